Source: an optimization exercise on an open RTL-to-GDS flow (aim: small area, a short achievable clock period and few clock cycles). Production flows keep margins and buffers that such runs may drop.
RTL that was checked went through simulation tests only; none was proved equivalent to the original.
The runs stand in the order in which they began. Some may have run side by side, so a run need not build on the results above it, and the first need not be the original design.
Not every run is shown, and edits may drop behaviour that the tests do not exercise.
No functional check of the RTL was part of run 2.

==> design.v <==
module arm (
	clk,
	reset,
	MemWrite,
	Adr,
	WriteData,
	ReadData
);
	input wire clk;
	input wire reset;
	output wire MemWrite;
	output wire [31:0] Adr;
	output wire [31:0] WriteData;
	input wire [31:0] ReadData;
	wire [31:0] Instr;
	wire [3:0] ALUFlags;
	wire PCWrite;
	wire RegWrite;
	wire IRWrite;
	wire AdrSrc;
	wire [1:0] RegSrc;
	wire [1:0] ALUSrcA;
	wire [1:0] ALUSrcB;
	wire [1:0] ImmSrc;
  	wire [2:0] ALUControl;
	wire [1:0] ResultSrc;
  	wire lmulFlag;
  	wire RegSrcMul;
	controller c(
		.clk(clk),
		.reset(reset),
		.Instr(Instr),
		.ALUFlags(ALUFlags),
		.PCWrite(PCWrite),
		.MemWrite(MemWrite),
		.RegWrite(RegWrite),
		.IRWrite(IRWrite),
		.AdrSrc(AdrSrc),
		.RegSrc(RegSrc),
		.ALUSrcA(ALUSrcA),
		.ALUSrcB(ALUSrcB),
		.ResultSrc(ResultSrc),
		.ImmSrc(ImmSrc),
      	.ALUControl(ALUControl),
      	.lmulFlag(lmulFlag),
      	.RegSrcMul(RegSrcMul)
	);
	datapath dp(
		.clk(clk),
		.reset(reset),
		.Adr(Adr),
		.WriteData(WriteData),
		.ReadData(ReadData),
		.Instr(Instr),
		.ALUFlags(ALUFlags),
		.PCWrite(PCWrite),
      	.RegWrite(RegWrite),
		.IRWrite(IRWrite),
		.AdrSrc(AdrSrc),
		.RegSrc(RegSrc),
		.ALUSrcA(ALUSrcA),
		.ALUSrcB(ALUSrcB),
		.ResultSrc(ResultSrc),
		.ImmSrc(ImmSrc),
      	.ALUControl(ALUControl),
      	.lmulFlag(lmulFlag),
      	.RegSrcMul(RegSrcMul)
	);
endmodule
module controller (
	clk,
	reset,
	Instr,
	ALUFlags,
	PCWrite,
	MemWrite,
	RegWrite,
	IRWrite,
	AdrSrc,
	RegSrc,
	ALUSrcA,
	ALUSrcB,
	ResultSrc,
	ImmSrc,
	ALUControl,
  	lmulFlag,
  	RegSrcMul
);
	input wire clk;
	input wire reset;
  	input wire [31:0] Instr;
	input wire [3:0] ALUFlags;
	output wire PCWrite;
	output wire MemWrite;
	output wire RegWrite;
	output wire IRWrite;
	output wire AdrSrc;
	output wire [1:0] RegSrc;
	output wire [1:0] ALUSrcA;
	output wire [1:0] ALUSrcB;
	output wire [1:0] ResultSrc;
	output wire [1:0] ImmSrc;
  	output wire [2:0] ALUControl;
  	output wire lmulFlag;
  	output wire RegSrcMul;
	wire [1:0] FlagW;
	wire PCS;
	wire NextPC;
	wire RegW;
	wire MemW;
	decode dec(
		.clk(clk),
		.reset(reset),
		.Op(Instr[27:26]),
      	.Mop(Instr[7:4]),
		.Funct(Instr[25:20]),
		.Rd(Instr[15:12]),
		.FlagW(FlagW),
		.PCS(PCS),
		.NextPC(NextPC),
		.RegW(RegW),
		.MemW(MemW),
		.IRWrite(IRWrite),
		.AdrSrc(AdrSrc),
		.ResultSrc(ResultSrc),
		.ALUSrcA(ALUSrcA),
		.ALUSrcB(ALUSrcB),
		.ImmSrc(ImmSrc),
		.RegSrc(RegSrc),
      	.ALUControl(ALUControl),
      	.lmulFlag(lmulFlag),
      	.RegSrcMul(RegSrcMul)
	);
	condlogic cl(
		.clk(clk),
		.reset(reset),
		.Cond(Instr[31:28]),
		.ALUFlags(ALUFlags),
		.FlagW(FlagW),
		.PCS(PCS),
		.NextPC(NextPC),
		.RegW(RegW),
		.MemW(MemW),
		.PCWrite(PCWrite),
		.RegWrite(RegWrite),
		.MemWrite(MemWrite)
	);
endmodule
module decode (
	clk,
	reset,
	Op,
  	Mop,
	Funct,
	Rd,
	FlagW,
	PCS,
	NextPC,
	RegW,
	MemW,
	IRWrite,
	AdrSrc,
	ResultSrc,
	ALUSrcA,
	ALUSrcB,
	ImmSrc,
	RegSrc,
	ALUControl,
  	lmulFlag,
  	RegSrcMul
);
	input wire clk;
	input wire reset;
	input wire [1:0] Op;
	input wire [5:0] Funct;
  	input wire [3:0] Mop;
	input wire [3:0] Rd;
	output reg [1:0] FlagW;
	output wire PCS;
	output wire NextPC;
	output wire RegW;
	output wire MemW;
	output wire IRWrite;
	output wire AdrSrc;
	output wire [1:0] ResultSrc;
	output wire [1:0] ALUSrcA;
	output wire [1:0] ALUSrcB;
	output wire [1:0] ImmSrc;
	output wire [1:0] RegSrc;
  	output wire lmulFlag;
  	output reg [2:0] ALUControl;
	wire Branch;
	wire ALUOp;
  	output wire RegSrcMul; 
	mainfsm fsm(
		.clk(clk),
		.reset(reset),
		.Op(Op),
		.Funct(Funct),
		.IRWrite(IRWrite),
		.AdrSrc(AdrSrc),
		.ALUSrcA(ALUSrcA),
		.ALUSrcB(ALUSrcB),
		.ResultSrc(ResultSrc),
		.NextPC(NextPC),
		.RegW(RegW),
		.MemW(MemW),
		.Branch(Branch),
      	.ALUOp(ALUOp),
      	.lmulFlag(lmulFlag)
	);
	always @(*) begin
    	if (ALUOp) begin
        	if (RegSrcMul) begin
            	ALUControl = 3'b101;                     
        	end
        	else begin
            	case (Funct[4:1])
                	4'b0100: ALUControl = 3'b000;        
                	4'b0010: ALUControl = 3'b001;        
                	4'b0000: ALUControl = 3'b010;        
                	4'b1100: ALUControl = 3'b011;        
                	4'b0001: ALUControl = 3'b100;        
                	default: ALUControl = 3'bxxx;
            	endcase
        	end
        	FlagW[1] = Funct[0];
        	FlagW[0] = Funct[0] & ((ALUControl == 3'b000) | (ALUControl == 3'b001));
    	end
    	else begin
        	ALUControl = 3'b000;
        	FlagW = 2'b00;
    	end
	end
	assign PCS = ((Rd == 4'b1111) & RegW) | Branch;
	assign ImmSrc = Op;
  	assign RegSrc[1] = Op == 2'b01;  
	assign RegSrc[0] = Op == 2'b10;  
    assign RegSrcMul = (Op == 2'b00) & ~Funct[5] & (Mop[3:0] == 4'b1001);
endmodule
module mainfsm (
	clk,
	reset,
	Op,
	Funct,
	IRWrite,
	AdrSrc,
	ALUSrcA,
	ALUSrcB,
	ResultSrc,
	NextPC,
	RegW,
	MemW,
	Branch,
	ALUOp,
  	lmulFlag
);
	input wire clk;
	input wire reset;
	input wire [1:0] Op;
	input wire [5:0] Funct;
	output wire IRWrite;
	output wire AdrSrc;
	output wire [1:0] ALUSrcA;
	output wire [1:0] ALUSrcB;
	output wire [1:0] ResultSrc;
	output wire NextPC;
	output wire RegW;
	output wire MemW;
	output wire Branch;
	output wire ALUOp;
  	output wire lmulFlag;
	reg [3:0] state;
	reg [3:0] nextstate;
  	reg [13:0] controls;
	localparam [3:0] FETCH = 0;
	localparam [3:0] DECODE = 1;
	localparam [3:0] MEMADR = 2;
	localparam [3:0] MEMRD = 3;
	localparam [3:0] MEMWB = 4;
	localparam [3:0] MEMWR = 5;
	localparam [3:0] EXECUTER = 6;
	localparam [3:0] EXECUTEI = 7;
	localparam [3:0] ALUWB = 8;
	localparam [3:0] BRANCH = 9;
	localparam [3:0] UNKNOWN = 10;
	always @(posedge clk or posedge reset)
		if (reset)
			state <= FETCH;
		else
			state <= nextstate;
	always @(*)
		casex (state)
			FETCH: nextstate = DECODE;
			DECODE:
				case (Op)
					2'b00:
						if (Funct[5])
							nextstate = EXECUTEI;
						else
							nextstate = EXECUTER;
					2'b01: nextstate = MEMADR;
					2'b10: nextstate = BRANCH;
					default: nextstate = UNKNOWN;
				endcase
			MEMADR:
				if (Funct[0]) 
					nextstate = MEMRD;
				else
					nextstate = MEMWR;
			MEMRD: nextstate = MEMWB;
			MEMWB: nextstate = FETCH;
			MEMWR: nextstate = FETCH;
			EXECUTER: nextstate = ALUWB;
			EXECUTEI: nextstate = ALUWB;
			ALUWB: nextstate = FETCH;
			BRANCH: nextstate = FETCH;
			default: nextstate = FETCH;
		endcase
	always @(*) begin
		case (state)
			FETCH: controls =    14'b10001010011000;
			DECODE: controls =   14'b00000010011000;
			MEMADR: controls =   14'b00000000000100;
			MEMRD: controls =    14'b00000100000000;
			MEMWB: controls =    14'b00010001000000;
			MEMWR: controls =    14'b00100100000000;
			EXECUTER: controls = 14'b00000000000010;
			EXECUTEI: controls = 14'b00000000000110;
			ALUWB: controls =    14'b00010000000000;
			BRANCH: controls =   14'b01000010100100;
			default: controls =  14'bxxxxxxxxxxxxxx;
		endcase
	end
  assign {NextPC, Branch, MemW, RegW, IRWrite, AdrSrc,
        ResultSrc, ALUSrcA, ALUSrcB, ALUOp, lmulFlag} = controls;
endmodule
module condlogic (
	clk,
	reset,
	Cond,
	ALUFlags,
	FlagW,
	PCS,
	NextPC,
	RegW,
	MemW,
	PCWrite,
	RegWrite,
	MemWrite
);
	input wire clk;
	input wire reset;
	input wire [3:0] Cond;
	input wire [3:0] ALUFlags;
	input wire [1:0] FlagW;
	input wire PCS;
	input wire NextPC;
	input wire RegW;
	input wire MemW;
	output wire PCWrite;
	output wire RegWrite;
	output wire MemWrite;
	wire [1:0] FlagWrite;
	wire [3:0] Flags;
	wire CondEx;
  	wire actualCondEx;
  	wire PCSrc;
	flopenr #(2) flagreg1 (      
        .clk(clk),
		.reset(reset),
		.en(FlagWrite[1]),
		.d(ALUFlags[3:2]),
		.q(Flags[3:2])           
    );
  	flopenr #(2) flagreg0 (     
        .clk(clk),
		.reset(reset),
		.en(FlagWrite[0]),
		.d(ALUFlags[1:0]),
		.q(Flags[1:0])
    );
  	flopr #(1) condexreg (
        .clk(clk),
		.reset(reset),
		.d(CondEx),
		.q(actualCondEx)
    );
  	condcheck cc (
        .Cond(Cond),
        .Flags(Flags),
        .CondEx(CondEx)
    );
  	assign FlagWrite = FlagW & {2 {CondEx}};
  	assign RegWrite = RegW & actualCondEx;
    assign MemWrite = MemW & actualCondEx;
    assign PCSrc   = PCS & actualCondEx;
    assign PCWrite = PCSrc | NextPC;
endmodule
module condcheck (
	Cond,
	Flags,
	CondEx
);
	input wire [3:0] Cond;
	input wire [3:0] Flags;
	output reg CondEx;
  	wire neg;
	wire zero;
	wire carry;
	wire overflow;
	wire ge;
	assign {neg, zero, carry, overflow} = Flags;
	assign ge = neg == overflow;
	always @(*)
		case (Cond)
			4'b0000: CondEx = zero;
			4'b0001: CondEx = ~zero;
			4'b0010: CondEx = carry;
			4'b0011: CondEx = ~carry;
			4'b0100: CondEx = neg;
			4'b0101: CondEx = ~neg;
			4'b0110: CondEx = overflow;
			4'b0111: CondEx = ~overflow;
			4'b1000: CondEx = carry & ~zero;
			4'b1001: CondEx = ~(carry & ~zero);
			4'b1010: CondEx = ge;
			4'b1011: CondEx = ~ge;
			4'b1100: CondEx = ~zero & ge;
			4'b1101: CondEx = ~(~zero & ge);
			4'b1110: CondEx = 1'b1;
			default: CondEx = 1'bx;
		endcase
endmodule
module datapath (
	clk,
	reset,
	Adr,
	WriteData,
	ReadData,
	Instr,
	ALUFlags,
	PCWrite,
	RegWrite,
	IRWrite,
	AdrSrc,
	RegSrc,
	ALUSrcA,
	ALUSrcB,
	ResultSrc,
	ImmSrc,
	ALUControl,
  	lmulFlag,
  	RegSrcMul
);
	input wire clk;
	input wire reset;
	output wire [31:0] Adr;
	output wire [31:0] WriteData;
	input wire [31:0] ReadData;
	output wire [31:0] Instr;
	output wire [3:0] ALUFlags;
	input wire PCWrite;
	input wire RegWrite;
	input wire IRWrite;
	input wire AdrSrc;
	input wire [1:0] RegSrc;
	input wire [1:0] ALUSrcA;
	input wire [1:0] ALUSrcB;
	input wire [1:0] ResultSrc;
	input wire [1:0] ImmSrc;
  	input wire [2:0] ALUControl;
  	input wire lmulFlag;
  	input wire RegSrcMul;
	wire [31:0] PCNext;
	wire [31:0] PC;
	wire [31:0] ExtImm;
	wire [31:0] SrcA;
	wire [31:0] SrcB;
	wire [31:0] Result;
	wire [31:0] Data;
	wire [31:0] RD1;
	wire [31:0] RD2;
	wire [31:0] A;
	wire [31:0] ALUResult;
	wire [31:0] ALUOut;
	wire [3:0] RA1;
	wire [3:0] RA2;
  	wire [3:0] _RA1, _RA2, A3;
  	flopenr #(32) pcreg(
		.clk(clk),
		.reset(reset),
		.en(PCWrite),
		.d(Result),
		.q(PC)
	);
	mux2 #(32) adrmux(
		.d0(PC),
		.d1(Result),
		.s(AdrSrc),
		.y(Adr)
	);
	flopenr #(32) instrreg(
		.clk(clk),
		.reset(reset),
		.en(IRWrite),
		.d(ReadData),
		.q(Instr)
	);
	flopr #(32) readdatareg(
		.clk(clk),
		.reset(reset),
		.d(ReadData),
		.q(Data)
	);
  	mux2 #(4) ra1mulmux(
      .d0(Instr[19:16]), 
      .d1(Instr[3:0]), 
      .s(RegSrcMul), 
      .y(_RA1)
    );
  	mux2 #(4) ra2mulmux(
    	.d0(Instr[3:0]),     
    	.d1(Instr[11:8]),    
    	.s(RegSrcMul),
    	.y(_RA2)
	);
  	mux2 #(4) a3mux(
    	.d0(Instr[15:12]),   
    	.d1(Instr[19:16]),   
    	.s(RegSrcMul),
    	.y(A3)
	);
  	mux2 #(4) ra1mux(
    	.d0(_RA1),
    	.d1(4'd15),
    	.s(RegSrc[0]),
    	.y(RA1)
	);
  	mux2 #(4) ra2mux(
    	.d0(_RA2),
    	.d1(Instr[15:12]),
    	.s(RegSrc[1]),
    	.y(RA2)
	);
	regfile rf(
		.clk(clk),
		.we3(RegWrite),
		.ra1(RA1),
		.ra2(RA2),
      	.wa3(A3),
		.wd3(Result),
		.r15(Result),
		.rd1(RD1),
		.rd2(RD2)
	);
	extend ext(
		.Instr(Instr[23:0]),
		.ImmSrc(ImmSrc),
		.ExtImm(ExtImm)
	);
	flopr2 #(32) regdatareg(
		.clk(clk),
		.reset(reset),
		.d0(RD1),
		.d1(RD2),
		.q0(A),
		.q1(WriteData)
	);
	mux3 #(32) srcamux(
		.d0(A),
		.d1(PC),
		.d2(ALUOut),
		.s(ALUSrcA),
		.y(SrcA)
	);
	mux3 #(32) srcbmux(
		.d0(WriteData),
		.d1(ExtImm),
		.d2(4),
		.s(ALUSrcB),
		.y(SrcB)
	);
	alu alu(
		SrcA,
		SrcB,
		ALUControl,
		ALUResult,
		ALUFlags
	);
	flopr #(32) aluresultreg(
		.clk(clk),
		.reset(reset),
		.d(ALUResult),
		.q(ALUOut)
	);
	mux3 #(32) resmux(
		.d0(ALUOut),
		.d1(Data),
		.d2(ALUResult),
		.s(ResultSrc),
		.y(Result)
	);
endmodule
module mux3 (
	d0,
	d1,
	d2,
	s,
	y
);
	parameter WIDTH = 8;
	input wire [WIDTH - 1:0] d0;
	input wire [WIDTH - 1:0] d1;
	input wire [WIDTH - 1:0] d2;
	input wire [1:0] s;
	output wire [WIDTH - 1:0] y;
	assign y = (s[1] ? d2 : (s[0] ? d1 : d0));
endmodule
module flopr (
	clk,
	reset,
	d,
	q
);
	parameter WIDTH = 8;
	input wire clk;
	input wire reset;
	input wire [WIDTH - 1:0] d;
	output reg [WIDTH - 1:0] q;
	always @(posedge clk or posedge reset)
		if (reset)
			q <= 0;
		else
			q <= d;
endmodule
module alu(input  [31:0] a, b,
           input  [2:0]  ALUControl,
           output reg [31:0] Result,
           output wire [3:0]  ALUFlags);
	wire        neg, zero, carry, overflow;
    wire [31:0] condinvb;
    wire [32:0] sum;
    assign condinvb = ALUControl[0] ? ~b : b;
    assign sum = a + condinvb + ALUControl[0];
    always @(*)
    begin
      	casex (ALUControl[2:0])
        3'b00?: Result = sum;
        3'b010: Result = a & b;
        3'b011: Result = a | b;
        3'b100: Result = a ^ b;
        3'b101: Result = a * b;
        default: Result = 32'bx;
        endcase
    end
    assign neg      = Result[31];
    assign zero     = (Result == 32'b0);
    assign carry    = (ALUControl[1] == 1'b0) & sum[32];
    assign overflow = (ALUControl[1] == 1'b0) & ~(a[31] ^ b[31] ^ ALUControl[0]) & (a[31] ^ sum[31]);
    assign ALUFlags = {neg, zero, carry, overflow};
endmodule
module flopr2 (
	clk,
	reset,
	d0,
    d1,
	q0,
    q1
);
	parameter WIDTH = 8;
	input wire clk;
	input wire reset;
	input wire [WIDTH - 1:0] d0;
    input wire [WIDTH - 1:0] d1;
	output reg [WIDTH - 1:0] q0;
    output reg [WIDTH - 1:0] q1;
	always @(posedge clk or posedge reset) begin
		if (reset) begin
			q0 <= 0;
            q1 <= 0;
        end
		else begin
			q0 <= d0;
            q1 <= d1;
        end
    end
endmodule
module extend (
	Instr,
	ImmSrc,
	ExtImm
);
	input wire [23:0] Instr;
	input wire [1:0] ImmSrc;
	output reg [31:0] ExtImm;
	always @(*)
		case (ImmSrc)
			2'b00: ExtImm = {24'b000000000000000000000000, Instr[7:0]};
			2'b01: ExtImm = {20'b00000000000000000000, Instr[11:0]};
			2'b10: ExtImm = {{6 {Instr[23]}}, Instr[23:0], 2'b00};
			default: ExtImm = 32'bxxxxxxxxxxxxxxxxxxxxxxxxxxxxxxxx;
		endcase
endmodule
module regfile (
	clk,
	we3,
	ra1,
	ra2,
	wa3,
	wd3,
	r15,
	rd1,
	rd2
);
	input wire clk;
	input wire we3;
	input wire [3:0] ra1;
	input wire [3:0] ra2;
	input wire [3:0] wa3;
	input wire [31:0] wd3;
	input wire [31:0] r15;
	output wire [31:0] rd1;
	output wire [31:0] rd2;
	reg [31:0] rf [14:0];
	always @(posedge clk)
		if (we3) begin
			rf[wa3] <= wd3;
		end
	assign rd1 = (ra1 == 4'b1111 ? r15 : rf[ra1]);
	assign rd2 = (ra2 == 4'b1111 ? r15 : rf[ra2]);
endmodule
module mux2 (
	d0,
	d1,
	s,
	y
);
	parameter WIDTH = 8;
	input wire [WIDTH - 1:0] d0;
	input wire [WIDTH - 1:0] d1;
	input wire s;
	output wire [WIDTH - 1:0] y;
	assign y = (s ? d1 : d0);
endmodule
module flopenr (
	clk,
	reset,
	en,
	d,
	q
);
	parameter WIDTH = 8;
	input wire clk;
	input wire reset;
	input wire en;
	input wire [WIDTH - 1:0] d;
	output reg [WIDTH - 1:0] q;
	always @(posedge clk or posedge reset)
		if (reset)
			q <= 0;
		else if (en)
			q <= d;
endmodule
==> run.sh <==
#!/bin/bash
# synth_recipe.tcl (not shown) runs the flow's synth.tcl, then flattens the netlist and writes it again
# the make line also repeats each setting of config.mk as NAME=value (left out here)
make -C /OpenROAD-flow-scripts/flow DESIGN_CONFIG=/design/flow/config.mk WORK_HOME=/design/flow/orfs CLKGATE_MAP_FILE= SYNTH_SCRIPT=/design/flow/synth_recipe.tcl finish
==> config.mk <==
export PLATFORM = sky130hd
export DESIGN_NAME = arm
export DESIGN_NICKNAME = arm
export VERILOG_FILES = /design/flow/design.v
export SDC_FILE = /design/flow/constraint.sdc
export NUM_CORES = 4
export LEC_CHECK = 0
export CAP_MARGIN = 20
export CORE_MARGIN = 2
export CORE_UTILIZATION = 40
export SETUP_SLACK_MARGIN = 0.4
export SLEW_MARGIN = 20
==> constraint.sdc <==
create_clock -name core_clock -period 13.0 [get_ports {clk}]
set_input_delay 2.6000 -clock core_clock [delete_from_list [all_inputs] [get_ports {clk}]]
set_output_delay 2.6000 -clock core_clock [all_outputs]
set_load 0.01 [all_outputs]
==> metrics.md, run 1 <==
| Metric | Value |
|---|---|
| Status | `no timing/DRC/antenna violations` |
| Fin nets | `5886` |
| Final period utilization | `95.6%` |
| WL per Instance | `27.3 microns` |
| Hold Violations, Final | `0` |
| Vias in the first global route | `40100` |
| Die height | `362 microns` |
| Largest net degree at the start of global routing | `175` |
| Root buf cell | `clkbuf_16` |
| Mapped Cells | `5102` |
| CP Depth | `31` |
| All-layer global routing usage | `28.5%` |
| Synth cell types | `90` |
| Antenna diode count | `0` |
| CP Max Fanout | `12` |
| Layout cells sized above 1 | `13.5%` |
| Main synth FF type | `edfxtp_1` |
| Post-DP HPWL | `133000 microns` |
| Initial DRC count | `4566` |
| Slowest CP cell | `clkdlybuf4s50_1` |
| Netlist Area Pre-Place | `0.0513 sq mm` |
| Most frequent cell after synthesis | `nand2_1` |
| Syn Nets | `5770` |
| Cell Rows | `131` |
| R2r setup slk | `3.06 ns` |
| Rel. slew slack | `25.8%` |
| Post-DRT Antenna Nets | `0` |
| Min Tclk post-route | `12.43 ns` |
| Achievable frequency | `80.5 MHz` |
| Seq/Total Area, Yosys | `37.9%` |
| Slew @ Worst Pin | `1.10 ns` |
| Clock-pin slew on the worst setup and hold paths | `0.07 ns` |
| Top area cells in the synthesized netlist | `edfxtp_1 28%, fa_1 16%, dfrtp_1 9.8%, nand2_1 6.8%, ha_1 5.5%` |
| Port bufs | `98` |
| CTS H-tree depth | `3` |
| # Max-Cap Violations | `0` |
| Setup crit end kind | `output port` |
| CTS tree | `built` |
| RSZ-0062 raised after global routing | `yes` |
| Ys async rst share | `29.5%` |
| Synth warn | `11` |
| Initial core utilization | `40.3%` |
| Chip width | `362 microns` |
| Final Max Slew Viols | `0` |
| First-pass GRT wire length | `274000 microns` |
| Syn-to-layout area delta | `14.5%` |
| Crit path required time | `10.40 ns` |
| Cell family with most CP delay | `adder cells` |
| CP Data Arrival Time | `9.83 ns` |
| DR vias | `40600` |
| CP startpoint kind | `flop` |
| RR Startpoint | `dp.instrreg.q[26]$_DFFE_PP0P_` |
| R2R Path End | `c.cl.flagreg1.q[1]$_DFFE_PP0P_` |
| TritonCTS Buffers | `68` |
| Clock Skew | `0.0393 ns` |
| Routed wire length | `189000 microns` |
| Full die area | `0.131 sq mm` |
| Buf/Inv on CP | `8` |
| DR pass1 iterations | `6` |
| Residual DRC | `0` |
| Top Layer Used | `met5` |
| Yosys top cell area share | `28.1%` |
| Gp weighted congestion | `1.04` |
| Post-synth EDFFs | `480` |
| Max stage delay on crit path | `0.54 ns` |
| Final setup vio count | `0` |
| Via density | `5.86` |
| Max Root-Sink Buffers | `3` |
| Final setup TNS | `0 ns` |
| Most used cell, CP | `fa_1` |
| Worst setup path startpoint | `c.dec.fsm.state[2]$_DFF_PP0_` |
| HP Class | `flop to flop` |
| Io pins | `99` |
| Flop and latch count out of synthesis | `681` |
| Worst Reg-to-Reg Cells | `32` |
| CTS sink cnt | `681` |
| WS Path Type | `flop to output port` |
| Met3 wire length | `15400 microns` |
| Met2 wire len | `88100 microns` |
| Mean Syn Cell Area | `10.0 sq um` |
| Gr ovfl total | `0` |
| Synth top cells by count | `934 x nand2_1, 529 x nor2_1, 480 x edfxtp_1, 452 x inv_1, 409 x fa_1` |
| Clk Latency, worst-skew pair | `0.65 ns` |
| Area of the core | `0.127 sq mm` |
| WL met1 | `73800 microns` |
| Synth area leader | `edfxtp_1` |
| Initial antenna violation count | `3` |
| Crit path capture | `Adr[21]` |
| CTS Hold Bufs | `0` |
[sequential cells by signal, indices dropped and copies added (netlist names)]
| register | flops |
|---|---|
| dp.readdatareg.q | 32 |
| c.cl.condexreg.q | 1 |
| dp.aluresultreg.q | 32 |
| dp.regdatareg.q1 | 32 |
| c.cl.flagreg0.q | 2 |
| dp.rf.rf | 480 |
| dp.pcreg.q | 32 |
| dp.regdatareg.q0 | 32 |
| c.cl.flagreg1.q | 2 |
| dp.instrreg.q | 32 |
| c.dec.fsm.state | 4 |
[layout make-up]
cell class	count	area, sq um
clock buffers	84	1850
clock inverters	38	534
fillers	11800	68700
inverters	472	1880
multi-input cells	3635	29600
flip-flops and latches	681	19400
well taps	1662	2080
repair buffers	360	3270
[worst register-to-register path, delay by kind of cell (launching register included)]
family	cells	cell delay [ns]
flip-flops	1	0.44
multiplexers	1	0.38
AND/OR/NAND/NOR	2	0.44
buffers and inverters	6	0.86
AO/OA/AOI/OAI	4	1.53
adder cells (fa/ha/maj)	9	3.84
XOR/XNOR	10	2.36
[metal layers]
layer / up-vias / global-route usage (%)
li1: 17700 / -
met3: 422 / 4.24
met4: 2 / 15.5
met5: - / 0
met1: 20500 / 36.8
met2: 1959 / 46.3
[placed cells by master, fill, tap and decap left out, types with 16 or more instances in the layout]
| cell type | synthesis | routed |
|---|---|---|
| fa_1 | 409 | 405 |
| a211oi_1 | 32 | 30 |
| a311oi_1 | 98 | 97 |
| mux2_2 | 58 | 57 |
| nor2_1 | 529 | 503 |
| xor2_1 | 22 | 22 |
| a31oi_1 | 77 | 69 |
| and3_1 | 46 | 46 |
| edfxtp_1 | 480 | 480 |
| nor3_1 | 22 | 19 |
| ha_1 | 225 | 210 |
| nand2_1 | 934 | 931 |
| nand3_1 | 168 | 168 |
| inv_2 | 17 | 16 |
| clkdlybuf4s50_1 | 0 | 94 |
| clkbuf_16 | 0 | 71 |
| inv_1 | 452 | 434 |
| nor2_4 | 0 | 19 |
| dfrtp_1 | 201 | 196 |
| o211ai_1 | 31 | 31 |
| a21o_1 | 43 | 43 |
| o21ai_1 | 19 | 28 |
| buf_4 | 5 | 223 |
| mux2i_1 | 95 | 85 |
| o21a_1 | 19 | 17 |
| mux4_2 | 96 | 96 |
| xnor2_1 | 103 | 103 |
| a21oi_1 | 150 | 141 |
| o21ai_0 | 220 | 201 |
| buf_6 | 3 | 20 |
[kinds of logic after synthesis]
kind of cell               share of synthesized area, %
adders and majority gates                          21.5
xor gates and xnor gates                           2.27
DFF                                                37.9
muxes                                              7.35
buffers and inverters                              5.89
AOI/OAI and AO/OA                                  10.4
and+or+nand+nor                                    14.7
[repair_timing]
action                     in CTS  in global routing
resized for setup             112                 87
gates cloned                    2                  0
pin swaps                      15                 24
buffers inserted               25                 19
setup endpoints to repair      17                 16
[through the flow]
stage               instance area [sq um]  utilization (%)  hold WS (ns)  std cells  worst slack (ns)
global placement                    55100             43.3         0.487       6764             0.294
finish                              58700             46.1         0.509       6932             0.571
global route                        58700             46.1         0.536       6932             0.353
detailed placement                  55100             43.3         0.492       6764             0.208
CTS                                 58200             45.7         0.508       6913             0.337
floorplan                           51300                -         0.471       5102              1.70
[worst min path at each step]
stage	startpoint	endpoint	slack [ns]	cells after the start
2_1_floorplan	dp.pcreg.q[0]$_DFFE_PP0P_	dp.pcreg.q[0]$_DFFE_PP0P_	0.47	2
3_3_place_gp	dp.pcreg.q[27]$_DFFE_PP0P_	dp.pcreg.q[27]$_DFFE_PP0P_	0.49	2
3_5_place_dp	dp.pcreg.q[29]$_DFFE_PP0P_	dp.pcreg.q[29]$_DFFE_PP0P_	0.49	2
4_1_cts	dp.pcreg.q[29]$_DFFE_PP0P_	dp.pcreg.q[29]$_DFFE_PP0P_	0.51	2
5_1_grt	dp.pcreg.q[26]$_DFFE_PP0P_	dp.pcreg.q[26]$_DFFE_PP0P_	0.54	2
6_report	dp.pcreg.q[29]$_DFFE_PP0P_	dp.pcreg.q[29]$_DFFE_PP0P_	0.51	2
Testbench counts, summed over its fixed seeds: cycles 127,253.
Power of run 1 is not shown: default switching activity piles up to over one toggle a cycle in this logic, so the estimate is an artifact.
==> run 2, diff against run 1 <==
==> design.v (replaced) <==
module arm (
	input  wire        clk,
	input  wire        reset,
	output wire        MemWrite,
	output wire [31:0] Adr,
	output wire [31:0] WriteData,
	input  wire [31:0] ReadData
);
	localparam [1:0] S_EX = 2'd0, S_MEM = 2'd1, S_M2 = 2'd2, S_M3 = 2'd3;
	reg  [1:0]  st;
	reg  [10:0] pc;         
	reg         iv;         
	reg  [3:0]  flags;      
	reg  [3:0]  d_cond;
	reg         d_dp, d_mul, d_ldr, d_str, d_b, d_immop, d_s;
	reg  [1:0]  d_lop;      
	reg         d_sub, d_arith;
	reg  [11:0] d_imm;
	reg  [3:0]  d_ra1, d_ra2, d_wa;
	reg  [31:0] X, Y;
	reg  [3:0]  ld_wa;
	reg         m_str;
	reg  [31:0] rf [0:14];
	wire [31:0] fw = ReadData;
	wire f_mul = (fw[27:26] == 2'b00) & ~fw[25] & (fw[7:4] == 4'b1001);
	wire f_mem = (fw[27:26] == 2'b01);
	wire [3:0] f_cmd = fw[24:21];
	reg cpass;
	wire fN = flags[3], fZ = flags[2], fC = flags[1], fV = flags[0];
	always @(*)
		case (d_cond)
			4'b0000: cpass = fZ;
			4'b0001: cpass = ~fZ;
			4'b0010: cpass = fC;
			4'b0011: cpass = ~fC;
			4'b0100: cpass = fN;
			4'b0101: cpass = ~fN;
			4'b0110: cpass = fV;
			4'b0111: cpass = ~fV;
			4'b1000: cpass = fC & ~fZ;
			4'b1001: cpass = ~(fC & ~fZ);
			4'b1010: cpass = fN == fV;
			4'b1011: cpass = fN != fV;
			4'b1100: cpass = ~fZ & (fN == fV);
			4'b1101: cpass = ~(~fZ & (fN == fV));
			default: cpass = 1'b1;
		endcase
	wire ex = (st == S_EX) & iv;
	wire go = ex & cpass;
	wire [31:0] r15 = {19'b0, pc + 11'd1, 2'b00};
	wire [31:0] rd1 = (d_ra1 == 4'd15) ? r15 : rf[d_ra1];
	wire [31:0] rd2 = (d_ra2 == 4'd15) ? r15 : rf[d_ra2];
	wire m3 = (st == S_M3);
	wire [31:0] opa = m3 ? X : rd1;
	wire [31:0] opb = m3 ? Y : (d_immop ? {20'b0, d_imm} : rd2);
	wire sub = d_sub & ~m3;
	wire [32:0] sum = {1'b0, opa} + {1'b0, sub ? ~opb : opb} + {32'b0, sub};
	reg  [31:0] res;
	always @(*)
		case (m3 ? 2'd0 : d_lop)
			2'd0: res = sum[31:0];
			2'd1: res = opa & opb;
			2'd2: res = opa | opb;
			default: res = opa ^ opb;
		endcase
	wire resN = res[31];
	wire resZ = (res == 32'b0);
	wire resC = sum[32];
	wire resV = ~(opa[31] ^ opb[31] ^ sub) & (opa[31] ^ sum[31]);
	wire        mem_ld = (st == S_MEM) & ~m_str;
	wire        we = (go & d_dp) | (m3) | mem_ld;
	wire [3:0]  wa = (st == S_MEM) ? ld_wa : d_wa;
	wire [31:0] wd = (st == S_MEM) ? ReadData : res;
	integer i;
	always @(posedge clk)
		for (i = 0; i < 15; i = i + 1)
			if (we && wa == i) rf[i] <= wd;
	always @(posedge clk or posedge reset)
		if (reset) flags <= 4'b0;
		else if ((go & d_dp & d_s) | (m3 & d_s)) begin
			flags[3] <= resN;
			flags[2] <= resZ;
			if (d_arith & ~m3) begin
				flags[1] <= resC;
				flags[0] <= resV;
			end
		end
	wire [31:0] prod = X * Y;
	always @(posedge clk) begin
		if (ex) begin
			X <= d_mul ? rd1 : sum[31:0];
			Y <= rd2;
			ld_wa <= d_wa;
			m_str <= d_str;
		end else if (st == S_M2) begin
			X <= prod;
			Y <= 32'b0;
		end
	end
	wire taken = go & d_b;
	wire fetch = ((st == S_EX) & ~(iv & d_mul & cpass)) | m3;
	always @(posedge clk or posedge reset)
		if (reset) begin
			st <= S_EX;
			pc <= 11'd0;
			iv <= 1'b0;
		end else begin
			case (st)
				S_EX: if (go & (d_ldr | d_str)) st <= S_MEM;
				      else if (go & d_mul) st <= S_M2;
				S_MEM: st <= S_EX;
				S_M2: st <= S_M3;
				default: st <= S_EX;
			endcase
			if (taken) begin
				pc <= pc + 11'd1 + d_imm[10:0];
				iv <= 1'b0;
			end else if (fetch) begin
				pc <= pc + 11'd1;
				iv <= 1'b1;
			end
		end
	always @(posedge clk)
		if (fetch) begin
			d_cond  <= fw[31:28];
			d_mul   <= f_mul;
			d_dp    <= (fw[27:26] == 2'b00) & ~f_mul;
			d_ldr   <= f_mem & fw[20];
			d_str   <= f_mem & ~fw[20];
			d_b     <= (fw[27:26] == 2'b10);
			d_immop <= fw[25] | f_mem;
			d_s     <= fw[20];
			d_imm   <= fw[11:0];
			d_sub   <= (f_cmd == 4'b0010) & ~f_mem;
			d_arith <= (f_cmd == 4'b0010) | (f_cmd == 4'b0100);
			d_lop   <= f_mem ? 2'd0 :
			           (f_cmd == 4'b0000) ? 2'd1 :
			           (f_cmd == 4'b1100) ? 2'd2 :
			           (f_cmd == 4'b0001) ? 2'd3 : 2'd0;
			d_ra1   <= f_mul ? fw[11:8] : fw[19:16];
			d_ra2   <= f_mem ? fw[15:12] : fw[3:0];
			d_wa    <= f_mul ? fw[19:16] : fw[15:12];
		end
	assign Adr       = (st == S_MEM) ? X : {19'b0, pc, 2'b00};
	assign WriteData = Y;
	assign MemWrite  = (st == S_MEM) & m_str;
endmodule
==> run 2 against run 1 <==
Against the previous run: via count decreased by 6.9%; critical path depth is 4 lower; still clean; worst setup slack gained 4.3 ns; hold slack got worse by 0.025 ns; synthesized cell count shrank 11%; global-route usage shrank 0.064 points; wire length down 7.3%; critical endpoint is now X[31]$_DFFE_PP_; design area decreased by 11%; register-to-register slack better by 1.8 ns; non-clock buffer count decreased by 142; count of clock-buffer cells in the layout is 4 lower.
==> metrics.md, run 2 <==
| Metric | Value |
|---|---|
| CTS Hold Bufs | `0` |
| WL met1 | `64800 microns` |
| # Max-Cap Violations | `0` |
| Residual DRC | `0` |
| Achievable frequency | `123 MHz` |
| Buf/Inv on CP | `5` |
| Layout cells sized above 1 | `6.69%` |
| Status | `no timing/DRC/antenna violations` |
| All-layer global routing usage | `28.5%` |
| Commonest non-fill, non-tap cells in the layout | `588 x edfxtp_1, 474 x inv_1, 467 x nand2_1` |
| CTS H-tree depth | `3` |
| HP Class | `flop to flop` |
| Clock-pin slew on the worst setup and hold paths | `0.06 ns` |
| Max FFs per register | `480` |
| WL per Instance | `28.7 microns` |
| Full die area | `0.121 sq mm` |
| CTS tree | `built` |
| Final setup vio count | `0` |
| Syn-to-layout area delta | `11.0%` |
| Fin nets | `5197` |
| Crit path required time | `13.38 ns` |
| Most frequent cell after synthesis | `edfxtp_1` |
| TritonCTS Buffers | `68` |
| Synth area leader | `edfxtp_1` |
| Gr ovfl total | `0` |
| Cell family with most CP delay | `adder cells` |
| Routed wire length | `175000 microns` |
| Largest net degree at the start of global routing | `86` |
| Max Root-Sink Buffers | `3` |
| Die height | `348 microns` |
| Seq/Total Area, Yosys | `38.3%` |
| CP Max Fanout | `25` |
| Post-DRT Antenna Nets | `0` |
| Io pins | `99` |
| Synth cell types | `82` |
| Mapped Cells | `4526` |
| Leading cell type in the layout, fill and taps excluded | `edfxtp_1` |
| Max stage delay on crit path | `1.07 ns` |
| Top area cells in the synthesized netlist | `edfxtp_1 37%, fa_1 17%, ha_1 6.1%, a22oi_1 5.0%, and2_1 4.5%` |
| Root buf cell | `clkbuf_16` |
| Synth top cells by count | `588 x edfxtp_1, 474 x inv_1, 469 x nand2_1, 410 x fa_1, 337 x and2_1` |
| CP Data Arrival Time | `8.53 ns` |
| Min Tclk post-route | `8.15 ns` |
| Port bufs | `98` |
| Syn Nets | `5199` |
| Most used cell, CP | `fa_1` |
| Mean Syn Cell Area | `10.4 sq um` |
| Vias in the first global route | `37900` |
| Flop and latch count out of synthesis | `606` |
| Post-CTS sizing | `0` |
| Post-DP HPWL | `113000 microns` |
| First-pass GRT wire length | `254000 microns` |
| DR vias | `37800` |
| WS Path Type | `flop to flop` |
| Gp weighted congestion | `0.967` |
| Ys async rst share | `2.97%` |
| Netlist Area Pre-Place | `0.0473 sq mm` |
| Final Max Slew Viols | `0` |
| Slew @ Worst Pin | `1.25 ns` |
| Post-synth EDFFs | `588` |
| Biggest regs | `rf: 480 flops, X: 32 flops, Y: 32 flops` |
| CP startpoint kind | `flop` |
| Clock Skew | `0.0325 ns` |
| Initial core utilization | `40.2%` |
| Final period utilization | `62.7%` |
| Area of the core | `0.118 sq mm` |
| Setup crit end kind | `flop` |
| Yosys top cell area share | `37.3%` |
| RSZ-0062 raised after global routing | `no` |
| Fill cell count | `11000` |
| CTS sink cnt | `606` |
| Clk Latency, worst-skew pair | `0.63 ns` |
| DR pass1 iterations | `10` |
| Met2 wire len | `79200 microns` |
| Rel. slew slack | `16.3%` |
| Final setup TNS | `0 ns` |
| Chip width | `348 microns` |
| Synth warn | `2` |
| Largest Register | `rf` |
| Via density | `6.18` |
| Main synth FF type | `edfxtp_1` |
| Top Layer Used | `met5` |
| Slowest CP cell | `edfxtp_1` |
| Hold Violations, Final | `0` |
| Initial antenna violation count | `8` |
| Cell Rows | `126` |
| Setup Fix Bufs, Post-CTS | `0` |
| Initial DRC count | `5652` |
| Met3 wire length | `20700 microns` |
## run 2: final timing paths
path | from | end | slack, ns | cells past startpoint
max in group asynchronous | reset | st[1]$_DFFE_PP0P_ | 9.93 | 2
worst max register to register | X[9]$_DFFE_PP_ | X[31]$_DFFE_PP_ | 4.85 | 27
worst min register to register | d_str$_DFFE_PP_ | m_str$_DFFE_PP_ | 0.48 | 0
min in group asynchronous | reset | pc[10]$_DFFE_PP0P_ | 2.49 | 2
worst min-delay path | d_str$_DFFE_PP_ | m_str$_DFFE_PP_ | 0.48 | 0
worst max-delay path | X[9]$_DFFE_PP_ | X[31]$_DFFE_PP_ | 4.85 | 27
## run 2: final cells by class
type / count / area (sq um) / area share, %
multi-input combinational: 3152 / 26600 / 50.7
sequential: 606 / 18100 / 34.5
tap: 1536 / 1920 / 3.66
timing repair buffer: 218 / 1880 / 3.59
inverter: 478 / 1790 / 3.42
clock buffer: 80 / 1750 / 3.33
clock inverter: 42 / 407 / 0.775
antenna: 2 / 5.00 / 0.00954
## run 2: metrics by stage
step | instances | setup WS (ns) | hold WS (ns) | util, % | area [sq um]
global placement | 5990 | 4.86 | 0.494 | 42.8 | 50300
finish | 6114 | 4.85 | 0.484 | 44.6 | 52500
CTS | 6112 | 4.77 | 0.486 | 44.6 | 52400
floorplan | 4526 | 5.66 | 0.445 | - | 47300
global route | 6112 | 4.49 | 0.511 | 44.6 | 52500
detailed placement | 5990 | 4.81 | 0.473 | 42.8 | 50300
## run 2: kinds of logic (layout without fill, tap and decap cells)
kind of cell    count (synthesis)  after routing  synth area share (%)
xor+xnor                      177            177                  3.28
other cells                     0              2                     0
flops                         606            606                  38.3
buf+inv                       768            818                  6.13
simple gates                 1315           1315                  13.7
compound gates                986            986                  14.4
fa+ha+maj                     639            639                  23.4
mux                            35             35                 0.765
## run 2: routing by layer
layer	GRT usage, %	vias to the layer above
li1	-	15900
met1	36.0	18700
met2	45.3	2597
met3	6.95	649
met4	14.6	2
met5	0	-
Power of run 2 is left out for the same reason.
==> run 3, diff against run 2 <==
--- a/design.v
+++ b/design.v
@@ -16,7 +16,8 @@
 	reg  [1:0]  d_lop;      
 	reg         d_sub, d_arith;
 	reg  [11:0] d_imm;
-	reg  [3:0]  d_ra1, d_ra2, d_wa;
+	reg  [15:0] d_ra1, d_ra2;    
+	reg  [3:0]  d_wa;
 	reg  [31:0] X, Y;
 	reg  [3:0]  ld_wa;
 	reg         m_str;
@@ -48,8 +49,16 @@
 	wire ex = (st == S_EX) & iv;
 	wire go = ex & cpass;
 	wire [31:0] r15 = {19'b0, pc + 11'd1, 2'b00};
-	wire [31:0] rd1 = (d_ra1 == 4'd15) ? r15 : rf[d_ra1];
-	wire [31:0] rd2 = (d_ra2 == 4'd15) ? r15 : rf[d_ra2];
+	reg  [31:0] rd1, rd2;
+	integer k;
+	always @(*) begin
+		rd1 = {32{d_ra1[15]}} & r15;
+		rd2 = {32{d_ra2[15]}} & r15;
+		for (k = 0; k < 15; k = k + 1) begin
+			rd1 = rd1 | ({32{d_ra1[k]}} & rf[k]);
+			rd2 = rd2 | ({32{d_ra2[k]}} & rf[k]);
+		end
+	end
 	wire m3 = (st == S_M3);
 	wire [31:0] opa = m3 ? X : rd1;
 	wire [31:0] opb = m3 ? Y : (d_immop ? {20'b0, d_imm} : rd2);
@@ -85,7 +94,8 @@
 				flags[0] <= resV;
 			end
 		end
-	wire [31:0] prod = X * Y;
+	wire [31:0] ps, pc2;
+	mul_csa mul (.a(X), .b(Y), .s(ps), .c(pc2));
 	always @(posedge clk) begin
 		if (ex) begin
 			X <= d_mul ? rd1 : sum[31:0];
@@ -93,8 +103,8 @@
 			ld_wa <= d_wa;
 			m_str <= d_str;
 		end else if (st == S_M2) begin
-			X <= prod;
-			Y <= 32'b0;
+			X <= ps;
+			Y <= pc2;
 		end
 	end
 	wire taken = go & d_b;
@@ -137,11 +147,815 @@
 			           (f_cmd == 4'b0000) ? 2'd1 :
 			           (f_cmd == 4'b1100) ? 2'd2 :
 			           (f_cmd == 4'b0001) ? 2'd3 : 2'd0;
-			d_ra1   <= f_mul ? fw[11:8] : fw[19:16];
-			d_ra2   <= f_mem ? fw[15:12] : fw[3:0];
+			d_ra1   <= 16'd1 << (f_mul ? fw[11:8] : fw[19:16]);
+			d_ra2   <= 16'd1 << (f_mem ? fw[15:12] : fw[3:0]);
 			d_wa    <= f_mul ? fw[19:16] : fw[15:12];
 		end
 	assign Adr       = (st == S_MEM) ? X : {19'b0, pc, 2'b00};
 	assign WriteData = Y;
 	assign MemWrite  = (st == S_MEM) & m_str;
 endmodule
+module mul_csa (input wire [31:0] a, input wire [31:0] b, output wire [31:0] s, output wire [31:0] c);
+	wire neg0 = b[1];
+	wire one0 = b[0] ^ 1'b0;
+	wire two0 = (b[1] & ~b[0] & ~1'b0) | (~b[1] & b[0] & 1'b0);
+	wire pp0_0 = (one0 & a[0]) ^ neg0;
+	wire pp0_1 = ((one0 & a[1]) | (two0 & a[0])) ^ neg0;
+	wire pp0_2 = ((one0 & a[2]) | (two0 & a[1])) ^ neg0;
+	wire pp0_3 = ((one0 & a[3]) | (two0 & a[2])) ^ neg0;
+	wire pp0_4 = ((one0 & a[4]) | (two0 & a[3])) ^ neg0;
+	wire pp0_5 = ((one0 & a[5]) | (two0 & a[4])) ^ neg0;
+	wire pp0_6 = ((one0 & a[6]) | (two0 & a[5])) ^ neg0;
+	wire pp0_7 = ((one0 & a[7]) | (two0 & a[6])) ^ neg0;
+	wire pp0_8 = ((one0 & a[8]) | (two0 & a[7])) ^ neg0;
+	wire pp0_9 = ((one0 & a[9]) | (two0 & a[8])) ^ neg0;
+	wire pp0_10 = ((one0 & a[10]) | (two0 & a[9])) ^ neg0;
+	wire pp0_11 = ((one0 & a[11]) | (two0 & a[10])) ^ neg0;
+	wire pp0_12 = ((one0 & a[12]) | (two0 & a[11])) ^ neg0;
+	wire pp0_13 = ((one0 & a[13]) | (two0 & a[12])) ^ neg0;
+	wire pp0_14 = ((one0 & a[14]) | (two0 & a[13])) ^ neg0;
+	wire pp0_15 = ((one0 & a[15]) | (two0 & a[14])) ^ neg0;
+	wire pp0_16 = ((one0 & a[16]) | (two0 & a[15])) ^ neg0;
+	wire pp0_17 = ((one0 & a[17]) | (two0 & a[16])) ^ neg0;
+	wire pp0_18 = ((one0 & a[18]) | (two0 & a[17])) ^ neg0;
+	wire pp0_19 = ((one0 & a[19]) | (two0 & a[18])) ^ neg0;
+	wire pp0_20 = ((one0 & a[20]) | (two0 & a[19])) ^ neg0;
+	wire pp0_21 = ((one0 & a[21]) | (two0 & a[20])) ^ neg0;
+	wire pp0_22 = ((one0 & a[22]) | (two0 & a[21])) ^ neg0;
+	wire pp0_23 = ((one0 & a[23]) | (two0 & a[22])) ^ neg0;
+	wire pp0_24 = ((one0 & a[24]) | (two0 & a[23])) ^ neg0;
+	wire pp0_25 = ((one0 & a[25]) | (two0 & a[24])) ^ neg0;
+	wire pp0_26 = ((one0 & a[26]) | (two0 & a[25])) ^ neg0;
+	wire pp0_27 = ((one0 & a[27]) | (two0 & a[26])) ^ neg0;
+	wire pp0_28 = ((one0 & a[28]) | (two0 & a[27])) ^ neg0;
+	wire pp0_29 = ((one0 & a[29]) | (two0 & a[28])) ^ neg0;
+	wire pp0_30 = ((one0 & a[30]) | (two0 & a[29])) ^ neg0;
+	wire pp0_31 = ((one0 & a[31]) | (two0 & a[30])) ^ neg0;
+	wire neg1 = b[3];
+	wire one1 = b[2] ^ b[1];
+	wire two1 = (b[3] & ~b[2] & ~b[1]) | (~b[3] & b[2] & b[1]);
+	wire pp1_0 = (one1 & a[0]) ^ neg1;
+	wire pp1_1 = ((one1 & a[1]) | (two1 & a[0])) ^ neg1;
+	wire pp1_2 = ((one1 & a[2]) | (two1 & a[1])) ^ neg1;
+	wire pp1_3 = ((one1 & a[3]) | (two1 & a[2])) ^ neg1;
+	wire pp1_4 = ((one1 & a[4]) | (two1 & a[3])) ^ neg1;
+	wire pp1_5 = ((one1 & a[5]) | (two1 & a[4])) ^ neg1;
+	wire pp1_6 = ((one1 & a[6]) | (two1 & a[5])) ^ neg1;
+	wire pp1_7 = ((one1 & a[7]) | (two1 & a[6])) ^ neg1;
+	wire pp1_8 = ((one1 & a[8]) | (two1 & a[7])) ^ neg1;
+	wire pp1_9 = ((one1 & a[9]) | (two1 & a[8])) ^ neg1;
+	wire pp1_10 = ((one1 & a[10]) | (two1 & a[9])) ^ neg1;
+	wire pp1_11 = ((one1 & a[11]) | (two1 & a[10])) ^ neg1;
+	wire pp1_12 = ((one1 & a[12]) | (two1 & a[11])) ^ neg1;
+	wire pp1_13 = ((one1 & a[13]) | (two1 & a[12])) ^ neg1;
+	wire pp1_14 = ((one1 & a[14]) | (two1 & a[13])) ^ neg1;
+	wire pp1_15 = ((one1 & a[15]) | (two1 & a[14])) ^ neg1;
+	wire pp1_16 = ((one1 & a[16]) | (two1 & a[15])) ^ neg1;
+	wire pp1_17 = ((one1 & a[17]) | (two1 & a[16])) ^ neg1;
+	wire pp1_18 = ((one1 & a[18]) | (two1 & a[17])) ^ neg1;
+	wire pp1_19 = ((one1 & a[19]) | (two1 & a[18])) ^ neg1;
+	wire pp1_20 = ((one1 & a[20]) | (two1 & a[19])) ^ neg1;
+	wire pp1_21 = ((one1 & a[21]) | (two1 & a[20])) ^ neg1;
+	wire pp1_22 = ((one1 & a[22]) | (two1 & a[21])) ^ neg1;
+	wire pp1_23 = ((one1 & a[23]) | (two1 & a[22])) ^ neg1;
+	wire pp1_24 = ((one1 & a[24]) | (two1 & a[23])) ^ neg1;
+	wire pp1_25 = ((one1 & a[25]) | (two1 & a[24])) ^ neg1;
+	wire pp1_26 = ((one1 & a[26]) | (two1 & a[25])) ^ neg1;
+	wire pp1_27 = ((one1 & a[27]) | (two1 & a[26])) ^ neg1;
+	wire pp1_28 = ((one1 & a[28]) | (two1 & a[27])) ^ neg1;
+	wire pp1_29 = ((one1 & a[29]) | (two1 & a[28])) ^ neg1;
+	wire neg2 = b[5];
+	wire one2 = b[4] ^ b[3];
+	wire two2 = (b[5] & ~b[4] & ~b[3]) | (~b[5] & b[4] & b[3]);
+	wire pp2_0 = (one2 & a[0]) ^ neg2;
+	wire pp2_1 = ((one2 & a[1]) | (two2 & a[0])) ^ neg2;
+	wire pp2_2 = ((one2 & a[2]) | (two2 & a[1])) ^ neg2;
+	wire pp2_3 = ((one2 & a[3]) | (two2 & a[2])) ^ neg2;
+	wire pp2_4 = ((one2 & a[4]) | (two2 & a[3])) ^ neg2;
+	wire pp2_5 = ((one2 & a[5]) | (two2 & a[4])) ^ neg2;
+	wire pp2_6 = ((one2 & a[6]) | (two2 & a[5])) ^ neg2;
+	wire pp2_7 = ((one2 & a[7]) | (two2 & a[6])) ^ neg2;
+	wire pp2_8 = ((one2 & a[8]) | (two2 & a[7])) ^ neg2;
+	wire pp2_9 = ((one2 & a[9]) | (two2 & a[8])) ^ neg2;
+	wire pp2_10 = ((one2 & a[10]) | (two2 & a[9])) ^ neg2;
+	wire pp2_11 = ((one2 & a[11]) | (two2 & a[10])) ^ neg2;
+	wire pp2_12 = ((one2 & a[12]) | (two2 & a[11])) ^ neg2;
+	wire pp2_13 = ((one2 & a[13]) | (two2 & a[12])) ^ neg2;
+	wire pp2_14 = ((one2 & a[14]) | (two2 & a[13])) ^ neg2;
+	wire pp2_15 = ((one2 & a[15]) | (two2 & a[14])) ^ neg2;
+	wire pp2_16 = ((one2 & a[16]) | (two2 & a[15])) ^ neg2;
+	wire pp2_17 = ((one2 & a[17]) | (two2 & a[16])) ^ neg2;
+	wire pp2_18 = ((one2 & a[18]) | (two2 & a[17])) ^ neg2;
+	wire pp2_19 = ((one2 & a[19]) | (two2 & a[18])) ^ neg2;
+	wire pp2_20 = ((one2 & a[20]) | (two2 & a[19])) ^ neg2;
+	wire pp2_21 = ((one2 & a[21]) | (two2 & a[20])) ^ neg2;
+	wire pp2_22 = ((one2 & a[22]) | (two2 & a[21])) ^ neg2;
+	wire pp2_23 = ((one2 & a[23]) | (two2 & a[22])) ^ neg2;
+	wire pp2_24 = ((one2 & a[24]) | (two2 & a[23])) ^ neg2;
+	wire pp2_25 = ((one2 & a[25]) | (two2 & a[24])) ^ neg2;
+	wire pp2_26 = ((one2 & a[26]) | (two2 & a[25])) ^ neg2;
+	wire pp2_27 = ((one2 & a[27]) | (two2 & a[26])) ^ neg2;
+	wire neg3 = b[7];
+	wire one3 = b[6] ^ b[5];
+	wire two3 = (b[7] & ~b[6] & ~b[5]) | (~b[7] & b[6] & b[5]);
+	wire pp3_0 = (one3 & a[0]) ^ neg3;
+	wire pp3_1 = ((one3 & a[1]) | (two3 & a[0])) ^ neg3;
+	wire pp3_2 = ((one3 & a[2]) | (two3 & a[1])) ^ neg3;
+	wire pp3_3 = ((one3 & a[3]) | (two3 & a[2])) ^ neg3;
+	wire pp3_4 = ((one3 & a[4]) | (two3 & a[3])) ^ neg3;
+	wire pp3_5 = ((one3 & a[5]) | (two3 & a[4])) ^ neg3;
+	wire pp3_6 = ((one3 & a[6]) | (two3 & a[5])) ^ neg3;
+	wire pp3_7 = ((one3 & a[7]) | (two3 & a[6])) ^ neg3;
+	wire pp3_8 = ((one3 & a[8]) | (two3 & a[7])) ^ neg3;
+	wire pp3_9 = ((one3 & a[9]) | (two3 & a[8])) ^ neg3;
+	wire pp3_10 = ((one3 & a[10]) | (two3 & a[9])) ^ neg3;
+	wire pp3_11 = ((one3 & a[11]) | (two3 & a[10])) ^ neg3;
+	wire pp3_12 = ((one3 & a[12]) | (two3 & a[11])) ^ neg3;
+	wire pp3_13 = ((one3 & a[13]) | (two3 & a[12])) ^ neg3;
+	wire pp3_14 = ((one3 & a[14]) | (two3 & a[13])) ^ neg3;
+	wire pp3_15 = ((one3 & a[15]) | (two3 & a[14])) ^ neg3;
+	wire pp3_16 = ((one3 & a[16]) | (two3 & a[15])) ^ neg3;
+	wire pp3_17 = ((one3 & a[17]) | (two3 & a[16])) ^ neg3;
+	wire pp3_18 = ((one3 & a[18]) | (two3 & a[17])) ^ neg3;
+	wire pp3_19 = ((one3 & a[19]) | (two3 & a[18])) ^ neg3;
+	wire pp3_20 = ((one3 & a[20]) | (two3 & a[19])) ^ neg3;
+	wire pp3_21 = ((one3 & a[21]) | (two3 & a[20])) ^ neg3;
+	wire pp3_22 = ((one3 & a[22]) | (two3 & a[21])) ^ neg3;
+	wire pp3_23 = ((one3 & a[23]) | (two3 & a[22])) ^ neg3;
+	wire pp3_24 = ((one3 & a[24]) | (two3 & a[23])) ^ neg3;
+	wire pp3_25 = ((one3 & a[25]) | (two3 & a[24])) ^ neg3;
+	wire neg4 = b[9];
+	wire one4 = b[8] ^ b[7];
+	wire two4 = (b[9] & ~b[8] & ~b[7]) | (~b[9] & b[8] & b[7]);
+	wire pp4_0 = (one4 & a[0]) ^ neg4;
+	wire pp4_1 = ((one4 & a[1]) | (two4 & a[0])) ^ neg4;
+	wire pp4_2 = ((one4 & a[2]) | (two4 & a[1])) ^ neg4;
+	wire pp4_3 = ((one4 & a[3]) | (two4 & a[2])) ^ neg4;
+	wire pp4_4 = ((one4 & a[4]) | (two4 & a[3])) ^ neg4;
+	wire pp4_5 = ((one4 & a[5]) | (two4 & a[4])) ^ neg4;
+	wire pp4_6 = ((one4 & a[6]) | (two4 & a[5])) ^ neg4;
+	wire pp4_7 = ((one4 & a[7]) | (two4 & a[6])) ^ neg4;
+	wire pp4_8 = ((one4 & a[8]) | (two4 & a[7])) ^ neg4;
+	wire pp4_9 = ((one4 & a[9]) | (two4 & a[8])) ^ neg4;
+	wire pp4_10 = ((one4 & a[10]) | (two4 & a[9])) ^ neg4;
+	wire pp4_11 = ((one4 & a[11]) | (two4 & a[10])) ^ neg4;
+	wire pp4_12 = ((one4 & a[12]) | (two4 & a[11])) ^ neg4;
+	wire pp4_13 = ((one4 & a[13]) | (two4 & a[12])) ^ neg4;
+	wire pp4_14 = ((one4 & a[14]) | (two4 & a[13])) ^ neg4;
+	wire pp4_15 = ((one4 & a[15]) | (two4 & a[14])) ^ neg4;
+	wire pp4_16 = ((one4 & a[16]) | (two4 & a[15])) ^ neg4;
+	wire pp4_17 = ((one4 & a[17]) | (two4 & a[16])) ^ neg4;
+	wire pp4_18 = ((one4 & a[18]) | (two4 & a[17])) ^ neg4;
+	wire pp4_19 = ((one4 & a[19]) | (two4 & a[18])) ^ neg4;
+	wire pp4_20 = ((one4 & a[20]) | (two4 & a[19])) ^ neg4;
+	wire pp4_21 = ((one4 & a[21]) | (two4 & a[20])) ^ neg4;
+	wire pp4_22 = ((one4 & a[22]) | (two4 & a[21])) ^ neg4;
+	wire pp4_23 = ((one4 & a[23]) | (two4 & a[22])) ^ neg4;
+	wire neg5 = b[11];
+	wire one5 = b[10] ^ b[9];
+	wire two5 = (b[11] & ~b[10] & ~b[9]) | (~b[11] & b[10] & b[9]);
+	wire pp5_0 = (one5 & a[0]) ^ neg5;
+	wire pp5_1 = ((one5 & a[1]) | (two5 & a[0])) ^ neg5;
+	wire pp5_2 = ((one5 & a[2]) | (two5 & a[1])) ^ neg5;
+	wire pp5_3 = ((one5 & a[3]) | (two5 & a[2])) ^ neg5;
+	wire pp5_4 = ((one5 & a[4]) | (two5 & a[3])) ^ neg5;
+	wire pp5_5 = ((one5 & a[5]) | (two5 & a[4])) ^ neg5;
+	wire pp5_6 = ((one5 & a[6]) | (two5 & a[5])) ^ neg5;
+	wire pp5_7 = ((one5 & a[7]) | (two5 & a[6])) ^ neg5;
+	wire pp5_8 = ((one5 & a[8]) | (two5 & a[7])) ^ neg5;
+	wire pp5_9 = ((one5 & a[9]) | (two5 & a[8])) ^ neg5;
+	wire pp5_10 = ((one5 & a[10]) | (two5 & a[9])) ^ neg5;
+	wire pp5_11 = ((one5 & a[11]) | (two5 & a[10])) ^ neg5;
+	wire pp5_12 = ((one5 & a[12]) | (two5 & a[11])) ^ neg5;
+	wire pp5_13 = ((one5 & a[13]) | (two5 & a[12])) ^ neg5;
+	wire pp5_14 = ((one5 & a[14]) | (two5 & a[13])) ^ neg5;
+	wire pp5_15 = ((one5 & a[15]) | (two5 & a[14])) ^ neg5;
+	wire pp5_16 = ((one5 & a[16]) | (two5 & a[15])) ^ neg5;
+	wire pp5_17 = ((one5 & a[17]) | (two5 & a[16])) ^ neg5;
+	wire pp5_18 = ((one5 & a[18]) | (two5 & a[17])) ^ neg5;
+	wire pp5_19 = ((one5 & a[19]) | (two5 & a[18])) ^ neg5;
+	wire pp5_20 = ((one5 & a[20]) | (two5 & a[19])) ^ neg5;
+	wire pp5_21 = ((one5 & a[21]) | (two5 & a[20])) ^ neg5;
+	wire neg6 = b[13];
+	wire one6 = b[12] ^ b[11];
+	wire two6 = (b[13] & ~b[12] & ~b[11]) | (~b[13] & b[12] & b[11]);
+	wire pp6_0 = (one6 & a[0]) ^ neg6;
+	wire pp6_1 = ((one6 & a[1]) | (two6 & a[0])) ^ neg6;
+	wire pp6_2 = ((one6 & a[2]) | (two6 & a[1])) ^ neg6;
+	wire pp6_3 = ((one6 & a[3]) | (two6 & a[2])) ^ neg6;
+	wire pp6_4 = ((one6 & a[4]) | (two6 & a[3])) ^ neg6;
+	wire pp6_5 = ((one6 & a[5]) | (two6 & a[4])) ^ neg6;
+	wire pp6_6 = ((one6 & a[6]) | (two6 & a[5])) ^ neg6;
+	wire pp6_7 = ((one6 & a[7]) | (two6 & a[6])) ^ neg6;
+	wire pp6_8 = ((one6 & a[8]) | (two6 & a[7])) ^ neg6;
+	wire pp6_9 = ((one6 & a[9]) | (two6 & a[8])) ^ neg6;
+	wire pp6_10 = ((one6 & a[10]) | (two6 & a[9])) ^ neg6;
+	wire pp6_11 = ((one6 & a[11]) | (two6 & a[10])) ^ neg6;
+	wire pp6_12 = ((one6 & a[12]) | (two6 & a[11])) ^ neg6;
+	wire pp6_13 = ((one6 & a[13]) | (two6 & a[12])) ^ neg6;
+	wire pp6_14 = ((one6 & a[14]) | (two6 & a[13])) ^ neg6;
+	wire pp6_15 = ((one6 & a[15]) | (two6 & a[14])) ^ neg6;
+	wire pp6_16 = ((one6 & a[16]) | (two6 & a[15])) ^ neg6;
+	wire pp6_17 = ((one6 & a[17]) | (two6 & a[16])) ^ neg6;
+	wire pp6_18 = ((one6 & a[18]) | (two6 & a[17])) ^ neg6;
+	wire pp6_19 = ((one6 & a[19]) | (two6 & a[18])) ^ neg6;
+	wire neg7 = b[15];
+	wire one7 = b[14] ^ b[13];
+	wire two7 = (b[15] & ~b[14] & ~b[13]) | (~b[15] & b[14] & b[13]);
+	wire pp7_0 = (one7 & a[0]) ^ neg7;
+	wire pp7_1 = ((one7 & a[1]) | (two7 & a[0])) ^ neg7;
+	wire pp7_2 = ((one7 & a[2]) | (two7 & a[1])) ^ neg7;
+	wire pp7_3 = ((one7 & a[3]) | (two7 & a[2])) ^ neg7;
+	wire pp7_4 = ((one7 & a[4]) | (two7 & a[3])) ^ neg7;
+	wire pp7_5 = ((one7 & a[5]) | (two7 & a[4])) ^ neg7;
+	wire pp7_6 = ((one7 & a[6]) | (two7 & a[5])) ^ neg7;
+	wire pp7_7 = ((one7 & a[7]) | (two7 & a[6])) ^ neg7;
+	wire pp7_8 = ((one7 & a[8]) | (two7 & a[7])) ^ neg7;
+	wire pp7_9 = ((one7 & a[9]) | (two7 & a[8])) ^ neg7;
+	wire pp7_10 = ((one7 & a[10]) | (two7 & a[9])) ^ neg7;
+	wire pp7_11 = ((one7 & a[11]) | (two7 & a[10])) ^ neg7;
+	wire pp7_12 = ((one7 & a[12]) | (two7 & a[11])) ^ neg7;
+	wire pp7_13 = ((one7 & a[13]) | (two7 & a[12])) ^ neg7;
+	wire pp7_14 = ((one7 & a[14]) | (two7 & a[13])) ^ neg7;
+	wire pp7_15 = ((one7 & a[15]) | (two7 & a[14])) ^ neg7;
+	wire pp7_16 = ((one7 & a[16]) | (two7 & a[15])) ^ neg7;
+	wire pp7_17 = ((one7 & a[17]) | (two7 & a[16])) ^ neg7;
+	wire neg8 = b[17];
+	wire one8 = b[16] ^ b[15];
+	wire two8 = (b[17] & ~b[16] & ~b[15]) | (~b[17] & b[16] & b[15]);
+	wire pp8_0 = (one8 & a[0]) ^ neg8;
+	wire pp8_1 = ((one8 & a[1]) | (two8 & a[0])) ^ neg8;
+	wire pp8_2 = ((one8 & a[2]) | (two8 & a[1])) ^ neg8;
+	wire pp8_3 = ((one8 & a[3]) | (two8 & a[2])) ^ neg8;
+	wire pp8_4 = ((one8 & a[4]) | (two8 & a[3])) ^ neg8;
+	wire pp8_5 = ((one8 & a[5]) | (two8 & a[4])) ^ neg8;
+	wire pp8_6 = ((one8 & a[6]) | (two8 & a[5])) ^ neg8;
+	wire pp8_7 = ((one8 & a[7]) | (two8 & a[6])) ^ neg8;
+	wire pp8_8 = ((one8 & a[8]) | (two8 & a[7])) ^ neg8;
+	wire pp8_9 = ((one8 & a[9]) | (two8 & a[8])) ^ neg8;
+	wire pp8_10 = ((one8 & a[10]) | (two8 & a[9])) ^ neg8;
+	wire pp8_11 = ((one8 & a[11]) | (two8 & a[10])) ^ neg8;
+	wire pp8_12 = ((one8 & a[12]) | (two8 & a[11])) ^ neg8;
+	wire pp8_13 = ((one8 & a[13]) | (two8 & a[12])) ^ neg8;
+	wire pp8_14 = ((one8 & a[14]) | (two8 & a[13])) ^ neg8;
+	wire pp8_15 = ((one8 & a[15]) | (two8 & a[14])) ^ neg8;
+	wire neg9 = b[19];
+	wire one9 = b[18] ^ b[17];
+	wire two9 = (b[19] & ~b[18] & ~b[17]) | (~b[19] & b[18] & b[17]);
+	wire pp9_0 = (one9 & a[0]) ^ neg9;
+	wire pp9_1 = ((one9 & a[1]) | (two9 & a[0])) ^ neg9;
+	wire pp9_2 = ((one9 & a[2]) | (two9 & a[1])) ^ neg9;
+	wire pp9_3 = ((one9 & a[3]) | (two9 & a[2])) ^ neg9;
+	wire pp9_4 = ((one9 & a[4]) | (two9 & a[3])) ^ neg9;
+	wire pp9_5 = ((one9 & a[5]) | (two9 & a[4])) ^ neg9;
+	wire pp9_6 = ((one9 & a[6]) | (two9 & a[5])) ^ neg9;
+	wire pp9_7 = ((one9 & a[7]) | (two9 & a[6])) ^ neg9;
+	wire pp9_8 = ((one9 & a[8]) | (two9 & a[7])) ^ neg9;
+	wire pp9_9 = ((one9 & a[9]) | (two9 & a[8])) ^ neg9;
+	wire pp9_10 = ((one9 & a[10]) | (two9 & a[9])) ^ neg9;
+	wire pp9_11 = ((one9 & a[11]) | (two9 & a[10])) ^ neg9;
+	wire pp9_12 = ((one9 & a[12]) | (two9 & a[11])) ^ neg9;
+	wire pp9_13 = ((one9 & a[13]) | (two9 & a[12])) ^ neg9;
+	wire neg10 = b[21];
+	wire one10 = b[20] ^ b[19];
+	wire two10 = (b[21] & ~b[20] & ~b[19]) | (~b[21] & b[20] & b[19]);
+	wire pp10_0 = (one10 & a[0]) ^ neg10;
+	wire pp10_1 = ((one10 & a[1]) | (two10 & a[0])) ^ neg10;
+	wire pp10_2 = ((one10 & a[2]) | (two10 & a[1])) ^ neg10;
+	wire pp10_3 = ((one10 & a[3]) | (two10 & a[2])) ^ neg10;
+	wire pp10_4 = ((one10 & a[4]) | (two10 & a[3])) ^ neg10;
+	wire pp10_5 = ((one10 & a[5]) | (two10 & a[4])) ^ neg10;
+	wire pp10_6 = ((one10 & a[6]) | (two10 & a[5])) ^ neg10;
+	wire pp10_7 = ((one10 & a[7]) | (two10 & a[6])) ^ neg10;
+	wire pp10_8 = ((one10 & a[8]) | (two10 & a[7])) ^ neg10;
+	wire pp10_9 = ((one10 & a[9]) | (two10 & a[8])) ^ neg10;
+	wire pp10_10 = ((one10 & a[10]) | (two10 & a[9])) ^ neg10;
+	wire pp10_11 = ((one10 & a[11]) | (two10 & a[10])) ^ neg10;
+	wire neg11 = b[23];
+	wire one11 = b[22] ^ b[21];
+	wire two11 = (b[23] & ~b[22] & ~b[21]) | (~b[23] & b[22] & b[21]);
+	wire pp11_0 = (one11 & a[0]) ^ neg11;
+	wire pp11_1 = ((one11 & a[1]) | (two11 & a[0])) ^ neg11;
+	wire pp11_2 = ((one11 & a[2]) | (two11 & a[1])) ^ neg11;
+	wire pp11_3 = ((one11 & a[3]) | (two11 & a[2])) ^ neg11;
+	wire pp11_4 = ((one11 & a[4]) | (two11 & a[3])) ^ neg11;
+	wire pp11_5 = ((one11 & a[5]) | (two11 & a[4])) ^ neg11;
+	wire pp11_6 = ((one11 & a[6]) | (two11 & a[5])) ^ neg11;
+	wire pp11_7 = ((one11 & a[7]) | (two11 & a[6])) ^ neg11;
+	wire pp11_8 = ((one11 & a[8]) | (two11 & a[7])) ^ neg11;
+	wire pp11_9 = ((one11 & a[9]) | (two11 & a[8])) ^ neg11;
+	wire neg12 = b[25];
+	wire one12 = b[24] ^ b[23];
+	wire two12 = (b[25] & ~b[24] & ~b[23]) | (~b[25] & b[24] & b[23]);
+	wire pp12_0 = (one12 & a[0]) ^ neg12;
+	wire pp12_1 = ((one12 & a[1]) | (two12 & a[0])) ^ neg12;
+	wire pp12_2 = ((one12 & a[2]) | (two12 & a[1])) ^ neg12;
+	wire pp12_3 = ((one12 & a[3]) | (two12 & a[2])) ^ neg12;
+	wire pp12_4 = ((one12 & a[4]) | (two12 & a[3])) ^ neg12;
+	wire pp12_5 = ((one12 & a[5]) | (two12 & a[4])) ^ neg12;
+	wire pp12_6 = ((one12 & a[6]) | (two12 & a[5])) ^ neg12;
+	wire pp12_7 = ((one12 & a[7]) | (two12 & a[6])) ^ neg12;
+	wire neg13 = b[27];
+	wire one13 = b[26] ^ b[25];
+	wire two13 = (b[27] & ~b[26] & ~b[25]) | (~b[27] & b[26] & b[25]);
+	wire pp13_0 = (one13 & a[0]) ^ neg13;
+	wire pp13_1 = ((one13 & a[1]) | (two13 & a[0])) ^ neg13;
+	wire pp13_2 = ((one13 & a[2]) | (two13 & a[1])) ^ neg13;
+	wire pp13_3 = ((one13 & a[3]) | (two13 & a[2])) ^ neg13;
+	wire pp13_4 = ((one13 & a[4]) | (two13 & a[3])) ^ neg13;
+	wire pp13_5 = ((one13 & a[5]) | (two13 & a[4])) ^ neg13;
+	wire neg14 = b[29];
+	wire one14 = b[28] ^ b[27];
+	wire two14 = (b[29] & ~b[28] & ~b[27]) | (~b[29] & b[28] & b[27]);
+	wire pp14_0 = (one14 & a[0]) ^ neg14;
+	wire pp14_1 = ((one14 & a[1]) | (two14 & a[0])) ^ neg14;
+	wire pp14_2 = ((one14 & a[2]) | (two14 & a[1])) ^ neg14;
+	wire pp14_3 = ((one14 & a[3]) | (two14 & a[2])) ^ neg14;
+	wire neg15 = b[31];
+	wire one15 = b[30] ^ b[29];
+	wire two15 = (b[31] & ~b[30] & ~b[29]) | (~b[31] & b[30] & b[29]);
+	wire pp15_0 = (one15 & a[0]) ^ neg15;
+	wire pp15_1 = ((one15 & a[1]) | (two15 & a[0])) ^ neg15;
+	wire s1 = pp0_24 ^ pp1_22;
+	wire c2 = pp0_24 & pp1_22;
+	wire s3 = pp0_25 ^ pp1_23;
+	wire c4 = pp0_25 & pp1_23;
+	wire s5 = pp0_26 ^ pp1_24 ^ pp2_22;
+	wire c6 = (pp0_26 & pp1_24) | (pp0_26 & pp2_22) | (pp1_24 & pp2_22);
+	wire s7 = pp3_20 ^ pp4_18;
+	wire c8 = pp3_20 & pp4_18;
+	wire s9 = pp0_27 ^ pp1_25 ^ pp2_23;
+	wire c10 = (pp0_27 & pp1_25) | (pp0_27 & pp2_23) | (pp1_25 & pp2_23);
+	wire s11 = pp3_21 ^ pp4_19;
+	wire c12 = pp3_21 & pp4_19;
+	wire s13 = pp0_28 ^ pp1_26 ^ pp2_24;
+	wire c14 = (pp0_28 & pp1_26) | (pp0_28 & pp2_24) | (pp1_26 & pp2_24);
+	wire s15 = pp3_22 ^ pp4_20 ^ pp5_18;
+	wire c16 = (pp3_22 & pp4_20) | (pp3_22 & pp5_18) | (pp4_20 & pp5_18);
+	wire s17 = pp6_16 ^ pp7_14;
+	wire c18 = pp6_16 & pp7_14;
+	wire s19 = pp0_29 ^ pp1_27 ^ pp2_25;
+	wire c20 = (pp0_29 & pp1_27) | (pp0_29 & pp2_25) | (pp1_27 & pp2_25);
+	wire s21 = pp3_23 ^ pp4_21 ^ pp5_19;
+	wire c22 = (pp3_23 & pp4_21) | (pp3_23 & pp5_19) | (pp4_21 & pp5_19);
+	wire s23 = pp6_17 ^ pp7_15;
+	wire c24 = pp6_17 & pp7_15;
+	wire s25 = pp0_30 ^ pp1_28 ^ pp2_26;
+	wire c26 = (pp0_30 & pp1_28) | (pp0_30 & pp2_26) | (pp1_28 & pp2_26);
+	wire s27 = pp3_24 ^ pp4_22 ^ pp5_20;
+	wire c28 = (pp3_24 & pp4_22) | (pp3_24 & pp5_20) | (pp4_22 & pp5_20);
+	wire s29 = pp6_18 ^ pp7_16 ^ pp8_14;
+	wire c30 = (pp6_18 & pp7_16) | (pp6_18 & pp8_14) | (pp7_16 & pp8_14);
+	wire s31 = pp9_12 ^ pp10_10;
+	wire c32 = pp9_12 & pp10_10;
+	wire s33 = pp0_31 ^ pp1_29 ^ pp2_27;
+	wire c34 = (pp0_31 & pp1_29) | (pp0_31 & pp2_27) | (pp1_29 & pp2_27);
+	wire s35 = pp3_25 ^ pp4_23 ^ pp5_21;
+	wire c36 = (pp3_25 & pp4_23) | (pp3_25 & pp5_21) | (pp4_23 & pp5_21);
+	wire s37 = pp6_19 ^ pp7_17 ^ pp8_15;
+	wire c38 = (pp6_19 & pp7_17) | (pp6_19 & pp8_15) | (pp7_17 & pp8_15);
+	wire s39 = pp9_13 ^ pp10_11;
+	wire c40 = pp9_13 & pp10_11;
+	wire s41 = pp0_16 ^ pp1_14;
+	wire c42 = pp0_16 & pp1_14;
+	wire s43 = pp0_17 ^ pp1_15;
+	wire c44 = pp0_17 & pp1_15;
+	wire s45 = pp0_18 ^ pp1_16 ^ pp2_14;
+	wire c46 = (pp0_18 & pp1_16) | (pp0_18 & pp2_14) | (pp1_16 & pp2_14);
+	wire s47 = pp3_12 ^ pp4_10;
+	wire c48 = pp3_12 & pp4_10;
+	wire s49 = pp0_19 ^ pp1_17 ^ pp2_15;
+	wire c50 = (pp0_19 & pp1_17) | (pp0_19 & pp2_15) | (pp1_17 & pp2_15);
+	wire s51 = pp3_13 ^ pp4_11;
+	wire c52 = pp3_13 & pp4_11;
+	wire s53 = pp0_20 ^ pp1_18 ^ pp2_16;
+	wire c54 = (pp0_20 & pp1_18) | (pp0_20 & pp2_16) | (pp1_18 & pp2_16);
+	wire s55 = pp3_14 ^ pp4_12 ^ pp5_10;
+	wire c56 = (pp3_14 & pp4_12) | (pp3_14 & pp5_10) | (pp4_12 & pp5_10);
+	wire s57 = pp6_8 ^ pp7_6;
+	wire c58 = pp6_8 & pp7_6;
+	wire s59 = pp0_21 ^ pp1_19 ^ pp2_17;
+	wire c60 = (pp0_21 & pp1_19) | (pp0_21 & pp2_17) | (pp1_19 & pp2_17);
+	wire s61 = pp3_15 ^ pp4_13 ^ pp5_11;
+	wire c62 = (pp3_15 & pp4_13) | (pp3_15 & pp5_11) | (pp4_13 & pp5_11);
+	wire s63 = pp6_9 ^ pp7_7;
+	wire c64 = pp6_9 & pp7_7;
+	wire s65 = pp0_22 ^ pp1_20 ^ pp2_18;
+	wire c66 = (pp0_22 & pp1_20) | (pp0_22 & pp2_18) | (pp1_20 & pp2_18);
+	wire s67 = pp3_16 ^ pp4_14 ^ pp5_12;
+	wire c68 = (pp3_16 & pp4_14) | (pp3_16 & pp5_12) | (pp4_14 & pp5_12);
+	wire s69 = pp6_10 ^ pp7_8 ^ pp8_6;
+	wire c70 = (pp6_10 & pp7_8) | (pp6_10 & pp8_6) | (pp7_8 & pp8_6);
+	wire s71 = pp9_4 ^ pp10_2;
+	wire c72 = pp9_4 & pp10_2;
+	wire s73 = pp0_23 ^ pp1_21 ^ pp2_19;
+	wire c74 = (pp0_23 & pp1_21) | (pp0_23 & pp2_19) | (pp1_21 & pp2_19);
+	wire s75 = pp3_17 ^ pp4_15 ^ pp5_13;
+	wire c76 = (pp3_17 & pp4_15) | (pp3_17 & pp5_13) | (pp4_15 & pp5_13);
+	wire s77 = pp6_11 ^ pp7_9 ^ pp8_7;
+	wire c78 = (pp6_11 & pp7_9) | (pp6_11 & pp8_7) | (pp7_9 & pp8_7);
+	wire s79 = pp9_5 ^ pp10_3;
+	wire c80 = pp9_5 & pp10_3;
+	wire s81 = s1 ^ pp2_20 ^ pp3_18;
+	wire c82 = (s1 & pp2_20) | (s1 & pp3_18) | (pp2_20 & pp3_18);
+	wire s83 = pp4_16 ^ pp5_14 ^ pp6_12;
+	wire c84 = (pp4_16 & pp5_14) | (pp4_16 & pp6_12) | (pp5_14 & pp6_12);
+	wire s85 = pp7_10 ^ pp8_8 ^ pp9_6;
+	wire c86 = (pp7_10 & pp8_8) | (pp7_10 & pp9_6) | (pp8_8 & pp9_6);
+	wire s87 = pp10_4 ^ pp11_2 ^ pp12_0;
+	wire c88 = (pp10_4 & pp11_2) | (pp10_4 & pp12_0) | (pp11_2 & pp12_0);
+	wire s89 = s3 ^ pp2_21 ^ pp3_19;
+	wire c90 = (s3 & pp2_21) | (s3 & pp3_19) | (pp2_21 & pp3_19);
+	wire s91 = pp4_17 ^ pp5_15 ^ pp6_13;
+	wire c92 = (pp4_17 & pp5_15) | (pp4_17 & pp6_13) | (pp5_15 & pp6_13);
+	wire s93 = pp7_11 ^ pp8_9 ^ pp9_7;
+	wire c94 = (pp7_11 & pp8_9) | (pp7_11 & pp9_7) | (pp8_9 & pp9_7);
+	wire s95 = pp10_5 ^ pp11_3 ^ pp12_1;
+	wire c96 = (pp10_5 & pp11_3) | (pp10_5 & pp12_1) | (pp11_3 & pp12_1);
+	wire s97 = s5 ^ s7 ^ pp5_16;
+	wire c98 = (s5 & s7) | (s5 & pp5_16) | (s7 & pp5_16);
+	wire s99 = pp6_14 ^ pp7_12 ^ pp8_10;
+	wire c100 = (pp6_14 & pp7_12) | (pp6_14 & pp8_10) | (pp7_12 & pp8_10);
+	wire s101 = pp9_8 ^ pp10_6 ^ pp11_4;
+	wire c102 = (pp9_8 & pp10_6) | (pp9_8 & pp11_4) | (pp10_6 & pp11_4);
+	wire s103 = pp12_2 ^ pp13_0 ^ neg13;
+	wire c104 = (pp12_2 & pp13_0) | (pp12_2 & neg13) | (pp13_0 & neg13);
+	wire s105 = s9 ^ s11 ^ pp5_17;
+	wire c106 = (s9 & s11) | (s9 & pp5_17) | (s11 & pp5_17);
+	wire s107 = pp6_15 ^ pp7_13 ^ pp8_11;
+	wire c108 = (pp6_15 & pp7_13) | (pp6_15 & pp8_11) | (pp7_13 & pp8_11);
+	wire s109 = pp9_9 ^ pp10_7 ^ pp11_5;
+	wire c110 = (pp9_9 & pp10_7) | (pp9_9 & pp11_5) | (pp10_7 & pp11_5);
+	wire s111 = pp12_3 ^ pp13_1 ^ c6;
+	wire c112 = (pp12_3 & pp13_1) | (pp12_3 & c6) | (pp13_1 & c6);
+	wire s113 = s13 ^ s15 ^ s17;
+	wire c114 = (s13 & s15) | (s13 & s17) | (s15 & s17);
+	wire s115 = pp8_12 ^ pp9_10 ^ pp10_8;
+	wire c116 = (pp8_12 & pp9_10) | (pp8_12 & pp10_8) | (pp9_10 & pp10_8);
+	wire s117 = pp11_6 ^ pp12_4 ^ pp13_2;
+	wire c118 = (pp11_6 & pp12_4) | (pp11_6 & pp13_2) | (pp12_4 & pp13_2);
+	wire s119 = pp14_0 ^ neg14 ^ c10;
+	wire c120 = (pp14_0 & neg14) | (pp14_0 & c10) | (neg14 & c10);
+	wire s121 = s19 ^ s21 ^ s23;
+	wire c122 = (s19 & s21) | (s19 & s23) | (s21 & s23);
+	wire s123 = pp8_13 ^ pp9_11 ^ pp10_9;
+	wire c124 = (pp8_13 & pp9_11) | (pp8_13 & pp10_9) | (pp9_11 & pp10_9);
+	wire s125 = pp11_7 ^ pp12_5 ^ pp13_3;
+	wire c126 = (pp11_7 & pp12_5) | (pp11_7 & pp13_3) | (pp12_5 & pp13_3);
+	wire s127 = pp14_1 ^ c14 ^ c16;
+	wire c128 = (pp14_1 & c14) | (pp14_1 & c16) | (c14 & c16);
+	wire s129 = s25 ^ s27 ^ s29;
+	wire c130 = (s25 & s27) | (s25 & s29) | (s27 & s29);
+	wire s131 = s31 ^ pp11_8 ^ pp12_6;
+	wire c132 = (s31 & pp11_8) | (s31 & pp12_6) | (pp11_8 & pp12_6);
+	wire s133 = pp13_4 ^ pp14_2 ^ pp15_0;
+	wire c134 = (pp13_4 & pp14_2) | (pp13_4 & pp15_0) | (pp14_2 & pp15_0);
+	wire s135 = neg15 ^ c20 ^ c22;
+	wire c136 = (neg15 & c20) | (neg15 & c22) | (c20 & c22);
+	wire s137 = s33 ^ s35 ^ s37;
+	wire c138 = (s33 & s35) | (s33 & s37) | (s35 & s37);
+	wire s139 = s39 ^ pp11_9 ^ pp12_7;
+	wire c140 = (s39 & pp11_9) | (s39 & pp12_7) | (pp11_9 & pp12_7);
+	wire s141 = pp13_5 ^ pp14_3 ^ pp15_1;
+	wire c142 = (pp13_5 & pp14_3) | (pp13_5 & pp15_1) | (pp14_3 & pp15_1);
+	wire s143 = c26 ^ c28 ^ c30;
+	wire c144 = (c26 & c28) | (c26 & c30) | (c28 & c30);
+	wire s145 = pp0_10 ^ pp1_8;
+	wire c146 = pp0_10 & pp1_8;
+	wire s147 = pp0_11 ^ pp1_9;
+	wire c148 = pp0_11 & pp1_9;
+	wire s149 = pp0_12 ^ pp1_10 ^ pp2_8;
+	wire c150 = (pp0_12 & pp1_10) | (pp0_12 & pp2_8) | (pp1_10 & pp2_8);
+	wire s151 = pp3_6 ^ pp4_4;
+	wire c152 = pp3_6 & pp4_4;
+	wire s153 = pp0_13 ^ pp1_11 ^ pp2_9;
+	wire c154 = (pp0_13 & pp1_11) | (pp0_13 & pp2_9) | (pp1_11 & pp2_9);
+	wire s155 = pp3_7 ^ pp4_5;
+	wire c156 = pp3_7 & pp4_5;
+	wire s157 = pp0_14 ^ pp1_12 ^ pp2_10;
+	wire c158 = (pp0_14 & pp1_12) | (pp0_14 & pp2_10) | (pp1_12 & pp2_10);
+	wire s159 = pp3_8 ^ pp4_6 ^ pp5_4;
+	wire c160 = (pp3_8 & pp4_6) | (pp3_8 & pp5_4) | (pp4_6 & pp5_4);
+	wire s161 = pp6_2 ^ pp7_0;
+	wire c162 = pp6_2 & pp7_0;
+	wire s163 = pp0_15 ^ pp1_13 ^ pp2_11;
+	wire c164 = (pp0_15 & pp1_13) | (pp0_15 & pp2_11) | (pp1_13 & pp2_11);
+	wire s165 = pp3_9 ^ pp4_7 ^ pp5_5;
+	wire c166 = (pp3_9 & pp4_7) | (pp3_9 & pp5_5) | (pp4_7 & pp5_5);
+	wire s167 = pp6_3 ^ pp7_1;
+	wire c168 = pp6_3 & pp7_1;
+	wire s169 = s41 ^ pp2_12 ^ pp3_10;
+	wire c170 = (s41 & pp2_12) | (s41 & pp3_10) | (pp2_12 & pp3_10);
+	wire s171 = pp4_8 ^ pp5_6 ^ pp6_4;
+	wire c172 = (pp4_8 & pp5_6) | (pp4_8 & pp6_4) | (pp5_6 & pp6_4);
+	wire s173 = pp7_2 ^ pp8_0 ^ neg8;
+	wire c174 = (pp7_2 & pp8_0) | (pp7_2 & neg8) | (pp8_0 & neg8);
+	wire s175 = s43 ^ pp2_13 ^ pp3_11;
+	wire c176 = (s43 & pp2_13) | (s43 & pp3_11) | (pp2_13 & pp3_11);
+	wire s177 = pp4_9 ^ pp5_7 ^ pp6_5;
+	wire c178 = (pp4_9 & pp5_7) | (pp4_9 & pp6_5) | (pp5_7 & pp6_5);
+	wire s179 = pp7_3 ^ pp8_1 ^ c42;
+	wire c180 = (pp7_3 & pp8_1) | (pp7_3 & c42) | (pp8_1 & c42);
+	wire s181 = s45 ^ s47 ^ pp5_8;
+	wire c182 = (s45 & s47) | (s45 & pp5_8) | (s47 & pp5_8);
+	wire s183 = pp6_6 ^ pp7_4 ^ pp8_2;
+	wire c184 = (pp6_6 & pp7_4) | (pp6_6 & pp8_2) | (pp7_4 & pp8_2);
+	wire s185 = pp9_0 ^ neg9 ^ c44;
+	wire c186 = (pp9_0 & neg9) | (pp9_0 & c44) | (neg9 & c44);
+	wire s187 = s49 ^ s51 ^ pp5_9;
+	wire c188 = (s49 & s51) | (s49 & pp5_9) | (s51 & pp5_9);
+	wire s189 = pp6_7 ^ pp7_5 ^ pp8_3;
+	wire c190 = (pp6_7 & pp7_5) | (pp6_7 & pp8_3) | (pp7_5 & pp8_3);
+	wire s191 = pp9_1 ^ c46 ^ c48;
+	wire c192 = (pp9_1 & c46) | (pp9_1 & c48) | (c46 & c48);
+	wire s193 = s53 ^ s55 ^ s57;
+	wire c194 = (s53 & s55) | (s53 & s57) | (s55 & s57);
+	wire s195 = pp8_4 ^ pp9_2 ^ pp10_0;
+	wire c196 = (pp8_4 & pp9_2) | (pp8_4 & pp10_0) | (pp9_2 & pp10_0);
+	wire s197 = neg10 ^ c50 ^ c52;
+	wire c198 = (neg10 & c50) | (neg10 & c52) | (c50 & c52);
+	wire s199 = s59 ^ s61 ^ s63;
+	wire c200 = (s59 & s61) | (s59 & s63) | (s61 & s63);
+	wire s201 = pp8_5 ^ pp9_3 ^ pp10_1;
+	wire c202 = (pp8_5 & pp9_3) | (pp8_5 & pp10_1) | (pp9_3 & pp10_1);
+	wire s203 = c54 ^ c56 ^ c58;
+	wire c204 = (c54 & c56) | (c54 & c58) | (c56 & c58);
+	wire s205 = s65 ^ s67 ^ s69;
+	wire c206 = (s65 & s67) | (s65 & s69) | (s67 & s69);
+	wire s207 = s71 ^ pp11_0 ^ neg11;
+	wire c208 = (s71 & pp11_0) | (s71 & neg11) | (pp11_0 & neg11);
+	wire s209 = c60 ^ c62 ^ c64;
+	wire c210 = (c60 & c62) | (c60 & c64) | (c62 & c64);
+	wire s211 = s73 ^ s75 ^ s77;
+	wire c212 = (s73 & s75) | (s73 & s77) | (s75 & s77);
+	wire s213 = s79 ^ pp11_1 ^ c66;
+	wire c214 = (s79 & pp11_1) | (s79 & c66) | (pp11_1 & c66);
+	wire s215 = c68 ^ c70 ^ c72;
+	wire c216 = (c68 & c70) | (c68 & c72) | (c70 & c72);
+	wire s217 = s81 ^ s83 ^ s85;
+	wire c218 = (s81 & s83) | (s81 & s85) | (s83 & s85);
+	wire s219 = s87 ^ neg12 ^ c74;
+	wire c220 = (s87 & neg12) | (s87 & c74) | (neg12 & c74);
+	wire s221 = c76 ^ c78 ^ c80;
+	wire c222 = (c76 & c78) | (c76 & c80) | (c78 & c80);
+	wire s223 = s89 ^ s91 ^ s93;
+	wire c224 = (s89 & s91) | (s89 & s93) | (s91 & s93);
+	wire s225 = s95 ^ c2 ^ c82;
+	wire c226 = (s95 & c2) | (s95 & c82) | (c2 & c82);
+	wire s227 = c84 ^ c86 ^ c88;
+	wire c228 = (c84 & c86) | (c84 & c88) | (c86 & c88);
+	wire s229 = s97 ^ s99 ^ s101;
+	wire c230 = (s97 & s99) | (s97 & s101) | (s99 & s101);
+	wire s231 = s103 ^ c4 ^ c90;
+	wire c232 = (s103 & c4) | (s103 & c90) | (c4 & c90);
+	wire s233 = c92 ^ c94 ^ c96;
+	wire c234 = (c92 & c94) | (c92 & c96) | (c94 & c96);
+	wire s235 = s105 ^ s107 ^ s109;
+	wire c236 = (s105 & s107) | (s105 & s109) | (s107 & s109);
+	wire s237 = s111 ^ c8 ^ c98;
+	wire c238 = (s111 & c8) | (s111 & c98) | (c8 & c98);
+	wire s239 = c100 ^ c102 ^ c104;
+	wire c240 = (c100 & c102) | (c100 & c104) | (c102 & c104);
+	wire s241 = s113 ^ s115 ^ s117;
+	wire c242 = (s113 & s115) | (s113 & s117) | (s115 & s117);
+	wire s243 = s119 ^ c12 ^ c106;
+	wire c244 = (s119 & c12) | (s119 & c106) | (c12 & c106);
+	wire s245 = c108 ^ c110 ^ c112;
+	wire c246 = (c108 & c110) | (c108 & c112) | (c110 & c112);
+	wire s247 = s121 ^ s123 ^ s125;
+	wire c248 = (s121 & s123) | (s121 & s125) | (s123 & s125);
+	wire s249 = s127 ^ c18 ^ c114;
+	wire c250 = (s127 & c18) | (s127 & c114) | (c18 & c114);
+	wire s251 = c116 ^ c118 ^ c120;
+	wire c252 = (c116 & c118) | (c116 & c120) | (c118 & c120);
+	wire s253 = s129 ^ s131 ^ s133;
+	wire c254 = (s129 & s131) | (s129 & s133) | (s131 & s133);
+	wire s255 = s135 ^ c24 ^ c122;
+	wire c256 = (s135 & c24) | (s135 & c122) | (c24 & c122);
+	wire s257 = c124 ^ c126 ^ c128;
+	wire c258 = (c124 & c126) | (c124 & c128) | (c126 & c128);
+	wire s259 = s137 ^ s139 ^ s141;
+	wire c260 = (s137 & s139) | (s137 & s141) | (s139 & s141);
+	wire s261 = s143 ^ c32 ^ c130;
+	wire c262 = (s143 & c32) | (s143 & c130) | (c32 & c130);
+	wire s263 = c132 ^ c134 ^ c136;
+	wire c264 = (c132 & c134) | (c132 & c136) | (c134 & c136);
+	wire s265 = pp0_6 ^ pp1_4;
+	wire c266 = pp0_6 & pp1_4;
+	wire s267 = pp0_7 ^ pp1_5;
+	wire c268 = pp0_7 & pp1_5;
+	wire s269 = pp0_8 ^ pp1_6 ^ pp2_4;
+	wire c270 = (pp0_8 & pp1_6) | (pp0_8 & pp2_4) | (pp1_6 & pp2_4);
+	wire s271 = pp3_2 ^ pp4_0;
+	wire c272 = pp3_2 & pp4_0;
+	wire s273 = pp0_9 ^ pp1_7 ^ pp2_5;
+	wire c274 = (pp0_9 & pp1_7) | (pp0_9 & pp2_5) | (pp1_7 & pp2_5);
+	wire s275 = pp3_3 ^ pp4_1;
+	wire c276 = pp3_3 & pp4_1;
+	wire s277 = s145 ^ pp2_6 ^ pp3_4;
+	wire c278 = (s145 & pp2_6) | (s145 & pp3_4) | (pp2_6 & pp3_4);
+	wire s279 = pp4_2 ^ pp5_0 ^ neg5;
+	wire c280 = (pp4_2 & pp5_0) | (pp4_2 & neg5) | (pp5_0 & neg5);
+	wire s281 = s147 ^ pp2_7 ^ pp3_5;
+	wire c282 = (s147 & pp2_7) | (s147 & pp3_5) | (pp2_7 & pp3_5);
+	wire s283 = pp4_3 ^ pp5_1 ^ c146;
+	wire c284 = (pp4_3 & pp5_1) | (pp4_3 & c146) | (pp5_1 & c146);
+	wire s285 = s149 ^ s151 ^ pp5_2;
+	wire c286 = (s149 & s151) | (s149 & pp5_2) | (s151 & pp5_2);
+	wire s287 = pp6_0 ^ neg6 ^ c148;
+	wire c288 = (pp6_0 & neg6) | (pp6_0 & c148) | (neg6 & c148);
+	wire s289 = s153 ^ s155 ^ pp5_3;
+	wire c290 = (s153 & s155) | (s153 & pp5_3) | (s155 & pp5_3);
+	wire s291 = pp6_1 ^ c150 ^ c152;
+	wire c292 = (pp6_1 & c150) | (pp6_1 & c152) | (c150 & c152);
+	wire s293 = s157 ^ s159 ^ s161;
+	wire c294 = (s157 & s159) | (s157 & s161) | (s159 & s161);
+	wire s295 = neg7 ^ c154 ^ c156;
+	wire c296 = (neg7 & c154) | (neg7 & c156) | (c154 & c156);
+	wire s297 = s163 ^ s165 ^ s167;
+	wire c298 = (s163 & s165) | (s163 & s167) | (s165 & s167);
+	wire s299 = c158 ^ c160 ^ c162;
+	wire c300 = (c158 & c160) | (c158 & c162) | (c160 & c162);
+	wire s301 = s169 ^ s171 ^ s173;
+	wire c302 = (s169 & s171) | (s169 & s173) | (s171 & s173);
+	wire s303 = c164 ^ c166 ^ c168;
+	wire c304 = (c164 & c166) | (c164 & c168) | (c166 & c168);
+	wire s305 = s175 ^ s177 ^ s179;
+	wire c306 = (s175 & s177) | (s175 & s179) | (s177 & s179);
+	wire s307 = c170 ^ c172 ^ c174;
+	wire c308 = (c170 & c172) | (c170 & c174) | (c172 & c174);
+	wire s309 = s181 ^ s183 ^ s185;
+	wire c310 = (s181 & s183) | (s181 & s185) | (s183 & s185);
+	wire s311 = c176 ^ c178 ^ c180;
+	wire c312 = (c176 & c178) | (c176 & c180) | (c178 & c180);
+	wire s313 = s187 ^ s189 ^ s191;
+	wire c314 = (s187 & s189) | (s187 & s191) | (s189 & s191);
+	wire s315 = c182 ^ c184 ^ c186;
+	wire c316 = (c182 & c184) | (c182 & c186) | (c184 & c186);
+	wire s317 = s193 ^ s195 ^ s197;
+	wire c318 = (s193 & s195) | (s193 & s197) | (s195 & s197);
+	wire s319 = c188 ^ c190 ^ c192;
+	wire c320 = (c188 & c190) | (c188 & c192) | (c190 & c192);
+	wire s321 = s199 ^ s201 ^ s203;
+	wire c322 = (s199 & s201) | (s199 & s203) | (s201 & s203);
+	wire s323 = c194 ^ c196 ^ c198;
+	wire c324 = (c194 & c196) | (c194 & c198) | (c196 & c198);
+	wire s325 = s205 ^ s207 ^ s209;
+	wire c326 = (s205 & s207) | (s205 & s209) | (s207 & s209);
+	wire s327 = c200 ^ c202 ^ c204;
+	wire c328 = (c200 & c202) | (c200 & c204) | (c202 & c204);
+	wire s329 = s211 ^ s213 ^ s215;
+	wire c330 = (s211 & s213) | (s211 & s215) | (s213 & s215);
+	wire s331 = c206 ^ c208 ^ c210;
+	wire c332 = (c206 & c208) | (c206 & c210) | (c208 & c210);
+	wire s333 = s217 ^ s219 ^ s221;
+	wire c334 = (s217 & s219) | (s217 & s221) | (s219 & s221);
+	wire s335 = c212 ^ c214 ^ c216;
+	wire c336 = (c212 & c214) | (c212 & c216) | (c214 & c216);
+	wire s337 = s223 ^ s225 ^ s227;
+	wire c338 = (s223 & s225) | (s223 & s227) | (s225 & s227);
+	wire s339 = c218 ^ c220 ^ c222;
+	wire c340 = (c218 & c220) | (c218 & c222) | (c220 & c222);
+	wire s341 = s229 ^ s231 ^ s233;
+	wire c342 = (s229 & s231) | (s229 & s233) | (s231 & s233);
+	wire s343 = c224 ^ c226 ^ c228;
+	wire c344 = (c224 & c226) | (c224 & c228) | (c226 & c228);
+	wire s345 = s235 ^ s237 ^ s239;
+	wire c346 = (s235 & s237) | (s235 & s239) | (s237 & s239);
+	wire s347 = c230 ^ c232 ^ c234;
+	wire c348 = (c230 & c232) | (c230 & c234) | (c232 & c234);
+	wire s349 = s241 ^ s243 ^ s245;
+	wire c350 = (s241 & s243) | (s241 & s245) | (s243 & s245);
+	wire s351 = c236 ^ c238 ^ c240;
+	wire c352 = (c236 & c238) | (c236 & c240) | (c238 & c240);
+	wire s353 = s247 ^ s249 ^ s251;
+	wire c354 = (s247 & s249) | (s247 & s251) | (s249 & s251);
+	wire s355 = c242 ^ c244 ^ c246;
+	wire c356 = (c242 & c244) | (c242 & c246) | (c244 & c246);
+	wire s357 = s253 ^ s255 ^ s257;
+	wire c358 = (s253 & s255) | (s253 & s257) | (s255 & s257);
+	wire s359 = c248 ^ c250 ^ c252;
+	wire c360 = (c248 & c250) | (c248 & c252) | (c250 & c252);
+	wire s361 = s259 ^ s261 ^ s263;
+	wire c362 = (s259 & s261) | (s259 & s263) | (s261 & s263);
+	wire s363 = c254 ^ c256 ^ c258;
+	wire c364 = (c254 & c256) | (c254 & c258) | (c256 & c258);
+	wire s365 = pp0_4 ^ pp1_2;
+	wire c366 = pp0_4 & pp1_2;
+	wire s367 = pp0_5 ^ pp1_3;
+	wire c368 = pp0_5 & pp1_3;
+	wire s369 = s265 ^ pp2_2 ^ pp3_0;
+	wire c370 = (s265 & pp2_2) | (s265 & pp3_0) | (pp2_2 & pp3_0);
+	wire s371 = s267 ^ pp2_3 ^ pp3_1;
+	wire c372 = (s267 & pp2_3) | (s267 & pp3_1) | (pp2_3 & pp3_1);
+	wire s373 = s269 ^ s271 ^ neg4;
+	wire c374 = (s269 & s271) | (s269 & neg4) | (s271 & neg4);
+	wire s375 = s273 ^ s275 ^ c270;
+	wire c376 = (s273 & s275) | (s273 & c270) | (s275 & c270);
+	wire s377 = s277 ^ s279 ^ c274;
+	wire c378 = (s277 & s279) | (s277 & c274) | (s279 & c274);
+	wire s379 = s281 ^ s283 ^ c278;
+	wire c380 = (s281 & s283) | (s281 & c278) | (s283 & c278);
+	wire s381 = s285 ^ s287 ^ c282;
+	wire c382 = (s285 & s287) | (s285 & c282) | (s287 & c282);
+	wire s383 = s289 ^ s291 ^ c286;
+	wire c384 = (s289 & s291) | (s289 & c286) | (s291 & c286);
+	wire s385 = s293 ^ s295 ^ c290;
+	wire c386 = (s293 & s295) | (s293 & c290) | (s295 & c290);
+	wire s387 = s297 ^ s299 ^ c294;
+	wire c388 = (s297 & s299) | (s297 & c294) | (s299 & c294);
+	wire s389 = s301 ^ s303 ^ c298;
+	wire c390 = (s301 & s303) | (s301 & c298) | (s303 & c298);
+	wire s391 = s305 ^ s307 ^ c302;
+	wire c392 = (s305 & s307) | (s305 & c302) | (s307 & c302);
+	wire s393 = s309 ^ s311 ^ c306;
+	wire c394 = (s309 & s311) | (s309 & c306) | (s311 & c306);
+	wire s395 = s313 ^ s315 ^ c310;
+	wire c396 = (s313 & s315) | (s313 & c310) | (s315 & c310);
+	wire s397 = s317 ^ s319 ^ c314;
+	wire c398 = (s317 & s319) | (s317 & c314) | (s319 & c314);
+	wire s399 = s321 ^ s323 ^ c318;
+	wire c400 = (s321 & s323) | (s321 & c318) | (s323 & c318);
+	wire s401 = s325 ^ s327 ^ c322;
+	wire c402 = (s325 & s327) | (s325 & c322) | (s327 & c322);
+	wire s403 = s329 ^ s331 ^ c326;
+	wire c404 = (s329 & s331) | (s329 & c326) | (s331 & c326);
+	wire s405 = s333 ^ s335 ^ c330;
+	wire c406 = (s333 & s335) | (s333 & c330) | (s335 & c330);
+	wire s407 = s337 ^ s339 ^ c334;
+	wire c408 = (s337 & s339) | (s337 & c334) | (s339 & c334);
+	wire s409 = s341 ^ s343 ^ c338;
+	wire c410 = (s341 & s343) | (s341 & c338) | (s343 & c338);
+	wire s411 = s345 ^ s347 ^ c342;
+	wire c412 = (s345 & s347) | (s345 & c342) | (s347 & c342);
+	wire s413 = s349 ^ s351 ^ c346;
+	wire c414 = (s349 & s351) | (s349 & c346) | (s351 & c346);
+	wire s415 = s353 ^ s355 ^ c350;
+	wire c416 = (s353 & s355) | (s353 & c350) | (s355 & c350);
+	wire s417 = s357 ^ s359 ^ c354;
+	wire c418 = (s357 & s359) | (s357 & c354) | (s359 & c354);
+	wire s419 = s361 ^ s363 ^ c358;
+	wire c420 = (s361 & s363) | (s361 & c358) | (s363 & c358);
+	wire s421 = pp0_2 ^ pp1_0;
+	wire c422 = pp0_2 & pp1_0;
+	wire s423 = pp0_3 ^ pp1_1;
+	wire c424 = pp0_3 & pp1_1;
+	wire s425 = s365 ^ pp2_0 ^ neg2;
+	wire c426 = (s365 & pp2_0) | (s365 & neg2) | (pp2_0 & neg2);
+	wire s427 = s367 ^ pp2_1 ^ c366;
+	wire c428 = (s367 & pp2_1) | (s367 & c366) | (pp2_1 & c366);
+	wire s429 = s369 ^ neg3 ^ c368;
+	wire c430 = (s369 & neg3) | (s369 & c368) | (neg3 & c368);
+	wire s431 = s371 ^ c266 ^ c370;
+	wire c432 = (s371 & c266) | (s371 & c370) | (c266 & c370);
+	wire s433 = s373 ^ c268 ^ c372;
+	wire c434 = (s373 & c268) | (s373 & c372) | (c268 & c372);
+	wire s435 = s375 ^ c272 ^ c374;
+	wire c436 = (s375 & c272) | (s375 & c374) | (c272 & c374);
+	wire s437 = s377 ^ c276 ^ c376;
+	wire c438 = (s377 & c276) | (s377 & c376) | (c276 & c376);
+	wire s439 = s379 ^ c280 ^ c378;
+	wire c440 = (s379 & c280) | (s379 & c378) | (c280 & c378);
+	wire s441 = s381 ^ c284 ^ c380;
+	wire c442 = (s381 & c284) | (s381 & c380) | (c284 & c380);
+	wire s443 = s383 ^ c288 ^ c382;
+	wire c444 = (s383 & c288) | (s383 & c382) | (c288 & c382);
+	wire s445 = s385 ^ c292 ^ c384;
+	wire c446 = (s385 & c292) | (s385 & c384) | (c292 & c384);
+	wire s447 = s387 ^ c296 ^ c386;
+	wire c448 = (s387 & c296) | (s387 & c386) | (c296 & c386);
+	wire s449 = s389 ^ c300 ^ c388;
+	wire c450 = (s389 & c300) | (s389 & c388) | (c300 & c388);
+	wire s451 = s391 ^ c304 ^ c390;
+	wire c452 = (s391 & c304) | (s391 & c390) | (c304 & c390);
+	wire s453 = s393 ^ c308 ^ c392;
+	wire c454 = (s393 & c308) | (s393 & c392) | (c308 & c392);
+	wire s455 = s395 ^ c312 ^ c394;
+	wire c456 = (s395 & c312) | (s395 & c394) | (c312 & c394);
+	wire s457 = s397 ^ c316 ^ c396;
+	wire c458 = (s397 & c316) | (s397 & c396) | (c316 & c396);
+	wire s459 = s399 ^ c320 ^ c398;
+	wire c460 = (s399 & c320) | (s399 & c398) | (c320 & c398);
+	wire s461 = s401 ^ c324 ^ c400;
+	wire c462 = (s401 & c324) | (s401 & c400) | (c324 & c400);
+	wire s463 = s403 ^ c328 ^ c402;
+	wire c464 = (s403 & c328) | (s403 & c402) | (c328 & c402);
+	wire s465 = s405 ^ c332 ^ c404;
+	wire c466 = (s405 & c332) | (s405 & c404) | (c332 & c404);
+	wire s467 = s407 ^ c336 ^ c406;
+	wire c468 = (s407 & c336) | (s407 & c406) | (c336 & c406);
+	wire s469 = s409 ^ c340 ^ c408;
+	wire c470 = (s409 & c340) | (s409 & c408) | (c340 & c408);
+	wire s471 = s411 ^ c344 ^ c410;
+	wire c472 = (s411 & c344) | (s411 & c410) | (c344 & c410);
+	wire s473 = s413 ^ c348 ^ c412;
+	wire c474 = (s413 & c348) | (s413 & c412) | (c348 & c412);
+	wire s475 = s415 ^ c352 ^ c414;
+	wire c476 = (s415 & c352) | (s415 & c414) | (c352 & c414);
+	wire s477 = s417 ^ c356 ^ c416;
+	wire c478 = (s417 & c356) | (s417 & c416) | (c356 & c416);
+	wire s479 = s419 ^ c360 ^ c418;
+	wire c480 = (s419 & c360) | (s419 & c418) | (c360 & c418);
+	assign s = {s479, s477, s475, s473, s471, s469, s467, s465, s463, s461, s459, s457, s455, s453, s451, s449, s447, s445, s443, s441, s439, s437, s435, s433, s431, s429, s427, s425, s423, s421, pp0_1, pp0_0};
+	assign c = {c478, c476, c474, c472, c470, c468, c466, c464, c462, c460, c458, c456, c454, c452, c450, c448, c446, c444, c442, c440, c438, c436, c434, c432, c430, c428, c426, c424, c422, neg1, 1'b0, neg0};
+endmodule
==> flow/run.sh (new file) <==
#!/bin/bash
# Standard ORFS layout (standard.sh), with timing repair aimed at a
# tighter setup slack than the default so that the layout's achieved period
# shrinks. Constraints (clock period, I/O delays) are the standard flow's, unchanged.
set -euo pipefail
MARGIN=$(cat flow/margin.txt 2>/dev/null || echo 8)
bash standard.sh SETUP_SLACK_MARGIN=$MARGIN finish > flow_standard.log 2>&1
==> flow/margin.txt (new file) <==
8
==> standard.sh (new file) <==
#!/bin/bash
# synth_recipe.tcl (not shown) runs the flow's synth.tcl, then flattens the netlist and writes it again
# the make line also repeats each setting of config.mk as NAME=value (left out here)
make -C /OpenROAD-flow-scripts/flow DESIGN_CONFIG=/design/flow/config.mk WORK_HOME=/design/flow/orfs CLKGATE_MAP_FILE= SYNTH_SCRIPT=/design/flow/synth_recipe.tcl "${@:-finish}"
removed: run.sh
==> run 3 against run 2 <==
Against the previous run: register-to-register slack gained 2.8 ns; count of clock-buffer cells in the layout fell by 1; first-iteration DRC count rose by 33%; global-route usage is 4.5 points higher.
==> metrics.md, run 3 <==
| Metric | Value |
|---|---|
| Achievable frequency | `188 MHz` |
| Gr ovfl total | `0` |
| Mean Syn Cell Area | `9.44 sq um` |
| Clk Latency, worst-skew pair | `0.67 ns` |
| Synth top cells by count | `612 x edfxtp_1, 510 x a22oi_1, 466 x nand2_1, 453 x nor2_1, 396 x clkbuf_1` |
| R2r setup slk | `7.69 ns` |
| Layout cells sized above 1 | `15.1%` |
| Worst Hold Endpoint | `m_str$_DFFE_PP_` |
| Rel. slew slack | `22.4%` |
| Synth warn | `2` |
| CP startpoint kind | `flop` |
| Leading cell type in the layout, fill and taps excluded | `edfxtp_1` |
| Post-DRT Antenna Nets | `0` |
| Syn-to-layout area delta | `18.6%` |
| Max FFs per register | `480` |
| Initial core utilization | `40.3%` |
| Worst Reg-to-Reg Cells | `24` |
| Hold Violations, Final | `0` |
| Vias in the first global route | `40500` |
| DR vias | `43900` |
| Final setup vio count | `0` |
| Port bufs | `98` |
| WS Path Type | `flop to flop` |
| CTS Hold Bufs | `0` |
| Ys async rst share | `2.86%` |
| Area of the core | `0.116 sq mm` |
| Gp weighted congestion | `0.987` |
| Full die area | `0.120 sq mm` |
| CP Max Fanout | `3` |
| Initial DRC count | `7498` |
| Clock Skew | `0.0426 ns` |
| Seq/Total Area, Yosys | `40.3%` |
| RSZ-0062 raised after global routing | `yes` |
| Post-synth EDFFs | `612` |
| DR pass1 iterations | `11` |
| CTS sink cnt | `630` |
| Root buf cell | `clkbuf_16` |
| CTS H-tree depth | `3` |
| RR Startpoint | `pc[1]$_DFFE_PP0P_` |
| HP Class | `flop to flop` |
| Slowest CP cell | `dfrtp_2` |
| Biggest regs | `rf: 480 flops, X: 32 flops, Y: 31 flops` |
| Setup crit end kind | `flop` |
| Largest net degree at the start of global routing | `94` |
| Slew @ Worst Pin | `1.16 ns` |
| Fin nets | `5339` |
| Initial antenna violation count | `8` |
| Top area cells in the synthesized netlist | `edfxtp_1 39%, a22oi_1 8.2%, fa_1 8.1%, nand2_1 3.7%, nor2_1 3.6%` |
| CTS tree | `built` |
| Io pins | `99` |
| Via density | `6.69` |
| All-layer global routing usage | `32.9%` |
| Yosys top cell area share | `39.3%` |
| Max Root-Sink Buffers | `3` |
| Clock-pin slew on the worst setup and hold paths | `0.07 ns` |
| Mapped Cells | `4947` |
| Fill cell count | `10700` |
| # Max-Cap Violations | `0` |
| Largest Register | `rf` |
| Residual DRC | `0` |
| Final period utilization | `40.8%` |
| Chip width | `346 microns` |
| Netlist Area Pre-Place | `0.0467 sq mm` |
| Synth cell types | `87` |
| Place WS | `6.53 ns` |
| Status | `no timing/DRC/antenna violations` |
| Commonest non-fill, non-tap cells in the layout | `612 x edfxtp_1, 502 x a22oi_1, 451 x nand2_1` |
| Hold depth | `0` |
| WL per Instance | `31.4 microns` |
| Cell Rows | `125` |
| First-pass GRT wire length | `290000 microns` |
| Hold slack | `0.489 ns` |
| Flop and latch count out of synthesis | `630` |
| Hold_sp | `d_str$_DFFE_PP_` |
| Syn Nets | `5306` |
| Crit-path cells | `ha_4, nand3_4, nor2_4, and3_4, nand3_4, xnor2_4, buf_12, a211oi_4, or2_4, xor2_1, o21ai_1, ha_2, and4_1, and3_4, nand2_2, or3_4, o2111a_2, o31a_1, xor2_2, buf_4, o211ai_1, nor4_4, nand2_1, o41ai_2` |
| R2R Path End | `flags[2]$_DFFE_PP0P_` |
| Routed wire length | `206000 microns` |
| Final setup TNS | `0 ns` |
| CP Data Arrival Time | `5.85 ns` |
| Post-DP HPWL | `125000 microns` |
| Synth area leader | `edfxtp_1` |
| Setup ws final | `7.69 ns` |
| Min Tclk post-route | `5.31 ns` |
| Die height | `346 microns` |
| Final Max Slew Viols | `0` |
| Max stage delay on crit path | `0.42 ns` |
| Most frequent cell after synthesis | `edfxtp_1` |
| Main synth FF type | `edfxtp_1` |
| Crit path required time | `13.54 ns` |
| TritonCTS Buffers | `71` |
run 3: cell families after synthesis:
| family | Yosys count | share of synthesized area (%) |
|---|---|---|
| adders and majority gates | 346 | 12.2 |
| AOI/OAI and AO/OA | 1666 | 23.9 |
| buffers and inverters | 759 | 6.25 |
| muxes | 90 | 2.01 |
| and+or+nand+nor | 1286 | 12.1 |
| xor gates and xnor gates | 170 | 3.19 |
| DFF | 630 | 40.3 |
run 3: worst max-delay path: cells and delay by family (launching register included):
kind	cells	cell delay [ns]
simple gates	11	2.04
compound gates	6	1.39
fa+ha+maj	2	0.53
buf+inv	2	0.29
xor+xnor	3	0.52
flops	1	0.42
run 3: routing by layer:
layer	GRT usage, %	vias up	wire [microns]	share of wire (%)
met5	0	-	71	0.034
met4	19.5	10	15200	7.4
li1	-	18400	-	-
met3	8.78	825	27700	13
met2	50.6	3535	90000	44
met1	41.6	21100	72800	35
run 3: how the worst max path moves through the flow:
stage | start | to | slack (ns) | cells after the start
CTS | pc[0]$_DFFE_PP0P_ | flags[2]$_DFFE_PP0P_ | 7.80 | 21
finish | pc[1]$_DFFE_PP0P_ | flags[2]$_DFFE_PP0P_ | 7.69 | 24
detailed placement | pc[1]$_DFFE_PP0P_ | flags[2]$_DFFE_PP0P_ | 6.53 | 22
global placement | pc[1]$_DFFE_PP0P_ | flags[2]$_DFFE_PP0P_ | 6.55 | 22
global route | Y[4]$_DFFE_PP_ | X[31]$_DFFE_PP_ | 7.57 | 23
floorplan | Y[1]$_SDFFCE_PN0P_ | X[31]$_DFFE_PP_ | 7.86 | 24
run 3: layout make-up:
| cell class | count | area [sq um] | area share [%] |
|---|---|---|---|
| tap | 1524 | 1910 | 3.44 |
| antenna | 3 | 7.51 | 0.0136 |
| inverter | 260 | 991 | 1.79 |
| timing repair buffer | 455 | 4830 | 8.73 |
| clock buffer | 79 | 1810 | 3.26 |
| clock inverter | 51 | 539 | 0.974 |
| multi-input combinational | 3562 | 26500 | 47.8 |
| sequential | 630 | 18800 | 34.0 |
run 3: timing repair:
action	in CTS	in global routing
cloned	23	5
buffers inserted	135	42
pin swaps	59	60
endpoints found under the setup margin	414	394
endpoints found under the hold margin	0	0
resized for setup	309	156
run 3: through the flow:
step           cells  cell area, sq um  util, %
2_1_floorplan   4947             46900        -
3_3_place_gp    6226             49000     42.2
3_5_place_dp    6226             49000     42.3
4_1_cts         6514             54400     46.8
5_1_grt         6562             55400     47.7
6_report        6564             55400     47.7
Testbench counts for the RTL of run 3, summed over its fixed seeds: cycles 47,477.
Power of run 3 is left out for the same reason.
==> run 4, diff against run 3 <==
--- a/design.v
+++ b/design.v
@@ -6,156 +6,235 @@
 	output wire [31:0] WriteData,
 	input  wire [31:0] ReadData
 );
-	localparam [1:0] S_EX = 2'd0, S_MEM = 2'd1, S_M2 = 2'd2, S_M3 = 2'd3;
-	reg  [1:0]  st;
 	reg  [10:0] pc;         
-	reg         iv;         
 	reg  [3:0]  flags;      
-	reg  [3:0]  d_cond;
-	reg         d_dp, d_mul, d_ldr, d_str, d_b, d_immop, d_s;
-	reg  [1:0]  d_lop;      
-	reg         d_sub, d_arith;
-	reg  [11:0] d_imm;
-	reg  [15:0] d_ra1, d_ra2;    
-	reg  [3:0]  d_wa;
-	reg  [31:0] X, Y;
-	reg  [3:0]  ld_wa;
-	reg         m_str;
+	reg         Dv;
+	reg  [3:0]  D_cond;
+	reg  [1:0]  D_op;
+	reg         D_I, D_S, D_mop, D_bneg, D_fpred;
+	reg  [3:0]  D_cmd, D_rn, D_rd;
+	reg  [11:0] D_imm;
+	reg  [10:0] D_pc8;      
+	reg         Ev;
+	reg         E_m2;       
+	reg         E_m3;       
+	reg  [3:0]  E_cond;
+	reg         E_dp, E_mul, E_ldr, E_str, E_immop, E_s, E_sub, E_arith;
+	reg  [1:0]  E_lop;
+	reg  [3:0]  E_ra1, E_ra2, E_wa;
+	reg  [31:0] A, B, Y;
+	reg         E_bchk;     
+	reg         E_pred;     
+	reg         Mv;
+	reg         M_ldr;
+	reg         M_wr;       
+	reg  [3:0]  M_wa;
+	reg  [31:0] AR;         
+	reg  [31:0] WD;
 	reg  [31:0] rf [0:14];
-	wire [31:0] fw = ReadData;
-	wire f_mul = (fw[27:26] == 2'b00) & ~fw[25] & (fw[7:4] == 4'b1001);
-	wire f_mem = (fw[27:26] == 2'b01);
-	wire [3:0] f_cmd = fw[24:21];
-	reg cpass;
-	wire fN = flags[3], fZ = flags[2], fC = flags[1], fV = flags[0];
-	always @(*)
-		case (d_cond)
-			4'b0000: cpass = fZ;
-			4'b0001: cpass = ~fZ;
-			4'b0010: cpass = fC;
-			4'b0011: cpass = ~fC;
-			4'b0100: cpass = fN;
-			4'b0101: cpass = ~fN;
-			4'b0110: cpass = fV;
-			4'b0111: cpass = ~fV;
-			4'b1000: cpass = fC & ~fZ;
-			4'b1001: cpass = ~(fC & ~fZ);
-			4'b1010: cpass = fN == fV;
-			4'b1011: cpass = fN != fV;
-			4'b1100: cpass = ~fZ & (fN == fV);
-			4'b1101: cpass = ~(~fZ & (fN == fV));
-			default: cpass = 1'b1;
-		endcase
-	wire ex = (st == S_EX) & iv;
-	wire go = ex & cpass;
-	wire [31:0] r15 = {19'b0, pc + 11'd1, 2'b00};
-	reg  [31:0] rd1, rd2;
-	integer k;
-	always @(*) begin
-		rd1 = {32{d_ra1[15]}} & r15;
-		rd2 = {32{d_ra2[15]}} & r15;
-		for (k = 0; k < 15; k = k + 1) begin
-			rd1 = rd1 | ({32{d_ra1[k]}} & rf[k]);
-			rd2 = rd2 | ({32{d_ra2[k]}} & rf[k]);
+	function automatic condok(input [3:0] c, input [3:0] f);
+		reg n, z, cc, v;
+		begin
+			{n, z, cc, v} = f;
+			case (c)
+				4'b0000: condok = z;
+				4'b0001: condok = ~z;
+				4'b0010: condok = cc;
+				4'b0011: condok = ~cc;
+				4'b0100: condok = n;
+				4'b0101: condok = ~n;
+				4'b0110: condok = v;
+				4'b0111: condok = ~v;
+				4'b1000: condok = cc & ~z;
+				4'b1001: condok = ~(cc & ~z);
+				4'b1010: condok = n == v;
+				4'b1011: condok = n != v;
+				4'b1100: condok = ~z & (n == v);
+				4'b1101: condok = ~(~z & (n == v));
+				default: condok = 1'b1;
+			endcase
 		end
-	end
-	wire m3 = (st == S_M3);
-	wire [31:0] opa = m3 ? X : rd1;
-	wire [31:0] opb = m3 ? Y : (d_immop ? {20'b0, d_imm} : rd2);
-	wire sub = d_sub & ~m3;
-	wire [32:0] sum = {1'b0, opa} + {1'b0, sub ? ~opb : opb} + {32'b0, sub};
-	reg  [31:0] res;
+	endfunction
+	wire e_run  = Ev & ~Mv;
+	wire pass   = condok(E_cond, flags);
+	wire e1     = e_run & ~E_m2 & ~E_m3;
+	wire go     = e1 & pass;
+	wire e_to_m2  = go & E_mul;
+	wire e_m2   = e_run & E_m2;
+	wire e_to_mem = go & (E_ldr | E_str);
+	wire e_last = ~Ev | (e_run & ~e_to_m2 & ~E_m2);
+	wire [32:0] sum = {1'b0, A} + {1'b0, B} + {32'b0, E_sub};
+	reg  [31:0] alures;
 	always @(*)
-		case (m3 ? 2'd0 : d_lop)
-			2'd0: res = sum[31:0];
-			2'd1: res = opa & opb;
-			2'd2: res = opa | opb;
-			default: res = opa ^ opb;
+		case (E_lop)
+			2'd0: alures = sum[31:0];
+			2'd1: alures = A & B;
+			2'd2: alures = A | B;
+			default: alures = A ^ B;
 		endcase
-	wire resN = res[31];
-	wire resZ = (res == 32'b0);
-	wire resC = sum[32];
-	wire resV = ~(opa[31] ^ opb[31] ^ sub) & (opa[31] ^ sum[31]);
-	wire        mem_ld = (st == S_MEM) & ~m_str;
-	wire        we = (go & d_dp) | (m3) | mem_ld;
-	wire [3:0]  wa = (st == S_MEM) ? ld_wa : d_wa;
-	wire [31:0] wd = (st == S_MEM) ? ReadData : res;
+	wire [31:0] r0, r1, r2, r3;
+	mul_csa4 mul (.a(A), .b(B), .s(r0), .c(r1), .t(r2), .u(r3));
+	wire [31:0] m2s, m2c;
+	csa42 m2 (.a(A), .b(B), .c(WD), .d(Y), .s(m2s), .co(m2c));
+	wire        we_e = (go & E_dp) | (e_run & E_m3);
+	wire        we   = we_e | (Mv & M_ldr);
+	wire [3:0]  wa   = Mv ? M_wa : E_wa;
+	wire [31:0] ewd  = alures;
+	wire [31:0] wd   = Mv ? ReadData : ewd;
 	integer i;
 	always @(posedge clk)
 		for (i = 0; i < 15; i = i + 1)
 			if (we && wa == i) rf[i] <= wd;
+	wire resN = ewd[31];
+	wire resZ = (ewd == 32'b0);
+	wire resC = sum[32];
+	wire resV = ~(A[31] ^ B[31]) & (A[31] ^ sum[31]);
 	always @(posedge clk or posedge reset)
 		if (reset) flags <= 4'b0;
-		else if ((go & d_dp & d_s) | (m3 & d_s)) begin
+		else if (E_s & we_e) begin
 			flags[3] <= resN;
 			flags[2] <= resZ;
-			if (d_arith & ~m3) begin
+			if (E_arith & ~E_m3) begin
 				flags[1] <= resC;
 				flags[0] <= resV;
 			end
 		end
-	wire [31:0] ps, pc2;
-	mul_csa mul (.a(X), .b(Y), .s(ps), .c(pc2));
+	wire d_mul = (D_op == 2'b00) & ~D_I & D_mop;
+	wire d_dp  = (D_op == 2'b00) & ~d_mul;
+	wire d_mem = (D_op == 2'b01);
+	wire d_b   = (D_op == 2'b10);
+	wire d_immop = D_I | d_mem;
+	wire d_sub = (D_cmd == 4'b0010) & ~d_mem;
+	wire [3:0] d_ra1 = d_mul ? D_imm[11:8] : D_rn;
+	wire [3:0] d_ra2 = d_mem ? D_rd : D_imm[3:0];
+	wire [3:0] d_wa  = d_mul ? D_rn : D_rd;
+	wire [31:0] r15 = {19'b0, D_pc8, 2'b00};
+	wire [31:0] rd1 = (d_ra1 == 4'd15) ? r15 : rf[d_ra1];
+	wire [31:0] rd2 = (d_ra2 == 4'd15) ? r15 : rf[d_ra2];
+	wire fe1 = we_e & (E_wa == d_ra1);
+	wire fe2 = we_e & (E_wa == d_ra2);
+	wire fm1 = Mv & M_ldr & (M_wa == d_ra1);
+	wire fm2 = Mv & M_ldr & (M_wa == d_ra2);
+	wire [31:0] rm1 = fm1 ? ReadData : rd1;
+	wire [31:0] rm2 = fm2 ? ReadData : rd2;
+	wire unstable = Ev & E_s & (E_dp | E_mul) & ~(e1 & ~pass);
+	wire e_misp  = e1 & E_bchk & (pass != E_pred);
+	wire d_stable = ~unstable | (D_cond == 4'b1110);
+	wire [10:0] btarget = D_pc8 + D_imm[10:0];
+	wire [10:0] fallthru = D_pc8 - 11'd1;
+	wire d_bres  = Dv & d_b & d_stable & ~e_misp;
+	wire d_act   = condok(D_cond, flags);
+	wire d_redir = d_bres & (d_act != D_fpred);
+	wire d_to_e  = Dv & (~d_b | ~d_stable) & e_last & ~e_misp;
+	wire d_free  = ~Dv | d_to_e | d_bres | e_misp;
+	wire f_load  = d_free & ~Mv & ~d_redir & ~e_misp;
+	wire [31:0] fw = ReadData;
+	wire f_pt = (fw[27:25] == 3'b101) & (fw[23] | (fw[31:28] == 4'b1110));
+	wire [10:0] f_target = pc + 11'd2 + fw[10:0];
+	wire [10:0] pc_next = e_misp ? Y[10:0] :
+	                      d_redir ? (d_act ? btarget : fallthru) :
+	                      ~f_load ? pc :
+	                      f_pt ? f_target : pc + 11'd1;
+	wire ld_fwd1 = Mv & M_ldr & (E_ra1 == M_wa);
+	wire ld_fwd2 = Mv & M_ldr & (E_ra2 == M_wa) & ~E_bchk;
+	wire [10:0] d_alt = D_fpred ? fallthru : btarget;
 	always @(posedge clk) begin
-		if (ex) begin
-			X <= d_mul ? rd1 : sum[31:0];
-			Y <= rd2;
-			ld_wa <= d_wa;
-			m_str <= d_str;
-		end else if (st == S_M2) begin
-			X <= ps;
-			Y <= pc2;
+		if (e_last & fe1) A <= ewd;
+		else if (e_last) A <= rm1;
+		else if (e_to_m2) A <= r0;
+		else if (e_m2) A <= m2s;
+		else if (ld_fwd1) A <= ReadData;
+		if (e_last & fe2 & ~d_immop) B <= ewd ^ {32{d_sub}};
+		else if (e_last) B <= (d_immop ? {20'b0, D_imm} : rm2) ^ {32{d_sub}};
+		else if (e_to_m2) B <= r1;
+		else if (e_m2) B <= m2c;
+		else if (ld_fwd2 & ~E_immop) B <= E_sub ? ~ReadData : ReadData;
+		if (e_last & d_b) Y <= {21'b0, d_alt};
+		else if (e_last & fe2) Y <= ewd;
+		else if (e_last) Y <= rm2;
+		else if (e_to_m2) Y <= r3;
+		else if (ld_fwd2) Y <= ReadData;
+		if (e_to_mem) begin
+			WD <= Y;
+			M_wa <= E_wa;
+			M_ldr <= E_ldr;
+		end else if (e_to_m2) begin
+			WD <= r2;
+		end
+		if (e_last) begin
+			E_cond  <= D_cond;
+			E_dp    <= d_dp;
+			E_mul   <= d_mul;
+			E_ldr   <= d_mem & D_S;
+			E_str   <= d_mem & ~D_S;
+			E_immop <= d_immop;
+			E_s     <= D_S;
+			E_sub   <= d_sub;
+			E_arith <= (D_cmd == 4'b0010) | (D_cmd == 4'b0100);
+			E_lop   <= (d_mem | d_mul) ? 2'd0 :
+			           (D_cmd == 4'b0000) ? 2'd1 :
+			           (D_cmd == 4'b1100) ? 2'd2 :
+			           (D_cmd == 4'b0001) ? 2'd3 : 2'd0;
+			E_ra1   <= d_ra1;
+			E_ra2   <= d_ra2;
+			E_wa    <= d_wa;
+			E_bchk  <= d_b;
+			E_pred  <= D_fpred;
 		end
 	end
-	wire taken = go & d_b;
-	wire fetch = ((st == S_EX) & ~(iv & d_mul & cpass)) | m3;
 	always @(posedge clk or posedge reset)
 		if (reset) begin
-			st <= S_EX;
-			pc <= 11'd0;
-			iv <= 1'b0;
+			pc   <= 11'd0;
+			Dv   <= 1'b0;
+			Ev   <= 1'b0;
+			E_m2 <= 1'b0;
+			E_m3 <= 1'b0;
+			Mv   <= 1'b0;
+			M_wr <= 1'b0;
+			AR   <= 32'b0;
 		end else begin
-			case (st)
-				S_EX: if (go & (d_ldr | d_str)) st <= S_MEM;
-				      else if (go & d_mul) st <= S_M2;
-				S_MEM: st <= S_EX;
-				S_M2: st <= S_M3;
-				default: st <= S_EX;
-			endcase
-			if (taken) begin
-				pc <= pc + 11'd1 + d_imm[10:0];
-				iv <= 1'b0;
-			end else if (fetch) begin
-				pc <= pc + 11'd1;
-				iv <= 1'b1;
-			end
+			pc   <= pc_next;
+			Dv   <= f_load | (Dv & ~d_free);
+			if (e_last) Ev <= d_to_e;
+			E_m2 <= e_to_m2;
+			E_m3 <= e_m2;
+			Mv   <= e_to_mem;
+			M_wr <= e_to_mem & E_str;
+			AR   <= e_to_mem ? sum[31:0] : {19'b0, pc_next, 2'b00};
 		end
 	always @(posedge clk)
-		if (fetch) begin
-			d_cond  <= fw[31:28];
-			d_mul   <= f_mul;
-			d_dp    <= (fw[27:26] == 2'b00) & ~f_mul;
-			d_ldr   <= f_mem & fw[20];
-			d_str   <= f_mem & ~fw[20];
-			d_b     <= (fw[27:26] == 2'b10);
-			d_immop <= fw[25] | f_mem;
-			d_s     <= fw[20];
-			d_imm   <= fw[11:0];
-			d_sub   <= (f_cmd == 4'b0010) & ~f_mem;
-			d_arith <= (f_cmd == 4'b0010) | (f_cmd == 4'b0100);
-			d_lop   <= f_mem ? 2'd0 :
-			           (f_cmd == 4'b0000) ? 2'd1 :
-			           (f_cmd == 4'b1100) ? 2'd2 :
-			           (f_cmd == 4'b0001) ? 2'd3 : 2'd0;
-			d_ra1   <= 16'd1 << (f_mul ? fw[11:8] : fw[19:16]);
-			d_ra2   <= 16'd1 << (f_mem ? fw[15:12] : fw[3:0]);
-			d_wa    <= f_mul ? fw[19:16] : fw[15:12];
+		if (f_load) begin
+			D_cond  <= fw[31:28];
+			D_op    <= fw[27:26];
+			D_I     <= fw[25];
+			D_cmd   <= fw[24:21];
+			D_S     <= fw[20];
+			D_rn    <= fw[19:16];
+			D_rd    <= fw[15:12];
+			D_imm   <= fw[11:0];
+			D_mop   <= (fw[7:4] == 4'b1001);
+			D_bneg  <= fw[23];
+			D_fpred <= f_pt;
+			D_pc8   <= pc + 11'd2;
 		end
-	assign Adr       = (st == S_MEM) ? X : {19'b0, pc, 2'b00};
-	assign WriteData = Y;
-	assign MemWrite  = (st == S_MEM) & m_str;
+	assign Adr       = AR;
+	assign WriteData = WD;
+	assign MemWrite  = M_wr;
+endmodule
+module csa42 (
+	input  wire [31:0] a,
+	input  wire [31:0] b,
+	input  wire [31:0] c,
+	input  wire [31:0] d,
+	output wire [31:0] s,
+	output wire [31:0] co
+);
+	wire [31:0] s1 = a ^ b ^ c;
+	wire [31:0] c1 = {(a[30:0] & b[30:0]) | (a[30:0] & c[30:0]) | (b[30:0] & c[30:0]), 1'b0};
+	assign s  = s1 ^ c1 ^ d;
+	assign co = {(s1[30:0] & c1[30:0]) | (s1[30:0] & d[30:0]) | (c1[30:0] & d[30:0]), 1'b0};
 endmodule
-module mul_csa (input wire [31:0] a, input wire [31:0] b, output wire [31:0] s, output wire [31:0] c);
+module mul_csa4 (input wire [31:0] a, input wire [31:0] b, output wire [31:0] s, output wire [31:0] c, output wire [31:0] t, output wire [31:0] u);
 	wire neg0 = b[1];
 	wire one0 = b[0] ^ 1'b0;
 	wire two0 = (b[1] & ~b[0] & ~1'b0) | (~b[1] & b[0] & 1'b0);
@@ -840,122 +919,8 @@
 	wire c362 = (s259 & s261) | (s259 & s263) | (s261 & s263);
 	wire s363 = c254 ^ c256 ^ c258;
 	wire c364 = (c254 & c256) | (c254 & c258) | (c256 & c258);
-	wire s365 = pp0_4 ^ pp1_2;
-	wire c366 = pp0_4 & pp1_2;
-	wire s367 = pp0_5 ^ pp1_3;
-	wire c368 = pp0_5 & pp1_3;
-	wire s369 = s265 ^ pp2_2 ^ pp3_0;
-	wire c370 = (s265 & pp2_2) | (s265 & pp3_0) | (pp2_2 & pp3_0);
-	wire s371 = s267 ^ pp2_3 ^ pp3_1;
-	wire c372 = (s267 & pp2_3) | (s267 & pp3_1) | (pp2_3 & pp3_1);
-	wire s373 = s269 ^ s271 ^ neg4;
-	wire c374 = (s269 & s271) | (s269 & neg4) | (s271 & neg4);
-	wire s375 = s273 ^ s275 ^ c270;
-	wire c376 = (s273 & s275) | (s273 & c270) | (s275 & c270);
-	wire s377 = s277 ^ s279 ^ c274;
-	wire c378 = (s277 & s279) | (s277 & c274) | (s279 & c274);
-	wire s379 = s281 ^ s283 ^ c278;
-	wire c380 = (s281 & s283) | (s281 & c278) | (s283 & c278);
-	wire s381 = s285 ^ s287 ^ c282;
-	wire c382 = (s285 & s287) | (s285 & c282) | (s287 & c282);
-	wire s383 = s289 ^ s291 ^ c286;
-	wire c384 = (s289 & s291) | (s289 & c286) | (s291 & c286);
-	wire s385 = s293 ^ s295 ^ c290;
-	wire c386 = (s293 & s295) | (s293 & c290) | (s295 & c290);
-	wire s387 = s297 ^ s299 ^ c294;
-	wire c388 = (s297 & s299) | (s297 & c294) | (s299 & c294);
-	wire s389 = s301 ^ s303 ^ c298;
-	wire c390 = (s301 & s303) | (s301 & c298) | (s303 & c298);
-	wire s391 = s305 ^ s307 ^ c302;
-	wire c392 = (s305 & s307) | (s305 & c302) | (s307 & c302);
-	wire s393 = s309 ^ s311 ^ c306;
-	wire c394 = (s309 & s311) | (s309 & c306) | (s311 & c306);
-	wire s395 = s313 ^ s315 ^ c310;
-	wire c396 = (s313 & s315) | (s313 & c310) | (s315 & c310);
-	wire s397 = s317 ^ s319 ^ c314;
-	wire c398 = (s317 & s319) | (s317 & c314) | (s319 & c314);
-	wire s399 = s321 ^ s323 ^ c318;
-	wire c400 = (s321 & s323) | (s321 & c318) | (s323 & c318);
-	wire s401 = s325 ^ s327 ^ c322;
-	wire c402 = (s325 & s327) | (s325 & c322) | (s327 & c322);
-	wire s403 = s329 ^ s331 ^ c326;
-	wire c404 = (s329 & s331) | (s329 & c326) | (s331 & c326);
-	wire s405 = s333 ^ s335 ^ c330;
-	wire c406 = (s333 & s335) | (s333 & c330) | (s335 & c330);
-	wire s407 = s337 ^ s339 ^ c334;
-	wire c408 = (s337 & s339) | (s337 & c334) | (s339 & c334);
-	wire s409 = s341 ^ s343 ^ c338;
-	wire c410 = (s341 & s343) | (s341 & c338) | (s343 & c338);
-	wire s411 = s345 ^ s347 ^ c342;
-	wire c412 = (s345 & s347) | (s345 & c342) | (s347 & c342);
-	wire s413 = s349 ^ s351 ^ c346;
-	wire c414 = (s349 & s351) | (s349 & c346) | (s351 & c346);
-	wire s415 = s353 ^ s355 ^ c350;
-	wire c416 = (s353 & s355) | (s353 & c350) | (s355 & c350);
-	wire s417 = s357 ^ s359 ^ c354;
-	wire c418 = (s357 & s359) | (s357 & c354) | (s359 & c354);
-	wire s419 = s361 ^ s363 ^ c358;
-	wire c420 = (s361 & s363) | (s361 & c358) | (s363 & c358);
-	wire s421 = pp0_2 ^ pp1_0;
-	wire c422 = pp0_2 & pp1_0;
-	wire s423 = pp0_3 ^ pp1_1;
-	wire c424 = pp0_3 & pp1_1;
-	wire s425 = s365 ^ pp2_0 ^ neg2;
-	wire c426 = (s365 & pp2_0) | (s365 & neg2) | (pp2_0 & neg2);
-	wire s427 = s367 ^ pp2_1 ^ c366;
-	wire c428 = (s367 & pp2_1) | (s367 & c366) | (pp2_1 & c366);
-	wire s429 = s369 ^ neg3 ^ c368;
-	wire c430 = (s369 & neg3) | (s369 & c368) | (neg3 & c368);
-	wire s431 = s371 ^ c266 ^ c370;
-	wire c432 = (s371 & c266) | (s371 & c370) | (c266 & c370);
-	wire s433 = s373 ^ c268 ^ c372;
-	wire c434 = (s373 & c268) | (s373 & c372) | (c268 & c372);
-	wire s435 = s375 ^ c272 ^ c374;
-	wire c436 = (s375 & c272) | (s375 & c374) | (c272 & c374);
-	wire s437 = s377 ^ c276 ^ c376;
-	wire c438 = (s377 & c276) | (s377 & c376) | (c276 & c376);
-	wire s439 = s379 ^ c280 ^ c378;
-	wire c440 = (s379 & c280) | (s379 & c378) | (c280 & c378);
-	wire s441 = s381 ^ c284 ^ c380;
-	wire c442 = (s381 & c284) | (s381 & c380) | (c284 & c380);
-	wire s443 = s383 ^ c288 ^ c382;
-	wire c444 = (s383 & c288) | (s383 & c382) | (c288 & c382);
-	wire s445 = s385 ^ c292 ^ c384;
-	wire c446 = (s385 & c292) | (s385 & c384) | (c292 & c384);
-	wire s447 = s387 ^ c296 ^ c386;
-	wire c448 = (s387 & c296) | (s387 & c386) | (c296 & c386);
-	wire s449 = s389 ^ c300 ^ c388;
-	wire c450 = (s389 & c300) | (s389 & c388) | (c300 & c388);
-	wire s451 = s391 ^ c304 ^ c390;
-	wire c452 = (s391 & c304) | (s391 & c390) | (c304 & c390);
-	wire s453 = s393 ^ c308 ^ c392;
-	wire c454 = (s393 & c308) | (s393 & c392) | (c308 & c392);
-	wire s455 = s395 ^ c312 ^ c394;
-	wire c456 = (s395 & c312) | (s395 & c394) | (c312 & c394);
-	wire s457 = s397 ^ c316 ^ c396;
-	wire c458 = (s397 & c316) | (s397 & c396) | (c316 & c396);
-	wire s459 = s399 ^ c320 ^ c398;
-	wire c460 = (s399 & c320) | (s399 & c398) | (c320 & c398);
-	wire s461 = s401 ^ c324 ^ c400;
-	wire c462 = (s401 & c324) | (s401 & c400) | (c324 & c400);
-	wire s463 = s403 ^ c328 ^ c402;
-	wire c464 = (s403 & c328) | (s403 & c402) | (c328 & c402);
-	wire s465 = s405 ^ c332 ^ c404;
-	wire c466 = (s405 & c332) | (s405 & c404) | (c332 & c404);
-	wire s467 = s407 ^ c336 ^ c406;
-	wire c468 = (s407 & c336) | (s407 & c406) | (c336 & c406);
-	wire s469 = s409 ^ c340 ^ c408;
-	wire c470 = (s409 & c340) | (s409 & c408) | (c340 & c408);
-	wire s471 = s411 ^ c344 ^ c410;
-	wire c472 = (s411 & c344) | (s411 & c410) | (c344 & c410);
-	wire s473 = s413 ^ c348 ^ c412;
-	wire c474 = (s413 & c348) | (s413 & c412) | (c348 & c412);
-	wire s475 = s415 ^ c352 ^ c414;
-	wire c476 = (s415 & c352) | (s415 & c414) | (c352 & c414);
-	wire s477 = s417 ^ c356 ^ c416;
-	wire c478 = (s417 & c356) | (s417 & c416) | (c356 & c416);
-	wire s479 = s419 ^ c360 ^ c418;
-	wire c480 = (s419 & c360) | (s419 & c418) | (c360 & c418);
-	assign s = {s479, s477, s475, s473, s471, s469, s467, s465, s463, s461, s459, s457, s455, s453, s451, s449, s447, s445, s443, s441, s439, s437, s435, s433, s431, s429, s427, s425, s423, s421, pp0_1, pp0_0};
-	assign c = {c478, c476, c474, c472, c470, c468, c466, c464, c462, c460, c458, c456, c454, c452, c450, c448, c446, c444, c442, c440, c438, c436, c434, c432, c430, c428, c426, c424, c422, neg1, 1'b0, neg0};
+	assign s = {s361, s357, s353, s349, s345, s341, s337, s333, s329, s325, s321, s317, s313, s309, s305, s301, s297, s293, s289, s285, s281, s277, s273, s269, s267, s265, pp0_5, pp0_4, pp0_3, pp0_2, pp0_1, pp0_0};
+	assign c = {s363, s359, s355, s351, s347, s343, s339, s335, s331, s327, s323, s319, s315, s311, s307, s303, s299, s295, s291, s287, s283, s279, s275, s271, pp2_3, pp2_2, pp1_3, pp1_2, pp1_1, pp1_0, 1'b0, neg0};
+	assign t = {c358, c354, c350, c346, c342, c338, c334, c330, c326, c322, c318, c314, c310, c306, c302, c298, c294, c290, c286, c282, c278, c274, c270, neg4, pp3_1, pp3_0, pp2_1, pp2_0, 1'b0, neg1, 1'b0, 1'b0};
+	assign u = {c360, c356, c352, c348, c344, c340, c336, c332, c328, c324, c320, c316, c312, c308, c304, c300, c296, c292, c288, c284, c280, c276, c272, c268, c266, neg3, 1'b0, neg2, 1'b0, 1'b0, 1'b0, 1'b0};
 endmodule
==> flow/run.sh (replaced) <==
#!/bin/bash
# The standard ORFS layout (standard.sh: standard synthesis and every
# step up to finish), with timing repair aimed at a tighter setup slack than the
# default so that the layout's achieved period shrinks. The clock period, I/O
# delays and loads are the standard flow's constraint.sdc, unchanged.
# flow/vars.txt holds the extra make variables, one per line.
set -euo pipefail
mapfile -t VARS < <(grep -v '^#' flow/vars.txt | sed '/^\s*$/d')
bash standard.sh "${VARS[@]}" finish > flow_standard.log 2>&1
==> flow/vars.txt (new file) <==
SETUP_SLACK_MARGIN=8.6
MATCH_CELL_FOOTPRINT=0
BUFFER_PORTS_ARGS=-buffer_cell sky130_fd_sc_hd__buf_4
removed: flow/margin.txt
==> run 4 against run 3 <==
Against the previous run: wire length up 36%; register-to-register slack improved by 0.87 ns; design area is 16% higher; largest cell class unchanged; core utilization shrank 1.7 points.
==> metrics.md, run 4 <==
| Metric | Value |
|---|---|
| Area of the core | `0.139 sq mm` |
| RR Startpoint | `D_op[0]$_DFFE_PN_` |
| Worst setup path startpoint | `D_op[0]$_DFFE_PN_` |
| Crit-path cells | `and2b_1, o31ai_1, buf_4, and2_4, buf_4, a222oi_1, nand3_1, o22ai_1, a31o_2, o21ai_0, xnor2_1, o21ai_1` |
| Clock-pin slew on the worst setup and hold paths | `0.07 ns` |
| Routed wire length | `280000 microns` |
| Most used cell, CP | `buf_4` |
| Cell Rows | `137` |
| Commonest non-fill, non-tap cells in the layout | `665 x edfxtp_1, 653 x a21oi_1, 559 x nand2_1` |
| Post-synth EDFFs | `665` |
| Die height | `379 microns` |
| Post-DRT Antenna Nets | `0` |
| Syn-to-layout area delta | `14.4%` |
| CTS tree | `built` |
| Chip width | `379 microns` |
| Via density | `7.09` |
| Rel. slew slack | `20.1%` |
| DR vias | `56100` |
| Initial antenna violation count | `16` |
| Final setup TNS | `0 ns` |
| Initial core utilization | `40.3%` |
| Final setup vio count | `0` |
| Hold_sp | `D_S$_DFFE_PN_` |
| Slew @ Worst Pin | `1.20 ns` |
| TritonCTS Buffers | `83` |
| Fin nets | `6320` |
| Hold depth | `0` |
| CTS sink cnt | `739` |
| Most frequent cell after synthesis | `edfxtp_1` |
| Initial DRC count | `10600` |
| Full die area | `0.143 sq mm` |
| Netlist Area Pre-Place | `0.0561 sq mm` |
| Mean Syn Cell Area | `9.26 sq um` |
| Slowest CP cell | `edfxtp_1` |
| Worst Reg-to-Reg Cells | `12` |
| # Max-Cap Violations | `0` |
| Main synth FF type | `edfxtp_1` |
| Yosys top cell area share | `35.6%` |
| Post-DP HPWL | `177000 microns` |
| Gr ovfl total | `0` |
| Max FFs per register | `480` |
| All-layer global routing usage | `37.2%` |
| Synth warn | `2` |
| Final Max Slew Viols | `0` |
| Max stage delay on crit path | `0.50 ns` |
| Hold Violations, Final | `0` |
| Syn Nets | `6409` |
| Root buf cell | `clkbuf_16` |
| CTS Hold Bufs | `0` |
| Setup crit end kind | `flop` |
| Port bufs | `98` |
| WL per Instance | `35.4 microns` |
| First-pass GRT wire length | `383000 microns` |
| Layout cells sized above 1 | `14.1%` |
| Mapped Cells | `6060` |
| Io pins | `99` |
| RSZ-0062 raised after global routing | `yes` |
| Synth top cells by count | `665 x edfxtp_1, 661 x a21oi_1, 571 x nand2_1, 475 x clkbuf_1, 457 x nor2_1` |
| Seq/Total Area, Yosys | `38.7%` |
| Max Root-Sink Buffers | `3` |
| CP Data Arrival Time | `4.90 ns` |
| Final period utilization | `34.1%` |
| Leading cell type in the layout, fill and taps excluded | `edfxtp_1` |
| Status | `no timing/DRC/antenna violations` |
| Achievable frequency | `225 MHz` |
| R2r setup slk | `8.56 ns` |
| Ys async rst share | `7.17%` |
| R2R Path End | `B[9]$_DFFE_PP_` |
| Clk Latency, worst-skew pair | `0.74 ns` |
| Worst Hold Endpoint | `E_s$_DFFE_PN_` |
| DR pass1 iterations | `9` |
| CP startpoint kind | `flop` |
| Largest Register | `rf` |
| Synth area leader | `edfxtp_1` |
| Gp weighted congestion | `1.02` |
| CP Max Fanout | `15` |
| HP Class | `flop to flop` |
| Vias in the first global route | `50800` |
| Clock Skew | `0.0698 ns` |
| Largest net degree at the start of global routing | `101` |
| Top area cells in the synthesized netlist | `edfxtp_1 36%, fa_1 7.2%, a21oi_1 5.9%, a22oi_1 5.3%, nand2_1 3.8%` |
| WS Path Type | `flop to flop` |
| Min Tclk post-route | `4.44 ns` |
| Crit path required time | `13.46 ns` |
| Residual DRC | `0` |
| Flop and latch count out of synthesis | `739` |
| Synth cell types | `99` |
| CTS H-tree depth | `3` |
[run 4: cell families (layout without fill, tap and decap cells)]
family / Yosys count / in the layout / synth area share [%]
AND/OR/NAND/NOR: 1476 / 1477 / 11.8
adder cells (fa/ha/maj): 325 / 325 / 9.91
AO/OA/AOI/OAI: 2332 / 2332 / 27.8
flip-flops: 739 / 739 / 38.7
multiplexers: 94 / 94 / 1.83
buffers and inverters: 823 / 802 / 5.69
XOR/XNOR: 271 / 271 / 4.25
other: 0 / 1 / 0
[run 4: stage by stage]
step / cells / worst slack, ns / cell area (sq um) / hold WS (ns) / util [%]
finish: 7917 / 8.56 / 64200 / 0.515 / 46.0
global route: 7916 / 8.48 / 64200 / 0.532 / 46.0
CTS: 7837 / 8.57 / 62800 / 0.512 / 45.1
detailed placement: 7633 / 6.75 / 58900 / 0.492 / 42.2
global placement: 7633 / 6.81 / 58900 / 0.484 / 42.2
floorplan: 6060 / 8.23 / 56200 / 0.421 / -
[run 4: final cells by class]
cell class | count | area (sq um)
clock inverter | 52 | 611
fill | 13100 | 75200
tap | 1876 | 2350
timing repair buffer | 451 | 4240
multi-input combinational | 4499 | 32200
inverter | 195 | 846
timing repair inverter | 2 | 12.5
antenna | 1 | 2.50
clock buffer | 102 | 2220
sequential | 739 | 21700
[run 4: what timing repair did]
action	4_1_cts	5_1_grt
pin swaps	12	17
setup endpoints to repair	529	300
gates cloned	6	15
setup buffers	44	63
gates resized for setup	202	135
[run 4: critical path: cells and delay by family, from the launching register on]
| family | cells | cell delay (ns) |
|---|---|---|
| XOR/XNOR | 1 | 0.20 |
| flip-flops | 1 | 0.50 |
| AND/OR/NAND/NOR | 3 | 1.00 |
| AO/OA/AOI/OAI | 6 | 1.76 |
| buffers and inverters | 2 | 0.67 |
[run 4: how the worst max path moves through the flow]
stage,to,depth (start not counted)
2_1_floorplan,AR[12]$_DFF_PP0_,12
3_3_place_gp,rf[10][28]$_DFFE_PP_,14
3_5_place_dp,rf[5][28]$_DFFE_PP_,14
4_1_cts,AR[5]$_DFF_PP0_,10
5_1_grt,flags[2]$_DFFE_PP0P_,13
6_report,B[9]$_DFFE_PP_,12
[run 4: per-layer routing]
metal / vias up / GRT usage, % / share of wire [%]
li1: 22800 / - / -
met4: 22 / 21.7 / 7.8
met3: 1184 / 13.4 / 16
met5: - / 0 / 0.074
met1: 27000 / 47.8 / 35
met2: 5119 / 53.6 / 41
Testbench counts for the RTL of run 4, summed over its fixed seeds: cycles 45,962.
Power of run 4 is left out for the same reason.
==> run 5, diff against run 4 <==
--- a/design.v
+++ b/design.v
@@ -86,7 +86,17 @@
 		for (i = 0; i < 15; i = i + 1)
 			if (we && wa == i) rf[i] <= wd;
 	wire resN = ewd[31];
-	wire resZ = (ewd == 32'b0);
+	wire [31:0] zp = A ^ B;
+	wire [31:0] zc = {A[30:0] | B[30:0], E_sub};
+	wire sumZ = (zp == zc);
+	reg  logZ;
+	always @(*)
+		case (E_lop)
+			2'd1: logZ = ((A & B) == 32'b0);
+			2'd2: logZ = ((A | B) == 32'b0);
+			default: logZ = ((A ^ B) == 32'b0);
+		endcase
+	wire resZ = (E_lop == 2'd0) ? sumZ : logZ;
 	wire resC = sum[32];
 	wire resV = ~(A[31] ^ B[31]) & (A[31] ^ sum[31]);
 	always @(posedge clk or posedge reset)
==> run 5 against run 4 <==
Against the previous run: still clean on timing, DRC and antenna; critical path type unchanged; critical path depth rose by 2; global-route usage fell by 0.11 points; clock skew fell by 0.038 ns; count of clock-buffer cells in the layout fell by 11.
==> metrics.md, run 5 <==
| Metric | Value |
|---|---|
| Status | `no timing/DRC/antenna violations` |
| Initial DRC count | `11300` |
| Mean Syn Cell Area | `9.10 sq um` |
| Synth warn | `2` |
| Achievable frequency | `221 MHz` |
| Die height | `381 microns` |
| Clk Latency, worst-skew pair | `0.73 ns` |
| Setup crit end kind | `flop` |
| Worst Hold Endpoint | `Y[15]$_SDFFE_PP0P_` |
| Post-DRT Antenna Nets | `0` |
| Hold_sp | `Y[15]$_SDFFE_PP0P_` |
| Slowest CP cell | `and2_1` |
| Max FFs per register | `480` |
| Hold depth | `2` |
| DR vias | `57300` |
| CTS Hold Bufs | `0` |
| Gr ovfl total | `0` |
| Layout cells sized above 1 | `13.5%` |
| Synth area leader | `edfxtp_1` |
| HP Class | `flop to flop` |
| Largest Register | `rf` |
| WL per Instance | `35.1 microns` |
| Most used cell, CP | `buf_4` |
| Mapped Cells | `6242` |
| Flop and latch count out of synthesis | `739` |
| Syn Nets | `6595` |
| Clock Skew | `0.0316 ns` |
| Min Tclk post-route | `4.53 ns` |
| Cell family with most CP delay | `compound AO/OA/AOI/OAI gates` |
| Buf/Inv on CP | `4` |
| RR Startpoint | `D_op[0]$_DFFE_PN_` |
| Netlist Area Pre-Place | `0.0568 sq mm` |
| Ys async rst share | `7.17%` |
| Commonest non-fill, non-tap cells in the layout | `723 x a21oi_1, 665 x edfxtp_1, 613 x nand2_1` |
| Main synth FF type | `edfxtp_1` |
| Top area cells in the synthesized netlist | `edfxtp_1 35%, fa_1 7.1%, a21oi_1 6.4%, a22oi_1 4.7%, nand2_1 4.1%` |
| Final setup TNS | `0 ns` |
| CTS sink cnt | `739` |
| First-pass GRT wire length | `394000 microns` |
| Vias in the first global route | `52500` |
| Max stage delay on crit path | `0.61 ns` |
| Slew @ Worst Pin | `1.15 ns` |
| RSZ-0062 raised after global routing | `yes` |
| Synth cell types | `98` |
| CTS H-tree depth | `3` |
| Port bufs | `98` |
| Crit path required time | `13.46 ns` |
| CP Max Fanout | `19` |
| Most frequent cell after synthesis | `a21oi_1` |
| # Max-Cap Violations | `0` |
| All-layer global routing usage | `37.1%` |
| Full die area | `0.145 sq mm` |
| Leading cell type in the layout, fill and taps excluded | `a21oi_1` |
| Area of the core | `0.141 sq mm` |
| Io pins | `99` |
| TritonCTS Buffers | `82` |
| Yosys top cell area share | `35.2%` |
| Fill cell count | `13400` |
| Max Root-Sink Buffers | `3` |
| Via density | `7.09` |
| Post-synth EDFFs | `665` |
| Routed wire length | `283000 microns` |
| Syn-to-layout area delta | `13.9%` |
| Gp weighted congestion | `1.05` |
| Final period utilization | `34.9%` |
| DR pass1 iterations | `10` |
| Clock-pin slew on the worst setup and hold paths | `0.06 ns` |
| CTS tree | `built` |
| CP Data Arrival Time | `4.99 ns` |
| Crit-path cells | `buf_4, nor2b_1, buf_4, o21ai_1, buf_4, and2_1, buf_4, a22oi_1, and3_1, a211oi_1, o21ai_0, xnor2_1, a211oi_1, a21oi_1` |
| WS Path Type | `flop to flop` |
| CP startpoint kind | `flop` |
| Post-DP HPWL | `187000 microns` |
| Seq/Total Area, Yosys | `38.2%` |
| Largest net degree at the start of global routing | `99` |
| Final Max Slew Viols | `0` |
| Root buf cell | `clkbuf_16` |
| R2R Path End | `B[30]$_DFFE_PP_` |
| R2r setup slk | `8.47 ns` |
| Fin nets | `6478` |
| Synth top cells by count | `730 x a21oi_1, 665 x edfxtp_1, 624 x nand2_1, 467 x nor2_1, 465 x clkbuf_1` |
| Initial core utilization | `40.2%` |
| Final setup vio count | `0` |
| Hold Violations, Final | `0` |
| Cell Rows | `138` |
| Chip width | `381 microns` |
| Worst Reg-to-Reg Cells | `14` |
| Residual DRC | `0` |
| Rel. slew slack | `23.2%` |
| Initial antenna violation count | `14` |
==> run 5: how the worst max path moves through the flow <==
stage               cells past startpoint  slack (ns)               end                  from
floorplan                              12        8.15  AR[12]$_DFF_PP0_           ReadData[0]
global placement                       14        7.18   Y[10]$_DFFE_PP_  flags[2]$_DFFE_PP0P_
detailed placement                     12        7.16    Y[3]$_DFFE_PP_        Ev$_DFFE_PP0N_
CTS                                    12        8.59   B[21]$_DFFE_PP_       A[18]$_DFFE_PP_
global route                           14        8.46   A[28]$_DFFE_PP_     D_op[0]$_DFFE_PN_
finish                                 14        8.47   B[30]$_DFFE_PP_     D_op[0]$_DFFE_PN_
==> run 5: per-layer routing <==
metal	vias up	share of wire, %	GRT usage (%)
li1	23300	-	-
met1	27600	35	47.9
met2	5174	42	54.8
met3	1261	15	12.1
met4	22	7.6	19.9
met5	-	0.052	0
==> run 5: cell families (layout without fill, tap and decap cells) <==
group / after synthesis / after routing / share of synthesized area (%)
AND/OR/NAND/NOR: 1577 / 1577 / 12.4
multiplexers: 88 / 88 / 1.67
AO/OA/AOI/OAI: 2362 / 2362 / 27.4
XOR/XNOR: 296 / 296 / 4.56
flip-flops: 739 / 739 / 38.2
adder cells (fa/ha/maj): 328 / 328 / 9.86
other: 0 / 3 / 0
buffers and inverters: 852 / 799 / 5.85
==> run 5: repair_timing <==
| item | CTS | global route |
|---|---|---|
| gates resized for setup | 204 | 157 |
| setup buffers | 58 | 32 |
| setup endpoints to repair | 573 | 290 |
| pin swaps | 17 | 29 |
| cloned | 7 | 11 |
| hold endpoints to repair | 0 | 0 |
==> run 5: worst min-delay path, stage by stage, from the launching register on <==
cell and delay [ns]:
dfxtp_1 0.36, nand2_1 0.09, a21oi_1 0.06
==> run 5: cell type report <==
| type | instances | area, sq um | share of cell area [%] |
|---|---|---|---|
| multi-input cells | 4651 | 32900 | 50.8 |
| flip-flops and latches | 739 | 21700 | 33.6 |
| repair buffers | 433 | 4050 | 6.26 |
| well taps | 1890 | 2360 | 3.65 |
| clock buffers | 91 | 2100 | 3.24 |
| inverters | 214 | 951 | 1.47 |
| clock inverters | 57 | 633 | 0.978 |
| repair inverters | 4 | 28.8 | 0.0445 |
| diodes | 3 | 7.51 | 0.0116 |
==> run 5: metrics by stage <==
| step | worst slack (ns) | std cells | instance area, sq um | hold slack (ns) | utilization [%] |
|---|---|---|---|---|---|
| floorplan | 8.15 | 6242 | 56800 | 0.421 | - |
| global placement | 7.18 | 7821 | 59500 | 0.519 | 42.1 |
| detailed placement | 7.16 | 7822 | 59500 | 0.526 | 42.1 |
| CTS | 8.59 | 8035 | 63600 | 0.536 | 45.0 |
| global route | 8.46 | 8079 | 64700 | 0.564 | 45.8 |
| finish | 8.47 | 8082 | 64700 | 0.545 | 45.8 |
Testbench counts for the RTL of run 5, summed over its fixed seeds: cycles 45,962.
Power of run 5 is left out for the same reason.
==> run 6, diff against run 5 <==
==> flow/vars.txt (replaced) <==
SETUP_SLACK_MARGIN=8.35
MATCH_CELL_FOOTPRINT=0
BUFFER_PORTS_ARGS=-buffer_cell sky130_fd_sc_hd__buf_4
==> run 6 against run 5 <==
Against the previous run: still clean; hold slack got worse by 0.025 ns; maximum frequency decreased by 4.4%; first-iteration DRC count decreased by 6.1%; wire length decreased by 0.71%; worst setup slack got worse by 0.21 ns; critical endpoint is now A[28]$_DFFE_PP_; highest routed layer unchanged.
==> metrics.md, run 6 <==
| Metric | Value |
|---|---|
| Status | `no timing/DRC/antenna violations` |
| Rel. slew slack | `13.3%` |
| Post-DRT Antenna Nets | `0` |
| CTS tree | `built` |
| Clock-pin slew on the worst setup and hold paths | `0.06 ns` |
| Hold Violations, Final | `0` |
| DR vias | `57000` |
| Initial core utilization | `40.2%` |
| Via density | `7.07` |
| Slew @ Worst Pin | `1.29 ns` |
| # Max-Cap Violations | `0` |
| Cell Rows | `138` |
| Initial DRC count | `10600` |
| Residual DRC | `0` |
| Io pins | `99` |
| Yosys top cell area share | `35.2%` |
| Final Max Slew Viols | `0` |
| Setup crit end kind | `flop` |
| Most frequent cell after synthesis | `a21oi_1` |
| Leading cell type in the layout, fill and taps excluded | `a21oi_1` |
| CP Data Arrival Time | `5.21 ns` |
| Achievable frequency | `211 MHz` |
| Final setup TNS | `0 ns` |
| Main synth FF type | `edfxtp_1` |
| Area of the core | `0.141 sq mm` |
| Layout cells sized above 1 | `12.4%` |
| CP startpoint kind | `flop` |
| RSZ-0062 raised after global routing | `yes` |
| Gp weighted congestion | `1.02` |
| All-layer global routing usage | `36.9%` |
| Top area cells in the synthesized netlist | `edfxtp_1 35%, fa_1 7.1%, a21oi_1 6.4%, a22oi_1 4.7%, nand2_1 4.1%` |
| Post-DP HPWL | `186000 microns` |
| Syn Nets | `6595` |
| Root buf cell | `clkbuf_16` |
| Crit path required time | `13.47 ns` |
| CTS sink cnt | `739` |
| Final setup vio count | `0` |
| Mean Syn Cell Area | `9.10 sq um` |
| Port bufs | `98` |
| Chip width | `381 microns` |
| Initial antenna violation count | `22` |
| Syn-to-layout area delta | `12.2%` |
| Flop and latch count out of synthesis | `739` |
| Max FFs per register | `480` |
| WS Path Type | `flop to flop` |
| Post-synth EDFFs | `665` |
| DR pass1 iterations | `13` |
| Min Tclk post-route | `4.74 ns` |
| Max Root-Sink Buffers | `3` |
| CTS Hold Bufs | `0` |
| Vias in the first global route | `52000` |
| Full die area | `0.145 sq mm` |
| Final period utilization | `36.5%` |
| TritonCTS Buffers | `81` |
| Die height | `381 microns` |
| Fin nets | `6461` |
| WL per Instance | `34.9 microns` |
| Largest Register | `rf` |
| Largest net degree at the start of global routing | `108` |
| Netlist Area Pre-Place | `0.0568 sq mm` |
| Ys async rst share | `7.17%` |
| Seq/Total Area, Yosys | `38.2%` |
| Synth warn | `2` |
| CP Max Fanout | `24` |
| CTS H-tree depth | `3` |
| Routed wire length | `281000 microns` |
| Gr ovfl total | `0` |
| Clk Latency, worst-skew pair | `0.74 ns` |
| Synth cell types | `98` |
| Synth area leader | `edfxtp_1` |
| Commonest non-fill, non-tap cells in the layout | `726 x a21oi_1, 665 x edfxtp_1, 618 x nand2_1` |
| First-pass GRT wire length | `390000 microns` |
| Mapped Cells | `6242` |
| HP Class | `flop to flop` |
| Synth top cells by count | `730 x a21oi_1, 665 x edfxtp_1, 624 x nand2_1, 467 x nor2_1, 465 x clkbuf_1` |
| Clock Skew | `0.0499 ns` |
## run 6: cell counts after synthesis
No cell type changed its count.
## run 6: logic make-up (layout without fill, tap and decap cells)
group / Yosys count / count (layout) / synth area share (%)
simple gates: 1577 / 1577 / 12.4
xor+xnor: 296 / 296 / 4.56
compound gates: 2362 / 2362 / 27.4
other cells: 0 / 3 / 0
mux: 88 / 88 / 1.67
buf+inv: 852 / 787 / 5.85
flops: 739 / 739 / 38.2
fa+ha+maj: 328 / 328 / 9.86
## run 6: final cells by class
type	instances	area, sq um
Antenna cell	3	7.51
Clock buffer	104	2140
Clock inverter	48	518
Fill cell	13600	77500
Inverter	214	928
Multi-Input combinational cell	4651	32500
Sequential cell	739	21700
Tap cell	1890	2360
Timing Repair Buffer	419	3560
Timing Repair inverter	2	10.0
## run 6: what timing repair did
item                       CTS  global route
gates cloned                 1             8
setup buffers               23            46
pin swaps                    4            17
setup endpoints to repair  391           292
resized for setup          117           101
## run 6: metrics by stage
step	hold slack (ns)	area, sq um	util, %	setup slack (ns)	std cells
after floorplan	0.421	56800	-	8.15	6242
after global placement	0.526	59500	42.2	6.81	7834
after detailed placement	0.509	59600	42.2	6.79	7836
after CTS	0.517	62800	44.5	8.35	8012
after global routing	0.576	63700	45.1	8.16	8067
final	0.521	63700	45.1	8.26	8070
## run 6: routing by layer
layer	global-route usage, %	vias to the layer above	routed length, microns
met3	12.4	1158	42000
met5	0	-	194
li1	-	23200	-
met4	20.9	32	20900
met2	53.7	5026	117000
met1	47.8	27600	101000
## run 6: worst paths after layout
path	endpoint	start	slack, ns	cells after the start
max	A[28]$_DFFE_PP_	D_I$_DFFE_PN_	8.26	14
min	Y[13]$_SDFFE_PP0P_	Y[13]$_SDFFE_PP0P_	0.52	2
max reg2reg	A[28]$_DFFE_PP_	D_I$_DFFE_PN_	8.26	14
min reg2reg	Y[13]$_SDFFE_PP0P_	Y[13]$_SDFFE_PP0P_	0.52	2
max in group asynchronous	Mv$_DFF_PP0_	reset	10.31	3
min in group asynchronous	AR[30]$_DFF_PP0_	reset	2.09	3
## run 6: critical path, stage by stage, from the launching register on
cell and delay (ns):
edfxtp_1 0.60, nor4b_2 0.29, buf_4 0.27, mux2i_2 0.23
buf_4 0.32, inv_2 0.24, nand4_1 0.24, buf_6 0.35
nand2_1 0.09, buf_4 0.26, a2111oi_0 0.44, nand4_1 0.37
a221oi_1 0.49, a211o_1 0.17, o21ai_0 0.07
Power of run 6 is left out for the same reason.

## afterwards: timing with drivers on the ports
How much do the figures lean on ideal ports? The routed layouts below were timed once more, with nothing changed but the port constraints. Step 1, drivers: a clkbuf_16 drives clk and a buf_2 each remaining input, both assumed. Step 2 moves the port delays by t, midway between the first and last clock arrival at a register: inputs arrive t later, outputs are due t later. That takes back most of the time a late clock gives input paths. a / b / c = ideal / step 1 / step 2; a / b = the first two.
run	t (ns)	setup slack, ns	hold WS [ns]	worst setup path at the end	worst data-port slew with drivers (ns)
run 1	0.695	0.571 / 0.502 / 1.197	0.509 / 0.509 / 0.509	register to output	0.05
run 2	0.683	4.854 / 4.854 / 4.854	0.484 / 0.484 / 0.484	register to register	0.04
run 3	0.714	7.693 / 7.693 / 7.636	0.489 / 0.489 / 0.489	input to register	0.14
run 4	0.781	8.561 / 8.561 / 7.855	0.515 / 0.515 / 0.515	input to register	0.15
run 5	0.786	8.465 / 8.465 / 7.830	0.545 / 0.545 / 0.545	input to register	0.18
run 6	0.788	8.257 / 8.257 / 7.688	0.521 / 0.521 / 0.521	input to register	0.18
After both steps every run listed still meets setup and hold. For run 4, which loses most, drivers alone change the setup slack by 0.000 ns; drivers and shift together by -0.706 ns.
